From an optimization exercise on the open Yosys and OpenROAD flow, aimed at small area; shortcuts taken in it are not production practice. Only simulation tests tie the RTL to the original design; equivalence was not proved. The runs stand in the order in which they began. Some may have run side by side, so a run need not build on the results above it, and the first need not be the original design. Some runs may be left out. An edit can pass the tests and still lose a function that they never use. The clock cells of runs 10 to 15 come from the design's own scripts or RTL, not from TritonCTS. The clock input has no modelled driver; a real chip could not lean on it and would need a root buffer or a full tree. No activity file was given, so power comes from the tool's default toggle rates.

### config.mk
export PLATFORM = sky130hd
export DESIGN_NAME = stopwatch
export DESIGN_NICKNAME = stopwatch
export VERILOG_FILES = /design/flow/design.v
export SDC_FILE = /design/flow/constraint.sdc
export NUM_CORES = 4
export LEC_CHECK = 0
export CAP_MARGIN = 20
export CORE_MARGIN = 2
export CORE_UTILIZATION = 40
export SLEW_MARGIN = 20
### constraint.sdc
create_clock -name core_clock -period 10.0 [get_ports {clk}]
set_input_delay 2.0000 -clock core_clock [delete_from_list [all_inputs] [get_ports {clk}]]
set_output_delay 2.0000 -clock core_clock [all_outputs]
set_load 0.01 [all_outputs]
### design.v
`timescale 1ns / 1ps
module debouncer(btn, clk, rst, btn_state);
    input btn;
    input clk;
    input rst;
    output btn_state;
    reg btn_state_reg;
    reg [15:0] count;
    always @ (posedge clk)
    begin
        if(rst) begin
            count <= 0;
            btn_state_reg <= 0;
        end
        else if(btn == 0) begin
            count <= 0;
            btn_state_reg <= 0;
        end
        else begin
            count <= count + 1'b1;
            if(count == 16'hffff) begin  
                btn_state_reg <= 1;
                count <= 0;
            end
        end
    end
    assign btn_state = btn_state_reg;
endmodule
`timescale 1ns / 1ps
module clocks(clk, rst, clk_2hz, clk_1hz, clk_fast, clk_blink, tick_2hz, tick_1hz, tick_fast);
input wire clk;
input wire rst;
output wire clk_2hz;
output wire clk_1hz; 
output wire clk_fast;
output wire clk_blink;
output wire tick_2hz;
output wire tick_1hz;
output wire tick_fast;
reg clk_2hz_reg;
reg clk_1hz_reg; 
reg clk_fast_reg;
reg clk_blink_reg;
reg [31:0] clk_2hz_counter;
reg [31:0] clk_1hz_counter; 
reg [31:0] clk_fast_counter;
reg [31:0] clk_blink_counter;
localparam TWO_HZ_MAX = 2500;
localparam ONE_HZ_MAX = 5000;
localparam FAST_MAX = 5;
localparam BLINK_MAX = 1250;
always @(posedge clk) begin
    if(rst == 1'b1) begin
        clk_2hz_counter <= 32'b0; 
        clk_2hz_reg <= 1'b0;
    end
    else if (clk_2hz_counter == TWO_HZ_MAX - 1) begin
        clk_2hz_counter <= 32'b0; 
        clk_2hz_reg <= ~clk_2hz;
    end
    else begin
        clk_2hz_counter <= clk_2hz_counter + 32'b1; 
        clk_2hz_reg <= clk_2hz;
    end
end
always @(posedge clk) begin
    if(rst == 1'b1) begin
        clk_1hz_counter <= 32'b0; 
        clk_1hz_reg <= 1'b0;
    end
    else if (clk_1hz_counter == ONE_HZ_MAX - 1) begin
        clk_1hz_counter <= 32'b0; 
        clk_1hz_reg <= ~clk_1hz;
    end
    else begin
        clk_1hz_counter <= clk_1hz_counter + 32'b1; 
        clk_1hz_reg <= clk_1hz;
    end
end
always @(posedge clk) begin
    if(rst == 1'b1) begin
        clk_fast_counter <= 32'b0; 
        clk_fast_reg <= 1'b0;
    end
    else if (clk_fast_counter == FAST_MAX - 1) begin
        clk_fast_counter <= 32'b0; 
        clk_fast_reg <= ~clk_fast;
    end
    else begin
        clk_fast_counter <= clk_fast_counter + 32'b1; 
        clk_fast_reg <= clk_fast;
    end
end
always @(posedge clk) begin
    if(rst == 1'b1) begin
        clk_blink_counter <= 32'b0; 
        clk_blink_reg <= 1'b0;
    end
    else if (clk_blink_counter == BLINK_MAX - 1) begin
        clk_blink_counter <= 32'b0; 
        clk_blink_reg <= ~clk_blink;
    end
    else begin
        clk_blink_counter <= clk_blink_counter + 32'b1; 
        clk_blink_reg <= clk_blink;
    end
end
assign clk_2hz = clk_2hz_reg;
assign clk_1hz = clk_1hz_reg;
assign clk_fast = clk_fast_reg;
assign clk_blink = clk_blink_reg;
assign tick_2hz = (clk_2hz_counter == TWO_HZ_MAX - 1) && ~clk_2hz_reg;
assign tick_1hz = (clk_1hz_counter == ONE_HZ_MAX - 1) && ~clk_1hz_reg;
assign tick_fast = (clk_fast_counter == FAST_MAX - 1) && ~clk_fast_reg;
endmodule
`timescale 1ns / 1ps
module counter(sys_rst, rst, ps, adj, select, clk, tick, tick_adj, sec1, sec0, min1, min0);
input wire sys_rst;
input wire rst;
input wire ps;
input wire [1:0] adj;
input wire select;
input wire clk; 
input wire tick;
input wire tick_adj;
output wire [3:0] sec1;
output wire [3:0] sec0;
output wire [3:0] min1;
output wire [3:0] min0;
reg tick_reg;
wire step;
always@(*) begin
    if(adj == 0) begin
        tick_reg = tick;
    end
    else begin
        tick_reg = tick_adj;
    end
end
assign step = tick_reg;
reg pause;
reg ps_prev;
always @(posedge clk) begin
    if(sys_rst) begin
        pause <= 1'b0;
        ps_prev <= 1'b0;
    end
    else begin 
        ps_prev <= ps;
        if(ps && ~ps_prev) begin
            pause <= ~pause;
        end
    end 
end
reg [3:0] counter_sec1;
reg [3:0] counter_sec0;
reg [3:0] counter_min1;
reg [3:0] counter_min0;
always @(posedge clk) begin
    if(rst == 1'b1) begin
        counter_sec1 <= 4'b0000;
        counter_sec0 <= 4'b0000;
        counter_min1 <= 4'b0000;
        counter_min0 <= 4'b0000;
    end
    else if(~step) begin
    end
    else if(adj == 0 && ~pause) begin
        if (counter_sec1 == 9 && counter_sec0 == 5) begin
            counter_sec1 <= 4'b0;
            counter_sec0 <= 4'b0;
            if(counter_min1 == 9 && counter_min0 == 5) begin
                counter_min1 <= 4'b0;
                counter_min0 <= 4'b0;
            end 
            else if (counter_min1 == 9) begin
                counter_min1 <= 4'b0;
                counter_min0 <= counter_min0 + 4'b1;
            end 
            else begin
                counter_min1 <= counter_min1 + 4'b1;
            end
        end 
        else if (counter_sec1 == 9) begin
            counter_sec1 <= 4'b0;
            counter_sec0 <= counter_sec0 + 4'b1;
        end
        else begin
            counter_sec1 <= counter_sec1 + 4'b1;
        end 
    end
    else if(adj == 1 && ~pause && select) begin
         if (counter_sec1 == 9 && counter_sec0 == 5) begin
            counter_sec1 <= 4'b0;
            counter_sec0 <= 4'b0;
         end
         else if (counter_sec1 == 9) begin
            counter_sec1 <= 4'b0;
            counter_sec0 <= counter_sec0 + 4'b1;
         end
         else begin
             counter_sec1 <= counter_sec1 + 4'b1;
         end 
    end
    else if(adj == 1 && ~pause && ~select) begin
      if (counter_min1 == 9 && counter_min0 == 5) begin
        counter_min1 <= 4'b0;
        counter_min0 <= 4'b0;
      end
      else if (counter_min1 == 9) begin
        counter_min1 <= 4'b0;
        counter_min0 <= counter_min0 + 4'b1;
      end
      else begin
        counter_min1 <= counter_min1 + 4'b1;
      end 
    end
end
assign sec1 = counter_sec1;
assign sec0 = counter_sec0;
assign min1 = counter_min1;
assign min0 = counter_min0;
endmodule
`timescale 1ns / 1ps
module digit_to_segment(digit, segment);
input wire [3:0] digit; 
output reg [6:0] segment; 
always @ (*) begin
    case(digit)
        4'b0000: begin
            segment <= 7'b0000001;  
        end
        4'b0001: begin
            segment <= 7'b1001111;  
        end
        4'b0010: begin
            segment <= 7'b0010010;  
        end
        4'b0011: begin
            segment <= 7'b0000110;  
        end
        4'b0100: begin
            segment <= 7'b1001100;  
        end
        4'b0101: begin
            segment <= 7'b0100100;  
        end
        4'b0110: begin
            segment <= 7'b0100000;  
        end
        4'b0111: begin
            segment <= 7'b0001111;  
        end
        4'b1000: begin
            segment <= 7'b0000000;  
        end
        4'b1001: begin
            segment <= 7'b0000100;  
        end
        default: begin 
            segment <= 7'b1111111; 
        end
    endcase
end
endmodule
`timescale 1ns / 1ps
module stopwatch(clk, rst, btnR, btnC, sw, seg, an);
    input wire clk;  
    input wire rst;  
    input wire btnR;  
    input wire btnC;  
    input wire [1:0] sw;  
    output reg[6:0] seg;
    output reg[3:0] an; 
    wire [3:0] sec1;
    wire [3:0] sec0;
    wire [3:0] min1;
    wire [3:0] min0;
    wire [6:0] sec1_seg;
    wire [6:0] sec0_seg;
    wire [6:0] min1_seg;
    wire [6:0] min0_seg;
    wire clk_2hz;
    wire clk_1hz;
    wire clk_fast;
    wire clk_blink;
    wire btnR_st;
    wire btnC_st;
    wire tick_2hz;
    wire tick_1hz;
    wire tick_fast;
    debouncer reset(.btn(btnR), .clk(clk), .rst(rst), .btn_state(btnR_st));
    debouncer pause(.btn(btnC), .clk(clk), .rst(rst), .btn_state(btnC_st));
    wire clr = rst | btnR_st;
    clocks clk_wires(.clk(clk), .rst(clr), .clk_2hz(clk_2hz), .clk_1hz(clk_1hz), .clk_fast(clk_fast), .clk_blink(clk_blink),
                     .tick_2hz(tick_2hz), .tick_1hz(tick_1hz), .tick_fast(tick_fast));
    counter decide_digits(.sys_rst(rst), .rst(clr), .ps(btnC_st), .adj({1'b0, sw[1]}), .select(sw[0]), .clk(clk), .tick(tick_1hz), .tick_adj(tick_2hz), .sec1(sec1), .sec0(sec0), .min1(min1), .min0(min0));
    digit_to_segment display_sec1(.digit(sec1), .segment(sec1_seg));
    digit_to_segment display_sec0(.digit(sec0), .segment(sec0_seg));
    digit_to_segment display_min1(.digit(min1), .segment(min1_seg));
    digit_to_segment display_min0(.digit(min0), .segment(min0_seg));
    reg[1:0] dig_counter;
    always @(posedge clk) begin
        if (rst) begin
            seg <= 7'b1111111;
            an <= 4'b1111;
            dig_counter <= 2'b00;
        end
        else if (~tick_fast) begin
        end
        else if (sw[1] == 1'b0) begin  
            case(dig_counter)
                2'b00: begin
                    seg <= sec1_seg;
                    an <= 4'b1110;
                end
                2'b01: begin
                    seg <= sec0_seg;
                    an <= 4'b1101;
                end
                2'b10: begin
                    seg <= min1_seg;
                    an <= 4'b1011;
                end
                2'b11: begin
                    seg <= min0_seg;
                    an <= 4'b0111;
                end
                default: begin 
                    seg <= 7'b1111111;  
                    an <= 4'b1111;
                end
            endcase
            if(dig_counter == 2'b11) begin
                dig_counter <= 2'b00;
            end
            else begin
                dig_counter <= dig_counter + 2'b01;
            end
        end
        if (!rst && tick_fast && sw[1] == 1'b1) begin  
            if (sw[0] == 1'b0) begin  
                if (dig_counter == 2'b00) begin
                    an <= 4'b0111;
                    if (clk_blink) begin
                        seg <= min0_seg;
                    end
                    else begin
                        seg <= 7'b1111111;  
                    end 
                    dig_counter <= dig_counter + 2'b01;
                end 
                else if (dig_counter == 2'b01) begin
                    an <= 4'b1011;
                    if (clk_blink) begin
                        seg <= min1_seg;
                    end
                    else begin
                        seg <= 7'b1111111;  
                    end 
                    dig_counter <= dig_counter + 2'b01;
                end
                else if (dig_counter == 2'b10) begin
                    an <= 4'b1101;
                    seg <= sec0_seg;
                    dig_counter <= dig_counter + 2'b01;
               end
               else if (dig_counter == 2'b11) begin
                    an <= 4'b1110;
                    seg <= sec1_seg;
                    dig_counter <= dig_counter + 2'b01;
               end
            end 
            if(sw[0] == 1'b1) begin  
                if (dig_counter == 2'b00) begin
                    an <= 4'b0111;
                    seg <= min0_seg;  
                    dig_counter <= dig_counter + 2'b01;
                end 
                else if (dig_counter == 2'b01) begin
                    an <= 4'b1011;
                    seg <= min1_seg;
                    dig_counter <= dig_counter + 2'b01;
                end
                else if (dig_counter == 2'b10) begin
                    an <= 4'b1101;
                    if (clk_blink) begin
                        seg <= sec0_seg;
                    end
                    else begin
                        seg <= 7'b1111111;  
                    end 
                    dig_counter <= dig_counter + 2'b01;
               end
               else if (dig_counter == 2'b11) begin
                    an <= 4'b1110;
                    if (clk_blink) begin
                        seg <= sec1_seg;
                    end
                    else begin
                        seg <= 7'b1111111;  
                    end 
                    dig_counter <= dig_counter + 2'b01;
               end                
            end 
        end
    end
endmodule
### run.sh
#!/bin/bash
# synth_recipe.tcl (not shown) runs the flow's synth.tcl, then flattens the netlist and writes it again
# the make line also repeats each setting of config.mk as NAME=value (left out here)
make -C /OpenROAD-flow-scripts/flow DESIGN_CONFIG=/design/flow/config.mk WORK_HOME=/design/flow/orfs CLKGATE_MAP_FILE= SYNTH_SCRIPT=/design/flow/synth_recipe.tcl finish
==> notes.md, run 1 <==
* Worst VDD drop at 123 µV
* Critical Path, Cell by Cell: clkdlybuf4s50_1, inv_1, nor4_2, o21ai_0, a21oi_1, inv_1, ha_1, inv_1, mux2i_1, a21oi_1
* Synth Warn # at 5
* Fin crit share at between 40 and 50%
* Largest net degree at the start of global routing at 35
* Initial DRC Count at 674
* Seq pwr share at 47.5%
* Placed insts at 1740
* Hold buffer count at CTS at 0
* Sequential share of the synthesized area at 38.5%
* Setup CP Type: primary input to flop
* Grt ovf at 0
* Synthesized net count at around 1.4k
* Worst stage delay on the critical path at between 0.9 and 1 ns
* P&R area growth vs syn at 11.7%
* Total Routed Length at about 26 mm
* Final ANT Viol Nets at 0
* Syn_area_per_cell at 8.46 µm²
* Slowest-stage cell, CP: clkdlybuf4s50_1
* Clock sink count at 225
* DRC at 0
* Antenna violations before repair at 0
* Vias per std cell at roughly 5.3
* GRT Total Usage at between 15 and 20%
* Clock network power share at just under 50%
* Power, Total at slightly below 2 mW
* Top Ports at 17
* DP HPWL at 18.0 mm
* Full die area at 30600 µm²
* Peak Freq at a little over 200 MHz
* ANT cells at 0
* Worst path required time at just over 10 ns
* Top cells by area, synth: dfxtp_1 (39%), nor2_1 (7.6%), xor2_1 (7.1%)
* CTS tree: done
* DR pass1 iterations at 5
* Hold slack at 0.461 ns
* Sw Ratio at 22.7%
* Hold Vio Cnt, Final at 0
* Clk slew on worst S/H paths at 0.05 ns
* CTS root buf: clkbuf_16
* Sum Neg Setup Slack at 0 ns
* Nets@finish at 1436
* Top cell type by total area after synthesis: dfxtp_1
* Core Box Area at 28800 µm²
* Worst Path Buf+Inv at 4
* Hold Crit Class: flop to flop
* Vias in the first global route at 8843
* Max Cap Viol at 0
* Crit path max fanout at 20
* RePlAce Congestion at 0.898
* Finish-stage setup viols at 0
* Crit path capture type: flop
* FP Rows at 62
* Starting Density at 40.6%
* RSZ-0062 raised after global routing: no
* Register bit total from synthesis at 225
* Clk latency of the worst-skew pair at 0.54 ns
* Design area at between 10000 and 15000 µm²
* Post-DP Area at 12200 µm²
* Internal cell power at 1.49 mW
* Cell Count, Final, Fillers Out at 1784
* Top post-synthesis cells by count: nor2_1 (236), dfxtp_1 (225), xor2_1 (95)
* Outcome: complete, no violations
* Switching power at 436 µW
* Cts bufs inserted at 26
* Post-synth EDFFs at 0
* Layout cell share with drive strength beyond 1 at under 10%
* CP most frequent cell: inv_1
* Cell Pwr Density at 147 nW/µm²
* Combinational share of power at 4.3%
* CP top delay family: buffers and inverters
* Postcts setup bufs at 0
* First-pass GRT wire length at between 40 and 50 mm
* DR WL/cell at 14.5 µm
* Most frequent cell after synthesis: nor2_1
* Synth top area share at 38.5%
* FFs w/ async S/R, synth at 0%
* Slew @ Worst Pin at 0.964 ns
* Min Tclk post-route at 4.88 ns
* Resized cells post-CTS at 0
* Synthesized cell area at 11700 µm²
* Synth Instances at around 1.4k
* CP Launch Type: primary input
* Final Skew at 0.0139 ns
* Max-slew headroom at around a third
* Clock Tree Buf Depth at 3
* CP Data Arrival Time at 5.27 ns
* CTS H-Tree Depth at 1
* Dominant synthesized flop cell: dfxtp_1
* Slew Viols, Final at 0
* Unique masters post-synth at 73
* Overall die height at roughly 170 µm
* Leak at 4.81 nW
* Via count at 9531
* Port bufs at 16
* Die Wd at 175 µm
-- layout make-up --
type                       count  area, µm²
clock buffer                  37        762
clock inverter                 7       75.1
fill                        2758      15700
inverter                      50        190
multi-input combinational   1057       6830
sequential                   225       4500
tap                          384        480
timing repair buffer          24        220
-- routing by layer --
metal | global-route usage, % | up-vias | wire (µm)
li1 | - | 4872 | -
met2 | 26.8 | 177 | 11400
met3 | 2.70 | 47 | 1110
met4 | 4.69 | 0 | 629
met5 | 0 | - | 0
met1 | 23.6 | 4435 | 12600
-- power by group through the flow --
stage | clock (mW) | sequential [mW] | combinational (mW)
6_report | 0.928 | 0.913 | 0.0819
5_1_grt | 0.995 | 0.914 | 0.0914
4_1_cts | 0.953 | 0.913 | 0.0819
3_5_place_dp | 0 | 0.933 | 0.0814
3_3_place_gp | 0 | 0.933 | 0.0807
2_1_floorplan | 0 | 0.932 | 0.0570
-- metrics by stage --
step / util [%] / setup WS, ns
after floorplan: - / 5.68
after global placement: 42.5 / 4.68
after detailed placement: 42.5 / 4.57
after CTS: 45.4 / 5.15
after global routing: 45.4 / 4.89
final: 45.4 / 5.12
-- final timing paths --
kind / start / end / slack [ns] / cells after the start
max: sw[0] / sec1_seg[3] / 5.12 / 10
min: reset.count[0] / reset.count[0] / 0.46 / 1
max reg2reg: clk_wires.clk_1hz_counter[0] / min0_seg[0] / 6.60 / 10
min reg2reg: reset.count[0] / reset.count[0] / 0.46 / 1
-- kinds of logic (layout without fill, tap and decap cells) --
group	count (synthesis)	count (layout)	synth area share [%]
and+or+nand+nor	635	635	28.3
DFF	225	225	38.5
AOI/OAI and AO/OA	204	204	11.6
xor gates and xnor gates	145	145	10.9
buffers and inverters	100	118	3.24
adders and majority gates	46	46	4.92
muxes	27	27	2.54
-- placed cells by master, fill, tap and decap left out, drive strengths merged, types with 10 or more instances in the layout --
| master | synthesis | routed |
|---|---|---|
| xnor2 | 50 | 50 |
| nand4 | 34 | 34 |
| and4 | 21 | 21 |
| nor3 | 22 | 22 |
| inv | 50 | 51 |
| ha | 46 | 46 |
| dfxtp | 225 | 225 |
| a21oi | 52 | 52 |
| nand2b | 18 | 18 |
| nor2b | 10 | 10 |
| nand3 | 82 | 82 |
| and3 | 36 | 36 |
| mux2i | 18 | 18 |
| clkbuf | 47 | 37 |
| clkdlybuf4s50 | 0 | 16 |
| nor2 | 236 | 236 |
| and2 | 11 | 11 |
| a31oi | 11 | 11 |
| xor2 | 95 | 95 |
| nand2 | 86 | 86 |
| or3 | 16 | 16 |
| nor4 | 36 | 36 |
| o21ai | 53 | 53 |
==> run 2: changes to the inputs <==
==> design.v (replaced) <==
`timescale 1ns / 1ps
module debouncer(btn, clk, rst, btn_state, btn_rise);
    input btn;
    input clk;
    input rst;
    output btn_state;
    output btn_rise;
    localparam [16:0] LAST = 17'h0aa01;
    reg state;
    reg [16:0] lfsr;
    wire clear = rst | ~btn;
    always @(posedge clk) begin
        if (clear | state)
            lfsr <= 17'b0;
        else
            lfsr <= {~lfsr[15:0], lfsr[16] ^ lfsr[13]};
        state <= ~clear & (state | (lfsr == LAST));
    end
    assign btn_state = state;
    assign btn_rise = state & lfsr[0];
endmodule
`timescale 1ns / 1ps
module clocks(clk, rst, clk_blink, tick_2hz, tick_1hz, tick_fast);
input wire clk;
input wire rst;
output wire clk_blink;
output wire tick_2hz;
output wire tick_1hz;
output wire tick_fast;
reg [3:0] a;    
reg [6:0] m;    
reg [2:0] k;    
wire a_last = a[3] & a[0];                 
wire m_last = (m[6:2] == 5'b11111);        
wire m_en = a_last;
wire k_en = a_last & m_last;
always @(posedge clk) begin
    if (rst) begin
        a <= 4'd0;
        m <= 7'd0;
        k <= 3'd0;
    end else begin
        a <= a_last ? 4'd0 : a + 4'd1;
        if (m_en) m <= m_last ? 7'd0 : m + 7'd1;
        if (k_en) k <= k + 3'd1;
    end
end
assign clk_blink = k[0];
assign tick_fast = (a == 4'd4);
assign tick_2hz = k_en & k[0] & ~k[1];
assign tick_1hz = k_en & k[0] & k[1] & ~k[2];
endmodule
`timescale 1ns / 1ps
module counter(sys_rst, rst, ps_rise, adj, select, clk, tick, tick_adj, sec1, sec0, min1, min0);
input wire sys_rst;
input wire rst;
input wire ps_rise;
input wire adj;
input wire select;
input wire clk;
input wire tick;
input wire tick_adj;
output reg [3:0] sec1;   
output reg [2:0] sec0;   
output reg [3:0] min1;   
output reg [2:0] min0;   
reg pause;
always @(posedge clk) begin
    if (sys_rst) pause <= 1'b0;
    else if (ps_rise) pause <= ~pause;
end
wire run = (adj ? tick_adj : tick) & ~pause;
wire s1_9 = sec1[3] & sec1[0];
wire s0_5 = sec0[2] & sec0[0];
wire m1_9 = min1[3] & min1[0];
wire m0_5 = min0[2] & min0[0];
wire inc_s = run & (~adj | select);
wire inc_m = run & (adj ? ~select : (s1_9 & s0_5));
always @(posedge clk) begin
    if (rst) begin
        sec1 <= 4'd0;
        sec0 <= 3'd0;
        min1 <= 4'd0;
        min0 <= 3'd0;
    end else begin
        if (inc_s) begin
            sec1 <= s1_9 ? 4'd0 : sec1 + 4'd1;
            if (s1_9) sec0 <= s0_5 ? 3'd0 : sec0 + 3'd1;
        end
        if (inc_m) begin
            min1 <= m1_9 ? 4'd0 : min1 + 4'd1;
            if (m1_9) min0 <= m0_5 ? 3'd0 : min0 + 3'd1;
        end
    end
end
endmodule
`timescale 1ns / 1ps
module digit_to_segment(digit, segment);
input wire [3:0] digit;
output reg [6:0] segment;
always @(*) begin
    case (digit)
        4'd0: segment = 7'b0000001;
        4'd1: segment = 7'b1001111;
        4'd2: segment = 7'b0010010;
        4'd3: segment = 7'b0000110;
        4'd4: segment = 7'b1001100;
        4'd5: segment = 7'b0100100;
        4'd6: segment = 7'b0100000;
        4'd7: segment = 7'b0001111;
        4'd8: segment = 7'b0000000;
        4'd9: segment = 7'b0000100;
        default: segment = 7'b1111111;
    endcase
end
endmodule
`timescale 1ns / 1ps
module stopwatch(clk, rst, btnR, btnC, sw, seg, an);
    input wire clk;
    input wire rst;
    input wire btnR;
    input wire btnC;
    input wire [1:0] sw;
    output wire [6:0] seg;
    output reg [3:0] an;
    localparam [3:0] BLANK = 4'b1010;
    localparam [3:0] OFF = 4'b1100;
    wire btnR_st, btnC_st, btnC_rise;
    wire clk_blink, tick_2hz, tick_1hz, tick_fast;
    wire [3:0] sec1, min1;
    wire [2:0] sec0, min0;
    debouncer reset(.btn(btnR), .clk(clk), .rst(rst), .btn_state(btnR_st), .btn_rise());
    debouncer pause(.btn(btnC), .clk(clk), .rst(rst), .btn_state(btnC_st), .btn_rise(btnC_rise));
    wire clr = rst | btnR_st;
    clocks clk_wires(.clk(clk), .rst(clr), .clk_blink(clk_blink),
                     .tick_2hz(tick_2hz), .tick_1hz(tick_1hz), .tick_fast(tick_fast));
    counter decide_digits(.sys_rst(rst), .rst(clr), .ps_rise(btnC_rise), .adj(sw[1]), .select(sw[0]),
                          .clk(clk), .tick(tick_1hz), .tick_adj(tick_2hz),
                          .sec1(sec1), .sec0(sec0), .min1(min1), .min0(min0));
    reg [1:0] dig_counter;
    reg mode;          
    reg [3:0] code;
    wire [1:0] pos = dig_counter ^ {2{sw[1]}};
    reg [3:0] digit;
    always @(*) begin
        case (pos)
            2'd0: digit = sec1;
            2'd1: digit = {1'b0, sec0};
            2'd2: digit = min1;
            default: digit = {1'b0, min0};
        endcase
    end
    wire blank = sw[1] & ~clk_blink & (pos[1] ^ sw[0]);
    always @(posedge clk) begin
        if (rst) begin
            dig_counter <= 2'b00;
            code <= OFF;
        end else if (tick_fast) begin
            dig_counter <= dig_counter + 2'b01;
            mode <= sw[1];
            code <= blank ? BLANK : digit;
        end
    end
    digit_to_segment display(.digit(code), .segment(seg));
    wire [1:0] shown = (dig_counter - 2'b01) ^ {2{mode}};
    wire off = code[3] & code[2];
    always @(*) begin
        an = 4'b1111;
        if (!off) an[shown] = 1'b0;
    end
endmodule
--- a/config.mk
+++ b/config.mk
@@ -5,7 +5,8 @@
 export SDC_FILE = /design/flow/constraint.sdc
 export NUM_CORES = 4
 export LEC_CHECK = 0
+export ABC_AREA = 1
 export CAP_MARGIN = 20
 export CORE_MARGIN = 2
-export CORE_UTILIZATION = 40
+export CORE_UTILIZATION = 60
 export SLEW_MARGIN = 20
==> run 2 against run 1 <==
  * Synthesized cell count fell by 70%
  * Clock skew fell by 0.0062 ns
  * Critical path type unchanged
  * Total power fell by 69%
  * Combinational power fell by 51%
  * Clock power fell by 76%
  * Largest cell class is now sequential cells
  * Via count fell by 72%
  * Hold slack got worse by 0.049 ns
  * Critical endpoint is now seg[3]
==> notes.md, run 2 <==
* Outcome: complete, no violations
* RePlAce Congestion at a little over 0.9
* Worst hold path depth at 1
* Register bit total from synthesis at 79
* CP Data Arrival Time at 4.13 ns
* Commonest non-fill, non-tap cells in the layout: dfxtp_1 (78), nand2_1 (69), nor2_1 (65)
* Sequential share of the synthesized area at about 49%
* GRT Total Usage at 22.8%
* Post-Synth XOR/XNOR Area at 2.15%
* Worst stage delay on the critical path at 0.57 ns
* DR WL/cell at 11.9 µm
* Crit path capture type: flop
* Die Wd at 77.7 µm
* DR pass1 iterations at 4
* Max-slew headroom at 51.1%
* Adder-cell share of the synthesized area at under 10%
* CP Launch Type: primary input
* R2R cell count at 14
* Top cells by area, synth: dfxtp_1 (48%), nand2_1 (7.9%), nor2_1 (7.5%)
* Finish-stage setup viols at 0
* CP most frequent cell: nand2_1
* Fin crit share at between 30% and 40%
* Synth top area share at 47.9%
* Top post-synthesis cells by count: dfxtp_1 (78), nand2_1 (69), nor2_1 (65)
* Vias per std cell at roughly 5.2
* Top cell type by total area after synthesis: dfxtp_1
* Synth Warn # at 5
* Grt ovf at 0
* Total Routed Length at 6.08 mm
* Synth Area in Compound Gates at 7.41%
* Hold Startpoint: pause.lfsr[11]
* DRT met1 WL at roughly 2.8 mm
* Slew Viols, Final at 0
* Cell Pwr Density at 163 nW/µm²
* Nets@finish at 453
* Post-synthesis simple-gate area fraction at between 20% and 30%
* Worst Hold Path EP: pause.lfsr[12]
* DR WL met3 at ~270 µm
* Peak Freq at 258 MHz
* Multiplexer share of the synthesized area at 0%
* DP HPWL at 4.40 mm
* Core Box Area at roughly 5200 µm²
* Clk latency of the worst-skew pair at 0.37 ns
* Crit path max fanout at 8
* Full die area at 6040 µm²
* Slew @ Worst Pin at 0.732 ns
* Port bufs at 16
* Synthesized net count at approximately 430
* Initial DRC Count at between 90 and 100
* Clock Tree Buf Depth at 2
* Final ANT Viol Nets at 0
* Leak at 1.57 nW
* CP startpoint: sw[1]
* Met2 wire len at 2.92 mm
* Final Skew at 0.00770 ns
* Min Tclk post-route at around 3.9 ns
* Hold Crit Class: flop to flop
* Syn_area_per_cell at ~8 µm²
* FFs w/ async S/R, synth at 0%
* CTS tree: done
* Post-synth EDFFs at 1
* Biggest regs: pause.lfsr x17, reset.lfsr x17
* ANT cells at 0
* Worst path required time at 10.26 ns
* R2R Path Start: clk_wires.a[0]
* Final core utilization at 70.9%
* P&R area growth vs syn at 12.6%
* Clock sink count at 79
* Overall die height at 77.7 µm
* Critical Path, Cell by Cell: clkdlybuf4s50_1, inv_2, nand2_1, nand2_1, nand2_1, nor2_1, nor2_1, a21boi_1, nor2_1, inv_1, ha_1, inv_1, nand2_1, nand3_1, nand2_1
* Worst VDD drop at 128 µV
* Layout cell share with drive strength beyond 1 at between 7 and 8%
* Vias in the first global route at 2557
* Reg2reg end: seg[3]
* Via count at 2644
* Fill cells at 431
* Synth Instances at 412
* Starting Density at 63.0%
* Most common cell after layout, fill and taps aside: dfxtp_1
* Cts bufs inserted at 9
* R2r setup slk at just under 8 ns
* Clk slew on worst S/H paths at 0.08 ns
* Max Cap Viol at 0
* DRC at 0
* CTS root buf: clkbuf_8
* First-pass GRT wire length at about 11 mm
* FP Rows at 26
* Dominant synthesized flop cell: dfxtp_1
* Hold Vio Cnt, Final at 0
* Slowest-stage cell, CP: clkdlybuf4s50_1
* CTS H-Tree Depth at 3
* Top layer in use: met4
* RSZ-0062 raised after global routing: no
* Hold buffer count at CTS at 0
* Antenna violations before repair at 0
* Unique masters post-synth at 35
* Synthesized cell area at 3260 µm²
* Most frequent cell after synthesis: dfxtp_1
* Postcts setup bufs at 0
* Largest family of logic cells by synthesized area: simple AND/OR/NAND/NOR gates
* Sum Neg Setup Slack at 0 ns
* Top Ports at 17
* Largest net degree at the start of global routing at 19
* Resized cells post-CTS at 0
* Setup CP Type: primary input to flop
-- run 2: cell count changes after synthesis, moves of 32 or more --
cell | previous run | this run
xnor2_1 | 50 | 4
nor2_1 | 236 | 65
xor2_1 | 95 | 4
dfxtp_1 | 225 | 78
clkbuf_1 | 47 | 4
nand3_1 | 82 | 35
and3_1 | 36 | 0
o21ai_0 | 46 | 12
ha_1 | 46 | 13
a21oi_1 | 49 | 17
-- run 2: kinds of logic after synthesis --
group | Yosys count
xor gates and xnor gates | 8
buffers and inverters | 61
adders and majority gates | 13
AOI/OAI and AO/OA | 41
DFF | 79
and+or+nand+nor | 210
-- run 2: worst max-delay path by stage --
stage / to / slack, ns / depth (start not counted)
6_report: seg[3] / 6.13 / 15
5_1_grt: seg[3] / 5.83 / 15
4_1_cts: seg[3] / 6.16 / 15
3_5_place_dp: seg[3] / 5.79 / 15
3_3_place_gp: seg[3] / 5.87 / 15
2_1_floorplan: seg[3] / 6.63 / 9
-- run 2: worst max-delay path: cells and delay by family --
kind	cells	cell delay (ns)
and+or+nand+nor	9	0.74
AOI/OAI and AO/OA	1	0.24
buffers and inverters	4	0.91
adders and majority gates	1	0.23
-- run 2: final cells by class --
class,count,area [µm²],share of cell area [%]
flip-flops and latches,79,1590,43.4
multi-input cells,272,1430,39.0
inverters,56,210,5.73
repair buffers,16,160,4.36
clock buffers,10,138,3.75
well taps,70,87.6,2.39
clock inverters,6,51.3,1.40
-- run 2: report_power, final --
group | internal [mW] | switching (mW) | leakage, nW
combinational | 0.0163 | 0.0238 | 0.826
clock | 0.101 | 0.124 | 0.0992
sequential | 0.327 | 0.00666 | 0.647
total | 0.444 | 0.154 | 1.57
-- run 2: metal layers --
layer	track usage, %	vias up
li1	-	1374
met1	25.9	1211
met2	39.3	47
met3	7.67	12
met4	8.93	0
met5	0	-
-- run 2: metrics by stage --
stage | power (mW) | hold WS [ns] | worst slack (ns) | area, µm² | cells
2_1_floorplan | 0.366 | 0.392 | 6.63 | 3260 | 412
3_3_place_gp | 0.380 | 0.395 | 5.87 | 3480 | 493
3_5_place_dp | 0.382 | 0.401 | 5.79 | 3480 | 493
4_1_cts | 0.605 | 0.415 | 6.16 | 3670 | 509
5_1_grt | 0.623 | 0.423 | 5.83 | 3670 | 509
6_report | 0.598 | 0.412 | 6.13 | 3670 | 509
==> run 3: changes to the inputs <==
==> design.v (replaced) <==
`timescale 1ns / 1ps
module debouncer(btn, clk, rst, btn_state, btn_rise);
    input btn;
    input clk;
    input rst;
    output btn_state;
    output btn_rise;
    localparam [16:0] LAST = 17'h0aa01;
    reg state;
    reg [16:0] lfsr;
    wire clear = rst | ~btn;
    always @(posedge clk) begin
        if (clear | state)
            lfsr <= 17'b0;
        else
            lfsr <= {~lfsr[15:0], lfsr[16] ^ lfsr[13]};
        state <= ~clear & (state | (lfsr == LAST));
    end
    assign btn_state = state;
    assign btn_rise = state & lfsr[0];
endmodule
`timescale 1ns / 1ps
module clocks(clk, rst, adj, clk_blink, tick_fast, step);
input wire clk;
input wire rst;
input wire adj;
output wire clk_blink;
output wire tick_fast;
output wire step;
reg [3:0] a;    
reg [6:0] m;    
reg [2:0] k;    
wire a_last = a[3] & a[0];                        
wire m_last = m[6] & m[5] & m[4] & m[3] & m[2];   
wire k_en = a_last & m_last;
wire [5:0] mp;
assign mp[0] = m[0];
genvar i;
generate for (i = 1; i < 6; i = i + 1) begin : g_mp
    assign mp[i] = mp[i-1] & m[i];
end endgenerate
wire a_clr = rst | a_last;
wire m_clr = rst | k_en;
always @(posedge clk) begin
    a[0] <= ~a_clr & ~a[0];
    a[1] <= ~a_clr & (a[1] ^ a[0]);
    a[2] <= ~a_clr & (a[2] ^ (a[1] & (a[0] & ~a[3])));
    a[3] <= ~a_clr & (a[3] | (a[2] & a[1] & a[0]));
    m[0] <= ~m_clr & (m[0] ^ a_last);
    m[1] <= ~m_clr & (m[1] ^ (a[3] & (a[0] & m[0])));
    m[2] <= ~m_clr & (m[2] ^ (a_last & mp[1]));
    m[3] <= ~m_clr & (m[3] ^ (a_last & mp[2]));
    m[4] <= ~m_clr & (m[4] ^ (a_last & mp[3]));
    m[5] <= ~m_clr & (m[5] ^ (a_last & mp[4]));
    m[6] <= ~m_clr & (m[6] ^ (a_last & mp[5]));
    k[0] <= ~rst & (k[0] ^ k_en);
    k[1] <= ~rst & (k[1] ^ (a_last & (m_last & k[0])));
    k[2] <= ~rst & (k[2] ^ (k_en & (k[0] & k[1])));
end
assign clk_blink = k[0];
assign tick_fast = ~a[3] & a[2] & ~a[1] & ~a[0];    
assign step = k_en & (k[0] & (adj ? ~k[1] : (k[1] & ~k[2])));
endmodule
`timescale 1ns / 1ps
module counter(sys_rst, rst, ps_rise, adj, select, clk, step, sec1, sec0, min1, min0);
input wire sys_rst;
input wire rst;
input wire ps_rise;
input wire adj;
input wire select;
input wire clk;
input wire step;
output reg [3:0] sec1;   
output reg [2:0] sec0;   
output reg [3:0] min1;   
output reg [2:0] min0;   
reg pause;
always @(posedge clk)
    pause <= ~sys_rst & (pause ^ ps_rise);
wire run = step & ~pause;
wire s1_9 = sec1[3] & sec1[0];
wire s0_5 = sec0[2] & sec0[0];
wire m1_9 = min1[3] & min1[0];
wire inc_s = run & (~adj | select);
wire inc_m = run & (adj ? ~select : (s1_9 & s0_5));
wire inc_s0 = inc_s & s1_9;
wire inc_m0 = inc_m & m1_9;
always @(posedge clk) begin
    sec1[0] <= ~rst & (sec1[0] ^ inc_s);
    sec1[1] <= ~rst & (sec1[1] ^ (inc_s & (sec1[0] & ~sec1[3])));
    sec1[2] <= ~rst & (sec1[2] ^ (inc_s & (sec1[0] & sec1[1])));
    sec1[3] <= ~rst & (sec1[3] ^ (inc_s & (sec1[0] & (sec1[3] | (sec1[1] & sec1[2])))));
    sec0[0] <= ~rst & (sec0[0] ^ inc_s0);
    sec0[1] <= ~rst & (sec0[1] ^ (inc_s0 & (sec0[0] & ~sec0[2])));
    sec0[2] <= ~rst & (sec0[2] ^ (inc_s0 & (sec0[0] & (sec0[2] | sec0[1]))));
    min1[0] <= ~rst & (min1[0] ^ inc_m);
    min1[1] <= ~rst & (min1[1] ^ (inc_m & (min1[0] & ~min1[3])));
    min1[2] <= ~rst & (min1[2] ^ (inc_m & (min1[0] & min1[1])));
    min1[3] <= ~rst & (min1[3] ^ (inc_m & (min1[0] & (min1[3] | (min1[1] & min1[2])))));
    min0[0] <= ~rst & (min0[0] ^ inc_m0);
    min0[1] <= ~rst & (min0[1] ^ (inc_m0 & (min0[0] & ~min0[2])));
    min0[2] <= ~rst & (min0[2] ^ (inc_m0 & (min0[0] & (min0[2] | min0[1]))));
end
endmodule
`timescale 1ns / 1ps
module digit_to_segment(digit, segment);
input wire [3:0] digit;
output wire [6:0] segment;
wire c3 = digit[3], c2 = digit[2], c1 = digit[1], c0 = digit[0];
wire bl = c3 & c2;
assign segment[6] = (~c3 & ~c2 & ~c1 & c0) | bl | (c2 & ~c1 & ~c0);
assign segment[5] = bl | (c2 & ~c1 & c0) | (c2 & c1 & ~c0);
assign segment[4] = bl | (~c2 & c1 & ~c0);
assign segment[3] = (~c3 & ~c2 & ~c1 & c0) | (c2 & ~c1 & ~c0) | (c2 & c1 & c0);
assign segment[2] = (c2 & ~c1) | c0;
assign segment[1] = (~c3 & ~c2 & c0) | bl | (~c2 & c1) | (c1 & c0);
assign segment[0] = (~c3 & ~c2 & ~c1) | bl | (c2 & c1 & c0);
endmodule
`timescale 1ns / 1ps
module stopwatch(clk, rst, btnR, btnC, sw, seg, an);
    input wire clk;
    input wire rst;
    input wire btnR;
    input wire btnC;
    input wire [1:0] sw;
    output wire [6:0] seg;
    output wire [3:0] an;
    wire btnR_st, btnC_st, btnC_rise;
    wire clk_blink, tick_fast, step;
    wire [3:0] sec1, min1;
    wire [2:0] sec0, min0;
    debouncer reset(.btn(btnR), .clk(clk), .rst(rst), .btn_state(btnR_st), .btn_rise());
    debouncer pause(.btn(btnC), .clk(clk), .rst(rst), .btn_state(btnC_st), .btn_rise(btnC_rise));
    wire clr = rst | btnR_st;
    clocks clk_wires(.clk(clk), .rst(clr), .adj(sw[1]), .clk_blink(clk_blink),
                     .tick_fast(tick_fast), .step(step));
    counter decide_digits(.sys_rst(rst), .rst(clr), .ps_rise(btnC_rise), .adj(sw[1]), .select(sw[0]),
                          .clk(clk), .step(step),
                          .sec1(sec1), .sec0(sec0), .min1(min1), .min0(min0));
    reg [1:0] dig_counter;
    reg mode;          
    reg [3:0] code;    
    wire [1:0] pos = dig_counter ^ {2{sw[1]}};
    wire blank = sw[1] & ~clk_blink & (pos[1] ^ sw[0]);
    wire [3:0] digit = pos[1] ? (pos[0] ? {1'b0, min0} : min1)
                              : (pos[0] ? {1'b0, sec0} : sec1);
    always @(posedge clk) begin
        if (rst) begin
            dig_counter <= 2'b00;
            code <= 4'b1111;
        end else if (tick_fast) begin
            dig_counter[0] <= ~dig_counter[0];
            dig_counter[1] <= dig_counter[1] ^ dig_counter[0];
            mode <= sw[1];
            code <= {digit[3] | blank, digit[2] | blank, digit[1] & ~blank, digit[0] & ~blank};
        end
    end
    digit_to_segment display(.digit(code), .segment(seg));
    wire sh0 = ~dig_counter[0] ^ mode;
    wire sh1 = dig_counter[1] ^ ~dig_counter[0] ^ mode;
    wire on = ~(code[3] & code[1]);
    assign an[0] = ~(on & ~sh1 & ~sh0);
    assign an[1] = ~(on & ~sh1 & sh0);
    assign an[2] = ~(on & sh1 & ~sh0);
    assign an[3] = ~(on & sh1 & sh0);
endmodule
--- a/config.mk
+++ b/config.mk
@@ -5,8 +5,10 @@
 export SDC_FILE = /design/flow/constraint.sdc
 export NUM_CORES = 4
 export LEC_CHECK = 0
-export ABC_AREA = 1
 export CAP_MARGIN = 20
 export CORE_MARGIN = 2
 export CORE_UTILIZATION = 60
+export CTS_BUF_LIST = sky130_fd_sc_hd__clkbuf_8
+export CTS_CLUSTER_DIAMETER = 500
+export CTS_CLUSTER_SIZE = 100
 export SLEW_MARGIN = 20
==> run 3 against run 2 <==
  * Still clean
  * Final cell count decreased by 24%
  * Sequential power decreased by 8.4%
  * First-iteration DRC count increased by 30%
  * Critical path type unchanged
  * Highest routed layer unchanged
==> notes.md, run 3 <==
* Crit path capture type: flop
* Commonest non-fill, non-tap cells in the layout: dfxtp_1 (71), nor2_1 (61), nand2_1 (24)
* First-pass GRT wire length at 8.70 mm
* Hold Startpoint: pause.lfsr[9]
* CTS root buf: clkbuf_8
* Top cells by area, synth: dfxtp_1 (49%), nor2_1 (7.9%), xor2_1 (3.6%)
* Total Routed Length at 5.20 mm
* Top Ports at 17
* Overall die height at 73.7 µm
* Grt ovf at 0
* Sum Neg Setup Slack at 0 ns
* Worst hold path depth at 1
* Cts bufs inserted at 9
* Biggest regs: pause.lfsr x17, reset.lfsr x17, clk_wires.m x7
* Slew Viols, Final at 0
* Hold Vio Cnt, Final at 0
* R2r setup slk at 7.93 ns
* R2R cell count at 4
* Hold buffer count at CTS at 0
* Worst VDD drop at approximately 120 µV
* Finish-stage setup viols at 0
* Hold slack at 0.401 ns
* DR pass1 iterations at 4
* Setup WS pre-CTS at 5.63 ns
* Initial DRC Count at 125
* Setup CP Type: primary input to flop
* P&R area growth vs syn at 12.5%
* Unique masters post-synth at 51
* Synth top area share at between 40% and 50%
* CP Launch Type: primary input
* Final ANT Viol Nets at 0
* Reg2reg end: decide_digits.min1[3]
* Worst Hold Path EP: pause.lfsr[10]
* Most common cell after layout, fill and taps aside: dfxtp_1
* RSZ-0062 raised after global routing: no
* Nets@finish at 333
* Slew @ Worst Pin at 0.795 ns
* Grt met3 use at 6.58%
* Largest net degree at the start of global routing at 22
* Syn_area_per_cell at 9.14 µm²
* CP Data Arrival Time at 4.33 ns
* GRT Total Usage at 21.2%
* Leak at 1.28 nW
* Resized cells post-CTS at 0
* Crit path max fanout at 21
* Busiest grt layer: met2
* Met2 GRT Util at 30.0%
* Clk slew on worst S/H paths at 0.08 ns
* Top cell type by total area after synthesis: dfxtp_1
* Fin crit share at 40.5%
* DR WL/cell at 13.5 µm
* Peak Freq at roughly 250 MHz
* Design area at 3280 µm²
* Outcome: complete, no violations
* Clock Tree Buf Depth at 2
* Fin worst setup slack at 5.95 ns
* Dominant synthesized flop cell: dfxtp_1
* Worst path required time at 10.28 ns
* Core Box Area at 4690 µm²
* Vias in the first global route at 1879
* FP Rows at 25
* Placed insts at 370
* Die Wd at ~74 µm
* Register bit total from synthesis at 72
* Antenna violations before repair at 0
* Postcts setup bufs at 0
* Synthesized net count at 325
* Via count at 2170
* Port bufs at 16
* Min Tclk post-route at 4.05 ns
* Clock sink count at 72
* Post-synth EDFFs at 1
* Starting Density at just over 60%
* Final Skew at 0.00732 ns
* Vias per std cell at 5.62
* Synth Warn # at 4
* Top post-synthesis cells by count: dfxtp_1 (71), nor2_1 (61), nand2_1 (24)
* CTS H-Tree Depth at 3
* Synth Instances at 319
* CTS tree: done
* Full die area at 5430 µm²
* Synthesized cell area at 2920 µm²
* Most frequent cell after synthesis: dfxtp_1
* FFs w/ async S/R, synth at 0%
* DP HPWL at 3.50 mm
* Final core utilization at 69.9%
* Met1 Resource Use GR at 29.7%
* R2R Path Start: clk_wires.a[3]
* Hold Crit Class: flop to flop
* Cell Count, Final, Fillers Out at 386
* Max Cap Viol at 0
* Cell Pwr Density at between 150 and 200 nW/µm²
* Max-slew headroom at 46.8%
* Layout cell share with drive strength beyond 1 at 8.13%
* DRC at 0
* Post-DP Area at 3050 µm²
* ANT cells at 0
* Power, Total at roughly 600 µW
* Clk latency of the worst-skew pair at 0.35 ns
* RePlAce Congestion at 0.847
* Sequential share of the synthesized area at 49.8%
run 3: changes by cell type after synthesis, sizes merged, moves of 7 or more:
cell | before | now
or3 | 0 | 7
nor2 | 69 | 61
dfxtp | 78 | 71
ha | 13 | 0
nand4 | 13 | 5
inv | 56 | 10
nand2 | 74 | 24
buf | 1 | 9
nand3 | 37 | 10
xor2 | 4 | 13
run 3: metal layers:
metal / share of wire [%] / wire, µm
met2: 45 / 2360
met1: 50 / 2610
met5: 0 / 0
met3: 4.0 / 210
met4: 0.42 / 22
run 3: cells by family (layout without fill, tap and decap cells):
| logic type | count (synthesis) | after routing | synth area share [%] |
|---|---|---|---|
| buffers and inverters | 29 | 42 | 4.42 |
| flip-flops | 72 | 72 | 49.8 |
| XOR/XNOR | 21 | 21 | 6.56 |
| AND/OR/NAND/NOR | 142 | 142 | 24.7 |
| multiplexers | 8 | 8 | 4.03 |
| AO/OA/AOI/OAI | 47 | 47 | 10.5 |
run 3: area by class of cell:
class | instances | area (µm²)
timing repair buffer | 16 | 160
inverter | 10 | 37.5
clock inverter | 7 | 105
tap | 54 | 67.6
clock buffer | 9 | 124
multi-input combinational | 218 | 1340
fill | 366 | 1410
sequential | 72 | 1450
run 3: critical path, stage by stage:
cell	delay (ns)
clkdlybuf4s50_1	0.64
nor4b_2	0.44
o2111ai_2	0.48
or4_1	0.65
a21oi_1	0.12
run 3: report_power, final:
group | leakage, nW | internal, mW | switching (mW)
Combinational | 0.575 | 0.0177 | 0.0186
Sequential | 0.590 | 0.297 | 0.00848
Clock | 0.112 | 0.143 | 0.114
Total | 1.28 | 0.458 | 0.141
run 3: worst max path at each step:
stage | slack, ns | start | endpoint | cells past startpoint
floorplan | 6.56 | sw[1] | code[2] | 5
global placement | 5.69 | sw[1] | decide_digits.min1[3] | 5
detailed placement | 5.63 | sw[1] | decide_digits.min1[3] | 5
CTS | 5.98 | sw[1] | decide_digits.min1[3] | 5
global route | 5.78 | sw[1] | decide_digits.sec0[0] | 5
finish | 5.95 | sw[1] | decide_digits.min1[3] | 5
==> run 4: changes to the inputs <==
--- a/config.mk
+++ b/config.mk
@@ -8,7 +8,4 @@
 export CAP_MARGIN = 20
 export CORE_MARGIN = 2
 export CORE_UTILIZATION = 60
-export CTS_BUF_LIST = sky130_fd_sc_hd__clkbuf_8
-export CTS_CLUSTER_DIAMETER = 500
-export CTS_CLUSTER_SIZE = 100
 export SLEW_MARGIN = 20
==> run 4 against run 3 <==
  * Clock-buffer cell count stayed put
  * Clock power hardly changed
  * Die area did not move
  * Cell area is the same
  * Still clean on timing, DRC and antenna
  * Fmax unchanged
  * Worst setup slack unchanged
  * Final cell count unchanged
  * Critical path depth stayed put
  * Synthesized cell count stayed put
  * Critical path type unchanged
  * First-iteration DRC count stayed put
  * Sequential power barely moved
  * Hold slack stayed put
  * Highest routed layer unchanged
==> notes.md, run 4 <==
* Outcome: complete, no violations
* CTS root buf: clkbuf_8
* Synthesized net count at 325
* Reg2reg end: decide_digits.min1[3]
* Cell Count, Final, Fillers Out at 386
* Clock sink count at 72
* Most common cell after layout, fill and taps aside: dfxtp_1
* Clk slew on worst S/H paths at 0.08 ns
* GRT Total Usage at 21.2%
* Starting Density at 62.2%
* Sequential share of the synthesized area at between 40% and 50%
* Grt ovf at 0
* Max Cap Viol at 0
* Vias in the first global route at 1879
* RePlAce Congestion at between 0.8 and 0.9
* Final Skew at roughly 0.0073 ns
* R2r setup slk at 7.93 ns
* Clk latency of the worst-skew pair at 0.35 ns
* Max-slew headroom at 46.8%
* Dominant synthesized flop cell: dfxtp_1
* CTS H-Tree Depth at 3
* CP Data Arrival Time at 4.33 ns
* Die Wd at 73.7 µm
* Total Routed Length at 5.20 mm
* Min Tclk post-route at around 4 ns
* FP Rows at 25
* Overall die height at roughly 74 µm
* Nets@finish at about 330
* Unique masters post-synth at 51
* Hold buffer count at CTS at 0
* End point of the critical path: decide_digits.min1[3]
* Slew @ Worst Pin at 0.795 ns
* Top cell type by total area after synthesis: dfxtp_1
* Synth top area share at 48.7%
* Synth Warn # at 4
* Port bufs at 16
* Slew Viols, Final at 0
* Fin crit share at 40.5%
* Hold Vio Cnt, Final at 0
* DP HPWL at 3.50 mm
* Placed insts at 370
* Resized cells post-CTS at 0
* Hold Crit Class: flop to flop
* Syn_area_per_cell at ~9 µm²
* RSZ-0062 raised after global routing: no
* Commonest non-fill, non-tap cells in the layout: dfxtp_1 (71), nor2_1 (61), nand2_1 (24)
* Via count at approximately 2.2k
* Synth Instances at roughly 320
* Setup CP Type: primary input to flop
* Sum Neg Setup Slack at 0 ns
* Cell Pwr Density at 183 nW/µm²
* Most frequent cell after synthesis: dfxtp_1
* Synthesized cell area at between 2000 and 3000 µm²
* Peak Freq at 247 MHz
* Core Box Area at 4690 µm²
* Worst VDD drop at 122 µV
* R2R Path Start: clk_wires.a[3]
* CTS tree: done
* R2R cell count at 4
* Register bit total from synthesis at between 70 and 80
* Layout cell share with drive strength beyond 1 at 8.13%
* DRC at 0
* P&R area growth vs syn at 12.5%
* DR WL/cell at about 13 µm
* Finish-stage setup viols at 0
* Top post-synthesis cells by count: dfxtp_1 (71), nor2_1 (61), nand2_1 (24)
* CP Launch Type: primary input
* Full die area at 5430 µm²
* Antenna violations before repair at 0
* CP startpoint: sw[1]
* Crit path capture type: flop
* Cts bufs inserted at 9
* First-pass GRT wire length at 8.70 mm
* Postcts setup bufs at 0
* Top cells by area, synth: dfxtp_1 (49%), nor2_1 (7.9%), xor2_1 (3.6%)
* Post-synth EDFFs at 1
* Biggest regs: pause.lfsr x17, reset.lfsr x17, clk_wires.m x7
* FFs w/ async S/R, synth at 0%
* Top Ports at 17
* Leak at 1.28 nW
* Largest net degree at the start of global routing at 22
* Final ANT Viol Nets at 0
* Clock Tree Buf Depth at 2
* Crit path max fanout at 21
* Vias per std cell at 5.62
* ANT cells at 0
* DR pass1 iterations at 4
* Initial DRC Count at 125
* Worst path required time at around 10 ns
==> run 4: cell counts after synthesis <==
Identical to the previous run, type by type.
==> run 4: power breakdown <==
| part | switching, mW | total, mW | internal [mW] |
|---|---|---|---|
| logic | 0.0186 | 0.0363 | 0.0177 |
| registers | 0.00848 | 0.306 | 0.297 |
| clock network | 0.114 | 0.257 | 0.143 |
| total | 0.141 | 0.599 | 0.458 |
==> run 4: area by class of cell <==
class / count / area [µm²]
repair buffers: 16 / 160
clock buffers: 9 / 124
multi-input cells: 218 / 1340
fillers: 366 / 1410
inverters: 10 / 37.5
flip-flops and latches: 72 / 1450
well taps: 54 / 67.6
clock inverters: 7 / 105
==> run 4: layer usage <==
layer / share of wire (%) / vias up / global-route usage (%)
li1: - / 1119 / -
met1: 50 / 1016 / 29.7
met2: 45 / 33 / 30.0
met3: 4.0 / 2 / 6.58
met4: 0.42 / 0 / 9.09
met5: 0 / - / 0
==> run 4: cell families after synthesis <==
logic type      synth area share (%)
compound gates                  10.5
xor+xnor                        6.56
buf+inv                         4.42
flops                           49.8
mux                             4.03
simple gates                    24.7
==> run 4: worst max-delay path, stage by stage <==
cell and delay [ns]:
clkdlybuf4s50_1 0.64, nor4b_2 0.44, o2111ai_2 0.48, or4_1 0.65
a21oi_1 0.12
==> run 4: worst min-delay path by stage <==
stage,from,endpoint,slack [ns],depth (start not counted)
after floorplan,pause.lfsr[9],pause.lfsr[10],0.38,1
after detailed placement,reset.lfsr[12],reset.lfsr[13],0.39,1
after global routing,reset.lfsr[2],reset.lfsr[3],0.43,1
after CTS,pause.lfsr[9],pause.lfsr[10],0.40,1
after global placement,reset.lfsr[12],reset.lfsr[13],0.39,1
final,pause.lfsr[9],pause.lfsr[10],0.40,1
==> run 4: through the flow <==
step | hold WS, ns | util, % | setup WS [ns] | power (mW) | area (µm²)
2_1_floorplan | 0.384 | - | 6.56 | 0.336 | 2920
3_3_place_gp | 0.389 | 65.1 | 5.69 | 0.348 | 3050
3_5_place_dp | 0.395 | 65.1 | 5.63 | 0.349 | 3050
4_1_cts | 0.405 | 69.9 | 5.98 | 0.604 | 3280
5_1_grt | 0.432 | 69.9 | 5.78 | 0.624 | 3280
6_report | 0.401 | 69.9 | 5.95 | 0.599 | 3280
==> run 5: changes to the inputs <==
==> flow/run.sh (new file) <==
#!/bin/bash
# Own layout flow: the standard flow, with
#  - synthesis as synth_recipe.tcl, but ABC run with an area-only script and
#    without Yosys's half/full adder extraction (same registers and names);
#  - the smallest buffer on the ports;
#  - a clock tree without dummy loads.
# Each tool's output goes to a log file of its own in this folder.
set -euo pipefail
WORK=$(pwd)
export OWN_FLOW_DIR="$WORK/flow"
bash standard.sh SYNTH_SCRIPT="$WORK/flow/own_synth.tcl" synth > "$WORK/synth.log" 2>&1
bash standard.sh SYNTH_SCRIPT="$WORK/flow/own_synth.tcl" \
  BUFFER_PORTS_ARGS="-buffer_cell sky130_fd_sc_hd__buf_1" \
  CTS_ARGS="-sink_clustering_enable -repair_clock_nets -dont_use_dummy_load -sink_clustering_size 100 -sink_clustering_max_diameter 500 -buf_list sky130_fd_sc_hd__clkbuf_8" \
  finish > "$WORK/layout.log" 2>&1
==> flow/area.abc (new file) <==
strash
balance -l; resub -K 6 -l; rewrite -l; resub -K 6 -N 2 -l; refactor -l; resub -K 8 -l; balance -l; resub -K 8 -N 2 -l; rewrite -l; resub -K 10 -l; rewrite -z -l; resub -K 10 -N 2 -l; balance -l; resub -K 12 -l; refactor -z -l; resub -K 12 -N 2 -l; rewrite -z -l; balance -l
dch -f
amap
topo
==> flow/own_synth.tcl (new file) <==
# synth_recipe.tcl with ABC's area-only mapping and no adder extraction.
# The procs below are defined before synth.tcl imports Yosys's commands, so
# they take the place of Yosys's abc and extract_fa there.
proc abc {args} {
  set i [lsearch $args -script]
  if {$i >= 0} {
    set args [lreplace $args $i [expr {$i + 1}] -script $::env(OWN_FLOW_DIR)/area.abc]
  }
  yosys abc {*}$args
}
proc extract_fa {args} { }
source [file join [file dirname $::env(OWN_FLOW_DIR)] synth_recipe.tcl]
==> standard.sh (new file) <==
#!/bin/bash
# synth_recipe.tcl (not shown) runs the flow's synth.tcl, then flattens the netlist and writes it again
# the make line also repeats each setting of config.mk as NAME=value (left out here)
make -C /OpenROAD-flow-scripts/flow DESIGN_CONFIG=/design/flow/config.mk WORK_HOME=/design/flow/orfs CLKGATE_MAP_FILE= SYNTH_SCRIPT=/design/flow/synth_recipe.tcl "${@:-finish}"
removed: run.sh
==> run 5 against run 4 <==
  * Total power fell by 18%
  * Still clean on timing, DRC and antenna
  * Sequential share of layout area rose by 7.9 points
  * Largest cell class unchanged
  * Synthesized area is 13% lower
  * Flip-flop and latch count unchanged
  * Via count fell by 8.2%
==> notes.md, run 5 <==
* Outcome: complete, no violations
* Biggest regs: pause.lfsr x17, reset.lfsr x17, clk_wires.m x7
* Grt ovf at 0
* Post-Synth XOR/XNOR Area at 0%
* Clk latency of the worst-skew pair at approximately 0.33 ns
* Cts bufs inserted at 9
* Adder-cell share of the synthesized area at 0%
* Starting Density at 63.0%
* Syn_area_per_cell at 8.85 µm²
* Finish-stage setup viols at 0
* Total Routed Length at 4.41 mm
* Setup WS pre-CTS at 6.05 ns
* Dominant synthesized flop cell: dfxtp_1
* Synthesized cell area at 2540 µm²
* Clock network power share at roughly 34%
* Clock Tree Buf Depth at 2
* P&R area growth vs syn at 9.70%
* Post-synthesis simple-gate area fraction at 23.6%
* Peak Freq at 272 MHz
* Overall die height at 69.1 µm
* DP HPWL at 3.20 mm
* Internal cell power at 385 µW
* Worst path required time at 8.00 ns
* Post-synth EDFFs at 1
* Fin crit share at 36.8%
* Multiplexer share of the synthesized area at 0%
* Worst VDD drop at 142 µV
* Switching power at 107 µW
* Synth top area share at between 50% and 60%
* Vias in the first global route at 1814
* Synth Instances at 287
* Leak at 1.04 nW
* FFs w/ async S/R, synth at 0%
* Combinational share of power at 4.9%
* Largest net degree at the start of global routing at 18
* Worst stage delay on the critical path at 0.36 ns
* Fin worst setup slack at 6.32 ns
* Most common cell after layout, fill and taps aside: nor2_1
* DR WL/cell at about 12 µm
* CTS H-Tree Depth at 3
* RSZ-0062 raised after global routing: no
* Min Tclk post-route at 3.68 ns
* Max Cap Viol at 0
* Die Wd at 69.1 µm
* Layout cell share with drive strength beyond 1 at 2.88%
* CTS root buf: clkbuf_8
* Synth Area in Compound Gates at between 15 and 20%
* Final ANT Viol Nets at 0
* Crit path capture type: primary output
* Most frequent cell after synthesis: nor2_1
* Crit path max fanout at 5
* Register bit total from synthesis at between 70 and 80
* Hold slack at 0.405 ns
* CP Launch Type: flop
* FP Rows at 23
* ANT cells at 0
* Resized cells post-CTS at 0
* Fill cells at 332
* GRT Total Usage at 20.6%
* Port bufs at 16
* Unique masters post-synth at 33
* Sum Neg Setup Slack at 0 ns
* Postcts setup bufs at 0
* Clk slew on worst S/H paths at approximately 0.07 ns
* Top cells by area, synth: dfxtp_1 (56%), nor2_1 (11%), clkinv_1 (3.8%)
* Commonest non-fill, non-tap cells in the layout: nor2_1 (74), dfxtp_1 (71), clkinv_1 (26)
* CTS tree: done
* Core Box Area at 4030 µm²
* Synth Warn # at 4
* CP most frequent cell: clkinv_1
* Top post-synthesis cells by count: nor2_1 (74), dfxtp_1 (71), clkinv_1 (26)
* Top cell type by total area after synthesis: dfxtp_1
* Max-slew headroom at 57.4%
* Critical Path, Cell by Cell: clkinv_1, a21oi_1, clkinv_1, or3_1, buf_1
* Initial DRC Count at 62
* Antenna violations before repair at 0
* Hold Crit Class: flop to flop
* Vias per std cell at about 5.5
* First-pass GRT wire length at 7.92 mm
* Via count at 1993
* RePlAce Congestion at 0.907
* Sw Ratio at 21.8%
* Slew @ Worst Pin at around 0.64 ns
* DR pass1 iterations at 4
* CP Data Arrival Time at 1.68 ns
* Seq pwr share at 61.4%
* Hold buffer count at CTS at 0
* Largest family of logic cells by synthesized area: simple AND/OR/NAND/NOR gates
* Hold Vio Cnt, Final at 0
* Sequential share of the synthesized area at 57.1%
* Cell Pwr Density at 177 nW/µm²
* Clock sink count at 72
* Top Ports at 17
* Final Skew at 0.0171 ns
* Synthesized net count at 293
* DRC at 0
* Nets@finish at 320
* Slew Viols, Final at 0
* Setup CP Type: flop to primary output
* Slowest-stage cell, CP: or3_1
* Full die area at 4770 µm²
run 5: power groups by stage:
| stage | clock network (mW) | registers (mW) | logic (mW) |
|---|---|---|---|
| floorplan | 0 | 0.307 | 0.0175 |
| global placement | 0 | 0.308 | 0.0235 |
| detailed placement | 0 | 0.308 | 0.0240 |
| CTS | 0.172 | 0.302 | 0.0241 |
| global route | 0.184 | 0.303 | 0.0274 |
| finish | 0.166 | 0.302 | 0.0240 |
run 5: final timing paths:
path,start,end,slack (ns),cells after the start
setup / recovery,dig_counter[0],an[1],6.32,5
setup reg to reg,clk_wires.a[0],decide_digits.min0[1],7.62,13
hold reg to reg,pause.lfsr[1],pause.lfsr[2],0.40,1
hold / removal,pause.lfsr[1],pause.lfsr[2],0.40,1
run 5: critical path: cells and delay by family (launching register included):
family                 cells  cell delay (ns)
buffers and inverters      3             0.42
flip-flops                 1             0.34
AO/OA/AOI/OAI              1             0.24
AND/OR/NAND/NOR            1             0.36
run 5: per-stage QoR:
| stage | area (µm²) | cells | power [mW] | utilization (%) |
|---|---|---|---|---|
| floorplan | 2540 | 287 | 0.325 | - |
| global placement | 2660 | 353 | 0.332 | 66.1 |
| detailed placement | 2660 | 353 | 0.332 | 66.1 |
| CTS | 2790 | 362 | 0.499 | 69.2 |
| global route | 2790 | 362 | 0.514 | 69.2 |
| finish | 2790 | 362 | 0.492 | 69.2 |
run 5: cells by family (layout without fill, tap and decap cells):
group           count (synthesis)  count (layout)
flops                          72              72
compound gates                 57              57
buf+inv                        26              51
simple gates                  132             132
run 5: final cells by class:
class                   instances  area (µm²)  area share [%]
repair buffers                 16        60.1            2.16
well taps                      50        62.6            2.25
clock buffers                   9         124            4.45
flip-flops and latches         72        1450            52.1
inverters                      26        97.6            3.50
multi-input cells             189         991            35.6
run 5: metal layers:
| metal | vias to the layer above | global-route usage [%] | part of all wire [%] |
|---|---|---|---|
| met4 | 0 | 11.1 | 2.2 |
| met2 | 32 | 28.7 | 40 |
| met3 | 9 | 4.68 | 3.8 |
| met5 | - | 0 | 0 |
| li1 | 1058 | - | - |
| met1 | 894 | 29.6 | 54 |
==> run 6: changes to the inputs <==
--- a/flow/run.sh
+++ b/flow/run.sh
@@ -11,5 +11,5 @@
 bash standard.sh SYNTH_SCRIPT="$WORK/flow/own_synth.tcl" synth > "$WORK/synth.log" 2>&1
 bash standard.sh SYNTH_SCRIPT="$WORK/flow/own_synth.tcl" \
   BUFFER_PORTS_ARGS="-buffer_cell sky130_fd_sc_hd__buf_1" \
-  CTS_ARGS="-sink_clustering_enable -repair_clock_nets -dont_use_dummy_load -sink_clustering_size 100 -sink_clustering_max_diameter 500 -buf_list sky130_fd_sc_hd__clkbuf_8" \
+  CTS_ARGS="-sink_clustering_enable -repair_clock_nets -dont_use_dummy_load -buf_list sky130_fd_sc_hd__clkbuf_4" \
   finish > "$WORK/layout.log" 2>&1
==> run 6 against run 5 <==
  * Synthesized cell count unchanged
  * Fmax is 2.0% lower
  * First-iteration DRC count decreased by 19%
  * Cell area fell by 2.0%
  * Sequential share of layout area rose by 1.1 points
  * Critical path depth stayed put
  * Via count rose by 0.10%
  * Global-route usage about the same
  * Synthesized area is the same
  * Non-clock buffer count unchanged
  * Register-to-register slack is essentially flat
  * Core utilization down 1.4 points
==> notes.md, run 6 <==
* CTS tree: done
* Top post-synthesis cells by count: nor2_1 (74), dfxtp_1 (71), clkinv_1 (26)
* Initial DRC Count at 50
* Grt ovf at 0
* Postcts setup bufs at 0
* RePlAce Congestion at 0.907
* Biggest regs: pause.lfsr x17, reset.lfsr x17, clk_wires.m x7
* Commonest non-fill, non-tap cells in the layout: nor2_1 (74), dfxtp_1 (71), clkinv_1 (26)
* First-pass GRT wire length at 7.94 mm
* CP Launch Type: flop
* Post-synth EDFFs at 1
* Clk latency of the worst-skew pair at 0.41 ns
* Final ANT Viol Nets at 0
* FFs w/ async S/R, synth at 0%
* CP Data Arrival Time at 1.75 ns
* Die Wd at 69.1 µm
* Hold slack at 0.397 ns
* Core Box Area at between 4000 and 5000 µm²
* Layout cell share with drive strength beyond 1 at 2.88%
* Max-slew headroom at 55.6%
* Most common cell after layout, fill and taps aside: nor2_1
* DP HPWL at ~3.2 mm
* Post-DP Area at approximately 2700 µm²
* Hold buffer count at CTS at 0
* CTS root buf: clkbuf_4
* Resized cells post-CTS at 0
* Synthesized net count at 293
* Peak Freq at 267 MHz
* Register bit total from synthesis at 72
* Via count at around 2.0k
* DRC at 0
* Cell Pwr Density at 165 nW/µm²
* Largest net degree at the start of global routing at 18
* Synth Warn # at 4
* Final Skew at 0.0294 ns
* Synth Instances at about 290
* Antenna violations before repair at 0
* Sum Neg Setup Slack at 0 ns
* Finish-stage setup viols at 0
* RSZ-0062 raised after global routing: no
* Min Tclk post-route at around 3.8 ns
* ANT cells at 0
* FP Rows at 23
* Sequential share of the synthesized area at 57.1%
* Clock sink count at 72
* Crit path capture type: primary output
* Crit path max fanout at 5
* Unique masters post-synth at 33
* Nets@finish at 320
* Most frequent cell after synthesis: nor2_1
* CTS H-Tree Depth at 3
* Slew Viols, Final at 0
* Hold Crit Class: flop to flop
* Dominant synthesized flop cell: dfxtp_1
* Design area at between 2000 and 3000 µm²
* Syn_area_per_cell at 8.85 µm²
* Max Cap Viol at 0
* Top cells by area, synth: dfxtp_1 (56%), nor2_1 (11%), clkinv_1 (3.8%)
* Power, Total at 450 µW
* DR WL/cell at 12.3 µm
* Starting Density at between 60% and 70%
* Worst path required time at 8.00 ns
* DR pass1 iterations at 4
* Outcome: complete, no violations
* Full die area at 4770 µm²
* Vias per std cell at between 5 and 6
* GRT Total Usage at 20.7%
* Final core utilization at about two thirds
* Worst VDD drop at 127 µV
* Synth top area share at 56.0%
* Cts bufs inserted at 9
* Hold Vio Cnt, Final at 0
* Clk slew on worst S/H paths at 0.10 ns
* Synthesized cell area at 2540 µm²
* Fin crit share at 37.5%
* Overall die height at 69.1 µm
* Top cell type by total area after synthesis: dfxtp_1
* Setup CP Type: flop to primary output
* Clock Tree Buf Depth at 2
* Top Ports at 17
* Vias in the first global route at ~1.8k
* Total Routed Length at 4.44 mm
* Leak at 1.02 nW
* Port bufs at 16
* Slew @ Worst Pin at 0.667 ns
* P&R area growth vs syn at 7.49%
## run 6: cell counts after synthesis
Identical to the previous run, type by type.
## run 6: area by class of cell
cell class / count / area [µm²]
Sequential cell: 72 / 1450
Fill cell: 346 / 1300
Multi-Input combinational cell: 189 / 991
Inverter: 26 / 97.6
Clock buffer: 9 / 67.6
Tap cell: 50 / 62.6
Timing Repair Buffer: 16 / 60.1
## run 6: power by group
part | internal [mW] | leakage [nW] | total, mW | switching [mW]
sequential | 0.297 | 0.590 | 0.302 | 0.00518
combinational | 0.00813 | 0.386 | 0.0240 | 0.0159
clock | 0.0419 | 0.0414 | 0.125 | 0.0827
## run 6: kinds of logic after synthesis
family	after synthesis	share of synthesized area, %
simple gates	132	23.6
flops	72	57.1
compound gates	57	15.4
buf+inv	26	3.84
## run 6: metrics by stage
stage / setup WS (ns) / instances
6_report: 6.25 / 362
5_1_grt: 6.13 / 362
4_1_cts: 6.25 / 362
3_5_place_dp: 6.05 / 353
3_3_place_gp: 6.15 / 353
2_1_floorplan: 6.51 / 287
## run 6: path summary, 6_finish.rpt
| check | from | endpoint | slack, ns | depth (start not counted) |
|---|---|---|---|---|
| setup / recovery | dig_counter[0] | an[1] | 6.25 | 5 |
| hold / removal | reset.lfsr[7] | reset.lfsr[8] | 0.40 | 1 |
| setup reg to reg | clk_wires.a[0] | decide_digits.sec0[1] | 7.61 | 12 |
| hold reg to reg | reset.lfsr[7] | reset.lfsr[8] | 0.40 | 1 |
## run 6: worst max-delay path: stages, from the launching register on
cell and delay, ns:
dfxtp_1 0.35, clkinv_1 0.16, a21oi_1 0.24, clkinv_1 0.12, or3_1 0.36, buf_1 0.13
## run 6: per-layer routing
layer | wire length (µm) | global-route usage, % | part of all wire, % | vias to the layer above
met3 | 230 | 5.12 | 5.2 | 4
met1 | 2370 | 29.7 | 53 | 891
li1 | - | - | - | 1059
met5 | 0 | 0 | 0 | -
met4 | 43 | 10.5 | 0.97 | 0
met2 | 1800 | 28.7 | 41 | 41
==> run 7: changes to the inputs <==
--- a/flow/run.sh
+++ b/flow/run.sh
@@ -11,5 +11,5 @@
 bash standard.sh SYNTH_SCRIPT="$WORK/flow/own_synth.tcl" synth > "$WORK/synth.log" 2>&1
 bash standard.sh SYNTH_SCRIPT="$WORK/flow/own_synth.tcl" \
   BUFFER_PORTS_ARGS="-buffer_cell sky130_fd_sc_hd__buf_1" \
-  CTS_ARGS="-sink_clustering_enable -repair_clock_nets -dont_use_dummy_load -buf_list sky130_fd_sc_hd__clkbuf_4" \
+  CTS_ARGS="-sink_clustering_enable -repair_clock_nets -dont_use_dummy_load -sink_clustering_size 100 -sink_clustering_max_diameter 500 -buf_list sky130_fd_sc_hd__clkbuf_16" \
   finish > "$WORK/layout.log" 2>&1
==> run 7 against run 6 <==
  * Still clean on timing, DRC and antenna
  * Hold slack better by 0.0045 ns
  * Total power grew 30%
  * Final cell count is the same
  * Global-route usage rose by 0.77 points
  * Core utilization increased by 3.9 points
  * Non-clock buffer count stayed put
  * Sequential power hardly changed
  * Die area stayed put
  * Sequential share of layout area is 2.9 points lower
  * Via count grew 0.55%
  * Critical path type is now primary input to flop
  * Largest cell class unchanged
==> notes.md, run 7 <==
* Peak Freq at 270 MHz
* Syn_area_per_cell at 8.85 µm²
* Fill cells at 330
* Finish-stage setup viols at 0
* Nets@finish at 320
* Biggest regs: pause.lfsr x17, reset.lfsr x17, clk_wires.m x7
* Die Wd at about 69 µm
* Postcts setup bufs at 0
* Clock Tree Buf Depth at 2
* RSZ-0062 raised after global routing: no
* P&R area growth vs syn at 13.7%
* Final Skew at 0.0105 ns
* Vias per std cell at 5.54
* Slowest-stage cell, CP: o22ai_1
* Most frequent cell after synthesis: nor2_1
* RePlAce Congestion at between 0.9 and 1
* Via count at 2006
* Hold Crit Class: flop to flop
* Clock sink count at 72
* Setup WS pre-CTS at ~6.0 ns
* First-pass GRT wire length at 8.11 mm
* Dominant synthesized flop cell: dfxtp_1
* CTS root buf: clkbuf_16
* Core Box Area at 4030 µm²
* Slew @ Worst Pin at 0.652 ns
* Critical Path, Cell by Cell: buf_1, clkinv_1, o22ai_1, clkinv_1, a221oi_1, o21a_1, o21ai_0
* Largest net degree at the start of global routing at 18
* R2r setup slk at 7.59 ns
* Overall die height at around 69 µm
* Hold Vio Cnt, Final at 0
* Max-slew headroom at 56.5%
* Synth Instances at around 290
* Cts bufs inserted at 9
* Placed insts at 353
* Crit path max fanout at 9
* ANT cells at 0
* Final core utilization at 71.7%
* Leak at 1.09 nW
* Synth top area share at 56.0%
* Full die area at approximately 4800 µm²
* Crit path capture type: flop
* Post-synth EDFFs at 1
* Register bit total from synthesis at 72
* Most common cell after layout, fill and taps aside: nor2_1
* Synthesized net count at 293
* Worst VDD drop at 138 µV
* Worst stage delay on the critical path at 0.55 ns
* Top Ports at 17
* CTS tree: done
* GRT Total Usage at 21.4%
* FFs w/ async S/R, synth at 0%
* Final ANT Viol Nets at 0
* Max Cap Viol at 0
* Worst path required time at 10.20 ns
* DR WL/cell at 12.6 µm
* Worst Path Buf+Inv at 3
* Sequential share of the synthesized area at between 50% and 60%
* Setup CP Type: primary input to flop
* Fin worst setup slack at 6.30 ns
* Cell Pwr Density at 202 nW/µm²
* Port bufs at 16
* Top cell type by total area after synthesis: dfxtp_1
* CP Data Arrival Time at roughly 4 ns
* Antenna violations before repair at 0
* Vias in the first global route at approximately 1.9k
* Commonest non-fill, non-tap cells in the layout: nor2_1 (74), dfxtp_1 (71), clkinv_1 (26)
* Fin crit share at 37.0%
* Grt ovf at 0
* Initial DRC Count at 53
* Synthesized cell area at 2540 µm²
* Unique masters post-synth at 33
* Top post-synthesis cells by count: nor2_1 (74), dfxtp_1 (71), clkinv_1 (26)
* CTS H-Tree Depth at 3
* CP most frequent cell: clkinv_1
* Hold buffer count at CTS at 0
* FP Rows at 23
* Top cells by area, synth: dfxtp_1 (56%), nor2_1 (11%), clkinv_1 (3.8%)
* Slew Viols, Final at 0
* Cell Count, Final, Fillers Out at 362
* Starting Density at 63.0%
* Layout cell share with drive strength beyond 1 at 2.88%
* DP HPWL at roughly 3.2 mm
* Outcome: complete, no violations
* Resized cells post-CTS at 0
* CP Launch Type: primary input
* Sum Neg Setup Slack at 0 ns
* Clk slew on worst S/H paths at approximately 0.050 ns
* DR pass1 iterations at 4
* Min Tclk post-route at 3.70 ns
* Clk latency of the worst-skew pair at between 0.3 and 0.4 ns
* Synth Warn # at 4
* Power, Total at 585 µW
* CP top delay family: compound AO/OA/AOI/OAI gates
* DRC at 0
* Total Routed Length at 4.55 mm
==> run 7: stage by stage <==
stage	instance area [µm²]	hold slack, ns
after floorplan	2540	0.384
after global placement	2660	0.393
after detailed placement	2660	0.396
after CTS	2890	0.404
after global routing	2890	0.427
final	2890	0.401
==> run 7: cell families (layout without fill, tap and decap cells) <==
kind of cell	Yosys count	in the layout	share of synthesized area, %
buf+inv	26	51	3.84
compound gates	57	57	15.4
simple gates	132	132	23.6
flops	72	72	57.1
==> run 7: worst paths after layout <==
kind	startpoint	endpoint	cells past startpoint
setup / recovery	sw[1]	code[2]	7
hold / removal	reset.lfsr[7]	reset.lfsr[8]	1
setup reg to reg	clk_wires.a[0]	decide_digits.min0[1]	13
hold reg to reg	reset.lfsr[7]	reset.lfsr[8]	1
==> run 7: cell type report <==
type,count,area [µm²],share of cell area [%]
repair buffers,16,60.1,2.08
well taps,50,62.6,2.17
flip-flops and latches,72,1450,50.3
multi-input cells,189,991,34.3
inverters,26,97.6,3.38
clock buffers,9,225,7.80
==> run 7: layer usage <==
layer  vias to the layer above  GRT usage, %  wire length, µm
met5                         -             0                0
met4                         0          13.7              115
met3                        13          4.68              148
met2                        34          30.3             1860
met1                       896          29.5             2430
li1                       1063             -                -
==> run 7: worst reg2reg max path, stage by stage, from the launching register on <==
cell and delay (ns):
dfxtp_1 0.38, nand2_1 0.11, clkinv_1 0.10, and3_1 0.16, nand4_1 0.15, nor2_1 0.27
nand3_1 0.14, nor2_1 0.17, nand2_1 0.09, clkinv_1 0.10, nand2_1 0.09, nor3_1 0.31
o21ai_0 0.12, a21oi_1 0.15
==> run 7: report_power, final <==
part | leakage [nW] | internal, mW | switching (mW)
Sequential | 0.590 | 0.298 | 0.00532
Combinational | 0.386 | 0.00813 | 0.0160
Clock | 0.111 | 0.157 | 0.100
Total | 1.09 | 0.463 | 0.122
==> run 8: changes to the inputs <==
==> flow/run.sh (replaced) <==
#!/bin/bash
# Own layout flow: the standard flow, with
#  - synthesis as synth_recipe.tcl, but ABC run with an area-only script and
#    without Yosys's half/full adder extraction (same registers and names);
#  - the smallest buffer on the ports;
#  - one clock buffer driving all flip-flops in place of an H-tree.
# Each tool's output goes to a log file of its own in this folder.
set -euo pipefail
WORK=$(pwd)
export OWN_FLOW_DIR="$WORK/flow"
bash standard.sh SYNTH_SCRIPT="$WORK/flow/own_synth.tcl" synth > "$WORK/synth.log" 2>&1
bash standard.sh SYNTH_SCRIPT="$WORK/flow/own_synth.tcl" \
  BUFFER_PORTS_ARGS="-buffer_cell sky130_fd_sc_hd__buf_1" \
  PRE_CTS_TCL="$WORK/flow/cts_one_buffer.tcl" OWN_CLOCK_BUFFER=sky130_fd_sc_hd__clkbuf_16 \
  finish > "$WORK/layout.log" 2>&1
==> flow/cts_one_buffer.tcl (new file) <==
# Sourced by ORFS's cts.tcl before its clock tree synthesis (PRE_CTS_TCL).
# The design has only a few dozen flip-flops, so in place of TritonCTS's
# H-tree the clock port drives one clock buffer, placed at the centre of the
# flip-flops, and that buffer drives every flip-flop's clock pin.
proc clock_tree_synthesis {args} {
  set block [ord::get_db_block]
  set sx 0
  set sy 0
  set n 0
  foreach inst [$block getInsts] {
    if {[[$inst getMaster] isSequential]} {
      set bb [$inst getBBox]
      set sx [expr {$sx + ([$bb xMin] + [$bb xMax]) / 2}]
      set sy [expr {$sy + ([$bb yMin] + [$bb yMax]) / 2}]
      incr n
    }
  }
  set dbu [$block getDbUnitsPerMicron]
  set x [expr {double($sx) / $n / $dbu}]
  set y [expr {double($sy) / $n / $dbu}]
  puts "one clock buffer for $n flip-flops at ($x, $y)"
  insert_buffer -buffer_cell $::env(OWN_CLOCK_BUFFER) -net clk \
    -location [list $x $y] -buffer_name clkbuf_root -net_name clknet_root
  set net [$block findNet clknet_root]
  $net setSigType CLOCK
  set_propagated_clock [all_clocks]
}
==> run 8 against run 7 <==
  * The flow now stops in clock tree synthesis (4_1_cts)
  * Synthesized cell count stayed put
  * Synthesized area stayed put
==> notes.md, run 8 <==
* Stop stage: clock tree synthesis (4_1_cts)
* Overall die height at 69.1 µm
* DP HPWL at 3.20 mm
* Outcome: aborted with a tool error
* Top Ports at 17
* FP Rows at 23
* Synthesized net count at 293
* Starting Density at 63.0%
* FFs w/ async S/R, synth at 0%
* Unique masters post-synth at 33
* Dominant synthesized flop cell: dfxtp_1
* Most frequent cell after synthesis: nor2_1
* Port bufs at 16
* Post-synth EDFFs at 1
* Top post-synthesis cells by count: nor2_1 (74), dfxtp_1 (71), clkinv_1 (26)
* Sequential share of the synthesized area at 57.1%
* Synth Instances at ~290
* Register bit total from synthesis at just over 70
* Synthesized cell area at 2540 µm²
* Top cell type by total area after synthesis: dfxtp_1
* Error msg: Error: cts.tcl, 36 invalid command name "NULL"
* Synth Warn # at 4
* Synth top area share at 56.0%
* Syn_area_per_cell at 8.85 µm²
* Placed insts at approximately 350
* RePlAce Congestion at 0.907
* Top cells by area, synth: dfxtp_1 (56%), nor2_1 (11%), clkinv_1 (3.8%)
* Die Wd at 69.1 µm
## run 8: cell counts after synthesis
No cell type changed its count.
## run 8: cell families after synthesis
group | Yosys count | share of synthesized area, %
AO/OA/AOI/OAI | 57 | 15.4
AND/OR/NAND/NOR | 132 | 23.6
flip-flops | 72 | 57.1
buffers and inverters | 26 | 3.84
## run 8: per-stage QoR
| step | instance area [µm²] | worst slack, ns | utilization [%] |
|---|---|---|---|
| 3_5_place_dp | 2660 | 6.05 | 66.1 |
| 2_1_floorplan | 2540 | 6.51 | - |
| 3_3_place_gp | 2660 | 6.15 | 66.1 |
## run 8: how the worst max path moves through the flow
stage	startpoint	end	slack (ns)
2_1_floorplan	sw[1]	code[3]	6.51
3_3_place_gp	sw[1]	code[3]	6.15
3_5_place_dp	sw[1]	code[3]	6.05
## run 8: power by group through the flow
| stage | combinational [mW] | sequential, mW | clock [mW] |
|---|---|---|---|
| after detailed placement | 0.0240 | 0.308 | 0 |
| after global placement | 0.0235 | 0.308 | 0 |
| after floorplan | 0.0175 | 0.307 | 0 |
==> run 9: changes to the inputs <==
--- a/flow/cts_one_buffer.tcl
+++ b/flow/cts_one_buffer.tcl
@@ -21,7 +21,13 @@
   puts "one clock buffer for $n flip-flops at ($x, $y)"
   insert_buffer -buffer_cell $::env(OWN_CLOCK_BUFFER) -net clk \
     -location [list $x $y] -buffer_name clkbuf_root -net_name clknet_root
-  set net [$block findNet clknet_root]
-  $net setSigType CLOCK
+  set buf [$block findInst clkbuf_root]
+  foreach iterm [$buf getITerms] {
+    set net [$iterm getNet]
+    if {$net != "NULL"} {
+      puts "clock buffer pin [[$iterm getMTerm] getName] on net [$net getName]"
+      $net setSigType CLOCK
+    }
+  }
   set_propagated_clock [all_clocks]
 }
==> run 9 against run 8 <==
  * The flow again stops in clock tree synthesis (4_1_cts)
  * Synthesized area unchanged
  * Synthesized cell count unchanged
==> notes.md, run 9 <==
* Starting Density at 63.0%
* RePlAce Congestion at about 0.91
* Multiplexer share of the synthesized area at 0%
* Post-Synth XOR/XNOR Area at 0%
* Synth Warn # at 4
* Synth top area share at 56.0%
* Post-synth EDFFs at 1
* Outcome: aborted with a tool error
* Top cell type by total area after synthesis: dfxtp_1
* Largest family of logic cells by synthesized area: simple AND/OR/NAND/NOR gates
* Top post-synthesis cells by count: nor2_1 (74), dfxtp_1 (71), clkinv_1 (26)
* Overall die height at 69.1 µm
* Setup WS pre-CTS at just over 6 ns
* Top Ports at 17
* Sequential share of the synthesized area at 57.1%
* Dominant synthesized flop cell: dfxtp_1
* Synth Area in Compound Gates at 15.4%
* Most frequent cell after synthesis: nor2_1
* FFs w/ async S/R, synth at 0%
* Register bit total from synthesis at 72
* FP Rows at 23
* Error msg: Error: cts.tcl, 36 invalid command name "NULL"
* Stop stage: clock tree synthesis (4_1_cts)
* Syn_area_per_cell at 8.85 µm²
* Top cells by area, synth: dfxtp_1 (56%), nor2_1 (11%), clkinv_1 (3.8%)
* Synthesized net count at 293
* Unique masters post-synth at 33
* Adder-cell share of the synthesized area at 0%
* Post-synthesis simple-gate area fraction at 23.6%
* DP HPWL at 3.20 mm
* Port bufs at 16
* Synthesized cell area at 2540 µm²
* Synth Instances at roughly 290
* Die Wd at 69.1 µm
[run 9: worst min path at each step]
stage                          endpoint  slack, ns  depth (start not counted)
after floorplan           reset.lfsr[2]       0.38                          1
after global placement    reset.lfsr[4]       0.39                          1
after detailed placement  reset.lfsr[6]       0.40                          1
[run 9: cells by family after synthesis]
group	after synthesis
simple gates	132
flops	72
compound gates	57
buf+inv	26
[run 9: power by group through the flow]
stage	combinational (mW)	sequential [mW]	clock [mW]
global placement	0.0235	0.308	0
detailed placement	0.0240	0.308	0
floorplan	0.0175	0.307	0
[run 9: through the flow]
stage               cells  power [mW]  instance area (µm²)  hold WS, ns
detailed placement    353       0.332                 2660        0.396
floorplan             287       0.325                 2540        0.384
global placement      353       0.332                 2660        0.393
==> run 10: changes to the inputs <==
==> flow/run.sh (replaced) <==
#!/bin/bash
# Own layout flow: the standard flow, with
#  - synthesis as synth_recipe.tcl, but ABC run with an area-only script and
#    without Yosys's half/full adder extraction (same registers and names);
#  - the smallest buffer on the ports;
#  - a few clock buffers straight from the clock port in place of an H-tree.
# Each tool's output goes to a log file of its own in this folder.
set -euo pipefail
WORK=$(pwd)
export OWN_FLOW_DIR="$WORK/flow"
bash standard.sh SYNTH_SCRIPT="$WORK/flow/own_synth.tcl" synth > "$WORK/synth.log" 2>&1
bash standard.sh SYNTH_SCRIPT="$WORK/flow/own_synth.tcl" \
  BUFFER_PORTS_ARGS="-buffer_cell sky130_fd_sc_hd__buf_1" \
  PRE_CTS_TCL="$WORK/flow/cts_one_buffer.tcl" OWN_CLOCK_BUFFER=sky130_fd_sc_hd__clkbuf_8 OWN_CLOCK_GROUPS=4 \
  finish > "$WORK/layout.log" 2>&1
==> flow/cts_one_buffer.tcl (replaced) <==
proc own_centre {insts} {
  set sx 0.0
  set sy 0.0
  foreach inst $insts {
    set bb [$inst getBBox]
    set sx [expr {$sx + ([$bb xMin] + [$bb xMax]) / 2.0}]
    set sy [expr {$sy + ([$bb yMin] + [$bb yMax]) / 2.0}]
  }
  set n [llength $insts]
  return [list [expr {$sx / $n}] [expr {$sy / $n}]]
}

proc own_split {insts axis} {
  set keyed {}
  foreach inst $insts {
    set bb [$inst getBBox]
    if {$axis == "x"} {
      lappend keyed [list [expr {[$bb xMin] + [$bb xMax]}] $inst]
    } else {
      lappend keyed [list [expr {[$bb yMin] + [$bb yMax]}] $inst]
    }
  }
  set sorted {}
  foreach k [lsort -real -index 0 $keyed] { lappend sorted [lindex $k 1] }
  set half [expr {[llength $sorted] / 2}]
  return [list [lrange $sorted 0 [expr {$half - 1}]] [lrange $sorted $half end]]
}

proc clock_tree_synthesis {args} {
  set block [ord::get_db_block]
  set dbu [$block getDbUnitsPerMicron]
  set flops {}
  foreach inst [$block getInsts] {
    if {[[$inst getMaster] isSequential]} { lappend flops $inst }
  }
  set groups [list $flops]
  if {$::env(OWN_CLOCK_GROUPS) >= 2} { set groups [own_split $flops x] }
  if {$::env(OWN_CLOCK_GROUPS) >= 4} {
    set g {}
    foreach grp $groups { lappend g {*}[own_split $grp y] }
    set groups $g
  }
  set i 0
  foreach grp $groups {
    set c [own_centre $grp]
    set x [expr {[lindex $c 0] / $dbu}]
    set y [expr {[lindex $c 1] / $dbu}]
    set pins {}
    foreach inst $grp {
      foreach iterm [$inst getITerms] {
        if {[[$iterm getMTerm] getSigType] == "CLOCK" || [[$iterm getMTerm] getName] == "CLK"} {
          lappend pins [get_pins -of_objects [get_cells [$inst getName]] -filter "name == [[$iterm getMTerm] getName]"]
        }
      }
    }
    puts "clock buffer $i for [llength $grp] flip-flops at ($x, $y)"
    insert_buffer -buffer_cell $::env(OWN_CLOCK_BUFFER) -net clk -load_pins $pins \
      -location [list $x $y] -buffer_name clkbuf_grp$i -net_name clknet_grp$i
    incr i
  }
  foreach inst [$block getInsts] {
    if {[string match clkbuf_grp* [$inst getName]]} {
      foreach iterm [$inst getITerms] {
        set net [$iterm getNet]
        if {$net != "NULL"} { $net setSigType CLOCK }
      }
    }
  }
  set_propagated_clock [all_clocks]
}
==> run 10 against run 9 <==
  * Now clean on timing, DRC and antenna
  * Synthesized cell count unchanged
  * Synthesized area unchanged
==> notes.md, run 10 <==
* GRT Total Usage at 18.3%
* Synthesized cell area at 2540 µm²
* Synth Instances at 287
* Clk latency of the worst-skew pair at 0.16 ns
* Sequential share of the synthesized area at 57.1%
* CP top delay family: compound AO/OA/AOI/OAI gates
* Power, Total at between 400 and 500 µW
* Top post-synthesis cells by count: nor2_1 (74), dfxtp_1 (71), clkinv_1 (26)
* Starting Density at 63.0%
* Top Ports at 17
* Synthesized net count at 293
* P&R area growth vs syn at 7.00%
* Register bit total from synthesis at roughly 70
* RSZ-0062 raised after global routing: no
* Layout cell share with drive strength beyond 1 at ~1.3%
* Worst stage delay on the critical path at just over 0.4 ns
* Initial DRC Count at 60
* Fin crit share at 37.9%
* Clk slew on worst S/H paths at 0.11 ns
* R2r setup slk at 7.63 ns
* Cell Pwr Density at ~160 nW/µm²
* RePlAce Congestion at 0.907
* Setup CP Type: primary input to flop
* Top cell type by total area after synthesis: dfxtp_1
* Crit path capture type: flop
* Worst VDD drop at 170 µV
* Worst path required time at 10.07 ns
* CP Launch Type: primary input
* Total Routed Length at 4.24 mm
* Core Box Area at 4030 µm²
* Post-synth EDFFs at 1
* Synth Warn # at 4
* FP Rows at 23
* Via count at 1956
* Slew @ Worst Pin at 0.610 ns
* Slowest-stage cell, CP: o22ai_1
* Hold buffer count at CTS at 0
* Hold Vio Cnt, Final at 0
* Max-slew headroom at 59.3%
* Most common cell after layout, fill and taps aside: nor2_1
* Hold Crit Class: flop to flop
* Slew Viols, Final at 0
* Antenna violations before repair at 0
* First-pass GRT wire length at between 7 and 8 mm
* Postcts setup bufs at 0
* Commonest non-fill, non-tap cells in the layout: nor2_1 (74), dfxtp_1 (71), clkinv_1 (26)
* Synth top area share at a little under three fifths
* Resized cells post-CTS at 0
* Dominant synthesized flop cell: dfxtp_1
* DP HPWL at 3.20 mm
* Final ANT Viol Nets at 0
* Port bufs at 16
* Most frequent cell after synthesis: nor2_1
* Vias in the first global route at 1766
* Vias per std cell at approximately 5.5
* Finish-stage setup viols at 0
* Syn_area_per_cell at 8.85 µm²
* Nets@finish at approximately 320
* Worst Path Buf+Inv at 3
* Peak Freq at 264 MHz
* Outcome: complete, no violations
* Max Cap Viol at 0
* DR WL/cell at 11.9 µm
* Largest net degree at the start of global routing at 19
* Critical Path, Cell by Cell: buf_1, clkinv_1, o22ai_1, clkinv_1, or2_0, a31oi_1, a22oi_1, or2_0
* Final Skew at 0.0118 ns
* Die Wd at between 60 and 70 µm
* Fill cells at between 300 and 400
* DR pass1 iterations at 4
* Crit path max fanout at 7
* Full die area at around 4800 µm²
* Overall die height at 69.1 µm
* Biggest regs: pause.lfsr x17, reset.lfsr x17, clk_wires.m x7
* Unique masters post-synth at 33
* CP Data Arrival Time at 3.86 ns
* Min Tclk post-route at 3.79 ns
* Sum Neg Setup Slack at 0 ns
* FFs w/ async S/R, synth at 0%
* DRC at 0
* Leak at 1.00 nW
* Top cells by area, synth: dfxtp_1 (56%), nor2_1 (11%), clkinv_1 (3.8%)
* ANT cells at 0
* Grt ovf at 0
-- run 10: cell counts after synthesis --
No cell type changed its count.
-- run 10: path summary, 6_finish.rpt --
kind / to / from / depth (start not counted)
worst max-delay path: code[3] / sw[1] / 8
worst min register to register: reset.lfsr[4] / reset.lfsr[3] / 1
worst min-delay path: reset.lfsr[4] / reset.lfsr[3] / 1
worst max register to register: decide_digits.min0[1] / clk_wires.a[0] / 13
-- run 10: kinds of logic after synthesis --
group	Yosys count	share of synthesized area (%)
buffers and inverters	26	3.84
AO/OA/AOI/OAI	57	15.4
flip-flops	72	57.1
AND/OR/NAND/NOR	132	23.6
-- run 10: through the flow --
step           hold WS, ns  instance area [µm²]  setup WS, ns  cells  utilization [%]
6_report             0.407                 2720          6.21    357             67.5
5_1_grt              0.428                 2720          5.98    357             67.5
4_1_cts              0.411                 2720          6.23    357             67.5
3_5_place_dp         0.396                 2660          6.05    353             66.1
3_3_place_gp         0.393                 2660          6.15    353             66.1
2_1_floorplan        0.384                 2540          6.51    287                -
-- run 10: area by class of cell, without the clock buffers --
class	instances	area (µm²)	area share (%)
Inverter	26	97.6	3.59
Timing Repair Buffer	16	60.1	2.21
Multi-Input combinational cell	189	991	36.5
Sequential cell	72	1450	53.4
Tap cell	50	62.6	2.30
-- run 10: report_power, final --
| group | internal, mW | switching [mW] | total, mW |
|---|---|---|---|
| combinational | 0.00812 | 0.0157 | 0.0238 |
| sequential | 0.297 | 0.00522 | 0.302 |
| clock | 0.0372 | 0.0678 | 0.105 |
| total | 0.342 | 0.0887 | 0.431 |
-- run 10: routing by layer --
layer	vias up	share of wire [%]	GRT usage [%]
met2	21	41	28.6
met3	5	2.6	1.32
li1	1048	-	-
met1	882	55	28.5
met4	0	1.5	2.61
met5	-	0	0
-- run 10: worst reg2reg max path, stage by stage, from the launching register on --
cell and delay [ns]:
dfxtp_1 0.39, nand2_1 0.11, clkinv_1 0.10, and3_1 0.16, nand4_1 0.15, nor2_1 0.26, nand3_1 0.14, nor2_1 0.16
nand2_1 0.09, clkinv_1 0.09, nand2_1 0.09, nor3_1 0.31, o21ai_0 0.12, a21oi_1 0.14
==> run 11: changes to the inputs <==
--- a/design.v
+++ b/design.v
@@ -30,7 +30,7 @@
 reg [3:0] a;    
 reg [6:0] m;    
 reg [2:0] k;    
-wire a_last = a[3] & a[0];                        
+wire a_last = a[3] & a[2];                        
 wire m_last = m[6] & m[5] & m[4] & m[3] & m[2];   
 wire k_en = a_last & m_last;
 wire [5:0] mp;
@@ -42,10 +42,10 @@
 wire a_clr = rst | a_last;
 wire m_clr = rst | k_en;
 always @(posedge clk) begin
-    a[0] <= ~a_clr & ~a[0];
-    a[1] <= ~a_clr & (a[1] ^ a[0]);
-    a[2] <= ~a_clr & (a[2] ^ (a[1] & (a[0] & ~a[3])));
-    a[3] <= ~a_clr & (a[3] | (a[2] & a[1] & a[0]));
+    a[0] <= ~a_clr & ~a[2];
+    a[1] <= ~a_clr & a[0];
+    a[2] <= ~a_clr & a[1];
+    a[3] <= ~a_clr & (a[2] ? ~a[1] : a[3]);
     m[0] <= ~m_clr & (m[0] ^ a_last);
     m[1] <= ~m_clr & (m[1] ^ (a[3] & (a[0] & m[0])));
     m[2] <= ~m_clr & (m[2] ^ (a_last & mp[1]));
@@ -58,7 +58,7 @@
     k[2] <= ~rst & (k[2] ^ (k_en & (k[0] & k[1])));
 end
 assign clk_blink = k[0];
-assign tick_fast = ~a[3] & a[2] & ~a[1] & ~a[0];    
+assign tick_fast = a[1] & ~a[0];                   
 assign step = k_en & (k[0] & (adj ? ~k[1] : (k[1] & ~k[2])));
 endmodule
 `timescale 1ns / 1ps
@@ -77,29 +77,34 @@
 reg pause;
 always @(posedge clk)
     pause <= ~sys_rst & (pause ^ ps_rise);
+wire s1_9 = sec1[3] & sec1[2];
+wire s0_5 = sec0[2] & ~sec0[1];
+wire m1_9 = min1[3] & min1[2];
 wire run = step & ~pause;
-wire s1_9 = sec1[3] & sec1[0];
-wire s0_5 = sec0[2] & sec0[0];
-wire m1_9 = min1[3] & min1[0];
 wire inc_s = run & (~adj | select);
 wire inc_m = run & (adj ? ~select : (s1_9 & s0_5));
 wire inc_s0 = inc_s & s1_9;
 wire inc_m0 = inc_m & m1_9;
+function [3:0] ones_next(input [3:0] d);
+    begin
+        ones_next[0] = ~d[2];
+        ones_next[1] = d[0] & ~(d[3] & d[2]);
+        ones_next[2] = d[1] & ~(d[3] & d[2]);
+        ones_next[3] = d[2] ? ~d[1] : d[3];
+    end
+endfunction
 always @(posedge clk) begin
-    sec1[0] <= ~rst & (sec1[0] ^ inc_s);
-    sec1[1] <= ~rst & (sec1[1] ^ (inc_s & (sec1[0] & ~sec1[3])));
-    sec1[2] <= ~rst & (sec1[2] ^ (inc_s & (sec1[0] & sec1[1])));
-    sec1[3] <= ~rst & (sec1[3] ^ (inc_s & (sec1[0] & (sec1[3] | (sec1[1] & sec1[2])))));
-    sec0[0] <= ~rst & (sec0[0] ^ inc_s0);
-    sec0[1] <= ~rst & (sec0[1] ^ (inc_s0 & (sec0[0] & ~sec0[2])));
-    sec0[2] <= ~rst & (sec0[2] ^ (inc_s0 & (sec0[0] & (sec0[2] | sec0[1]))));
-    min1[0] <= ~rst & (min1[0] ^ inc_m);
-    min1[1] <= ~rst & (min1[1] ^ (inc_m & (min1[0] & ~min1[3])));
-    min1[2] <= ~rst & (min1[2] ^ (inc_m & (min1[0] & min1[1])));
-    min1[3] <= ~rst & (min1[3] ^ (inc_m & (min1[0] & (min1[3] | (min1[1] & min1[2])))));
-    min0[0] <= ~rst & (min0[0] ^ inc_m0);
-    min0[1] <= ~rst & (min0[1] ^ (inc_m0 & (min0[0] & ~min0[2])));
-    min0[2] <= ~rst & (min0[2] ^ (inc_m0 & (min0[0] & (min0[2] | min0[1]))));
+    if (rst) begin
+        sec1 <= 4'd0;
+        sec0 <= 3'd0;
+        min1 <= 4'd0;
+        min0 <= 3'd0;
+    end else begin
+        if (inc_s) sec1 <= ones_next(sec1);
+        if (inc_s0) sec0 <= {sec0[1:0], ~sec0[2]};
+        if (inc_m) min1 <= ones_next(min1);
+        if (inc_m0) min0 <= {min0[1:0], ~min0[2]};
+    end
 end
 endmodule
 `timescale 1ns / 1ps
@@ -107,14 +112,13 @@
 input wire [3:0] digit;
 output wire [6:0] segment;
 wire c3 = digit[3], c2 = digit[2], c1 = digit[1], c0 = digit[0];
-wire bl = c3 & c2;
-assign segment[6] = (~c3 & ~c2 & ~c1 & c0) | bl | (c2 & ~c1 & ~c0);
-assign segment[5] = bl | (c2 & ~c1 & c0) | (c2 & c1 & ~c0);
-assign segment[4] = bl | (~c2 & c1 & ~c0);
-assign segment[3] = (~c3 & ~c2 & ~c1 & c0) | (c2 & ~c1 & ~c0) | (c2 & c1 & c0);
-assign segment[2] = (c2 & ~c1) | c0;
-assign segment[1] = (~c3 & ~c2 & c0) | bl | (~c2 & c1) | (c1 & c0);
-assign segment[0] = (~c3 & ~c2 & ~c1) | bl | (c2 & c1 & c0);
+assign segment[6] = (~c3 & ~c1 & c0) | (c3 & c2 & ~c1) | (c1 & ~c0);
+assign segment[5] = (c3 & ~c0) | (c2 & ~c1);
+assign segment[4] = (~c3 & ~c2 & c1) | (c2 & ~c1 & c0);
+assign segment[3] = (~c1 & c0) | (c1 & ~c0);
+assign segment[2] = c2 | (~c1 & c0);
+assign segment[1] = (~c3 & c0) | (~c1 & c0);
+assign segment[0] = (~c3 & ~c2 & ~c1) | (~c1 & c0);
 endmodule
 `timescale 1ns / 1ps
 module stopwatch(clk, rst, btnR, btnC, sw, seg, an);
@@ -147,18 +151,18 @@
     always @(posedge clk) begin
         if (rst) begin
             dig_counter <= 2'b00;
-            code <= 4'b1111;
+            code <= 4'b1101;
         end else if (tick_fast) begin
             dig_counter[0] <= ~dig_counter[0];
             dig_counter[1] <= dig_counter[1] ^ dig_counter[0];
             mode <= sw[1];
-            code <= {digit[3] | blank, digit[2] | blank, digit[1] & ~blank, digit[0] & ~blank};
+            code <= {digit[3] & ~blank, digit[2] | blank, digit[1] & ~blank, digit[0] | blank};
         end
     end
     digit_to_segment display(.digit(code), .segment(seg));
     wire sh0 = ~dig_counter[0] ^ mode;
     wire sh1 = dig_counter[1] ^ ~dig_counter[0] ^ mode;
-    wire on = ~(code[3] & code[1]);
+    wire on = ~(code[3] & code[2] & ~code[1]);
     assign an[0] = ~(on & ~sh1 & ~sh0);
     assign an[1] = ~(on & ~sh1 & sh0);
     assign an[2] = ~(on & sh1 & ~sh0);
==> run 11 against run 10 <==
  * Hold slack better by 0.00067 ns
  * Fmax grew 1.4%
  * Worst setup slack improved by 0.053 ns
  * First-iteration DRC count increased by 32%
  * Synthesized area decreased by 2.1%
  * Wire length fell by 1.5%
  * Flip-flop and latch count unchanged
  * Core utilization fell by 0.86 points
  * Largest power group unchanged
  * Die area decreased by 2.0%
  * Sequential share of layout area increased by 1.1 points
  * Sequential power hardly changed
  * Clock skew increased by 0.0036 ns
==> notes.md, run 11 <==
* Outcome: complete, no violations
* Hold Crit Class: flop to flop
* R2r setup slk at 7.50 ns
* Syn_area_per_cell at 8.72 µm²
* Finish-stage setup viols at 0
* Post-DP Area at around 2600 µm²
* CP Data Arrival Time at 3.81 ns
* Hold buffer count at CTS at 0
* Final Skew at 0.0154 ns
* R2R cell count at 10
* Placed insts at 351
* Max Cap Viol at 0
* Setup CP Type: primary input to flop
* Min Tclk post-route at 3.74 ns
* Synthesized net count at 291
* Clk latency of the worst-skew pair at roughly 0.17 ns
* DP HPWL at between 3 and 4 mm
* Hold Startpoint: reset.lfsr[1]
* Reg2reg end: decide_digits.min0[1]
* Register bit total from synthesis at 72
* CP Launch Type: primary input
* Slew Viols, Final at 0
* Post-synth EDFFs at 1
* Max-slew headroom at 61.0%
* Synthesized cell area at 2490 µm²
* GRT Total Usage at 18.7%
* Full die area at 4670 µm²
* Initial DRC Count at 79
* Layout cell share with drive strength beyond 1 at 1.31%
* Met2 wire len at about 1.8 mm
* Cell Pwr Density at about 160 nW/µm²
* First-pass GRT wire length at 7.00 mm
* DR WL/cell at around 12 µm
* DRC at 0
* Postcts setup bufs at 0
* ANT cells at 0
* FP Rows at 23
* RSZ-0062 raised after global routing: no
* Crit path capture type: flop
* Design area at 2660 µm²
* Slew @ Worst Pin at 0.580 ns
* Worst path required time at 10.07 ns
* Top post-synthesis cells by count: nor2_1 (79), dfxtp_1 (71), clkinv_1 (27)
* Commonest non-fill, non-tap cells in the layout: nor2_1 (79), dfxtp_1 (71), clkinv_1 (27)
* Dominant synthesized flop cell: dfxtp_1
* FFs w/ async S/R, synth at 0%
* Top cell type by total area after synthesis: dfxtp_1
* Nets@finish at 313
* Hold Vio Cnt, Final at 0
* Core Box Area at 4000 µm²
* Fin crit share at a little under two fifths
* Clk slew on worst S/H paths at 0.11 ns
* DRT met1 WL at 2.18 mm
* Most common cell after layout, fill and taps aside: nor2_1
* Sum Neg Setup Slack at 0 ns
* Crit path max fanout at 7
* Grt ovf at 0
* R2R Path Start: clk_wires.m[3]
* Most frequent cell after synthesis: nor2_1
* Vias per std cell at between 5 and 6
* Total Routed Length at 4.18 mm
* Vias in the first global route at 1652
* Synth Warn # at 4
* Port bufs at 16
* Overall die height at 68.4 µm
* Cell Count, Final, Fillers Out at around 360
* Starting Density at 62.2%
* Final ANT Viol Nets at 0
* P&R area growth vs syn at 7.15%
* Biggest regs: pause.lfsr x17, reset.lfsr x17, clk_wires.m x7
* Worst Hold Path EP: reset.lfsr[2]
* Peak Freq at 267 MHz
* DR WL met3 at 103 µm
* Leak at 0.967 nW
* Via count at 1950
* Synth Instances at 285
* Worst hold path depth at 1
* Sequential share of the synthesized area at 58.4%
* Antenna violations before repair at 0
* Unique masters post-synth at 33
* DR pass1 iterations at 4
* Die Wd at 68.4 µm
* Resized cells post-CTS at 0
* Top Ports at 17
* Synth top area share at a little under three fifths
* Top layer in use: met4
* Worst VDD drop at 126 µV
* Top cells by area, synth: dfxtp_1 (57%), nor2_1 (12%), clkinv_1 (4.1%)
* Largest net degree at the start of global routing at 19
* RePlAce Congestion at between 0.8 and 0.9
-- run 11: worst max path at each step --
stage,startpoint,end,slack (ns)
after floorplan,sw[1],code[2],6.72
after CTS,sw[1],code[2],6.31
after global routing,sw[1],code[2],6.01
after detailed placement,sw[1],code[2],6.13
after global placement,sw[1],code[1],6.29
final,sw[1],code[2],6.26
-- run 11: final cells by class, without the clock buffers --
cell class	instances	area [µm²]
Multi-Input combinational cell	186	933
Inverter	27	101
Tap cell	50	62.6
Fill cell	341	1340
Sequential cell	72	1450
Timing Repair Buffer	16	60.1
-- run 11: kinds of logic (layout without fill, tap and decap cells) --
group	count (synthesis)	after routing	synth area share (%)
and+or+nand+nor	129	129	22.4
DFF	72	72	58.4
AOI/OAI and AO/OA	57	57	15.1
buffers and inverters	27	47	4.08
-- run 11: stage by stage --
step | util [%] | setup WS [ns] | hold WS (ns) | power, mW
global route | 66.6 | 6.01 | 0.422 | 0.454
detailed placement | 65.2 | 6.13 | 0.397 | 0.338
floorplan | - | 6.72 | 0.383 | 0.329
global placement | 65.2 | 6.29 | 0.389 | 0.337
finish | 66.6 | 6.26 | 0.408 | 0.436
CTS | 66.6 | 6.31 | 0.411 | 0.439
-- run 11: report_power, final --
part / internal [mW] / switching, mW / total, mW
registers: 0.297 / 0.00604 / 0.303
clock network: 0.0372 / 0.0674 / 0.105
logic: 0.00956 / 0.0184 / 0.0280
-- run 11: worst max-delay path: stages --
cell and delay, ns:
buf_1 0.21, clkinv_1 0.19, o22ai_1 0.47, clkinv_1 0.34, a221oi_1 0.37, a21oi_1 0.08
nor2_1 0.10, o21bai_1 0.06
-- run 11: metal layers --
metal | up-vias | GRT usage (%)
met1 | 892 | 26.6
met4 | 0 | 2.50
met5 | - | 0
met2 | 23 | 32.0
met3 | 6 | 0.987
li1 | 1029 | -
==> run 12: changes to the inputs <==
--- a/design.v
+++ b/design.v
@@ -5,7 +5,8 @@
     input rst;
     output btn_state;
     output btn_rise;
-    localparam [16:0] LAST = 17'h0aa01;
+    localparam [16:0] LAST = 17'h0ff55;
+    localparam [16:0] SEEN = 17'b00111010111111111;
     reg state;
     reg [16:0] lfsr;
     wire clear = rst | ~btn;
@@ -13,8 +14,8 @@
         if (clear | state)
             lfsr <= 17'b0;
         else
-            lfsr <= {~lfsr[15:0], lfsr[16] ^ lfsr[13]};
-        state <= ~clear & (state | (lfsr == LAST));
+            lfsr <= {~lfsr[15:0], lfsr[16] ^ lfsr[2]};
+        state <= ~clear & (state | ((lfsr & SEEN) == (LAST & SEEN)));
     end
     assign btn_state = state;
     assign btn_rise = state & lfsr[0];
==> run 12 against run 11 <==
  * Wire length decreased by 4.2%
  * Critical path depth did not move
  * Hold slack lost 0.021 ns
  * Global-route usage fell by 0.95 points
  * Sequential power hardly changed
  * Still clean
  * Via count shrank 5.0%
  * Register-to-register slack hardly changed
==> notes.md, run 12 <==
* Commonest non-fill, non-tap cells in the layout: nor2_1 (77), dfxtp_1 (71), clkinv_1 (27)
* Core Box Area at just under 4000 µm²
* R2R Path Start: clk_wires.a[2]
* First-pass GRT wire length at between 6 and 7 mm
* DP HPWL at 2.93 mm
* Via count at about 1.9k
* P&R area growth vs syn at 7.23%
* Crit path capture type: flop
* Worst Hold Path EP: pause.lfsr[16]
* Synth Warn # at 4
* Synthesized net count at 285
* Hold Crit Class: flop to flop
* Largest net degree at the start of global routing at 19
* Port bufs at 16
* Min Tclk post-route at ~3.7 ns
* Vias in the first global route at 1564
* Vias per std cell at 5.31
* Top cells by area, synth: dfxtp_1 (58%), nor2_1 (12%), clkinv_1 (4.1%)
* FFs w/ async S/R, synth at 0%
* Clk slew on worst S/H paths at 0.11 ns
* CP Data Arrival Time at ~3.8 ns
* Final ANT Viol Nets at 0
* Die Wd at 68.0 µm
* RSZ-0062 raised after global routing: no
* Setup CP Type: primary input to flop
* Sum Neg Setup Slack at 0 ns
* Most common cell after layout, fill and taps aside: nor2_1
* Top cell type by total area after synthesis: dfxtp_1
* Crit path max fanout at 7
* Synth top area share at 57.8%
* Hold Vio Cnt, Final at 0
* Resized cells post-CTS at 0
* Postcts setup bufs at 0
* RePlAce Congestion at 0.837
* Hold Startpoint: pause.lfsr[15]
* Overall die height at 68.0 µm
* Nets@finish at 307
* Layout cell share with drive strength beyond 1 at 1.34%
* Peak Freq at 270 MHz
* Post-synth EDFFs at 1
* Syn_area_per_cell at 8.81 µm²
* Fin crit share at 37.0%
* Worst VDD drop at ~150 µV
* Setup WS pre-CTS at ~6.2 ns
* Unique masters post-synth at 30
* Hold buffer count at CTS at 0
* DR pass1 iterations at 4
* Cell Pwr Density at 165 nW/µm²
* Grt ovf at 0
* Register bit total from synthesis at 72
* Clk latency of the worst-skew pair at 0.17 ns
* GRT Total Usage at about 18%
* Full die area at 4620 µm²
* Total Routed Length at 4.00 mm
* Final Skew at 0.0156 ns
* Synth Instances at 279
* Outcome: complete, no violations
* Dominant synthesized flop cell: dfxtp_1
* Post-DP Area at 2580 µm²
* Reg2reg end: decide_digits.min0[0]
* Slew Viols, Final at 0
* Fill cells at roughly 360
* Most frequent cell after synthesis: nor2_1
* DRC at 0
* Synthesized cell area at 2460 µm²
* Max-slew headroom at 62.3%
* Initial DRC Count at 91
* Antenna violations before repair at 0
* Top post-synthesis cells by count: nor2_1 (77), dfxtp_1 (71), clkinv_1 (27)
* Biggest regs: pause.lfsr x17, reset.lfsr x17, clk_wires.m x7
* Fin worst setup slack at 6.30 ns
* DR WL/cell at 11.5 µm
* Slew @ Worst Pin at 0.560 ns
* Leak at about 0.95 nW
* Starting Density at slightly above 60%
* Sequential share of the synthesized area at a little under 60%
* Worst hold path depth at 1
* R2R cell count at 9
* ANT cells at 0
* FP Rows at 23
* Finish-stage setup viols at 0
* Design area at 2640 µm²
* Top Ports at 17
* R2r setup slk at between 7 and 8 ns
* Max Cap Viol at 0
* Worst path required time at 10.05 ns
* CP Launch Type: primary input
[run 12: cell types whose count changed after synthesis, sizes merged]
cell,previous run,this run
nor3,12,11
nand2,16,15
a21oi,13,12
a221oi,3,2
nor3b,2,0
nor2,79,77
a41oi,0,1
a31oi,1,0
nand4,1,2
nor4b,1,0
a211oi,9,11
or4,1,0
nand4b,1,2
[run 12: cell families after synthesis]
family	Yosys count	synth area share, %
simple gates	123	21.4
flops	72	59.1
compound gates	57	15.4
buf+inv	27	4.12
[run 12: where the power goes]
group	leakage, nW	switching [mW]	internal [mW]	total (mW)
combinational	0.333	0.0175	0.00875	0.0263
clock	0.0288	0.0674	0.0372	0.105
sequential	0.590	0.00577	0.297	0.303
[run 12: worst max-delay path by stage]
stage,start,to,slack [ns],cells after the start
final,sw[1],code[1],6.30,8
after global routing,sw[1],code[1],6.02,8
after CTS,sw[1],code[1],6.34,8
after detailed placement,sw[1],code[2],6.16,8
after global placement,sw[1],code[2],6.26,8
after floorplan,sw[1],code[2],6.72,7
[run 12: cell type report, without the clock buffers]
| cell class | instances | area (µm²) | share of cell area (%) |
|---|---|---|---|
| Sequential cell | 72 | 1450 | 55.1 |
| Tap cell | 50 | 62.6 | 2.37 |
| Inverter | 27 | 101 | 3.85 |
| Multi-Input combinational cell | 180 | 905 | 34.3 |
| Timing Repair Buffer | 16 | 60.1 | 2.28 |
[run 12: per-layer routing]
| metal | vias up | part of all wire (%) | GRT usage [%] | wire length (µm) |
|---|---|---|---|---|
| met1 | 828 | 52 | 26.2 | 2100 |
| met5 | - | 0 | 0 | 0 |
| met2 | 17 | 44 | 28.8 | 1750 |
| met4 | 0 | 1.9 | 3.25 | 77 |
| li1 | 1000 | - | - | - |
| met3 | 8 | 1.9 | 1.15 | 75 |
[run 12: critical path, cell delays in order]
cell      delay (ns)
buf_1           0.20
clkinv_1        0.18
o22ai_1         0.46
clkinv_1        0.33
o22ai_1         0.26
a221oi_1        0.12
a21oi_1         0.14
nor2_1          0.05
[run 12: stage by stage]
step	utilization, %	cells	power (mW)	hold WS, ns
2_1_floorplan	-	279	0.327	0.368
3_3_place_gp	65.0	345	0.335	0.371
3_5_place_dp	65.0	345	0.336	0.373
4_1_cts	66.4	349	0.437	0.389
5_1_grt	66.4	349	0.450	0.409
6_report	66.4	349	0.434	0.387
==> run 13: changes to the inputs <==
--- a/flow/run.sh
+++ b/flow/run.sh
@@ -1,6 +1,7 @@
 #!/bin/bash
 # Own layout flow: the standard flow, with
-#  - synthesis as synth_recipe.tcl, but ABC run with an area-only script and
+#  - synthesis as synth_recipe.tcl, but ABC run with an area-only script
+#    (deepsyn and compress2rs rounds, then amap; see area.abc) and
 #    without Yosys's half/full adder extraction (same registers and names);
 #  - the smallest buffer on the ports;
 #  - a few clock buffers straight from the clock port in place of an H-tree.
==> flow/area.abc (replaced) <==
strash
&get -n
&deepsyn -J 100 -T 300 -S 1
&put
balance -l; resub -K 6 -l; rewrite -l; resub -K 6 -N 2 -l; refactor -l; resub -K 8 -l; balance -l; resub -K 8 -N 2 -l; rewrite -l; resub -K 10 -l; rewrite -z -l; resub -K 10 -N 2 -l; balance -l; resub -K 12 -l; refactor -z -l; resub -K 12 -N 2 -l; rewrite -z -l; balance -l
&get -n
&deepsyn -J 100 -T 300 -S 2
&put
dch -f
amap
topo
==> run 13 against run 12 <==
  * Clock power about the same
  * Clock skew decreased by 0.0022 ns
  * Die area decreased by 1.5%
  * Total power increased by 0.27%
  * Still clean
  * Cell area decreased by 1.5%
  * Hold slack improved by 0.0028 ns
  * Worst setup slack improved by 0.038 ns
  * Sequential power about the same
  * Critical path depth decreased by 1
  * Fmax increased by 1.0%
  * Highest routed layer unchanged
  * Synthesized cell count decreased by 1.8%
==> notes.md, run 13 <==
* Outcome: complete, no violations
* Synth top area share at between 50% and 60%
* Peak Freq at 273 MHz
* Die Wd at 67.5 µm
* Commonest non-fill, non-tap cells in the layout: dfxtp_1 (71), nor2_1 (57), clkinv_1 (37)
* Worst path required time at between 10 and 15 ns
* Hold slack at 0.390 ns
* Hold buffer count at CTS at 0
* Postcts setup bufs at 0
* Max-slew headroom at 63.5%
* Sum Neg Setup Slack at 0 ns
* Top cells by area, synth: dfxtp_1 (59%), nor2_1 (8.8%), o22ai_1 (5.9%)
* Hold Vio Cnt, Final at 0
* Total Routed Length at 4.05 mm
* Internal cell power at 344 µW
* GRT Total Usage at a little under a fifth
* Nets@finish at 302
* Design area at around 2600 µm²
* Sequential share of the synthesized area at 60.0%
* Initial DRC Count at around 120
* Clk slew on worst S/H paths at 0.10 ns
* Max Cap Viol at 0
* Resized cells post-CTS at 0
* Register bit total from synthesis at between 70 and 80
* Syn_area_per_cell at 8.83 µm²
* CP Data Arrival Time at 3.71 ns
* Clock network power share at 23.7%
* Synth Warn # at 4
* Final Skew at 0.0134 ns
* Post-synth EDFFs at 1
* Grt ovf at 0
* Top post-synthesis cells by count: dfxtp_1 (71), nor2_1 (57), clkinv_1 (37)
* Dominant synthesized flop cell: dfxtp_1
* Unique masters post-synth at 28
* Setup CP Type: primary input to flop
* Vias in the first global route at 1594
* Slew Viols, Final at 0
* CP Launch Type: primary input
* DR pass1 iterations at 4
* Antenna violations before repair at 0
* DRC at 0
* Synth Instances at 274
* DR WL/cell at 11.8 µm
* Most common cell after layout, fill and taps aside: dfxtp_1
* Sw Ratio at 20.9%
* Biggest regs: pause.lfsr x17, reset.lfsr x17, clk_wires.m x7
* Hold Crit Class: flop to flop
* Vias per std cell at 5.42
* Top Ports at 17
* Layout cell share with drive strength beyond 1 at under 10%
* DP HPWL at 3.11 mm
* Final ANT Viol Nets at 0
* Largest net degree at the start of global routing at 19
* Synthesized cell area at roughly 2400 µm²
* Port bufs at 16
* Cell Pwr Density at 168 nW/µm²
* FP Rows at 23
* Via count at 1864
* FFs w/ async S/R, synth at 0%
* ANT cells at 0
* Cell Count, Final, Fillers Out at 344
* Seq pwr share at 69.8%
* Top cell type by total area after synthesis: dfxtp_1
* Crit path capture type: flop
* Setup WS pre-CTS at ~6.1 ns
* Full die area at 4550 µm²
* Slew @ Worst Pin at 0.545 ns
* Synthesized net count at 280
* Fin crit share at between 30% and 40%
* Leak at 0.933 nW
* Worst VDD drop at 141 µV
* Finish-stage setup viols at 0
* Most frequent cell after synthesis: dfxtp_1
* Overall die height at around 67 µm
* Crit path max fanout at 8
* First-pass GRT wire length at 6.85 mm
* RePlAce Congestion at between 0.7 and 0.8
* Clk latency of the worst-skew pair at approximately 0.16 ns
* Fin worst setup slack at 6.34 ns
* RSZ-0062 raised after global routing: no
* Min Tclk post-route at 3.66 ns
* Placed insts at 340
* Starting Density at 61.3%
* P&R area growth vs syn at 7.35%
* Post-DP Area at ~2500 µm²
* Combinational share of power at 6.5%
* Switching power at 90.8 µW
* Core Box Area at 3940 µm²
## run 13: changes by cell type after synthesis, moves of 3 or more
| cell | before | now |
|---|---|---|
| o22ai_1 | 8 | 23 |
| a32oi_1 | 4 | 1 |
| nor2_1 | 77 | 57 |
| nand2_1 | 15 | 22 |
| o21ai_0 | 9 | 6 |
| a21oi_1 | 12 | 9 |
| clkinv_1 | 27 | 37 |
| a211oi_1 | 11 | 5 |
## run 13: final cells by class, without the clock buffers
cell class,count,area (µm²)
fill,348,1350
inverter,37,139
multi-input combinational,165,828
sequential,72,1450
tap,50,62.6
timing repair buffer,16,60.1
## run 13: final timing paths
| kind | endpoint | slack [ns] | startpoint | depth (start not counted) |
|---|---|---|---|---|
| max | decide_digits.sec0[2] | 6.34 | rst | 7 |
| min | pause.lfsr[16] | 0.39 | pause.lfsr[15] | 1 |
| max reg2reg | decide_digits.sec0[2] | 7.67 | clk_wires.a[2] | 11 |
| min reg2reg | pause.lfsr[16] | 0.39 | pause.lfsr[15] | 1 |
## run 13: cell families (layout without fill, tap and decap cells)
family,Yosys count,count (layout),share of synthesized area (%)
and+or+nand+nor,109,109,19.0
DFF,72,72,60.0
AOI/OAI and AO/OA,56,56,15.2
buffers and inverters,37,57,5.74
## run 13: worst max-delay path, cell delays in order
cell,delay (ns)
buf_1,0.15
nor2_1,0.47
clkinv_1,0.31
nor3_1,0.33
nand3_1,0.19
nand2_1,0.17
o22ai_1,0.08
## run 13: stage by stage
step | utilization, % | power [mW]
floorplan | - | 0.329
global placement | 64.5 | 0.338
detailed placement | 64.5 | 0.339
CTS | 65.9 | 0.439
global route | 65.9 | 0.456
finish | 65.9 | 0.435
## run 13: power by group through the flow
| stage | registers (mW) | logic, mW | clock network (mW) |
|---|---|---|---|
| floorplan | 0.309 | 0.0205 | 0 |
| global placement | 0.310 | 0.0277 | 0 |
| detailed placement | 0.310 | 0.0282 | 0 |
| CTS | 0.304 | 0.0283 | 0.107 |
| global route | 0.305 | 0.0324 | 0.118 |
| finish | 0.304 | 0.0281 | 0.103 |
## run 13: metal layers
metal  share of wire [%]  global-route usage [%]  vias up
li1                    -                       -      998
met1                  49                    26.4      828
met2                  45                    32.8       36
met3                 4.7                    1.50        2
met4                 1.1                    1.53        0
met5                   0                       0        -
==> run 14: changes to the inputs <==
--- a/flow/cts_one_buffer.tcl
+++ b/flow/cts_one_buffer.tcl
@@ -10,7 +10,7 @@
   return [list [expr {$sx / $n}] [expr {$sy / $n}]]
 }
 
-proc own_split {insts axis} {
+proc own_split {insts axis {parts 2}} {
   set keyed {}
   foreach inst $insts {
     set bb [$inst getBBox]
@@ -22,8 +22,12 @@
   }
   set sorted {}
   foreach k [lsort -real -index 0 $keyed] { lappend sorted [lindex $k 1] }
-  set half [expr {[llength $sorted] / 2}]
-  return [list [lrange $sorted 0 [expr {$half - 1}]] [lrange $sorted $half end]]
+  set n [llength $sorted]
+  set out {}
+  for {set p 0} {$p < $parts} {incr p} {
+    lappend out [lrange $sorted [expr {$p * $n / $parts}] [expr {($p + 1) * $n / $parts - 1}]]
+  }
+  return $out
 }
 
 proc clock_tree_synthesis {args} {
@@ -34,7 +38,8 @@
     if {[[$inst getMaster] isSequential]} { lappend flops $inst }
   }
   set groups [list $flops]
-  if {$::env(OWN_CLOCK_GROUPS) >= 2} { set groups [own_split $flops x] }
+  if {$::env(OWN_CLOCK_GROUPS) == 2 || $::env(OWN_CLOCK_GROUPS) >= 4} { set groups [own_split $flops x] }
+  if {$::env(OWN_CLOCK_GROUPS) == 3} { set groups [own_split $flops x 3] }
   if {$::env(OWN_CLOCK_GROUPS) >= 4} {
     set g {}
     foreach grp $groups { lappend g {*}[own_split $grp y] }
--- a/config.mk
+++ b/config.mk
@@ -7,5 +7,5 @@
 export LEC_CHECK = 0
 export CAP_MARGIN = 20
 export CORE_MARGIN = 2
-export CORE_UTILIZATION = 60
+export CORE_UTILIZATION = 80
 export SLEW_MARGIN = 20
==> run 14 against run 13 <==
  * Final cell count decreased by 5.5%
  * Total power up 0.92%
  * Global-route usage grew 12 points
  * Combinational power is 7.1% higher
  * Synthesized cell count unchanged
  * Register-to-register slack lost 0.30 ns
  * Worst setup slack worse by 0.17 ns
  * Highest routed layer unchanged
  * Core utilization is 26 points higher
  * Still clean
  * Die area shrank 24%
  * Critical path depth is the same
==> notes.md, run 14 <==
* Fin crit share at 38.3%
* Resized cells post-CTS at 0
* Fill cells at 105
* Port bufs at 16
* DP HPWL at 3.81 mm
* Vias in the first global route at around 1.9k
* Slew Viols, Final at 0
* Vias per std cell at 6.34
* Synth Instances at between 200 and 300
* Post-synth EDFFs at 1
* Clk latency of the worst-skew pair at roughly 0.16 ns
* First-pass GRT wire length at 8.19 mm
* Final core utilization at 91.7%
* Setup CP Type: primary input to flop
* Cell Pwr Density at about 170 nW/µm²
* Hold Startpoint: pause.lfsr[11]
* Most common cell after layout, fill and taps aside: dfxtp_1
* Hold Crit Class: flop to flop
* GRT Total Usage at 30.3%
* DRC at 0
* Design area at 2570 µm²
* Leak at roughly 0.93 nW
* Grt ovf at 0
* Top post-synthesis cells by count: dfxtp_1 (71), nor2_1 (57), clkinv_1 (37)
* Dominant synthesized flop cell: dfxtp_1
* Crit path capture type: flop
* Core Box Area at about 2800 µm²
* Outcome: complete, no violations
* RSZ-0062 raised after global routing: no
* P&R area growth vs syn at 6.36%
* Top cell type by total area after synthesis: dfxtp_1
* Worst path required time at 10.05 ns
* CP Data Arrival Time at between 3 and 4 ns
* Initial DRC Count at about 130
* Peak Freq at between 200 and 300 MHz
* Syn_area_per_cell at 8.83 µm²
* Slew @ Worst Pin at 0.522 ns
* Top cells by area, synth: dfxtp_1 (59%), nor2_1 (8.8%), o22ai_1 (5.9%)
* Synthesized net count at 280
* Layout cell share with drive strength beyond 1 at 1.36%
* Via count at a little over 2k
* Overall die height at 59.0 µm
* Unique masters post-synth at 28
* Starting Density at 86.2%
* Clk slew on worst S/H paths at 0.11 ns
* Met1 Resource Use GR at 35.9%
* Worst hold path depth at 1
* Met2 GRT Util at ~56%
* Commonest non-fill, non-tap cells in the layout: dfxtp_1 (71), nor2_1 (57), clkinv_1 (37)
* FP Rows at 19
* Final ANT Viol Nets at 0
* Post-DP Area at about 2500 µm²
* Synth Warn # at 4
* Antenna violations before repair at 0
* Finish-stage setup viols at 0
* DR WL/cell at 15.6 µm
* Worst VDD drop at 180 µV
* Grt met3 use at 3.28%
* CP Launch Type: primary input
* Top Ports at 17
* Sequential share of the synthesized area at approximately three fifths
* Postcts setup bufs at 0
* Largest net degree at the start of global routing at 19
* ANT cells at 0
* Die Wd at 59.0 µm
* Full die area at 3480 µm²
* Synthesized cell area at 2420 µm²
* Crit path max fanout at 8
* Biggest regs: pause.lfsr x17, reset.lfsr x17, clk_wires.m x7
* DR pass1 iterations at 16
* R2R Path Start: clk_wires.a[2]
* Nets@finish at between 300 and 400
* Register bit total from synthesis at a little over 70
* Total Routed Length at 5.06 mm
* Hold buffer count at CTS at 0
* CP startpoint: rst
* Final Skew at just under 0.01 ns
* R2R cell count at 11
* Min Tclk post-route at approximately 3.8 ns
* Hold Vio Cnt, Final at 0
* FFs w/ async S/R, synth at 0%
* Sum Neg Setup Slack at 0 ns
* Max Cap Viol at 0
* Max-slew headroom at about two thirds
* Most frequent cell after synthesis: dfxtp_1
* Synth top area share at 58.8%
* RePlAce Congestion at 0.821
* Busiest grt layer: met2
-- run 14: cell counts in the layout (fill, tap and decap cells not counted) --
Identical to the previous run, type by type.
-- run 14: cell families (layout without fill, tap and decap cells) --
logic type | count (synthesis) | after routing | share of synthesized area (%)
AOI/OAI and AO/OA | 56 | 56 | 15.2
DFF | 72 | 72 | 60.0
buffers and inverters | 37 | 57 | 5.74
and+or+nand+nor | 109 | 109 | 19.0
-- run 14: final timing paths --
path | end | slack, ns
setup / recovery | decide_digits.sec0[0] | 6.17
hold reg to reg | pause.lfsr[12] | 0.39
hold / removal | pause.lfsr[12] | 0.39
setup reg to reg | decide_digits.sec0[0] | 7.37
-- run 14: cell type report, without the clock buffers --
class | count | area [µm²] | share of cell area [%]
sequential | 72 | 1450 | 56.4
multi-input combinational | 165 | 828 | 32.2
tap | 31 | 38.8 | 1.51
inverter | 37 | 139 | 5.40
timing repair buffer | 16 | 60.1 | 2.33
-- run 14: worst max-delay path: stages --
cell and delay, ns:
buf_1 0.14, nor2_1 0.43, clkinv_1 0.30, nor3_1 0.42
nand3_1 0.26, nand2_1 0.22, o22ai_1 0.11
-- run 14: power breakdown --
| group | internal (mW) | switching [mW] |
|---|---|---|
| combinational | 0.00930 | 0.0208 |
| sequential | 0.298 | 0.00673 |
| clock | 0.0372 | 0.0671 |
| total | 0.344 | 0.0947 |
-- run 14: stage by stage --
stage / power (mW) / setup slack [ns] / hold slack [ns] / std cells
global route: 0.452 / 6.01 / 0.396 / 325
finish: 0.439 / 6.17 / 0.389 / 325
floorplan: 0.329 / 6.75 / 0.368 / 274
global placement: 0.337 / 6.32 / 0.369 / 321
detailed placement: 0.340 / 6.07 / 0.377 / 321
CTS: 0.436 / 6.24 / 0.391 / 325
-- run 14: metal layers --
metal  routed length, µm  part of all wire (%)
met2                2570                    51
met1                1950                    39
met5                   0                     0
met3                 335                   6.6
met4                 197                   3.9
==> run 15: changes to the inputs <==
--- a/design.v
+++ b/design.v
@@ -32,14 +32,8 @@
 reg [6:0] m;    
 reg [2:0] k;    
 wire a_last = a[3] & a[2];                        
-wire m_last = m[6] & m[5] & m[4] & m[3] & m[2];   
+wire m_last = (m == 7'b0011111);
 wire k_en = a_last & m_last;
-wire [5:0] mp;
-assign mp[0] = m[0];
-genvar i;
-generate for (i = 1; i < 6; i = i + 1) begin : g_mp
-    assign mp[i] = mp[i-1] & m[i];
-end endgenerate
 wire a_clr = rst | a_last;
 wire m_clr = rst | k_en;
 always @(posedge clk) begin
@@ -47,13 +41,8 @@
     a[1] <= ~a_clr & a[0];
     a[2] <= ~a_clr & a[1];
     a[3] <= ~a_clr & (a[2] ? ~a[1] : a[3]);
-    m[0] <= ~m_clr & (m[0] ^ a_last);
-    m[1] <= ~m_clr & (m[1] ^ (a[3] & (a[0] & m[0])));
-    m[2] <= ~m_clr & (m[2] ^ (a_last & mp[1]));
-    m[3] <= ~m_clr & (m[3] ^ (a_last & mp[2]));
-    m[4] <= ~m_clr & (m[4] ^ (a_last & mp[3]));
-    m[5] <= ~m_clr & (m[5] ^ (a_last & mp[4]));
-    m[6] <= ~m_clr & (m[6] ^ (a_last & mp[5]));
+    if (m_clr) m <= 7'd0;
+    else if (a_last) m <= {~m[5:0], m[6] ^ m[5]};
     k[0] <= ~rst & (k[0] ^ k_en);
     k[1] <= ~rst & (k[1] ^ (a_last & (m_last & k[0])));
     k[2] <= ~rst & (k[2] ^ (k_en & (k[0] & k[1])));
--- a/flow/run.sh
+++ b/flow/run.sh
@@ -1,8 +1,9 @@
 #!/bin/bash
 # Own layout flow: the standard flow, with
-#  - synthesis as synth_recipe.tcl, but ABC run with an area-only script
-#    (deepsyn and compress2rs rounds, then amap; see area.abc) and
-#    without Yosys's half/full adder extraction (same registers and names);
+#  - synthesis as synth_recipe.tcl, but ABC run with area-only scripts
+#    (deepsyn and compress2rs rounds, then amap; the smallest result of the
+#    area*.abc scripts is kept, see own_synth.tcl) and without Yosys's
+#    half/full adder extraction (same registers and names);
 #  - the smallest buffer on the ports;
 #  - a few clock buffers straight from the clock port in place of an H-tree.
 # Each tool's output goes to a log file of its own in this folder.
==> flow/area00.abc (new file) <==
strash
&get -n
&deepsyn -J 100 -T 300 -S 1
&put
balance -l; resub -K 6 -l; rewrite -l; resub -K 6 -N 2 -l; refactor -l; resub -K 8 -l; balance -l; resub -K 8 -N 2 -l; rewrite -l; resub -K 10 -l; rewrite -z -l; resub -K 10 -N 2 -l; balance -l; resub -K 12 -l; refactor -z -l; resub -K 12 -N 2 -l; rewrite -z -l; balance -l
&get -n
&deepsyn -J 100 -T 300 -S 2
&put
dch -f
amap
topo
==> flow/area01.abc (new file) <==
strash
&get -n
&deepsyn -J 100 -T 300 -S 3
&put
balance -l; resub -K 6 -l; rewrite -l; resub -K 6 -N 2 -l; refactor -l; resub -K 8 -l; balance -l; resub -K 8 -N 2 -l; rewrite -l; resub -K 10 -l; rewrite -z -l; resub -K 10 -N 2 -l; balance -l; resub -K 12 -l; refactor -z -l; resub -K 12 -N 2 -l; rewrite -z -l; balance -l
&get -n
&deepsyn -J 100 -T 300 -S 4
&put
dch -f
amap
topo
==> flow/area02.abc (new file) <==
strash
&get -n
&deepsyn -J 100 -T 300 -S 5
&put
balance -l; resub -K 6 -l; rewrite -l; resub -K 6 -N 2 -l; refactor -l; resub -K 8 -l; balance -l; resub -K 8 -N 2 -l; rewrite -l; resub -K 10 -l; rewrite -z -l; resub -K 10 -N 2 -l; balance -l; resub -K 12 -l; refactor -z -l; resub -K 12 -N 2 -l; rewrite -z -l; balance -l
&get -n
&deepsyn -J 100 -T 300 -S 6
&put
dch -f
amap
topo
==> flow/area03.abc (new file) <==
strash
&get -n
&deepsyn -J 100 -T 300 -S 7
&put
balance -l; resub -K 6 -l; rewrite -l; resub -K 6 -N 2 -l; refactor -l; resub -K 8 -l; balance -l; resub -K 8 -N 2 -l; rewrite -l; resub -K 10 -l; rewrite -z -l; resub -K 10 -N 2 -l; balance -l; resub -K 12 -l; refactor -z -l; resub -K 12 -N 2 -l; rewrite -z -l; balance -l
&get -n
&deepsyn -J 100 -T 300 -S 8
&put
dch -f
amap
topo
==> flow/area04.abc (new file) <==
strash
&get -n
&deepsyn -J 100 -T 300 -S 9
&put
balance -l; resub -K 6 -l; rewrite -l; resub -K 6 -N 2 -l; refactor -l; resub -K 8 -l; balance -l; resub -K 8 -N 2 -l; rewrite -l; resub -K 10 -l; rewrite -z -l; resub -K 10 -N 2 -l; balance -l; resub -K 12 -l; refactor -z -l; resub -K 12 -N 2 -l; rewrite -z -l; balance -l
&get -n
&deepsyn -J 100 -T 300 -S 10
&put
dch -f
amap
topo
==> flow/area05.abc (new file) <==
strash
&get -n
&deepsyn -J 100 -T 300 -S 11
&put
balance -l; resub -K 6 -l; rewrite -l; resub -K 6 -N 2 -l; refactor -l; resub -K 8 -l; balance -l; resub -K 8 -N 2 -l; rewrite -l; resub -K 10 -l; rewrite -z -l; resub -K 10 -N 2 -l; balance -l; resub -K 12 -l; refactor -z -l; resub -K 12 -N 2 -l; rewrite -z -l; balance -l
&get -n
&deepsyn -J 100 -T 300 -S 12
&put
dch -f
amap
topo
==> flow/area06.abc (new file) <==
strash
balance -l; resub -K 6 -l; rewrite -l; resub -K 6 -N 2 -l; refactor -l; resub -K 8 -l; balance -l; resub -K 8 -N 2 -l; rewrite -l; resub -K 10 -l; rewrite -z -l; resub -K 10 -N 2 -l; balance -l; resub -K 12 -l; refactor -z -l; resub -K 12 -N 2 -l; rewrite -z -l; balance -l
dch -f
amap
topo
==> flow/area07.abc (new file) <==
strash
&get -n
&deepsyn -J 100 -T 300 -S 13
&put
balance -l; resub -K 6 -l; rewrite -l; resub -K 6 -N 2 -l; refactor -l; resub -K 8 -l; balance -l; resub -K 8 -N 2 -l; rewrite -l; resub -K 10 -l; rewrite -z -l; resub -K 10 -N 2 -l; balance -l; resub -K 12 -l; refactor -z -l; resub -K 12 -N 2 -l; rewrite -z -l; balance -l
&get -n
&deepsyn -J 100 -T 300 -S 14
&put
dch -f
amap
topo
==> flow/area08.abc (new file) <==
strash
&get -n
&deepsyn -J 100 -T 300 -S 15
&put
balance -l; resub -K 6 -l; rewrite -l; resub -K 6 -N 2 -l; refactor -l; resub -K 8 -l; balance -l; resub -K 8 -N 2 -l; rewrite -l; resub -K 10 -l; rewrite -z -l; resub -K 10 -N 2 -l; balance -l; resub -K 12 -l; refactor -z -l; resub -K 12 -N 2 -l; rewrite -z -l; balance -l
&get -n
&deepsyn -J 100 -T 300 -S 16
&put
dch -f
amap
topo
==> flow/area09.abc (new file) <==
strash
&get -n
&deepsyn -J 100 -T 300 -S 17
&put
balance -l; resub -K 6 -l; rewrite -l; resub -K 6 -N 2 -l; refactor -l; resub -K 8 -l; balance -l; resub -K 8 -N 2 -l; rewrite -l; resub -K 10 -l; rewrite -z -l; resub -K 10 -N 2 -l; balance -l; resub -K 12 -l; refactor -z -l; resub -K 12 -N 2 -l; rewrite -z -l; balance -l
&get -n
&deepsyn -J 100 -T 300 -S 18
&put
dch -f
amap
topo
==> flow/area10.abc (new file) <==
strash
&get -n
&deepsyn -J 100 -T 300 -S 19
&put
balance -l; resub -K 6 -l; rewrite -l; resub -K 6 -N 2 -l; refactor -l; resub -K 8 -l; balance -l; resub -K 8 -N 2 -l; rewrite -l; resub -K 10 -l; rewrite -z -l; resub -K 10 -N 2 -l; balance -l; resub -K 12 -l; refactor -z -l; resub -K 12 -N 2 -l; rewrite -z -l; balance -l
&get -n
&deepsyn -J 100 -T 300 -S 20
&put
dch -f
amap
topo
==> flow/area11.abc (new file) <==
strash
balance -l; resub -K 6 -l; rewrite -l; resub -K 6 -N 2 -l; refactor -l; resub -K 8 -l; balance -l; resub -K 8 -N 2 -l; rewrite -l; resub -K 10 -l; rewrite -z -l; resub -K 10 -N 2 -l; balance -l; resub -K 12 -l; refactor -z -l; resub -K 12 -N 2 -l; rewrite -z -l; balance -l
&get -n
&deepsyn -J 100 -T 300 -S 1
&put
dch -f
amap
topo
==> flow/area12.abc (new file) <==
strash
balance -l; resub -K 6 -l; rewrite -l; resub -K 6 -N 2 -l; refactor -l; resub -K 8 -l; balance -l; resub -K 8 -N 2 -l; rewrite -l; resub -K 10 -l; rewrite -z -l; resub -K 10 -N 2 -l; balance -l; resub -K 12 -l; refactor -z -l; resub -K 12 -N 2 -l; rewrite -z -l; balance -l
&get -n
&deepsyn -J 100 -T 300 -S 2
&put
dch -f
amap
topo
==> flow/own_synth.tcl (replaced) <==
# synth_recipe.tcl with ABC's area-only mapping and no adder extraction.
# The procs below are defined before synth.tcl imports Yosys's commands, so
# they take the place of Yosys's abc and extract_fa there.
# abc runs each area*.abc script in this folder on the same netlist (they
# differ in deepsyn's random seeds) and keeps the smallest result; ties go
# to the first script. Registers are not touched by abc, so their names
# and cells are those of the standard synthesis.
proc own_area {} {
  set s [tee -q -s result.string stat {*}$::lib_args]
  if {![regexp {Chip area for module '[^']*': ([0-9.]+)} $s -> area]} {
    error "own_synth.tcl: no chip area in stat output"
  }
  return $area
}

proc abc {args} {
  set i [lsearch $args -script]
  set scripts [lsort [glob $::env(OWN_FLOW_DIR)/area*.abc]]
  yosys design -save own_before_abc
  set best ""
  set best_area 0
  foreach script $scripts {
    yosys design -load own_before_abc
    yosys abc {*}[lreplace $args $i [expr {$i + 1}] -script $script]
    set area [own_area]
    puts "own_synth: [file tail $script] gives $area"
    if {$best eq "" || $area < $best_area} {
      set best $script
      set best_area $area
    }
  }
  puts "own_synth: keeping [file tail $best] ($best_area)"
  yosys design -load own_before_abc
  yosys abc {*}[lreplace $args $i [expr {$i + 1}] -script $best]
}
proc extract_fa {args} { }
source [file join [file dirname $::env(OWN_FLOW_DIR)] synth_recipe.tcl]
--- a/config.mk
+++ b/config.mk
@@ -7,5 +7,5 @@
 export LEC_CHECK = 0
 export CAP_MARGIN = 20
 export CORE_MARGIN = 2
-export CORE_UTILIZATION = 80
+export CORE_UTILIZATION = 60
 export SLEW_MARGIN = 20
removed: flow/area.abc
==> run 15 against run 14 <==
  * Core utilization is 26 points lower
  * Still clean
  * Highest routed layer unchanged
  * Critical path depth stayed put
  * Sequential share of layout area is 0.35 points lower
  * Critical path type unchanged
  * Cell area is 0.63% higher
  * Synthesized cell count is 1.1% lower
  * Register-to-register slack better by 0.07 ns
  * Wire length is 19% lower
  * Worst setup slack better by 0.23 ns
==> notes.md, run 15 <==
* Met1 Resource Use GR at 24.6%
* Slowest-stage cell, CP: nor2_1
* CP most frequent cell: nor2_1
* Postcts setup bufs at 0
* Top cells by area, synth: dfxtp_1 (59%), nor2_1 (8.9%), o22ai_1 (7.0%)
* R2r setup slk at 7.44 ns
* CP startpoint: rst
* P&R area growth vs syn at 7.37%
* Clk latency of the worst-skew pair at ~0.17 ns
* GRT Total Usage at 18.1%
* Antenna violations before repair at 0
* RSZ-0062 raised after global routing: no
* Met2 GRT Util at 31.1%
* Synth Instances at 271
* Resized cells post-CTS at 0
* Sum Neg Setup Slack at 0 ns
* Port bufs at 16
* Hold Vio Cnt, Final at 0
* ANT cells at 0
* Top post-synthesis cells by count: dfxtp_1 (71), nor2_1 (57), clkinv_1 (36)
* DRC at 0
* Setup CP Type: primary input to flop
* Max Cap Viol at 0
* Sequential share of the synthesized area at 60.2%
* DR pass1 iterations at 4
* Hold Crit Class: flop to flop
* Cell Pwr Density at 168 nW/µm²
* Min Tclk post-route at 3.60 ns
* FFs w/ async S/R, synth at 0%
* Worst Path Buf+Inv at 2
* Final core utilization at between 60 and 70%
* Crit path capture type: flop
* Crit path max fanout at 11
* First-pass GRT wire length at around 6.6 mm
* Initial DRC Count at 68
* Post-synth EDFFs at 1
* Worst stage delay on the critical path at 0.55 ns
* Vias in the first global route at 1592
* CP Data Arrival Time at 3.67 ns
* Synthesized cell area at roughly 2400 µm²
* Clk slew on worst S/H paths at 0.11 ns
* Vias per std cell at 5.38
* CP Launch Type: primary input
* Finish-stage setup viols at 0
* Most common cell after layout, fill and taps aside: dfxtp_1
* Starting Density at 61.2%
* Top Ports at 17
* Slew Viols, Final at 0
* Peak Freq at 278 MHz
* DP HPWL at around 3.1 mm
* Overall die height at 67.4 µm
* Grt ovf at 0
* End point of the critical path: decide_digits.sec0[1]
* CP top delay family: simple AND/OR/NAND/NOR gates
* Hold buffer count at CTS at 0
* Fill cells at 337
* R2R Path Start: clk_wires.m[0]
* Largest net degree at the start of global routing at 19
* Layout cell share with drive strength beyond 1 at 1.37%
* Reg2reg end: decide_digits.sec0[1]
* Full die area at 4540 µm²
* Synthesized net count at 277
* RePlAce Congestion at 0.900
* Leak at between 0.9 and 1 nW
* Grt met3 use at roughly 2.3%
* Most frequent cell after synthesis: dfxtp_1
* Biggest regs: pause.lfsr x17, reset.lfsr x17, clk_wires.m x7
* FP Rows at 23
* R2R cell count at 15
* Outcome: complete, no violations
* Critical path depth at 7
* Synth top area share at between 50% and 60%
* Die Wd at 67.4 µm
* Unique masters post-synth at 27
* Syn_area_per_cell at between 8 and 9 µm²
* Critical Path, Cell by Cell: buf_1, nor2_1, clkinv_1, nor2_1, nand3_1, nand2_1, o22ai_1
* Worst VDD drop at between 100 and 150 µV
* Total Routed Length at 4.13 mm
* Dominant synthesized flop cell: dfxtp_1
* Busiest grt layer: met2
* Core Box Area at 3940 µm²
* Final Skew at 0.0144 ns
* Via count at 1833
* Commonest non-fill, non-tap cells in the layout: dfxtp_1 (71), nor2_1 (57), clkinv_1 (36)
* Top cell type by total area after synthesis: dfxtp_1
* Slew @ Worst Pin at about 0.75 ns
* DR WL/cell at around 12 µm
* Final ANT Viol Nets at 0
* Fin crit share at a little over a third
* Synth Warn # at 4
* Worst path required time at 10.07 ns
* Max-slew headroom at 49.6%
* Register bit total from synthesis at slightly above 70
* Nets@finish at 299
==> run 15: changes by cell type in the layout (fill, tap and decap cells not counted), sizes merged, moves of 2 or more <==
cell | previous run | this run
nor3 | 11 | 6
nand2 | 22 | 18
o22ai | 23 | 27
a211oi | 5 | 2
o21ai | 6 | 9
a21oi | 9 | 7
nand3 | 9 | 11
==> run 15: layout make-up, without the clock buffers <==
class	count	area (µm²)	area share, %
sequential	72	1450	56.1
multi-input combinational	163	825	31.9
inverter	36	135	5.22
tap	50	62.6	2.42
timing repair buffer	16	60.1	2.32
==> run 15: per-layer routing <==
metal  routed length, µm  vias to the layer above
met5                   0                        -
met4                  73                        0
met3                 165                        8
met2                1790                       35
met1                2100                      806
li1                    -                      984
==> run 15: where the power goes <==
group,switching (mW),internal (mW)
clock,0.0674,0.0372
sequential,0.00645,0.298
combinational,0.0178,0.00913
==> run 15: cell families (layout without fill, tap and decap cells) <==
group | after synthesis | in the layout | synth area share (%)
compound gates | 56 | 56 | 14.8
buf+inv | 36 | 56 | 5.60
flops | 72 | 72 | 60.2
simple gates | 107 | 107 | 19.4
==> run 15: worst reg2reg max path: cells and delay by family, from the launching register on <==
family	cells	cell delay, ns
DFF	1	0.35
AOI/OAI and AO/OA	2	0.27
and+or+nand+nor	11	1.69
buffers and inverters	2	0.16
==> run 15: worst min path at each step <==
stage / depth (start not counted) / from / slack (ns) / to
2_1_floorplan: 1 / pause.lfsr[9] / 0.37 / pause.lfsr[10]
3_3_place_gp: 1 / reset.lfsr[9] / 0.37 / reset.lfsr[10]
3_5_place_dp: 1 / reset.lfsr[15] / 0.37 / reset.lfsr[16]
4_1_cts: 1 / reset.lfsr[9] / 0.39 / reset.lfsr[10]
5_1_grt: 1 / reset.lfsr[9] / 0.39 / reset.lfsr[10]
6_report: 1 / reset.lfsr[15] / 0.39 / reset.lfsr[16]
==> run 15: metrics by stage <==
stage / cells / hold WS, ns / total power, mW / instance area [µm²] / setup WS [ns]
after floorplan: 271 / 0.368 / 0.329 / 2410 / 6.73
after global placement: 337 / 0.369 / 0.338 / 2530 / 6.30
after detailed placement: 337 / 0.371 / 0.338 / 2530 / 6.22
after CTS: 341 / 0.388 / 0.439 / 2590 / 6.41
after global routing: 341 / 0.389 / 0.454 / 2590 / 6.16
final: 341 / 0.386 / 0.436 / 2590 / 6.40

## static timing again, ports no longer ideal
The results above use ideal ports. As a check the final layouts listed here were re-extracted and re-timed, cells and wires unchanged. Step 1 assumes that a clkbuf_16 drives the clock port and a buf_2 every other input. Step 2 adds t to the input delays and takes it off the output delays; t is the mean of the earliest and latest rising clock arrival at the registers after step 1. Input paths then give back, and output paths get back, about the clock's delay inside the block. Slacks: no drivers / after step 1 / after step 2; pairs: no drivers / after step 1.
run	shift t [ns]	slack for setup (ns)	worst data-port slew with drivers (ns)
run 1	0.577	5.125 / 5.114 / 4.538	0.05
run 2	0.390	6.126 / 6.127 / 5.737	0.04
run 3	0.373	5.948 / 5.954 / 5.581	0.03
run 4	0.373	5.948 / 5.954 / 5.581	0.03
run 5	0.351	6.323 / 6.297 / 5.983	0.03
run 6	0.414	6.249 / 6.225 / 5.965	0.03
run 7	0.352	6.302 / 6.303 / 5.956	0.03
run 10	0.212	6.205 / 6.235 / 6.023	0.03
run 11	0.213	6.258 / 6.292 / 6.079	0.03
run 12	0.213	6.303 / 6.335 / 6.122	0.03
run 13	0.211	6.341 / 6.372 / 6.161	0.03
run 14	0.212	6.175 / 6.196 / 5.984	0.04
run 15	0.212	6.401 / 6.433 / 6.221	0.03
After both steps every run listed still meets setup and hold. The setup slack of run 1, which loses most, moves by -0.011 ns with the drivers and by -0.587 ns with both steps.
